Source: an optimization exercise on an open RTL-to-GDS flow (aim: small area). Production flows keep margins and buffers that such runs may drop.
Where RTL was checked, it was by simulation tests only, not by an equivalence proof against the original.
The runs stand in the order in which they began. Some may have run side by side, so a run need not build on the results above it, and the first need not be the original design.
Not every run is shown, and edits may drop behaviour that the tests do not exercise.
Function not checked in run 1: the RTL went through the layout flow alone.
Power figures rest on the tool's default switching activity, not on a simulated workload.

$ cat flow/run.sh
#!/bin/bash
# synth_recipe.tcl (not shown) runs the flow's synth.tcl, then flattens the netlist and writes it again
# the make line also repeats each setting of config.mk as NAME=value (left out here)
make -C /OpenROAD-flow-scripts/flow DESIGN_CONFIG=/design/flow/config.mk WORK_HOME=/design/flow/orfs CLKGATE_MAP_FILE= SYNTH_SCRIPT=/design/flow/synth_recipe.tcl finish
$ cat flow/config.mk
export PLATFORM = sky130hd
export DESIGN_NAME = q100_core
export DESIGN_NICKNAME = q100_core
export VERILOG_FILES = /design/flow/design.v
export SDC_FILE = /design/flow/constraint.sdc
export NUM_CORES = 4
export LEC_CHECK = 0
export CAP_MARGIN = 20
export CORE_MARGIN = 2
export CORE_UTILIZATION = 40
export SLEW_MARGIN = 20
export SYNTH_HIERARCHICAL = 1
export SYNTH_MINIMUM_KEEP_SIZE = 0
$ cat flow/constraint.sdc
create_clock -name core_clock -period 10.0 [get_ports {clk}]
set_input_delay 2.0000 -clock core_clock [delete_from_list [all_inputs] [get_ports {clk}]]
set_output_delay 2.0000 -clock core_clock [all_outputs]
set_load 0.01 [all_outputs]
$ cat flow/design.v
module q100_multree(input [15:0] a, input [15:0] b, output [31:0] r0, output [31:0] r1);
wire m1;
assign m1 = ~(a[0] & b[0]);
wire m2;
assign m2 = ~(a[0] & b[1]);
wire m3;
assign m3 = ~(a[0] & b[2]);
wire m4;
assign m4 = ~(a[0] & b[3]);
wire m5;
assign m5 = ~(a[0] & b[4]);
wire m6;
assign m6 = ~(a[0] & b[5]);
wire m7;
assign m7 = ~(a[0] & b[6]);
wire m8;
assign m8 = ~(a[0] & b[7]);
wire m9;
assign m9 = ~(a[0] & b[8]);
wire m10;
assign m10 = ~(a[0] & b[9]);
wire m11;
assign m11 = ~(a[0] & b[10]);
wire m12;
assign m12 = ~(a[0] & b[11]);
wire m13;
assign m13 = ~(a[0] & b[12]);
wire m14;
assign m14 = ~(a[0] & b[13]);
wire m15;
assign m15 = ~(a[0] & b[14]);
wire m16;
assign m16 = ~(a[0] & b[15]);
wire m17;
assign m17 = ~(a[1] & b[0]);
wire m18;
assign m18 = ~(a[1] & b[1]);
wire m19;
assign m19 = ~(a[1] & b[2]);
wire m20;
assign m20 = ~(a[1] & b[3]);
wire m21;
assign m21 = ~(a[1] & b[4]);
wire m22;
assign m22 = ~(a[1] & b[5]);
wire m23;
assign m23 = ~(a[1] & b[6]);
wire m24;
assign m24 = ~(a[1] & b[7]);
wire m25;
assign m25 = ~(a[1] & b[8]);
wire m26;
assign m26 = ~(a[1] & b[9]);
wire m27;
assign m27 = ~(a[1] & b[10]);
wire m28;
assign m28 = ~(a[1] & b[11]);
wire m29;
assign m29 = ~(a[1] & b[12]);
wire m30;
assign m30 = ~(a[1] & b[13]);
wire m31;
assign m31 = ~(a[1] & b[14]);
wire m32;
assign m32 = ~(a[1] & b[15]);
wire m33;
assign m33 = ~(a[2] & b[0]);
wire m34;
assign m34 = ~(a[2] & b[1]);
wire m35;
assign m35 = ~(a[2] & b[2]);
wire m36;
assign m36 = ~(a[2] & b[3]);
wire m37;
assign m37 = ~(a[2] & b[4]);
wire m38;
assign m38 = ~(a[2] & b[5]);
wire m39;
assign m39 = ~(a[2] & b[6]);
wire m40;
assign m40 = ~(a[2] & b[7]);
wire m41;
assign m41 = ~(a[2] & b[8]);
wire m42;
assign m42 = ~(a[2] & b[9]);
wire m43;
assign m43 = ~(a[2] & b[10]);
wire m44;
assign m44 = ~(a[2] & b[11]);
wire m45;
assign m45 = ~(a[2] & b[12]);
wire m46;
assign m46 = ~(a[2] & b[13]);
wire m47;
assign m47 = ~(a[2] & b[14]);
wire m48;
assign m48 = ~(a[2] & b[15]);
wire m49;
assign m49 = ~(a[3] & b[0]);
wire m50;
assign m50 = ~(a[3] & b[1]);
wire m51;
assign m51 = ~(a[3] & b[2]);
wire m52;
assign m52 = ~(a[3] & b[3]);
wire m53;
assign m53 = ~(a[3] & b[4]);
wire m54;
assign m54 = ~(a[3] & b[5]);
wire m55;
assign m55 = ~(a[3] & b[6]);
wire m56;
assign m56 = ~(a[3] & b[7]);
wire m57;
assign m57 = ~(a[3] & b[8]);
wire m58;
assign m58 = ~(a[3] & b[9]);
wire m59;
assign m59 = ~(a[3] & b[10]);
wire m60;
assign m60 = ~(a[3] & b[11]);
wire m61;
assign m61 = ~(a[3] & b[12]);
wire m62;
assign m62 = ~(a[3] & b[13]);
wire m63;
assign m63 = ~(a[3] & b[14]);
wire m64;
assign m64 = ~(a[3] & b[15]);
wire m65;
assign m65 = ~(a[4] & b[0]);
wire m66;
assign m66 = ~(a[4] & b[1]);
wire m67;
assign m67 = ~(a[4] & b[2]);
wire m68;
assign m68 = ~(a[4] & b[3]);
wire m69;
assign m69 = ~(a[4] & b[4]);
wire m70;
assign m70 = ~(a[4] & b[5]);
wire m71;
assign m71 = ~(a[4] & b[6]);
wire m72;
assign m72 = ~(a[4] & b[7]);
wire m73;
assign m73 = ~(a[4] & b[8]);
wire m74;
assign m74 = ~(a[4] & b[9]);
wire m75;
assign m75 = ~(a[4] & b[10]);
wire m76;
assign m76 = ~(a[4] & b[11]);
wire m77;
assign m77 = ~(a[4] & b[12]);
wire m78;
assign m78 = ~(a[4] & b[13]);
wire m79;
assign m79 = ~(a[4] & b[14]);
wire m80;
assign m80 = ~(a[4] & b[15]);
wire m81;
assign m81 = ~(a[5] & b[0]);
wire m82;
assign m82 = ~(a[5] & b[1]);
wire m83;
assign m83 = ~(a[5] & b[2]);
wire m84;
assign m84 = ~(a[5] & b[3]);
wire m85;
assign m85 = ~(a[5] & b[4]);
wire m86;
assign m86 = ~(a[5] & b[5]);
wire m87;
assign m87 = ~(a[5] & b[6]);
wire m88;
assign m88 = ~(a[5] & b[7]);
wire m89;
assign m89 = ~(a[5] & b[8]);
wire m90;
assign m90 = ~(a[5] & b[9]);
wire m91;
assign m91 = ~(a[5] & b[10]);
wire m92;
assign m92 = ~(a[5] & b[11]);
wire m93;
assign m93 = ~(a[5] & b[12]);
wire m94;
assign m94 = ~(a[5] & b[13]);
wire m95;
assign m95 = ~(a[5] & b[14]);
wire m96;
assign m96 = ~(a[5] & b[15]);
wire m97;
assign m97 = ~(a[6] & b[0]);
wire m98;
assign m98 = ~(a[6] & b[1]);
wire m99;
assign m99 = ~(a[6] & b[2]);
wire m100;
assign m100 = ~(a[6] & b[3]);
wire m101;
assign m101 = ~(a[6] & b[4]);
wire m102;
assign m102 = ~(a[6] & b[5]);
wire m103;
assign m103 = ~(a[6] & b[6]);
wire m104;
assign m104 = ~(a[6] & b[7]);
wire m105;
assign m105 = ~(a[6] & b[8]);
wire m106;
assign m106 = ~(a[6] & b[9]);
wire m107;
assign m107 = ~(a[6] & b[10]);
wire m108;
assign m108 = ~(a[6] & b[11]);
wire m109;
assign m109 = ~(a[6] & b[12]);
wire m110;
assign m110 = ~(a[6] & b[13]);
wire m111;
assign m111 = ~(a[6] & b[14]);
wire m112;
assign m112 = ~(a[6] & b[15]);
wire m113;
assign m113 = ~(a[7] & b[0]);
wire m114;
assign m114 = ~(a[7] & b[1]);
wire m115;
assign m115 = ~(a[7] & b[2]);
wire m116;
assign m116 = ~(a[7] & b[3]);
wire m117;
assign m117 = ~(a[7] & b[4]);
wire m118;
assign m118 = ~(a[7] & b[5]);
wire m119;
assign m119 = ~(a[7] & b[6]);
wire m120;
assign m120 = ~(a[7] & b[7]);
wire m121;
assign m121 = ~(a[7] & b[8]);
wire m122;
assign m122 = ~(a[7] & b[9]);
wire m123;
assign m123 = ~(a[7] & b[10]);
wire m124;
assign m124 = ~(a[7] & b[11]);
wire m125;
assign m125 = ~(a[7] & b[12]);
wire m126;
assign m126 = ~(a[7] & b[13]);
wire m127;
assign m127 = ~(a[7] & b[14]);
wire m128;
assign m128 = ~(a[7] & b[15]);
wire m129;
assign m129 = ~(a[8] & b[0]);
wire m130;
assign m130 = ~(a[8] & b[1]);
wire m131;
assign m131 = ~(a[8] & b[2]);
wire m132;
assign m132 = ~(a[8] & b[3]);
wire m133;
assign m133 = ~(a[8] & b[4]);
wire m134;
assign m134 = ~(a[8] & b[5]);
wire m135;
assign m135 = ~(a[8] & b[6]);
wire m136;
assign m136 = ~(a[8] & b[7]);
wire m137;
assign m137 = ~(a[8] & b[8]);
wire m138;
assign m138 = ~(a[8] & b[9]);
wire m139;
assign m139 = ~(a[8] & b[10]);
wire m140;
assign m140 = ~(a[8] & b[11]);
wire m141;
assign m141 = ~(a[8] & b[12]);
wire m142;
assign m142 = ~(a[8] & b[13]);
wire m143;
assign m143 = ~(a[8] & b[14]);
wire m144;
assign m144 = ~(a[8] & b[15]);
wire m145;
assign m145 = ~(a[9] & b[0]);
wire m146;
assign m146 = ~(a[9] & b[1]);
wire m147;
assign m147 = ~(a[9] & b[2]);
wire m148;
assign m148 = ~(a[9] & b[3]);
wire m149;
assign m149 = ~(a[9] & b[4]);
wire m150;
assign m150 = ~(a[9] & b[5]);
wire m151;
assign m151 = ~(a[9] & b[6]);
wire m152;
assign m152 = ~(a[9] & b[7]);
wire m153;
assign m153 = ~(a[9] & b[8]);
wire m154;
assign m154 = ~(a[9] & b[9]);
wire m155;
assign m155 = ~(a[9] & b[10]);
wire m156;
assign m156 = ~(a[9] & b[11]);
wire m157;
assign m157 = ~(a[9] & b[12]);
wire m158;
assign m158 = ~(a[9] & b[13]);
wire m159;
assign m159 = ~(a[9] & b[14]);
wire m160;
assign m160 = ~(a[9] & b[15]);
wire m161;
assign m161 = ~(a[10] & b[0]);
wire m162;
assign m162 = ~(a[10] & b[1]);
wire m163;
assign m163 = ~(a[10] & b[2]);
wire m164;
assign m164 = ~(a[10] & b[3]);
wire m165;
assign m165 = ~(a[10] & b[4]);
wire m166;
assign m166 = ~(a[10] & b[5]);
wire m167;
assign m167 = ~(a[10] & b[6]);
wire m168;
assign m168 = ~(a[10] & b[7]);
wire m169;
assign m169 = ~(a[10] & b[8]);
wire m170;
assign m170 = ~(a[10] & b[9]);
wire m171;
assign m171 = ~(a[10] & b[10]);
wire m172;
assign m172 = ~(a[10] & b[11]);
wire m173;
assign m173 = ~(a[10] & b[12]);
wire m174;
assign m174 = ~(a[10] & b[13]);
wire m175;
assign m175 = ~(a[10] & b[14]);
wire m176;
assign m176 = ~(a[10] & b[15]);
wire m177;
assign m177 = ~(a[11] & b[0]);
wire m178;
assign m178 = ~(a[11] & b[1]);
wire m179;
assign m179 = ~(a[11] & b[2]);
wire m180;
assign m180 = ~(a[11] & b[3]);
wire m181;
assign m181 = ~(a[11] & b[4]);
wire m182;
assign m182 = ~(a[11] & b[5]);
wire m183;
assign m183 = ~(a[11] & b[6]);
wire m184;
assign m184 = ~(a[11] & b[7]);
wire m185;
assign m185 = ~(a[11] & b[8]);
wire m186;
assign m186 = ~(a[11] & b[9]);
wire m187;
assign m187 = ~(a[11] & b[10]);
wire m188;
assign m188 = ~(a[11] & b[11]);
wire m189;
assign m189 = ~(a[11] & b[12]);
wire m190;
assign m190 = ~(a[11] & b[13]);
wire m191;
assign m191 = ~(a[11] & b[14]);
wire m192;
assign m192 = ~(a[11] & b[15]);
wire m193;
assign m193 = ~(a[12] & b[0]);
wire m194;
assign m194 = ~(a[12] & b[1]);
wire m195;
assign m195 = ~(a[12] & b[2]);
wire m196;
assign m196 = ~(a[12] & b[3]);
wire m197;
assign m197 = ~(a[12] & b[4]);
wire m198;
assign m198 = ~(a[12] & b[5]);
wire m199;
assign m199 = ~(a[12] & b[6]);
wire m200;
assign m200 = ~(a[12] & b[7]);
wire m201;
assign m201 = ~(a[12] & b[8]);
wire m202;
assign m202 = ~(a[12] & b[9]);
wire m203;
assign m203 = ~(a[12] & b[10]);
wire m204;
assign m204 = ~(a[12] & b[11]);
wire m205;
assign m205 = ~(a[12] & b[12]);
wire m206;
assign m206 = ~(a[12] & b[13]);
wire m207;
assign m207 = ~(a[12] & b[14]);
wire m208;
assign m208 = ~(a[12] & b[15]);
wire m209;
assign m209 = ~(a[13] & b[0]);
wire m210;
assign m210 = ~(a[13] & b[1]);
wire m211;
assign m211 = ~(a[13] & b[2]);
wire m212;
assign m212 = ~(a[13] & b[3]);
wire m213;
assign m213 = ~(a[13] & b[4]);
wire m214;
assign m214 = ~(a[13] & b[5]);
wire m215;
assign m215 = ~(a[13] & b[6]);
wire m216;
assign m216 = ~(a[13] & b[7]);
wire m217;
assign m217 = ~(a[13] & b[8]);
wire m218;
assign m218 = ~(a[13] & b[9]);
wire m219;
assign m219 = ~(a[13] & b[10]);
wire m220;
assign m220 = ~(a[13] & b[11]);
wire m221;
assign m221 = ~(a[13] & b[12]);
wire m222;
assign m222 = ~(a[13] & b[13]);
wire m223;
assign m223 = ~(a[13] & b[14]);
wire m224;
assign m224 = ~(a[13] & b[15]);
wire m225;
assign m225 = ~(a[14] & b[0]);
wire m226;
assign m226 = ~(a[14] & b[1]);
wire m227;
assign m227 = ~(a[14] & b[2]);
wire m228;
assign m228 = ~(a[14] & b[3]);
wire m229;
assign m229 = ~(a[14] & b[4]);
wire m230;
assign m230 = ~(a[14] & b[5]);
wire m231;
assign m231 = ~(a[14] & b[6]);
wire m232;
assign m232 = ~(a[14] & b[7]);
wire m233;
assign m233 = ~(a[14] & b[8]);
wire m234;
assign m234 = ~(a[14] & b[9]);
wire m235;
assign m235 = ~(a[14] & b[10]);
wire m236;
assign m236 = ~(a[14] & b[11]);
wire m237;
assign m237 = ~(a[14] & b[12]);
wire m238;
assign m238 = ~(a[14] & b[13]);
wire m239;
assign m239 = ~(a[14] & b[14]);
wire m240;
assign m240 = ~(a[14] & b[15]);
wire m241;
assign m241 = ~(a[15] & b[0]);
wire m242;
assign m242 = ~(a[15] & b[1]);
wire m243;
assign m243 = ~(a[15] & b[2]);
wire m244;
assign m244 = ~(a[15] & b[3]);
wire m245;
assign m245 = ~(a[15] & b[4]);
wire m246;
assign m246 = ~(a[15] & b[5]);
wire m247;
assign m247 = ~(a[15] & b[6]);
wire m248;
assign m248 = ~(a[15] & b[7]);
wire m249;
assign m249 = ~(a[15] & b[8]);
wire m250;
assign m250 = ~(a[15] & b[9]);
wire m251;
assign m251 = ~(a[15] & b[10]);
wire m252;
assign m252 = ~(a[15] & b[11]);
wire m253;
assign m253 = ~(a[15] & b[12]);
wire m254;
assign m254 = ~(a[15] & b[13]);
wire m255;
assign m255 = ~(a[15] & b[14]);
wire m256;
assign m256 = ~(a[15] & b[15]);
wire m257;
wire m258;
assign m257 = m14 ^ m29;
assign m258 = ~(m14 | m29);
wire m259;
wire m260;
q100_fa u_m259(.a(m15), .b(m30), .c(m45), .s(m259), .co(m260));
wire m261;
wire m262;
assign m261 = m60 ^ m75;
assign m262 = ~(m60 | m75);
wire m263;
wire m264;
q100_fa u_m263(.a(m31), .b(m46), .c(m61), .s(m263), .co(m264));
wire m265;
wire m266;
q100_fa u_m265(.a(m76), .b(m91), .c(m106), .s(m265), .co(m266));
wire m267;
wire m268;
assign m267 = m121 ^ m136;
assign m268 = ~(m121 | m136);
wire m269;
wire m270;
q100_fa u_m269(.a(m47), .b(m62), .c(m77), .s(m269), .co(m270));
wire m271;
wire m272;
q100_fa u_m271(.a(m92), .b(m107), .c(m122), .s(m271), .co(m272));
wire m273;
wire m274;
q100_fa u_m273(.a(m137), .b(m152), .c(m167), .s(m273), .co(m274));
wire m275;
wire m276;
q100_fa u_m275(.a(m63), .b(m78), .c(m93), .s(m275), .co(m276));
wire m277;
wire m278;
q100_fa u_m277(.a(m108), .b(m123), .c(m138), .s(m277), .co(m278));
wire m279;
wire m280;
q100_fa u_m279(.a(m79), .b(m94), .c(m109), .s(m279), .co(m280));
wire m281;
wire m282;
assign m281 = m10 ^ m25;
assign m282 = ~(m10 | m25);
wire m283;
wire m284;
q100_fa u_m283(.a(m11), .b(m26), .c(m41), .s(m283), .co(m284));
wire m285;
wire m286;
assign m285 = m56 ^ m71;
assign m286 = ~(m56 | m71);
wire m287;
wire m288;
q100_fa u_m287(.a(m12), .b(m27), .c(m42), .s(m287), .co(m288));
wire m289;
wire m290;
q100_fa u_m289(.a(m57), .b(m72), .c(m87), .s(m289), .co(m290));
wire m291;
wire m292;
assign m291 = m102 ^ m117;
assign m292 = ~(m102 | m117);
wire m293;
wire m294;
q100_fa u_m293(.a(m13), .b(m28), .c(m43), .s(m293), .co(m294));
wire m295;
wire m296;
q100_fa u_m295(.a(m58), .b(m73), .c(m88), .s(m295), .co(m296));
wire m297;
wire m298;
q100_fa u_m297(.a(m103), .b(m118), .c(m133), .s(m297), .co(m298));
wire m299;
wire m300;
assign m299 = m148 ^ m163;
assign m300 = ~(m148 | m163);
wire m301;
wire m302;
q100_fa u_m301(.a(m44), .b(m59), .c(m74), .s(m301), .co(m302));
wire m303;
wire m304;
q100_fa u_m303(.a(m89), .b(m104), .c(m119), .s(m303), .co(m304));
wire m305;
wire m306;
q100_fa u_m305(.a(m134), .b(m149), .c(m164), .s(m305), .co(m306));
wire m307;
wire m308;
q100_fa u_m307(.a(m179), .b(m194), .c(m209), .s(m307), .co(m308));
wire m309;
wire m310;
q100_fa u_m309(.a(m90), .b(m105), .c(m120), .s(m309), .co(m310));
wire m311;
wire m312;
q100_fa u_m311(.a(m135), .b(m150), .c(m165), .s(m311), .co(m312));
wire m313;
wire m314;
q100_fa u_m313(.a(m180), .b(m195), .c(m210), .s(m313), .co(m314));
wire m315;
wire m316;
q100_fa u_m315(.a(m225), .b(~m258), .c(m259), .s(m315), .co(m316));
wire m317;
wire m318;
q100_fa u_m317(.a(m151), .b(m166), .c(m181), .s(m317), .co(m318));
wire m319;
wire m320;
q100_fa u_m319(.a(m196), .b(m211), .c(m226), .s(m319), .co(m320));
wire m321;
wire m322;
q100_fa u_m321(.a(m260), .b(m263), .c(m265), .s(m321), .co(m322));
wire m323;
wire m324;
q100_fa u_m323(.a(m16), .b(m241), .c(m262), .s(m323), .co(m324));
wire m325;
wire m326;
q100_fa u_m325(.a(m182), .b(m197), .c(m212), .s(m325), .co(m326));
wire m327;
wire m328;
q100_fa u_m327(.a(m227), .b(m264), .c(m266), .s(m327), .co(m328));
wire m329;
wire m330;
q100_fa u_m329(.a(m269), .b(m271), .c(m273), .s(m329), .co(m330));
wire m331;
wire m332;
q100_fa u_m331(.a(m32), .b(m242), .c(1'b1), .s(m331), .co(m332));
wire m333;
wire m334;
q100_fa u_m333(.a(m153), .b(m168), .c(m183), .s(m333), .co(m334));
wire m335;
wire m336;
q100_fa u_m335(.a(m198), .b(m213), .c(m228), .s(m335), .co(m336));
wire m337;
wire m338;
q100_fa u_m337(.a(m270), .b(m272), .c(m274), .s(m337), .co(m338));
wire m339;
wire m340;
q100_fa u_m339(.a(m48), .b(m243), .c(~m275), .s(m339), .co(m340));
wire m341;
wire m342;
q100_fa u_m341(.a(m124), .b(m139), .c(m154), .s(m341), .co(m342));
wire m343;
wire m344;
q100_fa u_m343(.a(m169), .b(m184), .c(m199), .s(m343), .co(m344));
wire m345;
wire m346;
q100_fa u_m345(.a(m214), .b(m229), .c(m276), .s(m345), .co(m346));
wire m347;
wire m348;
q100_fa u_m347(.a(m64), .b(m244), .c(~m278), .s(m347), .co(m348));
wire m349;
wire m350;
q100_fa u_m349(.a(m95), .b(m110), .c(m125), .s(m349), .co(m350));
wire m351;
wire m352;
q100_fa u_m351(.a(m140), .b(m155), .c(m170), .s(m351), .co(m352));
wire m353;
wire m354;
q100_fa u_m353(.a(m185), .b(m200), .c(m215), .s(m353), .co(m354));
wire m355;
wire m356;
q100_fa u_m355(.a(m80), .b(~m230), .c(m245), .s(m355), .co(m356));
wire m357;
wire m358;
q100_fa u_m357(.a(m111), .b(m126), .c(m141), .s(m357), .co(m358));
wire m359;
wire m360;
q100_fa u_m359(.a(m156), .b(m171), .c(m186), .s(m359), .co(m360));
wire m361;
wire m362;
q100_fa u_m361(.a(m201), .b(m216), .c(m231), .s(m361), .co(m362));
wire m363;
wire m364;
q100_fa u_m363(.a(m127), .b(m142), .c(m157), .s(m363), .co(m364));
wire m365;
wire m366;
q100_fa u_m365(.a(m172), .b(m187), .c(m202), .s(m365), .co(m366));
wire m367;
wire m368;
q100_fa u_m367(.a(m143), .b(m158), .c(m173), .s(m367), .co(m368));
wire m369;
wire m370;
assign m369 = m7 ^ m22;
assign m370 = ~(m7 | m22);
wire m371;
wire m372;
q100_fa u_m371(.a(m8), .b(m23), .c(m38), .s(m371), .co(m372));
wire m373;
wire m374;
assign m373 = m53 ^ m68;
assign m374 = ~(m53 | m68);
wire m375;
wire m376;
q100_fa u_m375(.a(m9), .b(m24), .c(m39), .s(m375), .co(m376));
wire m377;
wire m378;
q100_fa u_m377(.a(m54), .b(m69), .c(m84), .s(m377), .co(m378));
wire m379;
wire m380;
assign m379 = m99 ^ m114;
assign m380 = ~(m99 | m114);
wire m381;
wire m382;
q100_fa u_m381(.a(m40), .b(m55), .c(m70), .s(m381), .co(m382));
wire m383;
wire m384;
q100_fa u_m383(.a(m85), .b(m100), .c(m115), .s(m383), .co(m384));
wire m385;
wire m386;
q100_fa u_m385(.a(m130), .b(m145), .c(~m281), .s(m385), .co(m386));
wire m387;
wire m388;
q100_fa u_m387(.a(m86), .b(m101), .c(m116), .s(m387), .co(m388));
wire m389;
wire m390;
q100_fa u_m389(.a(m131), .b(m146), .c(m161), .s(m389), .co(m390));
wire m391;
wire m392;
q100_fa u_m391(.a(m282), .b(~m283), .c(m285), .s(m391), .co(m392));
wire m393;
wire m394;
q100_fa u_m393(.a(m132), .b(m147), .c(m162), .s(m393), .co(m394));
wire m395;
wire m396;
q100_fa u_m395(.a(m177), .b(m284), .c(m287), .s(m395), .co(m396));
wire m397;
wire m398;
q100_fa u_m397(.a(m286), .b(~m289), .c(m291), .s(m397), .co(m398));
wire m399;
wire m400;
q100_fa u_m399(.a(m178), .b(m193), .c(m288), .s(m399), .co(m400));
wire m401;
wire m402;
q100_fa u_m401(.a(m290), .b(m293), .c(m295), .s(m401), .co(m402));
wire m403;
wire m404;
q100_fa u_m403(.a(m292), .b(~m297), .c(m299), .s(m403), .co(m404));
wire m405;
wire m406;
q100_fa u_m405(.a(m294), .b(m296), .c(m298), .s(m405), .co(m406));
wire m407;
wire m408;
q100_fa u_m407(.a(m301), .b(m303), .c(m305), .s(m407), .co(m408));
wire m409;
wire m410;
q100_fa u_m409(.a(m257), .b(m300), .c(~m307), .s(m409), .co(m410));
wire m411;
wire m412;
q100_fa u_m411(.a(m302), .b(m304), .c(m306), .s(m411), .co(m412));
wire m413;
wire m414;
q100_fa u_m413(.a(m308), .b(m309), .c(m311), .s(m413), .co(m414));
wire m415;
wire m416;
q100_fa u_m415(.a(~m261), .b(m313), .c(m315), .s(m415), .co(m416));
wire m417;
wire m418;
q100_fa u_m417(.a(m310), .b(m312), .c(m314), .s(m417), .co(m418));
wire m419;
wire m420;
q100_fa u_m419(.a(m316), .b(m317), .c(m319), .s(m419), .co(m420));
wire m421;
wire m422;
q100_fa u_m421(.a(m267), .b(~m321), .c(m323), .s(m421), .co(m422));
wire m423;
wire m424;
q100_fa u_m423(.a(m318), .b(m320), .c(m322), .s(m423), .co(m424));
wire m425;
wire m426;
q100_fa u_m425(.a(m325), .b(m327), .c(m329), .s(m425), .co(m426));
wire m427;
wire m428;
q100_fa u_m427(.a(m268), .b(m324), .c(m331), .s(m427), .co(m428));
wire m429;
wire m430;
q100_fa u_m429(.a(m277), .b(m326), .c(m328), .s(m429), .co(m430));
wire m431;
wire m432;
q100_fa u_m431(.a(m330), .b(m333), .c(m335), .s(m431), .co(m432));
wire m433;
wire m434;
q100_fa u_m433(.a(m332), .b(~m337), .c(m339), .s(m433), .co(m434));
wire m435;
wire m436;
q100_fa u_m435(.a(m279), .b(m334), .c(m336), .s(m435), .co(m436));
wire m437;
wire m438;
q100_fa u_m437(.a(m338), .b(m341), .c(m343), .s(m437), .co(m438));
wire m439;
wire m440;
q100_fa u_m439(.a(m340), .b(~m345), .c(m347), .s(m439), .co(m440));
wire m441;
wire m442;
q100_fa u_m441(.a(m280), .b(m342), .c(m344), .s(m441), .co(m442));
wire m443;
wire m444;
q100_fa u_m443(.a(m346), .b(m349), .c(m351), .s(m443), .co(m444));
wire m445;
wire m446;
q100_fa u_m445(.a(m348), .b(~m353), .c(m355), .s(m445), .co(m446));
wire m447;
wire m448;
q100_fa u_m447(.a(m350), .b(m352), .c(m354), .s(m447), .co(m448));
wire m449;
wire m450;
q100_fa u_m449(.a(m357), .b(m359), .c(m361), .s(m449), .co(m450));
wire m451;
wire m452;
q100_fa u_m451(.a(m96), .b(m246), .c(m356), .s(m451), .co(m452));
wire m453;
wire m454;
q100_fa u_m453(.a(m217), .b(m232), .c(m358), .s(m453), .co(m454));
wire m455;
wire m456;
q100_fa u_m455(.a(m360), .b(m362), .c(m363), .s(m455), .co(m456));
wire m457;
wire m458;
q100_fa u_m457(.a(m112), .b(m247), .c(~m365), .s(m457), .co(m458));
wire m459;
wire m460;
q100_fa u_m459(.a(m188), .b(m203), .c(m218), .s(m459), .co(m460));
wire m461;
wire m462;
q100_fa u_m461(.a(m233), .b(m364), .c(m366), .s(m461), .co(m462));
wire m463;
wire m464;
q100_fa u_m463(.a(m128), .b(m248), .c(~m367), .s(m463), .co(m464));
wire m465;
wire m466;
q100_fa u_m465(.a(m159), .b(m174), .c(m189), .s(m465), .co(m466));
wire m467;
wire m468;
q100_fa u_m467(.a(m204), .b(m219), .c(m234), .s(m467), .co(m468));
wire m469;
wire m470;
q100_fa u_m469(.a(m144), .b(m249), .c(~m368), .s(m469), .co(m470));
wire m471;
wire m472;
q100_fa u_m471(.a(m175), .b(m190), .c(m205), .s(m471), .co(m472));
wire m473;
wire m474;
q100_fa u_m473(.a(~m160), .b(m220), .c(m235), .s(m473), .co(m474));
wire m475;
wire m476;
q100_fa u_m475(.a(m191), .b(m206), .c(m221), .s(m475), .co(m476));
wire m477;
wire m478;
assign m477 = m5 ^ m20;
assign m478 = ~(m5 | m20);
wire m479;
wire m480;
q100_fa u_m479(.a(m6), .b(m21), .c(m36), .s(m479), .co(m480));
wire m481;
wire m482;
assign m481 = m51 ^ m66;
assign m482 = ~(m51 | m66);
wire m483;
wire m484;
q100_fa u_m483(.a(m37), .b(m52), .c(m67), .s(m483), .co(m484));
wire m485;
wire m486;
q100_fa u_m485(.a(m82), .b(m97), .c(~m369), .s(m485), .co(m486));
wire m487;
wire m488;
q100_fa u_m487(.a(m83), .b(m98), .c(m113), .s(m487), .co(m488));
wire m489;
wire m490;
q100_fa u_m489(.a(m370), .b(~m371), .c(m373), .s(m489), .co(m490));
wire m491;
wire m492;
q100_fa u_m491(.a(m129), .b(m372), .c(m375), .s(m491), .co(m492));
wire m493;
wire m494;
q100_fa u_m493(.a(m374), .b(~m377), .c(m379), .s(m493), .co(m494));
wire m495;
wire m496;
q100_fa u_m495(.a(m376), .b(m378), .c(m381), .s(m495), .co(m496));
wire m497;
wire m498;
q100_fa u_m497(.a(~m380), .b(m383), .c(m385), .s(m497), .co(m498));
wire m499;
wire m500;
q100_fa u_m499(.a(m382), .b(m384), .c(m386), .s(m499), .co(m500));
wire m501;
wire m502;
q100_fa u_m501(.a(m387), .b(m389), .c(~m391), .s(m501), .co(m502));
wire m503;
wire m504;
q100_fa u_m503(.a(m388), .b(m390), .c(m393), .s(m503), .co(m504));
wire m505;
wire m506;
q100_fa u_m505(.a(m392), .b(~m395), .c(m397), .s(m505), .co(m506));
wire m507;
wire m508;
q100_fa u_m507(.a(m394), .b(m396), .c(m399), .s(m507), .co(m508));
wire m509;
wire m510;
q100_fa u_m509(.a(m398), .b(~m401), .c(m403), .s(m509), .co(m510));
wire m511;
wire m512;
q100_fa u_m511(.a(m400), .b(m402), .c(m405), .s(m511), .co(m512));
wire m513;
wire m514;
q100_fa u_m513(.a(m404), .b(~m407), .c(m409), .s(m513), .co(m514));
wire m515;
wire m516;
q100_fa u_m515(.a(m406), .b(m408), .c(m411), .s(m515), .co(m516));
wire m517;
wire m518;
q100_fa u_m517(.a(~m410), .b(m413), .c(m415), .s(m517), .co(m518));
wire m519;
wire m520;
q100_fa u_m519(.a(m412), .b(m414), .c(m416), .s(m519), .co(m520));
wire m521;
wire m522;
q100_fa u_m521(.a(m417), .b(m419), .c(~m421), .s(m521), .co(m522));
wire m523;
wire m524;
q100_fa u_m523(.a(m418), .b(m420), .c(m423), .s(m523), .co(m524));
wire m525;
wire m526;
q100_fa u_m525(.a(m422), .b(~m425), .c(m427), .s(m525), .co(m526));
wire m527;
wire m528;
q100_fa u_m527(.a(m424), .b(m426), .c(m429), .s(m527), .co(m528));
wire m529;
wire m530;
q100_fa u_m529(.a(m428), .b(~m431), .c(m433), .s(m529), .co(m530));
wire m531;
wire m532;
q100_fa u_m531(.a(m430), .b(m432), .c(m435), .s(m531), .co(m532));
wire m533;
wire m534;
q100_fa u_m533(.a(m434), .b(~m437), .c(m439), .s(m533), .co(m534));
wire m535;
wire m536;
q100_fa u_m535(.a(m436), .b(m438), .c(m441), .s(m535), .co(m536));
wire m537;
wire m538;
q100_fa u_m537(.a(m440), .b(~m443), .c(m445), .s(m537), .co(m538));
wire m539;
wire m540;
q100_fa u_m539(.a(m442), .b(m444), .c(m447), .s(m539), .co(m540));
wire m541;
wire m542;
q100_fa u_m541(.a(m446), .b(~m449), .c(m451), .s(m541), .co(m542));
wire m543;
wire m544;
q100_fa u_m543(.a(m448), .b(m450), .c(m453), .s(m543), .co(m544));
wire m545;
wire m546;
q100_fa u_m545(.a(m452), .b(~m455), .c(m457), .s(m545), .co(m546));
wire m547;
wire m548;
q100_fa u_m547(.a(m454), .b(m456), .c(m459), .s(m547), .co(m548));
wire m549;
wire m550;
q100_fa u_m549(.a(m458), .b(~m461), .c(m463), .s(m549), .co(m550));
wire m551;
wire m552;
q100_fa u_m551(.a(m460), .b(m462), .c(m465), .s(m551), .co(m552));
wire m553;
wire m554;
q100_fa u_m553(.a(m464), .b(~m467), .c(m469), .s(m553), .co(m554));
wire m555;
wire m556;
q100_fa u_m555(.a(m466), .b(m468), .c(m471), .s(m555), .co(m556));
wire m557;
wire m558;
q100_fa u_m557(.a(m250), .b(m470), .c(~m473), .s(m557), .co(m558));
wire m559;
wire m560;
q100_fa u_m559(.a(m236), .b(m472), .c(m474), .s(m559), .co(m560));
wire m561;
wire m562;
q100_fa u_m561(.a(m176), .b(m251), .c(~m475), .s(m561), .co(m562));
wire m563;
wire m564;
q100_fa u_m563(.a(m207), .b(m222), .c(m237), .s(m563), .co(m564));
wire m565;
wire m566;
q100_fa u_m565(.a(m192), .b(m252), .c(~m476), .s(m565), .co(m566));
wire m567;
wire m568;
q100_fa u_m567(.a(~m208), .b(m223), .c(m238), .s(m567), .co(m568));
wire m569;
wire m570;
assign m569 = m4 ^ m19;
assign m570 = ~(m4 | m19);
wire m571;
wire m572;
q100_fa u_m571(.a(m35), .b(m50), .c(m65), .s(m571), .co(m572));
wire m573;
wire m574;
q100_fa u_m573(.a(m81), .b(~m478), .c(m479), .s(m573), .co(m574));
wire m575;
wire m576;
q100_fa u_m575(.a(m480), .b(m483), .c(m485), .s(m575), .co(m576));
wire m577;
wire m578;
q100_fa u_m577(.a(m484), .b(m486), .c(m487), .s(m577), .co(m578));
wire m579;
wire m580;
q100_fa u_m579(.a(m488), .b(~m490), .c(m491), .s(m579), .co(m580));
wire m581;
wire m582;
q100_fa u_m581(.a(m492), .b(m495), .c(m497), .s(m581), .co(m582));
wire m583;
wire m584;
q100_fa u_m583(.a(m496), .b(m498), .c(m499), .s(m583), .co(m584));
wire m585;
wire m586;
q100_fa u_m585(.a(m500), .b(m502), .c(m503), .s(m585), .co(m586));
wire m587;
wire m588;
q100_fa u_m587(.a(m504), .b(~m506), .c(m507), .s(m587), .co(m588));
wire m589;
wire m590;
q100_fa u_m589(.a(m508), .b(~m510), .c(m511), .s(m589), .co(m590));
wire m591;
wire m592;
q100_fa u_m591(.a(m512), .b(m515), .c(m517), .s(m591), .co(m592));
wire m593;
wire m594;
q100_fa u_m593(.a(m516), .b(m518), .c(m519), .s(m593), .co(m594));
wire m595;
wire m596;
q100_fa u_m595(.a(m520), .b(m522), .c(m523), .s(m595), .co(m596));
wire m597;
wire m598;
q100_fa u_m597(.a(m524), .b(~m526), .c(m527), .s(m597), .co(m598));
wire m599;
wire m600;
q100_fa u_m599(.a(m528), .b(~m530), .c(m531), .s(m599), .co(m600));
wire m601;
wire m602;
q100_fa u_m601(.a(m532), .b(~m534), .c(m535), .s(m601), .co(m602));
wire m603;
wire m604;
q100_fa u_m603(.a(m536), .b(~m538), .c(m539), .s(m603), .co(m604));
wire m605;
wire m606;
q100_fa u_m605(.a(m540), .b(~m542), .c(m543), .s(m605), .co(m606));
wire m607;
wire m608;
q100_fa u_m607(.a(m544), .b(~m546), .c(m547), .s(m607), .co(m608));
wire m609;
wire m610;
q100_fa u_m609(.a(m548), .b(~m550), .c(m551), .s(m609), .co(m610));
wire m611;
wire m612;
q100_fa u_m611(.a(m552), .b(~m554), .c(m555), .s(m611), .co(m612));
wire m613;
wire m614;
q100_fa u_m613(.a(m556), .b(~m558), .c(m559), .s(m613), .co(m614));
wire m615;
wire m616;
q100_fa u_m615(.a(m560), .b(~m562), .c(m563), .s(m615), .co(m616));
wire m617;
wire m618;
q100_fa u_m617(.a(m253), .b(~m564), .c(m566), .s(m617), .co(m618));
wire m619;
wire m620;
q100_fa u_m619(.a(m224), .b(~m239), .c(m254), .s(m619), .co(m620));
wire m621;
wire m622;
assign m621 = m3 ^ m18;
assign m622 = ~(m3 | m18);
wire m623;
wire m624;
q100_fa u_m623(.a(m34), .b(m49), .c(~m569), .s(m623), .co(m624));
wire m625;
wire m626;
q100_fa u_m625(.a(m477), .b(m570), .c(~m571), .s(m625), .co(m626));
wire m627;
wire m628;
q100_fa u_m627(.a(~m481), .b(m572), .c(m573), .s(m627), .co(m628));
wire m629;
wire m630;
q100_fa u_m629(.a(~m482), .b(m574), .c(m575), .s(m629), .co(m630));
wire m631;
wire m632;
q100_fa u_m631(.a(~m489), .b(m576), .c(m577), .s(m631), .co(m632));
wire m633;
wire m634;
q100_fa u_m633(.a(~m493), .b(m578), .c(m579), .s(m633), .co(m634));
wire m635;
wire m636;
q100_fa u_m635(.a(~m494), .b(m580), .c(m581), .s(m635), .co(m636));
wire m637;
wire m638;
q100_fa u_m637(.a(m501), .b(m582), .c(m583), .s(m637), .co(m638));
wire m639;
wire m640;
q100_fa u_m639(.a(~m505), .b(m584), .c(m585), .s(m639), .co(m640));
wire m641;
wire m642;
q100_fa u_m641(.a(~m509), .b(m586), .c(m587), .s(m641), .co(m642));
wire m643;
wire m644;
q100_fa u_m643(.a(~m513), .b(m588), .c(m589), .s(m643), .co(m644));
wire m645;
wire m646;
q100_fa u_m645(.a(~m514), .b(m590), .c(m591), .s(m645), .co(m646));
wire m647;
wire m648;
q100_fa u_m647(.a(m521), .b(m592), .c(m593), .s(m647), .co(m648));
wire m649;
wire m650;
q100_fa u_m649(.a(~m525), .b(m594), .c(m595), .s(m649), .co(m650));
wire m651;
wire m652;
q100_fa u_m651(.a(~m529), .b(m596), .c(m597), .s(m651), .co(m652));
wire m653;
wire m654;
q100_fa u_m653(.a(~m533), .b(m598), .c(m599), .s(m653), .co(m654));
wire m655;
wire m656;
q100_fa u_m655(.a(~m537), .b(m600), .c(m601), .s(m655), .co(m656));
wire m657;
wire m658;
q100_fa u_m657(.a(~m541), .b(m602), .c(m603), .s(m657), .co(m658));
wire m659;
wire m660;
q100_fa u_m659(.a(~m545), .b(m604), .c(m605), .s(m659), .co(m660));
wire m661;
wire m662;
q100_fa u_m661(.a(~m549), .b(m606), .c(m607), .s(m661), .co(m662));
wire m663;
wire m664;
q100_fa u_m663(.a(~m553), .b(m608), .c(m609), .s(m663), .co(m664));
wire m665;
wire m666;
q100_fa u_m665(.a(~m557), .b(m610), .c(m611), .s(m665), .co(m666));
wire m667;
wire m668;
q100_fa u_m667(.a(~m561), .b(m612), .c(m613), .s(m667), .co(m668));
wire m669;
wire m670;
q100_fa u_m669(.a(~m565), .b(m614), .c(m615), .s(m669), .co(m670));
wire m671;
wire m672;
q100_fa u_m671(.a(m567), .b(m616), .c(~m617), .s(m671), .co(m672));
wire m673;
wire m674;
q100_fa u_m673(.a(~m568), .b(m618), .c(m619), .s(m673), .co(m674));
wire m675;
wire m676;
q100_fa u_m675(.a(m240), .b(m255), .c(m620), .s(m675), .co(m676));
assign r0 = {1'b1, ~m256, m674, ~m672, ~m670, ~m668, ~m666, ~m664, ~m662, ~m660, ~m658, ~m656, ~m654, ~m652, ~m650, ~m648, ~m646, ~m644, ~m642, ~m640, ~m638, ~m636, ~m634, ~m632, ~m630, ~m628, m626, ~m624, m622, ~m33, ~m2, ~m1};
assign r1 = {1'b0, m676, m675, m673, ~m671, ~m669, ~m667, ~m665, ~m663, ~m661, ~m659, ~m657, ~m655, ~m653, ~m651, ~m649, ~m647, ~m645, ~m643, ~m641, ~m639, ~m637, ~m635, ~m633, ~m631, ~m629, ~m627, m625, ~m623, m621, ~m17, 1'b0};
endmodule
module q100_fa(input a, input b, input c, output s, output co);
assign s = a ^ b ^ c;
assign co = (a & b) | (a & c) | (b & c);
endmodule
module q100_rdport(
    input  [32:0]      sel,     
    input  [33*32-1:0] d,       
    output [31:0]      y
);
genvar b, k;
generate
    for (b = 0; b < 32; b++) begin : g_bit
        wire [10:0] t;
        for (k = 0; k < 11; k++) begin : g_grp
            q100_aoi222 u_aoi(
                .a1(sel[3*k]),   .b1(d[32*(3*k)   + b]),
                .a2(sel[3*k+1]), .b2(d[32*(3*k+1) + b]),
                .a3(sel[3*k+2]), .b3(d[32*(3*k+2) + b]),
                .y(t[k]));
        end
        q100_nand11 u_or(.a(t), .y(y[b]));
    end
endgenerate
endmodule
module q100_aoi222(input a1, input b1, input a2, input b2, input a3, input b3, output y);
assign y = ~((a1 & b1) | (a2 & b2) | (a3 & b3));
endmodule
module q100_nand11(input [10:0] a, output y);
assign y = ~&a;
endmodule
module q100_core
(
    input clk,
    input rst,
    output [12-1:0] itcm_addr_o,
    input  [32-1:0] itcm_din_i,
    output [17-1:0] dtcm_addr_o,
    output [4-1:0]       dtcm_we_o,
    output [32-1:0] dtcm_dout_o,
    input  [32-1:0] dtcm_din_i,
    output                        done_intr_o
);
localparam [6:0] OP_LUI   = 7'b0110111;
localparam [6:0] OP_AUIPC = 7'b0010111;
localparam [6:0] OP_JAL   = 7'b1101111;
localparam [6:0] OP_JALR  = 7'b1100111;
localparam [6:0] OP_BR    = 7'b1100011;
localparam [6:0] OP_LD    = 7'b0000011;
localparam [6:0] OP_ST    = 7'b0100011;
localparam [6:0] OP_IMM   = 7'b0010011;
localparam [6:0] OP_OP    = 7'b0110011;
localparam [6:0] OP_SYS   = 7'b1110011;
logic [31:0] pc, pc_d, instr_d;           
logic [31:0] d_ins, d_pc;                 
logic [31:0] e_ins, e_pc;                 
logic [31:0] e_xa, e_xb;                  
logic        e_bub;                       
logic        x_vld;                       
logic [31:0] x_tgt;
logic [2:0]  x_bd;
logic [31:0] x_res, x_rs2v;
logic        x_wb, x_ld, x_we0, x_we1, x_we23, x_csrw, x_csrv;
logic        f_ax, f_aw, f_bx, f_bw;     
logic [4:0]  x_rd;
logic        m_wb, m_ld, m_csrw, m_csrv;  
logic [31:0] m_res;
logic [4:0]  m_rd;
logic [31:0] rf [1:31];
logic        done;
logic keep;
wire [31:0] fa = x_vld ? x_tgt : pc;
assign itcm_addr_o = fa[12-1:0];
always_ff @(posedge clk) begin
    if (rst) pc <= 0;
    else if (!(keep | done)) pc <= fa + 32'd4;
    pc_d <= fa;
    if (rst || pc_d != pc) instr_d <= itcm_din_i;
end
wire [31:0] instr = (pc_d == pc) ? instr_d : itcm_din_i;
always_ff @(posedge clk) begin
    if (rst) begin
        d_ins <= 0;
        d_pc  <= 0;
    end else if (!keep) begin
        d_ins <= instr;
        d_pc  <= pc_d;
    end
end
function automatic logic rs1_none(input logic [6:0] op);
    rs1_none = (op == OP_LUI) | (op == OP_AUIPC) | (op == OP_JAL);
endfunction
function automatic logic rs2_none(input logic [6:0] op);
    rs2_none = (op == OP_LUI) | (op == OP_AUIPC) | (op == OP_JAL) | (op == OP_JALR) |
               (op == OP_LD) | (op == OP_IMM) | (op == OP_SYS);
endfunction
wire [4:0] d_rs1 = rs1_none(d_ins[6:0]) ? 5'd0 : d_ins[19:15];
wire [4:0] d_rs2 = rs2_none(d_ins[6:0]) ? 5'd0 : d_ins[24:20];
wire [6:0] e_opr = e_ins[6:0];
assign keep = !e_bub & (e_opr == OP_LD) & ((e_ins[11:7] == d_rs1) | (e_ins[11:7] == d_rs2));
wire [31:0] w_res = m_ld ? dtcm_din_i : m_res;
wire d_auipc = (d_ins[6:0] == OP_AUIPC);
wire fd_a = m_wb & (d_rs1 == m_rd);
wire fd_b = m_wb & (d_rs2 == m_rd);
logic [32:0] sel_a, sel_b;
logic [33*32-1:0] rd_in;
always_comb begin
    sel_a[0]  = d_auipc;
    sel_a[32] = fd_a & !d_auipc;
    sel_b[0]  = 1'b0;
    sel_b[32] = fd_b;
    rd_in[31:0] = d_pc;
    rd_in[32*32 +: 32] = w_res;
    for (int i = 1; i < 32; i++) begin
        sel_a[i] = (d_rs1 == i) & !fd_a & !d_auipc;
        sel_b[i] = (d_rs2 == i) & !fd_b;
        rd_in[32*i +: 32] = rf[i];
    end
end
wire [31:0] rd_a, rd_b;
q100_rdport u_rda(.sel(sel_a), .d(rd_in), .y(rd_a));
q100_rdport u_rdb(.sel(sel_b), .d(rd_in), .y(rd_b));
always_ff @(posedge clk) begin
    e_ins <= d_ins;
    e_pc  <= d_pc;
    e_bub <= keep;
    e_xa  <= rd_a;
    e_xb  <= rd_b;
end
wire v = !e_bub;
wire is_lui   = v & (e_opr == OP_LUI);
wire is_auipc = v & (e_opr == OP_AUIPC);
wire is_jal   = v & (e_opr == OP_JAL);
wire is_jalr  = v & (e_opr == OP_JALR);
wire is_br    = v & (e_opr == OP_BR);
wire is_ld    = v & (e_opr == OP_LD);
wire is_st    = v & (e_opr == OP_ST);
wire is_imm   = v & (e_opr == OP_IMM);
wire is_op    = v & (e_opr == OP_OP);
wire is_sys   = v & (e_opr == OP_SYS);
wire [2:0] f3  = e_ins[14:12];
wire       f70 = e_ins[25];
wire       f75 = e_ins[30];
wire [4:0] e_rs1  = (v & !rs1_none(e_opr)) ? e_ins[19:15] : 5'd0;
wire [4:0] e_rs2  = (v & !rs2_none(e_opr)) ? e_ins[24:20] : 5'd0;
wire [4:0] e_rd   = v ? e_ins[11:7] : 5'd0;
wire [31:0] imm_i = {{20{e_ins[31]}}, e_ins[31:20]};
wire [31:0] imm_s = {{20{e_ins[31]}}, e_ins[31:25], e_ins[11:7]};
wire [31:0] imm_b = {{20{e_ins[31]}}, e_ins[7], e_ins[30:25], e_ins[11:8], 1'b0};
wire [31:0] imm_u = {e_ins[31:12], 12'h0};
wire [31:0] imm_j = {{12{e_ins[31]}}, e_ins[19:12], e_ins[20], e_ins[30:21], 1'b0};
wire e_regwr = is_ld | is_imm | is_op | is_auipc | is_lui;
always_ff @(posedge clk) begin
    f_ax <= !keep & e_regwr & (e_rd != 0) & (e_rd == d_rs1);
    f_aw <= !keep & x_wb & (x_rd != 0) & (e_rd != d_rs1) & (x_rd == d_rs1);
    f_bx <= !keep & e_regwr & (e_rd != 0) & (e_rd == d_rs2);
    f_bw <= !keep & x_wb & (x_rd != 0) & (e_rd != d_rs2) & (x_rd == d_rs2);
end
wire [31:0] porta = f_ax ? x_res : f_aw ? w_res : e_xa;
wire [31:0] rs2v  = f_bx ? x_res : f_bw ? w_res : e_xb;
wire b_imm = is_imm | is_lui | is_auipc | is_ld | is_st;
wire [31:0] portb = !b_imm ? rs2v :
                    (is_lui | is_auipc) ? imm_u :
                    is_st ? imm_s : imm_i;
wire arith = is_imm | is_op;
wire op_mul = is_op & (f3 == 3'b000) & f70;
wire op_sub = is_op & (f3 == 3'b000) & !f70 & f75;
wire op_lt  = arith & (f3 == 3'b010);
wire op_ltu = arith & (f3 == 3'b011);
wire op_xor = arith & (f3 == 3'b100);
wire op_or  = arith & (f3 == 3'b110);
wire op_and = arith & (f3 == 3'b111);
wire op_sll = arith & (f3 == 3'b001);
wire op_sr  = arith & (f3 == 3'b101);
wire op_add = !(op_mul | op_sub | op_lt | op_ltu | op_xor | op_or | op_and | op_sll | op_sr | is_lui);
wire [31:0] mr0, mr1;
q100_multree u_mul(.a(porta[15:0]), .b(portb[15:0]), .r0(mr0), .r1(mr1));
wire [31:0] add_a = op_mul ? mr0 : porta;
wire [31:0] add_b = op_mul ? mr1 : op_sub ? ~portb : portb;
wire [31:0] sum = add_a + add_b + {31'd0, op_sub};
wire [32:0] diff = {1'b0, porta} + {1'b0, ~portb} + 33'd1;
wire ltu = !diff[32];
wire lts = (porta[31] ^ portb[31]) ? porta[31] : ltu;
wire eq  = (porta == portb);
wire        sh_left = (f3 == 3'b001);
wire        sh_fill = f75 & porta[31];
logic [31:0] sh_st [0:5];
assign sh_st[0] = porta;
generate
    for (genvar k = 0; k < 5; k++) begin : g_sh
        localparam int K = 1 << k;
        localparam bit P = k % 2;           
        wire s_n = !portb[k];
        wire s_r = portb[k] & !sh_left;
        wire s_l = portb[k] & sh_left;
        for (genvar i = 0; i < 32; i++) begin : g_b
            wire xr = (i + K <= 31) ? sh_st[k][(i + K) % 32] : (sh_fill ^ P);
            wire xl = (i - K >= 0)  ? sh_st[k][(i - K + 32) % 32] : P;
            q100_aoi222 u_m(.a1(s_n), .b1(sh_st[k][i]), .a2(s_r), .b2(xr), .a3(s_l), .b3(xl),
                            .y(sh_st[k + 1][i]));
        end
    end
endgenerate
wire [31:0] sh_out = ~sh_st[5];
wire [31:0] alu_res = ({32{op_add | op_sub | op_mul}} & sum) |
                      ({32{op_lt}}  & {31'd0, lts}) |
                      ({32{op_ltu}} & {31'd0, ltu}) |
                      ({32{op_xor}} & (porta ^ portb)) |
                      ({32{op_or}}  & (porta | portb)) |
                      ({32{op_and}} & (porta & portb)) |
                      ({32{op_sll | op_sr}} & sh_out) |
                      ({32{is_lui}} & portb);
logic br_take;
always_comb begin
    case (f3)
        3'b000: br_take = eq;
        3'b001: br_take = !eq;
        3'b100: br_take = lts;
        3'b101: br_take = !lts;
        3'b110: br_take = ltu;
        3'b111: br_take = !ltu;
        default: br_take = 1'b0;
    endcase
end
wire branch_en = is_jal | is_jalr | (is_br & br_take);
wire cancel = |x_bd;
wire [31:0] tgt_imm = (e_opr == OP_JAL) ? imm_j : (e_opr == OP_BR) ? imm_b : imm_i;
wire [31:0] tgt = ((e_opr == OP_JALR) ? porta : e_pc) + tgt_imm;
always_ff @(posedge clk) begin
    x_vld   <= branch_en;
    x_tgt   <= tgt;
    x_bd    <= {x_bd[1:0], branch_en};
    x_res   <= alu_res;
    x_rs2v  <= rs2v;
    x_rd    <= e_rd;
    x_wb    <= (is_lui | is_auipc | is_jal | is_jalr | is_ld | is_imm | is_op) & !cancel;
    x_ld    <= is_ld;
    x_we0   <= is_st & !cancel;
    x_we1   <= is_st & !cancel & (f3 != 3'b000);
    x_we23  <= is_st & !cancel & (f3 == 3'b010);
    x_csrw  <= is_sys & !cancel & (e_ins[31:20] == 12'd0);
    x_csrv  <= ((f3 == 3'b001) | (f3 == 3'b010) | (f3 == 3'b011)) ? e_xa[0] : e_ins[15];
end
assign dtcm_addr_o = x_res[17-1:0];
assign dtcm_dout_o = x_rs2v;
assign dtcm_we_o   = {x_we23, x_we23, x_we1, x_we0};
always_ff @(posedge clk) begin
    m_wb   <= x_wb;
    m_res  <= x_res;
    m_ld   <= x_ld;
    m_rd   <= x_rd;
    m_csrw <= x_csrw;
    m_csrv <= x_csrv;
end
wire [31:0] rf_wdata = rst ? 32'd0 : w_res;
generate
    for (genvar i = 1; i < 32; i++) begin : g_rf
        always_ff @(posedge clk)
            if (rst | (m_wb & (m_rd == i))) rf[i] <= rf_wdata;
    end
endgenerate
always_ff @(posedge clk)
    if (rst) done <= 1'b0;
    else if (m_csrw) done <= m_csrv;
assign done_intr_o = done;
endmodule
==> run_results.csv, run 1 <==
group,metric,value,unit
floorplan,die_x,423,um
logic_synthesis,ys_ff_latch,1438,
detailed_routing,drc,0,
floorplan,rows,153,
logic_synthesis,synth_compound_area_share,18.7,%
cells_and_area,synthToLayoutAreaGrowth,15.9,%
timing,final-hold-violation-count,0,
logic_synthesis,muxShareOfSynthArea,2.55,%
detailed_routing,ant_nets,0,
setup_path,crit_path_max_incr_delay,830,ps
timing,tightest_slew,1360,ps
pwr,peakVddDrop,0.000186,V
logic_synthesis,synth_top_family_by_area,"compound AO/OA/AOI/OAI gates",
clock_tree,clock-sinks,1438,
clock_tree,h-tree-depth,4,
place,io_buffers,131,
timing,grt_setup_unrepaired,"false",
setup_path,crit_path_max_fanout,11,
detailed_routing,routed_wl,294000,um
pwr,p_leak,0.0294,uW
logic_synthesis,ys.warnings.count,11,
logic_synthesis,synthArstFlopShare,0,%
logic_synthesis,synthSimpleGateAreaFrac,9.75,%
cells_and_area,mostFrequentLayoutCells,"1,024 x edfxtp_1, 868 x a222oi_1, 414 x nand2_1",
setup_path,cp.buffers_inverters,7,
setup_path,r2r_slack,1460,ps
cells_and_area,layout_commonest_cell,"edfxtp_1",
logic_synthesis,synthAdderAreaFrac,8.36,%
place,gp_congestion,1.01,
setup_path,cp_slowest_cell,"o21ai_0",
setup_path,critical_path_class,"primary input to register",
setup_path,worstSetupStartpointType,"primary input",
timing,setup_viol,0,
timing,drv_slew,0,
detailed_routing,via_per_inst,6.80,
setup_path,crit_top_cell,"fa_1",
logic_synthesis,yosysSeqAreaShare,55.7,%
cells_and_area,drive_gt1_share,12.2,%
global_route,overflow,0,
floorplan,coreArea,174000,sq um
global_route,antenna_found_initial,27,
timing,fin_crit_sh,91.2,%
global_route,grt_first_pass_wirelength,407000,um
status,outcome,"no timing/DRC/antenna violations",
detailed_routing,dr.pass1.iters,14,
setup_path,cp.arrival,9780,ps
timing,layout_min_cycle_time,9120,ps
floorplan,die_h,423,um
detailed_routing,vias,57600,
clock_tree,cts_hold_buf,0,
global_route,grt_pass1_vias,54600,
cells_and_area,nFillCells,15700,
hold_path,hp-class,"register to register",
clock_tree,cts_max_path_buffers,3,
logic_synthesis,ys.flop_type,"edfxtp_1",
pwr,pwr_density_cell,297,nW/um^2
cells_and_area,design_area,81300,sq um
clock_tree,post_cts_resize_count,0,
timing,finalClockSkew,43.4,ps
logic_synthesis,synth-xor-area-share,1.65,%
logic_synthesis,netlist_area,70100,sq um
place,dp_hpwl,195000,um
logic_synthesis,syn_avg_cell_area,12.5,sq um
detailed_routing,initialDrtViolationCount,12700,
timing,fmax,110,MHz
clock_tree,cts_made_buffers,153,
clock_tree,post-cts-setup-buffers,0,
clock_tree,cts_tree,"done",
cells_and_area,nets,6417,
floorplan,initial_utilization,40.3,%
logic_synthesis,ys_types,103,
logic_synthesis,synth-edff-count,1024,
clock_tree,clock_latency,810,ps
detailed_routing,wire_per_inst,34.8,um
timing,slew-limit-headroom,8.28,%
place,placed_area,76200,sq um
setup_path,end_kind,"register",
floorplan,dieArea,179000,sq um
setup_path,path_delay_family,"compound AO/OA/AOI/OAI gates",
logic_synthesis,syn-instance-count,5595,
cells_and_area,top_register,"rf",
global_route,grt_use_total,31.7,%
run,max_cap_viol_count,0,
timing,tns,0,ps
global_route,grt_max_degree,86,
clock_tree,cts-root-buf,"clkbuf_16",
clock_tree,clk_pin_slew_worst_paths,70,ps
floorplan,ioPinCount,132,
cells_and_area,largest_reg_flops,992,
setup_path,critPathRequiredTime,10670,ps
## report_power, final
group          total (uW)  internal (uW)  switching [uW]
registers            8670           7890             782
clock network        5670           3250            2420
logic                9810           3320            6500
total               24200          14500            9700
## routing by layer
metal | vias up | GRT usage [%] | wire length [um]
li1 | 23700 | - | -
met1 | 28500 | 39.9 | 106000
met2 | 4495 | 47.8 | 128000
met3 | 821 | 9.14 | 38200
met4 | 14 | 19.9 | 21800
met5 | - | 0.565 | 220
## area by class of cell
cell class                 instances  area, sq um  share of cell area, %
clock buffer                     212         4250                   5.24
tap                             2325         2910                   3.58
timing repair buffer             428         3560                   4.38
antenna                           12         30.0                 0.0370
clock inverter                    66          726                  0.893
multi-input combinational       3718        29700                   36.6
inverter                         263          988                   1.22
sequential                      1438        39000                   48.1
## modules after synthesis, one instance, submodules excluded, excerpt
| module | cells | flip-flops and latches | cell area [sq um] |
|---|---|---|---|
| q100_core | 3837 | 1438 | 53900 |
| q100_multree | 442 | 0 | 2110 |
| q100_nand11 | 4 | 0 | 23.8 |
| q100_fa | 1 | 0 | 20.0 |
| q100_aoi222 | 1 | 0 | 10.0 |
## synth_stat cells, types with 71 or more instances
cell,number,area [sq um]
nand3_1,106,531
o21ai_0,117,586
dfxtp_1,414,8290
nor2_1,486,1820
mux2i_1,138,1380
clkbuf_1,117,439
ha_1,150,1880
nand2_1,416,1560
edfxtp_1,1024,30700
or3_1,71,444
xnor2_1,82,718
nand4_1,147,920
fa_1,199,3980
inv_1,261,980
a222oi_1,868,8690
a21oi_1,217,1090
## path summary, 6_finish.rpt
path                 startpoint   endpoint  cells past startpoint
setup / recovery  dtcm_din_i[1]  x_res[31]                     29
hold / removal           x_csrv     m_csrv                      0
setup reg to reg           m_ld  x_res[31]                     28
hold reg to reg          x_csrv     m_csrv                      0
## metrics by stage
stage	setup slack (ps)	utilization [%]	total power, uW	std cells	hold WS, ps
after floorplan	623	-	14100	5658	310
after global placement	265	43.8	18200	8171	314
after detailed placement	225	43.8	18300	8172	314
after CTS	1010	46.7	23900	8450	313
after global routing	610	46.7	25100	8453	319
final	883	46.7	24200	8462	331
## kinds of logic (layout without fill, tap and decap cells)
family | after synthesis | in the layout
buffers and inverters | 502 | 969
XOR/XNOR | 132 | 132
flip-flops | 1438 | 1438
other | 4 | 79
AO/OA/AOI/OAI | 1533 | 1533
AND/OR/NAND/NOR | 1464 | 1464
adder cells (fa/ha/maj) | 349 | 349
multiplexers | 173 | 173
==> run 2, diff against run 1 <==
==> flow/design.v (replaced) <==
module q100_multree(input [15:0] a, input [15:0] b, output [31:0] r0, output [31:0] r1);
wire [15:0] a_n = ~a;
wire one_n1;
wire two_n2;
wire neg3;
assign one_n1 = ~(b[0] ^ 1'b0);
assign two_n2 = ~((b[1] & ~b[0] & ~1'b0) | (~b[1] & b[0] & 1'b0));
assign neg3 = b[1];
wire m4;
q100_bsel u_m4(.one_n(one_n1), .aj_n(a_n[0]), .two_n(two_n2), .aj1_n(1'b1), .neg(neg3), .y(m4));
wire m5;
q100_bsel u_m5(.one_n(one_n1), .aj_n(a_n[1]), .two_n(two_n2), .aj1_n(a_n[0]), .neg(neg3), .y(m5));
wire m6;
q100_bsel u_m6(.one_n(one_n1), .aj_n(a_n[2]), .two_n(two_n2), .aj1_n(a_n[1]), .neg(neg3), .y(m6));
wire m7;
q100_bsel u_m7(.one_n(one_n1), .aj_n(a_n[3]), .two_n(two_n2), .aj1_n(a_n[2]), .neg(neg3), .y(m7));
wire m8;
q100_bsel u_m8(.one_n(one_n1), .aj_n(a_n[4]), .two_n(two_n2), .aj1_n(a_n[3]), .neg(neg3), .y(m8));
wire m9;
q100_bsel u_m9(.one_n(one_n1), .aj_n(a_n[5]), .two_n(two_n2), .aj1_n(a_n[4]), .neg(neg3), .y(m9));
wire m10;
q100_bsel u_m10(.one_n(one_n1), .aj_n(a_n[6]), .two_n(two_n2), .aj1_n(a_n[5]), .neg(neg3), .y(m10));
wire m11;
q100_bsel u_m11(.one_n(one_n1), .aj_n(a_n[7]), .two_n(two_n2), .aj1_n(a_n[6]), .neg(neg3), .y(m11));
wire m12;
q100_bsel u_m12(.one_n(one_n1), .aj_n(a_n[8]), .two_n(two_n2), .aj1_n(a_n[7]), .neg(neg3), .y(m12));
wire m13;
q100_bsel u_m13(.one_n(one_n1), .aj_n(a_n[9]), .two_n(two_n2), .aj1_n(a_n[8]), .neg(neg3), .y(m13));
wire m14;
q100_bsel u_m14(.one_n(one_n1), .aj_n(a_n[10]), .two_n(two_n2), .aj1_n(a_n[9]), .neg(neg3), .y(m14));
wire m15;
q100_bsel u_m15(.one_n(one_n1), .aj_n(a_n[11]), .two_n(two_n2), .aj1_n(a_n[10]), .neg(neg3), .y(m15));
wire m16;
q100_bsel u_m16(.one_n(one_n1), .aj_n(a_n[12]), .two_n(two_n2), .aj1_n(a_n[11]), .neg(neg3), .y(m16));
wire m17;
q100_bsel u_m17(.one_n(one_n1), .aj_n(a_n[13]), .two_n(two_n2), .aj1_n(a_n[12]), .neg(neg3), .y(m17));
wire m18;
q100_bsel u_m18(.one_n(one_n1), .aj_n(a_n[14]), .two_n(two_n2), .aj1_n(a_n[13]), .neg(neg3), .y(m18));
wire m19;
q100_bsel u_m19(.one_n(one_n1), .aj_n(a_n[15]), .two_n(two_n2), .aj1_n(a_n[14]), .neg(neg3), .y(m19));
wire m20;
q100_bsel u_m20(.one_n(one_n1), .aj_n(a_n[15]), .two_n(two_n2), .aj1_n(a_n[15]), .neg(neg3), .y(m20));
wire one_n21;
wire two_n22;
wire neg23;
assign one_n21 = ~(b[2] ^ b[1]);
assign two_n22 = ~((b[3] & ~b[2] & ~b[1]) | (~b[3] & b[2] & b[1]));
assign neg23 = b[3];
wire m24;
q100_bsel u_m24(.one_n(one_n21), .aj_n(a_n[0]), .two_n(two_n22), .aj1_n(1'b1), .neg(neg23), .y(m24));
wire m25;
q100_bsel u_m25(.one_n(one_n21), .aj_n(a_n[1]), .two_n(two_n22), .aj1_n(a_n[0]), .neg(neg23), .y(m25));
wire m26;
q100_bsel u_m26(.one_n(one_n21), .aj_n(a_n[2]), .two_n(two_n22), .aj1_n(a_n[1]), .neg(neg23), .y(m26));
wire m27;
q100_bsel u_m27(.one_n(one_n21), .aj_n(a_n[3]), .two_n(two_n22), .aj1_n(a_n[2]), .neg(neg23), .y(m27));
wire m28;
q100_bsel u_m28(.one_n(one_n21), .aj_n(a_n[4]), .two_n(two_n22), .aj1_n(a_n[3]), .neg(neg23), .y(m28));
wire m29;
q100_bsel u_m29(.one_n(one_n21), .aj_n(a_n[5]), .two_n(two_n22), .aj1_n(a_n[4]), .neg(neg23), .y(m29));
wire m30;
q100_bsel u_m30(.one_n(one_n21), .aj_n(a_n[6]), .two_n(two_n22), .aj1_n(a_n[5]), .neg(neg23), .y(m30));
wire m31;
q100_bsel u_m31(.one_n(one_n21), .aj_n(a_n[7]), .two_n(two_n22), .aj1_n(a_n[6]), .neg(neg23), .y(m31));
wire m32;
q100_bsel u_m32(.one_n(one_n21), .aj_n(a_n[8]), .two_n(two_n22), .aj1_n(a_n[7]), .neg(neg23), .y(m32));
wire m33;
q100_bsel u_m33(.one_n(one_n21), .aj_n(a_n[9]), .two_n(two_n22), .aj1_n(a_n[8]), .neg(neg23), .y(m33));
wire m34;
q100_bsel u_m34(.one_n(one_n21), .aj_n(a_n[10]), .two_n(two_n22), .aj1_n(a_n[9]), .neg(neg23), .y(m34));
wire m35;
q100_bsel u_m35(.one_n(one_n21), .aj_n(a_n[11]), .two_n(two_n22), .aj1_n(a_n[10]), .neg(neg23), .y(m35));
wire m36;
q100_bsel u_m36(.one_n(one_n21), .aj_n(a_n[12]), .two_n(two_n22), .aj1_n(a_n[11]), .neg(neg23), .y(m36));
wire m37;
q100_bsel u_m37(.one_n(one_n21), .aj_n(a_n[13]), .two_n(two_n22), .aj1_n(a_n[12]), .neg(neg23), .y(m37));
wire m38;
q100_bsel u_m38(.one_n(one_n21), .aj_n(a_n[14]), .two_n(two_n22), .aj1_n(a_n[13]), .neg(neg23), .y(m38));
wire m39;
q100_bsel u_m39(.one_n(one_n21), .aj_n(a_n[15]), .two_n(two_n22), .aj1_n(a_n[14]), .neg(neg23), .y(m39));
wire m40;
q100_bsel u_m40(.one_n(one_n21), .aj_n(a_n[15]), .two_n(two_n22), .aj1_n(a_n[15]), .neg(neg23), .y(m40));
wire one_n41;
wire two_n42;
wire neg43;
assign one_n41 = ~(b[4] ^ b[3]);
assign two_n42 = ~((b[5] & ~b[4] & ~b[3]) | (~b[5] & b[4] & b[3]));
assign neg43 = b[5];
wire m44;
q100_bsel u_m44(.one_n(one_n41), .aj_n(a_n[0]), .two_n(two_n42), .aj1_n(1'b1), .neg(neg43), .y(m44));
wire m45;
q100_bsel u_m45(.one_n(one_n41), .aj_n(a_n[1]), .two_n(two_n42), .aj1_n(a_n[0]), .neg(neg43), .y(m45));
wire m46;
q100_bsel u_m46(.one_n(one_n41), .aj_n(a_n[2]), .two_n(two_n42), .aj1_n(a_n[1]), .neg(neg43), .y(m46));
wire m47;
q100_bsel u_m47(.one_n(one_n41), .aj_n(a_n[3]), .two_n(two_n42), .aj1_n(a_n[2]), .neg(neg43), .y(m47));
wire m48;
q100_bsel u_m48(.one_n(one_n41), .aj_n(a_n[4]), .two_n(two_n42), .aj1_n(a_n[3]), .neg(neg43), .y(m48));
wire m49;
q100_bsel u_m49(.one_n(one_n41), .aj_n(a_n[5]), .two_n(two_n42), .aj1_n(a_n[4]), .neg(neg43), .y(m49));
wire m50;
q100_bsel u_m50(.one_n(one_n41), .aj_n(a_n[6]), .two_n(two_n42), .aj1_n(a_n[5]), .neg(neg43), .y(m50));
wire m51;
q100_bsel u_m51(.one_n(one_n41), .aj_n(a_n[7]), .two_n(two_n42), .aj1_n(a_n[6]), .neg(neg43), .y(m51));
wire m52;
q100_bsel u_m52(.one_n(one_n41), .aj_n(a_n[8]), .two_n(two_n42), .aj1_n(a_n[7]), .neg(neg43), .y(m52));
wire m53;
q100_bsel u_m53(.one_n(one_n41), .aj_n(a_n[9]), .two_n(two_n42), .aj1_n(a_n[8]), .neg(neg43), .y(m53));
wire m54;
q100_bsel u_m54(.one_n(one_n41), .aj_n(a_n[10]), .two_n(two_n42), .aj1_n(a_n[9]), .neg(neg43), .y(m54));
wire m55;
q100_bsel u_m55(.one_n(one_n41), .aj_n(a_n[11]), .two_n(two_n42), .aj1_n(a_n[10]), .neg(neg43), .y(m55));
wire m56;
q100_bsel u_m56(.one_n(one_n41), .aj_n(a_n[12]), .two_n(two_n42), .aj1_n(a_n[11]), .neg(neg43), .y(m56));
wire m57;
q100_bsel u_m57(.one_n(one_n41), .aj_n(a_n[13]), .two_n(two_n42), .aj1_n(a_n[12]), .neg(neg43), .y(m57));
wire m58;
q100_bsel u_m58(.one_n(one_n41), .aj_n(a_n[14]), .two_n(two_n42), .aj1_n(a_n[13]), .neg(neg43), .y(m58));
wire m59;
q100_bsel u_m59(.one_n(one_n41), .aj_n(a_n[15]), .two_n(two_n42), .aj1_n(a_n[14]), .neg(neg43), .y(m59));
wire m60;
q100_bsel u_m60(.one_n(one_n41), .aj_n(a_n[15]), .two_n(two_n42), .aj1_n(a_n[15]), .neg(neg43), .y(m60));
wire one_n61;
wire two_n62;
wire neg63;
assign one_n61 = ~(b[6] ^ b[5]);
assign two_n62 = ~((b[7] & ~b[6] & ~b[5]) | (~b[7] & b[6] & b[5]));
assign neg63 = b[7];
wire m64;
q100_bsel u_m64(.one_n(one_n61), .aj_n(a_n[0]), .two_n(two_n62), .aj1_n(1'b1), .neg(neg63), .y(m64));
wire m65;
q100_bsel u_m65(.one_n(one_n61), .aj_n(a_n[1]), .two_n(two_n62), .aj1_n(a_n[0]), .neg(neg63), .y(m65));
wire m66;
q100_bsel u_m66(.one_n(one_n61), .aj_n(a_n[2]), .two_n(two_n62), .aj1_n(a_n[1]), .neg(neg63), .y(m66));
wire m67;
q100_bsel u_m67(.one_n(one_n61), .aj_n(a_n[3]), .two_n(two_n62), .aj1_n(a_n[2]), .neg(neg63), .y(m67));
wire m68;
q100_bsel u_m68(.one_n(one_n61), .aj_n(a_n[4]), .two_n(two_n62), .aj1_n(a_n[3]), .neg(neg63), .y(m68));
wire m69;
q100_bsel u_m69(.one_n(one_n61), .aj_n(a_n[5]), .two_n(two_n62), .aj1_n(a_n[4]), .neg(neg63), .y(m69));
wire m70;
q100_bsel u_m70(.one_n(one_n61), .aj_n(a_n[6]), .two_n(two_n62), .aj1_n(a_n[5]), .neg(neg63), .y(m70));
wire m71;
q100_bsel u_m71(.one_n(one_n61), .aj_n(a_n[7]), .two_n(two_n62), .aj1_n(a_n[6]), .neg(neg63), .y(m71));
wire m72;
q100_bsel u_m72(.one_n(one_n61), .aj_n(a_n[8]), .two_n(two_n62), .aj1_n(a_n[7]), .neg(neg63), .y(m72));
wire m73;
q100_bsel u_m73(.one_n(one_n61), .aj_n(a_n[9]), .two_n(two_n62), .aj1_n(a_n[8]), .neg(neg63), .y(m73));
wire m74;
q100_bsel u_m74(.one_n(one_n61), .aj_n(a_n[10]), .two_n(two_n62), .aj1_n(a_n[9]), .neg(neg63), .y(m74));
wire m75;
q100_bsel u_m75(.one_n(one_n61), .aj_n(a_n[11]), .two_n(two_n62), .aj1_n(a_n[10]), .neg(neg63), .y(m75));
wire m76;
q100_bsel u_m76(.one_n(one_n61), .aj_n(a_n[12]), .two_n(two_n62), .aj1_n(a_n[11]), .neg(neg63), .y(m76));
wire m77;
q100_bsel u_m77(.one_n(one_n61), .aj_n(a_n[13]), .two_n(two_n62), .aj1_n(a_n[12]), .neg(neg63), .y(m77));
wire m78;
q100_bsel u_m78(.one_n(one_n61), .aj_n(a_n[14]), .two_n(two_n62), .aj1_n(a_n[13]), .neg(neg63), .y(m78));
wire m79;
q100_bsel u_m79(.one_n(one_n61), .aj_n(a_n[15]), .two_n(two_n62), .aj1_n(a_n[14]), .neg(neg63), .y(m79));
wire m80;
q100_bsel u_m80(.one_n(one_n61), .aj_n(a_n[15]), .two_n(two_n62), .aj1_n(a_n[15]), .neg(neg63), .y(m80));
wire one_n81;
wire two_n82;
wire neg83;
assign one_n81 = ~(b[8] ^ b[7]);
assign two_n82 = ~((b[9] & ~b[8] & ~b[7]) | (~b[9] & b[8] & b[7]));
assign neg83 = b[9];
wire m84;
q100_bsel u_m84(.one_n(one_n81), .aj_n(a_n[0]), .two_n(two_n82), .aj1_n(1'b1), .neg(neg83), .y(m84));
wire m85;
q100_bsel u_m85(.one_n(one_n81), .aj_n(a_n[1]), .two_n(two_n82), .aj1_n(a_n[0]), .neg(neg83), .y(m85));
wire m86;
q100_bsel u_m86(.one_n(one_n81), .aj_n(a_n[2]), .two_n(two_n82), .aj1_n(a_n[1]), .neg(neg83), .y(m86));
wire m87;
q100_bsel u_m87(.one_n(one_n81), .aj_n(a_n[3]), .two_n(two_n82), .aj1_n(a_n[2]), .neg(neg83), .y(m87));
wire m88;
q100_bsel u_m88(.one_n(one_n81), .aj_n(a_n[4]), .two_n(two_n82), .aj1_n(a_n[3]), .neg(neg83), .y(m88));
wire m89;
q100_bsel u_m89(.one_n(one_n81), .aj_n(a_n[5]), .two_n(two_n82), .aj1_n(a_n[4]), .neg(neg83), .y(m89));
wire m90;
q100_bsel u_m90(.one_n(one_n81), .aj_n(a_n[6]), .two_n(two_n82), .aj1_n(a_n[5]), .neg(neg83), .y(m90));
wire m91;
q100_bsel u_m91(.one_n(one_n81), .aj_n(a_n[7]), .two_n(two_n82), .aj1_n(a_n[6]), .neg(neg83), .y(m91));
wire m92;
q100_bsel u_m92(.one_n(one_n81), .aj_n(a_n[8]), .two_n(two_n82), .aj1_n(a_n[7]), .neg(neg83), .y(m92));
wire m93;
q100_bsel u_m93(.one_n(one_n81), .aj_n(a_n[9]), .two_n(two_n82), .aj1_n(a_n[8]), .neg(neg83), .y(m93));
wire m94;
q100_bsel u_m94(.one_n(one_n81), .aj_n(a_n[10]), .two_n(two_n82), .aj1_n(a_n[9]), .neg(neg83), .y(m94));
wire m95;
q100_bsel u_m95(.one_n(one_n81), .aj_n(a_n[11]), .two_n(two_n82), .aj1_n(a_n[10]), .neg(neg83), .y(m95));
wire m96;
q100_bsel u_m96(.one_n(one_n81), .aj_n(a_n[12]), .two_n(two_n82), .aj1_n(a_n[11]), .neg(neg83), .y(m96));
wire m97;
q100_bsel u_m97(.one_n(one_n81), .aj_n(a_n[13]), .two_n(two_n82), .aj1_n(a_n[12]), .neg(neg83), .y(m97));
wire m98;
q100_bsel u_m98(.one_n(one_n81), .aj_n(a_n[14]), .two_n(two_n82), .aj1_n(a_n[13]), .neg(neg83), .y(m98));
wire m99;
q100_bsel u_m99(.one_n(one_n81), .aj_n(a_n[15]), .two_n(two_n82), .aj1_n(a_n[14]), .neg(neg83), .y(m99));
wire m100;
q100_bsel u_m100(.one_n(one_n81), .aj_n(a_n[15]), .two_n(two_n82), .aj1_n(a_n[15]), .neg(neg83), .y(m100));
wire one_n101;
wire two_n102;
wire neg103;
assign one_n101 = ~(b[10] ^ b[9]);
assign two_n102 = ~((b[11] & ~b[10] & ~b[9]) | (~b[11] & b[10] & b[9]));
assign neg103 = b[11];
wire m104;
q100_bsel u_m104(.one_n(one_n101), .aj_n(a_n[0]), .two_n(two_n102), .aj1_n(1'b1), .neg(neg103), .y(m104));
wire m105;
q100_bsel u_m105(.one_n(one_n101), .aj_n(a_n[1]), .two_n(two_n102), .aj1_n(a_n[0]), .neg(neg103), .y(m105));
wire m106;
q100_bsel u_m106(.one_n(one_n101), .aj_n(a_n[2]), .two_n(two_n102), .aj1_n(a_n[1]), .neg(neg103), .y(m106));
wire m107;
q100_bsel u_m107(.one_n(one_n101), .aj_n(a_n[3]), .two_n(two_n102), .aj1_n(a_n[2]), .neg(neg103), .y(m107));
wire m108;
q100_bsel u_m108(.one_n(one_n101), .aj_n(a_n[4]), .two_n(two_n102), .aj1_n(a_n[3]), .neg(neg103), .y(m108));
wire m109;
q100_bsel u_m109(.one_n(one_n101), .aj_n(a_n[5]), .two_n(two_n102), .aj1_n(a_n[4]), .neg(neg103), .y(m109));
wire m110;
q100_bsel u_m110(.one_n(one_n101), .aj_n(a_n[6]), .two_n(two_n102), .aj1_n(a_n[5]), .neg(neg103), .y(m110));
wire m111;
q100_bsel u_m111(.one_n(one_n101), .aj_n(a_n[7]), .two_n(two_n102), .aj1_n(a_n[6]), .neg(neg103), .y(m111));
wire m112;
q100_bsel u_m112(.one_n(one_n101), .aj_n(a_n[8]), .two_n(two_n102), .aj1_n(a_n[7]), .neg(neg103), .y(m112));
wire m113;
q100_bsel u_m113(.one_n(one_n101), .aj_n(a_n[9]), .two_n(two_n102), .aj1_n(a_n[8]), .neg(neg103), .y(m113));
wire m114;
q100_bsel u_m114(.one_n(one_n101), .aj_n(a_n[10]), .two_n(two_n102), .aj1_n(a_n[9]), .neg(neg103), .y(m114));
wire m115;
q100_bsel u_m115(.one_n(one_n101), .aj_n(a_n[11]), .two_n(two_n102), .aj1_n(a_n[10]), .neg(neg103), .y(m115));
wire m116;
q100_bsel u_m116(.one_n(one_n101), .aj_n(a_n[12]), .two_n(two_n102), .aj1_n(a_n[11]), .neg(neg103), .y(m116));
wire m117;
q100_bsel u_m117(.one_n(one_n101), .aj_n(a_n[13]), .two_n(two_n102), .aj1_n(a_n[12]), .neg(neg103), .y(m117));
wire m118;
q100_bsel u_m118(.one_n(one_n101), .aj_n(a_n[14]), .two_n(two_n102), .aj1_n(a_n[13]), .neg(neg103), .y(m118));
wire m119;
q100_bsel u_m119(.one_n(one_n101), .aj_n(a_n[15]), .two_n(two_n102), .aj1_n(a_n[14]), .neg(neg103), .y(m119));
wire m120;
q100_bsel u_m120(.one_n(one_n101), .aj_n(a_n[15]), .two_n(two_n102), .aj1_n(a_n[15]), .neg(neg103), .y(m120));
wire one_n121;
wire two_n122;
wire neg123;
assign one_n121 = ~(b[12] ^ b[11]);
assign two_n122 = ~((b[13] & ~b[12] & ~b[11]) | (~b[13] & b[12] & b[11]));
assign neg123 = b[13];
wire m124;
q100_bsel u_m124(.one_n(one_n121), .aj_n(a_n[0]), .two_n(two_n122), .aj1_n(1'b1), .neg(neg123), .y(m124));
wire m125;
q100_bsel u_m125(.one_n(one_n121), .aj_n(a_n[1]), .two_n(two_n122), .aj1_n(a_n[0]), .neg(neg123), .y(m125));
wire m126;
q100_bsel u_m126(.one_n(one_n121), .aj_n(a_n[2]), .two_n(two_n122), .aj1_n(a_n[1]), .neg(neg123), .y(m126));
wire m127;
q100_bsel u_m127(.one_n(one_n121), .aj_n(a_n[3]), .two_n(two_n122), .aj1_n(a_n[2]), .neg(neg123), .y(m127));
wire m128;
q100_bsel u_m128(.one_n(one_n121), .aj_n(a_n[4]), .two_n(two_n122), .aj1_n(a_n[3]), .neg(neg123), .y(m128));
wire m129;
q100_bsel u_m129(.one_n(one_n121), .aj_n(a_n[5]), .two_n(two_n122), .aj1_n(a_n[4]), .neg(neg123), .y(m129));
wire m130;
q100_bsel u_m130(.one_n(one_n121), .aj_n(a_n[6]), .two_n(two_n122), .aj1_n(a_n[5]), .neg(neg123), .y(m130));
wire m131;
q100_bsel u_m131(.one_n(one_n121), .aj_n(a_n[7]), .two_n(two_n122), .aj1_n(a_n[6]), .neg(neg123), .y(m131));
wire m132;
q100_bsel u_m132(.one_n(one_n121), .aj_n(a_n[8]), .two_n(two_n122), .aj1_n(a_n[7]), .neg(neg123), .y(m132));
wire m133;
q100_bsel u_m133(.one_n(one_n121), .aj_n(a_n[9]), .two_n(two_n122), .aj1_n(a_n[8]), .neg(neg123), .y(m133));
wire m134;
q100_bsel u_m134(.one_n(one_n121), .aj_n(a_n[10]), .two_n(two_n122), .aj1_n(a_n[9]), .neg(neg123), .y(m134));
wire m135;
q100_bsel u_m135(.one_n(one_n121), .aj_n(a_n[11]), .two_n(two_n122), .aj1_n(a_n[10]), .neg(neg123), .y(m135));
wire m136;
q100_bsel u_m136(.one_n(one_n121), .aj_n(a_n[12]), .two_n(two_n122), .aj1_n(a_n[11]), .neg(neg123), .y(m136));
wire m137;
q100_bsel u_m137(.one_n(one_n121), .aj_n(a_n[13]), .two_n(two_n122), .aj1_n(a_n[12]), .neg(neg123), .y(m137));
wire m138;
q100_bsel u_m138(.one_n(one_n121), .aj_n(a_n[14]), .two_n(two_n122), .aj1_n(a_n[13]), .neg(neg123), .y(m138));
wire m139;
q100_bsel u_m139(.one_n(one_n121), .aj_n(a_n[15]), .two_n(two_n122), .aj1_n(a_n[14]), .neg(neg123), .y(m139));
wire m140;
q100_bsel u_m140(.one_n(one_n121), .aj_n(a_n[15]), .two_n(two_n122), .aj1_n(a_n[15]), .neg(neg123), .y(m140));
wire one_n141;
wire two_n142;
wire neg143;
assign one_n141 = ~(b[14] ^ b[13]);
assign two_n142 = ~((b[15] & ~b[14] & ~b[13]) | (~b[15] & b[14] & b[13]));
assign neg143 = b[15];
wire m144;
q100_bsel u_m144(.one_n(one_n141), .aj_n(a_n[0]), .two_n(two_n142), .aj1_n(1'b1), .neg(neg143), .y(m144));
wire m145;
q100_bsel u_m145(.one_n(one_n141), .aj_n(a_n[1]), .two_n(two_n142), .aj1_n(a_n[0]), .neg(neg143), .y(m145));
wire m146;
q100_bsel u_m146(.one_n(one_n141), .aj_n(a_n[2]), .two_n(two_n142), .aj1_n(a_n[1]), .neg(neg143), .y(m146));
wire m147;
q100_bsel u_m147(.one_n(one_n141), .aj_n(a_n[3]), .two_n(two_n142), .aj1_n(a_n[2]), .neg(neg143), .y(m147));
wire m148;
q100_bsel u_m148(.one_n(one_n141), .aj_n(a_n[4]), .two_n(two_n142), .aj1_n(a_n[3]), .neg(neg143), .y(m148));
wire m149;
q100_bsel u_m149(.one_n(one_n141), .aj_n(a_n[5]), .two_n(two_n142), .aj1_n(a_n[4]), .neg(neg143), .y(m149));
wire m150;
q100_bsel u_m150(.one_n(one_n141), .aj_n(a_n[6]), .two_n(two_n142), .aj1_n(a_n[5]), .neg(neg143), .y(m150));
wire m151;
q100_bsel u_m151(.one_n(one_n141), .aj_n(a_n[7]), .two_n(two_n142), .aj1_n(a_n[6]), .neg(neg143), .y(m151));
wire m152;
q100_bsel u_m152(.one_n(one_n141), .aj_n(a_n[8]), .two_n(two_n142), .aj1_n(a_n[7]), .neg(neg143), .y(m152));
wire m153;
q100_bsel u_m153(.one_n(one_n141), .aj_n(a_n[9]), .two_n(two_n142), .aj1_n(a_n[8]), .neg(neg143), .y(m153));
wire m154;
q100_bsel u_m154(.one_n(one_n141), .aj_n(a_n[10]), .two_n(two_n142), .aj1_n(a_n[9]), .neg(neg143), .y(m154));
wire m155;
q100_bsel u_m155(.one_n(one_n141), .aj_n(a_n[11]), .two_n(two_n142), .aj1_n(a_n[10]), .neg(neg143), .y(m155));
wire m156;
q100_bsel u_m156(.one_n(one_n141), .aj_n(a_n[12]), .two_n(two_n142), .aj1_n(a_n[11]), .neg(neg143), .y(m156));
wire m157;
q100_bsel u_m157(.one_n(one_n141), .aj_n(a_n[13]), .two_n(two_n142), .aj1_n(a_n[12]), .neg(neg143), .y(m157));
wire m158;
q100_bsel u_m158(.one_n(one_n141), .aj_n(a_n[14]), .two_n(two_n142), .aj1_n(a_n[13]), .neg(neg143), .y(m158));
wire m159;
q100_bsel u_m159(.one_n(one_n141), .aj_n(a_n[15]), .two_n(two_n142), .aj1_n(a_n[14]), .neg(neg143), .y(m159));
wire m160;
q100_bsel u_m160(.one_n(one_n141), .aj_n(a_n[15]), .two_n(two_n142), .aj1_n(a_n[15]), .neg(neg143), .y(m160));
wire m161;
wire m162;
assign m161 = m14 ^ m32;
assign m162 = m14 & m32;
wire m163;
wire m164;
assign m163 = m15 ^ m33;
assign m164 = m15 & m33;
wire m165;
wire m166;
q100_fa u_m165(.a(m16), .b(m34), .c(m52), .s(m165), .co(m166));
wire m167;
wire m168;
assign m167 = m70 ^ m88;
assign m168 = m70 & m88;
wire m169;
wire m170;
q100_fa u_m169(.a(m17), .b(m35), .c(m53), .s(m169), .co(m170));
wire m171;
wire m172;
assign m171 = m71 ^ m89;
assign m172 = m71 & m89;
wire m173;
wire m174;
q100_fa u_m173(.a(m18), .b(m36), .c(m54), .s(m173), .co(m174));
wire m175;
wire m176;
q100_fa u_m175(.a(m72), .b(m90), .c(m108), .s(m175), .co(m176));
wire m177;
wire m178;
assign m177 = m126 ^ m144;
assign m178 = m126 & m144;
wire m179;
wire m180;
q100_fa u_m179(.a(m19), .b(m37), .c(m55), .s(m179), .co(m180));
wire m181;
wire m182;
q100_fa u_m181(.a(m73), .b(m91), .c(m109), .s(m181), .co(m182));
wire m183;
wire m184;
assign m183 = m127 ^ m145;
assign m184 = m127 & m145;
wire m185;
wire m186;
assign m185 = m38 ^ m56;
assign m186 = m38 | m56;
wire m187;
wire m188;
q100_fa u_m187(.a(m74), .b(m92), .c(m110), .s(m187), .co(m188));
wire m189;
wire m190;
q100_fa u_m189(.a(~m20), .b(m128), .c(m146), .s(m189), .co(m190));
wire m191;
wire m192;
assign m191 = m39 ^ m57;
assign m192 = m39 | m57;
wire m193;
wire m194;
q100_fa u_m193(.a(m75), .b(m93), .c(m111), .s(m193), .co(m194));
wire m195;
wire m196;
assign m195 = m129 ^ m147;
assign m196 = m129 & m147;
wire m197;
wire m198;
q100_fa u_m197(.a(m58), .b(m76), .c(m94), .s(m197), .co(m198));
wire m199;
wire m200;
q100_fa u_m199(.a(m112), .b(m130), .c(m148), .s(m199), .co(m200));
wire m201;
wire m202;
assign m201 = m59 ^ m77;
assign m202 = m59 | m77;
wire m203;
wire m204;
assign m203 = m95 ^ m113;
assign m204 = m95 & m113;
wire m205;
wire m206;
q100_fa u_m205(.a(m78), .b(m96), .c(m114), .s(m205), .co(m206));
wire m207;
wire m208;
assign m207 = m79 ^ m97;
assign m208 = m79 & m97;
wire m209;
wire m210;
assign m209 = m10 ^ m28;
assign m210 = m10 & m28;
wire m211;
wire m212;
assign m211 = m11 ^ m29;
assign m212 = m11 & m29;
wire m213;
wire m214;
q100_fa u_m213(.a(m12), .b(m30), .c(m48), .s(m213), .co(m214));
wire m215;
wire m216;
assign m215 = m66 ^ m84;
assign m216 = m66 & m84;
wire m217;
wire m218;
q100_fa u_m217(.a(m13), .b(m31), .c(m49), .s(m217), .co(m218));
wire m219;
wire m220;
assign m219 = m67 ^ m85;
assign m220 = m67 & m85;
wire m221;
wire m222;
q100_fa u_m221(.a(m50), .b(m68), .c(m86), .s(m221), .co(m222));
wire m223;
wire m224;
q100_fa u_m223(.a(m104), .b(neg103), .c(m161), .s(m223), .co(m224));
wire m225;
wire m226;
q100_fa u_m225(.a(m51), .b(m69), .c(m87), .s(m225), .co(m226));
wire m227;
wire m228;
q100_fa u_m227(.a(m105), .b(m162), .c(m163), .s(m227), .co(m228));
wire m229;
wire m230;
q100_fa u_m229(.a(m106), .b(m124), .c(neg123), .s(m229), .co(m230));
wire m231;
wire m232;
q100_fa u_m231(.a(m164), .b(m165), .c(m167), .s(m231), .co(m232));
wire m233;
wire m234;
q100_fa u_m233(.a(m107), .b(m125), .c(m166), .s(m233), .co(m234));
wire m235;
wire m236;
q100_fa u_m235(.a(m168), .b(m169), .c(m171), .s(m235), .co(m236));
wire m237;
wire m238;
q100_fa u_m237(.a(neg143), .b(m170), .c(m172), .s(m237), .co(m238));
wire m239;
wire m240;
q100_fa u_m239(.a(m173), .b(m175), .c(m177), .s(m239), .co(m240));
wire m241;
wire m242;
q100_fa u_m241(.a(m174), .b(m176), .c(m178), .s(m241), .co(m242));
wire m243;
wire m244;
q100_fa u_m243(.a(m179), .b(m181), .c(m183), .s(m243), .co(m244));
wire m245;
wire m246;
q100_fa u_m245(.a(m180), .b(m182), .c(m184), .s(m245), .co(m246));
wire m247;
wire m248;
q100_fa u_m247(.a(~m185), .b(m187), .c(m189), .s(m247), .co(m248));
wire m249;
wire m250;
q100_fa u_m249(.a(m186), .b(m188), .c(m190), .s(m249), .co(m250));
wire m251;
wire m252;
q100_fa u_m251(.a(~m191), .b(m193), .c(m195), .s(m251), .co(m252));
wire m253;
wire m254;
q100_fa u_m253(.a(m192), .b(m194), .c(m196), .s(m253), .co(m254));
wire m255;
wire m256;
q100_fa u_m255(.a(~m40), .b(m197), .c(m199), .s(m255), .co(m256));
wire m257;
wire m258;
q100_fa u_m257(.a(m131), .b(m149), .c(m198), .s(m257), .co(m258));
wire m259;
wire m260;
q100_fa u_m259(.a(m200), .b(~m201), .c(m203), .s(m259), .co(m260));
wire m261;
wire m262;
q100_fa u_m261(.a(m132), .b(m150), .c(m202), .s(m261), .co(m262));
wire m263;
wire m264;
q100_fa u_m263(.a(~m60), .b(m204), .c(m205), .s(m263), .co(m264));
wire m265;
wire m266;
assign m265 = m115 ^ m133;
assign m266 = m115 | m133;
wire m267;
wire m268;
q100_fa u_m267(.a(m151), .b(m206), .c(m207), .s(m267), .co(m268));
wire m269;
wire m270;
q100_fa u_m269(.a(m98), .b(m116), .c(m134), .s(m269), .co(m270));
wire m271;
wire m272;
q100_fa u_m271(.a(~m80), .b(m152), .c(m208), .s(m271), .co(m272));
wire m273;
wire m274;
assign m273 = m99 ^ m117;
assign m274 = m99 | m117;
wire m275;
wire m276;
assign m275 = m135 ^ m153;
assign m276 = m135 & m153;
wire m277;
wire m278;
q100_fa u_m277(.a(m118), .b(m136), .c(m154), .s(m277), .co(m278));
wire m279;
wire m280;
assign m279 = m119 ^ m137;
assign m280 = m119 & m137;
wire m281;
wire m282;
assign m281 = m8 ^ m26;
assign m282 = m8 & m26;
wire m283;
wire m284;
assign m283 = m9 ^ m27;
assign m284 = m9 & m27;
wire m285;
wire m286;
q100_fa u_m285(.a(m46), .b(m64), .c(neg63), .s(m285), .co(m286));
wire m287;
wire m288;
q100_fa u_m287(.a(m47), .b(m65), .c(m210), .s(m287), .co(m288));
wire m289;
wire m290;
q100_fa u_m289(.a(neg83), .b(m212), .c(m213), .s(m289), .co(m290));
wire m291;
wire m292;
q100_fa u_m291(.a(m214), .b(m216), .c(m217), .s(m291), .co(m292));
wire m293;
wire m294;
q100_fa u_m293(.a(m218), .b(m220), .c(m221), .s(m293), .co(m294));
wire m295;
wire m296;
q100_fa u_m295(.a(m222), .b(m224), .c(m225), .s(m295), .co(m296));
wire m297;
wire m298;
q100_fa u_m297(.a(m226), .b(m228), .c(m229), .s(m297), .co(m298));
wire m299;
wire m300;
q100_fa u_m299(.a(m230), .b(m232), .c(m233), .s(m299), .co(m300));
wire m301;
wire m302;
q100_fa u_m301(.a(m234), .b(m236), .c(m237), .s(m301), .co(m302));
wire m303;
wire m304;
q100_fa u_m303(.a(m238), .b(m240), .c(m241), .s(m303), .co(m304));
wire m305;
wire m306;
q100_fa u_m305(.a(m242), .b(m244), .c(m245), .s(m305), .co(m306));
wire m307;
wire m308;
q100_fa u_m307(.a(m246), .b(m248), .c(m249), .s(m307), .co(m308));
wire m309;
wire m310;
q100_fa u_m309(.a(m250), .b(m252), .c(m253), .s(m309), .co(m310));
wire m311;
wire m312;
q100_fa u_m311(.a(m254), .b(m256), .c(m257), .s(m311), .co(m312));
wire m313;
wire m314;
q100_fa u_m313(.a(m258), .b(m260), .c(m261), .s(m313), .co(m314));
wire m315;
wire m316;
q100_fa u_m315(.a(m262), .b(m264), .c(m267), .s(m315), .co(m316));
wire m317;
wire m318;
q100_fa u_m317(.a(m266), .b(m268), .c(m269), .s(m317), .co(m318));
wire m319;
wire m320;
q100_fa u_m319(.a(m270), .b(m272), .c(m275), .s(m319), .co(m320));
wire m321;
wire m322;
q100_fa u_m321(.a(m274), .b(m276), .c(m277), .s(m321), .co(m322));
wire m323;
wire m324;
assign m323 = m155 ^ m278;
assign m324 = m155 | m278;
wire m325;
wire m326;
q100_fa u_m325(.a(m138), .b(m156), .c(m280), .s(m325), .co(m326));
wire m327;
wire m328;
assign m327 = m139 ^ m157;
assign m328 = m139 & m157;
wire m329;
wire m330;
assign m329 = m6 ^ m24;
assign m330 = m6 & m24;
wire m331;
wire m332;
assign m331 = m7 ^ m25;
assign m332 = m7 & m25;
wire m333;
wire m334;
q100_fa u_m333(.a(m44), .b(neg43), .c(m281), .s(m333), .co(m334));
wire m335;
wire m336;
q100_fa u_m335(.a(m45), .b(m282), .c(m283), .s(m335), .co(m336));
wire m337;
wire m338;
q100_fa u_m337(.a(m209), .b(m284), .c(m285), .s(m337), .co(m338));
wire m339;
wire m340;
q100_fa u_m339(.a(m211), .b(m286), .c(m287), .s(m339), .co(m340));
wire m341;
wire m342;
q100_fa u_m341(.a(m215), .b(m288), .c(m289), .s(m341), .co(m342));
wire m343;
wire m344;
q100_fa u_m343(.a(m219), .b(m290), .c(m291), .s(m343), .co(m344));
wire m345;
wire m346;
q100_fa u_m345(.a(m223), .b(m292), .c(m293), .s(m345), .co(m346));
wire m347;
wire m348;
q100_fa u_m347(.a(m227), .b(m294), .c(m295), .s(m347), .co(m348));
wire m349;
wire m350;
q100_fa u_m349(.a(m231), .b(m296), .c(m297), .s(m349), .co(m350));
wire m351;
wire m352;
q100_fa u_m351(.a(m235), .b(m298), .c(m299), .s(m351), .co(m352));
wire m353;
wire m354;
q100_fa u_m353(.a(m239), .b(m300), .c(m301), .s(m353), .co(m354));
wire m355;
wire m356;
q100_fa u_m355(.a(m243), .b(m302), .c(m303), .s(m355), .co(m356));
wire m357;
wire m358;
q100_fa u_m357(.a(m247), .b(m304), .c(m305), .s(m357), .co(m358));
wire m359;
wire m360;
q100_fa u_m359(.a(m251), .b(m306), .c(m307), .s(m359), .co(m360));
wire m361;
wire m362;
q100_fa u_m361(.a(m255), .b(m308), .c(m309), .s(m361), .co(m362));
wire m363;
wire m364;
q100_fa u_m363(.a(m259), .b(m310), .c(m311), .s(m363), .co(m364));
wire m365;
wire m366;
q100_fa u_m365(.a(m263), .b(m312), .c(m313), .s(m365), .co(m366));
wire m367;
wire m368;
q100_fa u_m367(.a(~m265), .b(m314), .c(m315), .s(m367), .co(m368));
wire m369;
wire m370;
q100_fa u_m369(.a(m271), .b(m316), .c(m317), .s(m369), .co(m370));
wire m371;
wire m372;
q100_fa u_m371(.a(~m273), .b(m318), .c(m319), .s(m371), .co(m372));
wire m373;
wire m374;
q100_fa u_m373(.a(~m100), .b(m320), .c(m321), .s(m373), .co(m374));
wire m375;
wire m376;
q100_fa u_m375(.a(m279), .b(m322), .c(~m323), .s(m375), .co(m376));
wire m377;
wire m378;
q100_fa u_m377(.a(~m120), .b(m324), .c(m325), .s(m377), .co(m378));
wire m379;
wire m380;
assign m379 = m326 ^ m327;
assign m380 = m326 | m327;
wire m381;
wire m382;
q100_fa u_m381(.a(~m140), .b(m158), .c(m328), .s(m381), .co(m382));
assign r0 = {1'b1, ~m160, m382, m380, m378, m376, m374, m372, m370, m368, m366, m364, m362, m360, m358, m356, m354, m352, m350, m348, m346, m344, m342, m340, m338, m336, m334, m332, m330, neg23, m5, m4};
assign r1 = {1'b0, m159, ~m159, m381, ~m379, m377, m375, m373, m371, m369, m367, m365, m363, m361, m359, m357, m355, m353, m351, m349, m347, m345, m343, m341, m339, m337, m335, m333, m331, m329, 1'b0, neg3};
endmodule
module q100_bsel(input one_n, input aj_n, input two_n, input aj1_n, input neg, output y);
wire m;
q100_oai22 u_sel(.a1(one_n), .b1(aj_n), .a2(two_n), .b2(aj1_n), .y(m));
q100_xor2 u_neg(.a(m), .b(neg), .y(y));
endmodule
module q100_oai22(input a1, input b1, input a2, input b2, output y);
assign y = ~((a1 | b1) & (a2 | b2));
endmodule
module q100_xor2(input a, input b, output y);
assign y = a ^ b;
endmodule
module q100_fa(input a, input b, input c, output s, output co);
assign s = a ^ b ^ c;
assign co = (a & b) | (a & c) | (b & c);
endmodule
module q100_rdport(
    input  [32:0]      sel,     
    input  [33*32-1:0] d,       
    output [31:0]      y
);
genvar b, k;
generate
    for (b = 0; b < 32; b++) begin : g_bit
        wire [10:0] t;
        for (k = 0; k < 11; k++) begin : g_grp
            q100_aoi222 u_aoi(
                .a1(sel[3*k]),   .b1(d[32*(3*k)   + b]),
                .a2(sel[3*k+1]), .b2(d[32*(3*k+1) + b]),
                .a3(sel[3*k+2]), .b3(d[32*(3*k+2) + b]),
                .y(t[k]));
        end
        q100_nand11 u_or(.a(t), .y(y[b]));
    end
endgenerate
endmodule
module q100_aoi222(input a1, input b1, input a2, input b2, input a3, input b3, output y);
assign y = ~((a1 & b1) | (a2 & b2) | (a3 & b3));
endmodule
module q100_nand11(input [10:0] a, output y);
assign y = ~&a;
endmodule
module q100_core
(
    input clk,
    input rst,
    output [12-1:0] itcm_addr_o,
    input  [32-1:0] itcm_din_i,
    output [17-1:0] dtcm_addr_o,
    output [4-1:0]       dtcm_we_o,
    output [32-1:0] dtcm_dout_o,
    input  [32-1:0] dtcm_din_i,
    output                        done_intr_o
);
localparam [6:0] OP_LUI   = 7'b0110111;
localparam [6:0] OP_AUIPC = 7'b0010111;
localparam [6:0] OP_JAL   = 7'b1101111;
localparam [6:0] OP_JALR  = 7'b1100111;
localparam [6:0] OP_BR    = 7'b1100011;
localparam [6:0] OP_LD    = 7'b0000011;
localparam [6:0] OP_ST    = 7'b0100011;
localparam [6:0] OP_IMM   = 7'b0010011;
localparam [6:0] OP_OP    = 7'b0110011;
localparam [6:0] OP_SYS   = 7'b1110011;
logic [31:0] pc, pc_d, instr_d;           
logic [31:0] d_ins, d_pc;                 
logic [31:0] e_ins, e_pc;                 
logic [31:0] e_xa, e_xb;                  
logic        e_bub;                       
logic        x_vld;                       
logic [31:0] x_tgt;
logic [2:0]  x_bd;
logic [31:0] x_res, x_rs2v;
logic        x_wb, x_ld, x_we0, x_we1, x_we23, x_csrw, x_csrv;
logic        f_ax, f_aw, f_bx, f_bw;     
logic [4:0]  x_rd;
logic        m_wb, m_ld, m_csrw, m_csrv;  
logic [31:0] m_res;
logic [4:0]  m_rd;
logic [31:0] rf [1:31];
logic        done;
logic keep;
wire [31:0] fa = x_vld ? x_tgt : pc;
assign itcm_addr_o = fa[12-1:0];
wire [31:0] fa4;
wire [32:2] inc_c;
assign fa4[1:0] = fa[1:0];
assign inc_c[2] = 1'b1;
generate
    for (genvar i = 2; i < 32; i++) begin : g_inc
        q100_ha u_ha(.a(fa[i]), .b(inc_c[i]), .s(fa4[i]), .co(inc_c[i + 1]));
    end
endgenerate
always_ff @(posedge clk) begin
    if (rst) pc <= 0;
    else if (!(keep | done)) pc <= fa4;
    pc_d <= fa;
    if (rst || pc_d != pc) instr_d <= itcm_din_i;
end
wire [31:0] instr = (pc_d == pc) ? instr_d : itcm_din_i;
always_ff @(posedge clk) begin
    if (rst) d_ins <= 0;
    else if (!keep) d_ins <= instr;
    if (!keep) d_pc <= pc_d;
end
function automatic logic rs1_none(input logic [6:0] op);
    rs1_none = (op == OP_LUI) | (op == OP_AUIPC) | (op == OP_JAL);
endfunction
function automatic logic rs2_none(input logic [6:0] op);
    rs2_none = (op == OP_LUI) | (op == OP_AUIPC) | (op == OP_JAL) | (op == OP_JALR) |
               (op == OP_LD) | (op == OP_IMM) | (op == OP_SYS);
endfunction
wire [4:0] d_rs1 = rs1_none(d_ins[6:0]) ? 5'd0 : d_ins[19:15];
wire [4:0] d_rs2 = rs2_none(d_ins[6:0]) ? 5'd0 : d_ins[24:20];
wire [6:0] e_opr = e_ins[6:0];
assign keep = !e_bub & (e_opr == OP_LD) & ((e_ins[11:7] == d_rs1) | (e_ins[11:7] == d_rs2));
wire [31:0] w_res = m_ld ? dtcm_din_i : m_res;
wire d_auipc = (d_ins[6:0] == OP_AUIPC);
wire fd_a = m_wb & (d_rs1 == m_rd);
wire fd_b = m_wb & (d_rs2 == m_rd);
logic [32:0] sel_a, sel_b;
logic [33*32-1:0] rd_in;
always_comb begin
    sel_a[0]  = d_auipc;
    sel_a[32] = fd_a & !d_auipc;
    sel_b[0]  = 1'b0;
    sel_b[32] = fd_b;
    rd_in[31:0] = d_pc;
    rd_in[32*32 +: 32] = w_res;
    for (int i = 1; i < 32; i++) begin
        sel_a[i] = (d_rs1 == i) & !fd_a & !d_auipc;
        sel_b[i] = (d_rs2 == i) & !fd_b;
        rd_in[32*i +: 32] = rf[i];
    end
end
wire [31:0] rd_a, rd_b;
q100_rdport u_rda(.sel(sel_a), .d(rd_in), .y(rd_a));
q100_rdport u_rdb(.sel(sel_b), .d(rd_in), .y(rd_b));
always_ff @(posedge clk) begin
    e_ins <= d_ins;
    e_pc  <= d_pc;
    e_bub <= keep;
    e_xa  <= rd_a;
    e_xb  <= rd_b;
end
wire v = !e_bub;
wire is_lui   = v & (e_opr == OP_LUI);
wire is_auipc = v & (e_opr == OP_AUIPC);
wire is_jal   = v & (e_opr == OP_JAL);
wire is_jalr  = v & (e_opr == OP_JALR);
wire is_br    = v & (e_opr == OP_BR);
wire is_ld    = v & (e_opr == OP_LD);
wire is_st    = v & (e_opr == OP_ST);
wire is_imm   = v & (e_opr == OP_IMM);
wire is_op    = v & (e_opr == OP_OP);
wire is_sys   = v & (e_opr == OP_SYS);
wire [2:0] f3  = e_ins[14:12];
wire       f70 = e_ins[25];
wire       f75 = e_ins[30];
wire [4:0] e_rs1  = (v & !rs1_none(e_opr)) ? e_ins[19:15] : 5'd0;
wire [4:0] e_rs2  = (v & !rs2_none(e_opr)) ? e_ins[24:20] : 5'd0;
wire [4:0] e_rd   = v ? e_ins[11:7] : 5'd0;
wire [31:0] imm_i = {{20{e_ins[31]}}, e_ins[31:20]};
wire [31:0] imm_s = {{20{e_ins[31]}}, e_ins[31:25], e_ins[11:7]};
wire [31:0] imm_b = {{20{e_ins[31]}}, e_ins[7], e_ins[30:25], e_ins[11:8], 1'b0};
wire [31:0] imm_u = {e_ins[31:12], 12'h0};
wire [31:0] imm_j = {{12{e_ins[31]}}, e_ins[19:12], e_ins[20], e_ins[30:21], 1'b0};
wire e_regwr = is_ld | is_imm | is_op | is_auipc | is_lui;
always_ff @(posedge clk) begin
    f_ax <= !keep & e_regwr & (e_rd != 0) & (e_rd == d_rs1);
    f_aw <= !keep & x_wb & (x_rd != 0) & (e_rd != d_rs1) & (x_rd == d_rs1);
    f_bx <= !keep & e_regwr & (e_rd != 0) & (e_rd == d_rs2);
    f_bw <= !keep & x_wb & (x_rd != 0) & (e_rd != d_rs2) & (x_rd == d_rs2);
end
wire [31:0] porta = f_ax ? x_res : f_aw ? w_res : e_xa;
wire [31:0] rs2v  = f_bx ? x_res : f_bw ? w_res : e_xb;
wire b_imm = is_imm | is_lui | is_auipc | is_ld | is_st;
wire [31:0] portb = !b_imm ? rs2v :
                    (is_lui | is_auipc) ? imm_u :
                    is_st ? imm_s : imm_i;
wire arith = is_imm | is_op;
wire op_mul = is_op & (f3 == 3'b000) & f70;
wire op_sub = is_op & (f3 == 3'b000) & !f70 & f75;
wire op_lt  = arith & (f3 == 3'b010);
wire op_ltu = arith & (f3 == 3'b011);
wire op_xor = arith & (f3 == 3'b100);
wire op_or  = arith & (f3 == 3'b110);
wire op_and = arith & (f3 == 3'b111);
wire op_sll = arith & (f3 == 3'b001);
wire op_sr  = arith & (f3 == 3'b101);
wire op_add = !(op_mul | op_sub | op_lt | op_ltu | op_xor | op_or | op_and | op_sll | op_sr | is_lui);
wire [31:0] mr0, mr1;
q100_multree u_mul(.a(porta[15:0]), .b(portb[15:0]), .r0(mr0), .r1(mr1));
wire [31:0] add_a = op_mul ? mr0 : porta;
wire [31:0] add_b = op_mul ? mr1 : op_sub ? ~portb : portb;
wire [31:0] sum = add_a + add_b + {31'd0, op_sub};
wire [32:0] diff = {1'b0, porta} + {1'b0, ~portb} + 33'd1;
wire ltu = !diff[32];
wire lts = (porta[31] ^ portb[31]) ? porta[31] : ltu;
wire eq  = (porta == portb);
wire        sh_left = (f3 == 3'b001);
wire        sh_fill = f75 & porta[31];
logic [31:0] sh_st [0:5];
assign sh_st[0] = porta;
generate
    for (genvar k = 0; k < 5; k++) begin : g_sh
        localparam int K = 1 << k;
        localparam bit P = k % 2;           
        wire s_n = !portb[k];
        wire s_r = portb[k] & !sh_left;
        wire s_l = portb[k] & sh_left;
        for (genvar i = 0; i < 32; i++) begin : g_b
            wire xr = (i + K <= 31) ? sh_st[k][(i + K) % 32] : (sh_fill ^ P);
            wire xl = (i - K >= 0)  ? sh_st[k][(i - K + 32) % 32] : P;
            q100_aoi222 u_m(.a1(s_n), .b1(sh_st[k][i]), .a2(s_r), .b2(xr), .a3(s_l), .b3(xl),
                            .y(sh_st[k + 1][i]));
        end
    end
endgenerate
wire [31:0] sh_out = ~sh_st[5];
wire lu11 = op_and | op_or | is_lui;
wire lu10 = op_or | op_xor;
wire lu01 = op_or | op_xor | is_lui;
logic [31:0] logic_res;
always_comb
    for (int i = 0; i < 32; i++)
        logic_res[i] = porta[i] ? (portb[i] ? lu11 : lu10) : (portb[i] ? lu01 : 1'b0);
wire [31:0] alu_res = ({32{op_add | op_sub | op_mul}} & sum) |
                      ({32{op_lt}}  & {31'd0, lts}) |
                      ({32{op_ltu}} & {31'd0, ltu}) |
                      logic_res |
                      ({32{op_sll | op_sr}} & sh_out);
logic br_take;
always_comb begin
    case (f3)
        3'b000: br_take = eq;
        3'b001: br_take = !eq;
        3'b100: br_take = lts;
        3'b101: br_take = !lts;
        3'b110: br_take = ltu;
        3'b111: br_take = !ltu;
        default: br_take = 1'b0;
    endcase
end
wire branch_en = is_jal | is_jalr | (is_br & br_take);
wire cancel = |x_bd;
wire [31:0] tgt_imm = (e_opr == OP_JAL) ? imm_j : (e_opr == OP_BR) ? imm_b : imm_i;
wire [31:0] tgt = ((e_opr == OP_JALR) ? porta : e_pc) + tgt_imm;
always_ff @(posedge clk) begin
    x_vld   <= branch_en;
    x_tgt   <= tgt;
    x_bd    <= {x_bd[1:0], branch_en};
    x_res   <= alu_res;
    x_rs2v  <= rs2v;
    x_rd    <= e_rd;
    x_wb    <= (is_lui | is_auipc | is_jal | is_jalr | is_ld | is_imm | is_op) & !cancel;
    x_ld    <= is_ld;
    x_we0   <= is_st & !cancel;
    x_we1   <= is_st & !cancel & (f3 != 3'b000);
    x_we23  <= is_st & !cancel & (f3 == 3'b010);
    x_csrw  <= is_sys & !cancel & (e_ins[31:20] == 12'd0);
    x_csrv  <= ((f3 == 3'b001) | (f3 == 3'b010) | (f3 == 3'b011)) ? e_xa[0] : e_ins[15];
end
assign dtcm_addr_o = x_res[17-1:0];
assign dtcm_dout_o = x_rs2v;
assign dtcm_we_o   = {x_we23, x_we23, x_we1, x_we0};
always_ff @(posedge clk) begin
    m_wb   <= x_wb;
    m_res  <= x_res;
    m_ld   <= x_ld;
    m_rd   <= x_rd;
    m_csrw <= x_csrw;
    m_csrv <= x_csrv;
end
wire [31:0] rf_wdata = rst ? 32'd0 : w_res;
generate
    for (genvar i = 1; i < 32; i++) begin : g_rf
        always_ff @(posedge clk)
            if (rst | (m_wb & (m_rd == i))) rf[i] <= rf_wdata;
    end
endgenerate
always_ff @(posedge clk)
    if (rst) done <= 1'b0;
    else if (m_csrw) done <= m_csrv;
assign done_intr_o = done;
endmodule
module q100_ha(input a, input b, output s, output co);
assign s = a ^ b;
assign co = a & b;
endmodule
==> run 2 against run 1 <==
Still clean; via count is 3.3% lower; hold slack better by 4.3 ps; core utilization is 0.21 points lower; clock-buffer cell count is 12 lower; area after synthesis is 3.0% lower; clock power is 1% lower; global-route usage is 0.39 points lower; register-to-register slack worse by 90 ps; sequential cell count stayed put; critical path depth is 3 lower; critical path type unchanged.
==> run_results.csv, run 2 <==
group,metric,value,unit
status,outcome,"no timing/DRC/antenna violations",
global_route,grt_max_degree,92,
detailed_routing,vias,55600,
logic_synthesis,ys_types,89,
pwr,switching_power,10400,uW
detailed_routing,wire_per_inst,35.4,um
pwr,p_comb_share,44.6,%
clock_tree,clock_latency,820,ps
detailed_routing,via_per_inst,7.00,
pwr,pwr_density_cell,328,nW/um^2
setup_path,end_kind,"register",
detailed_routing,ant_nets,0,
pwr,sw_frac_of_total,40.2,%
cells_and_area,mostFrequentLayoutCells,"1,056 x edfxtp_1, 864 x a222oi_1, 377 x dfxtp_1",
setup_path,critical_path_class,"primary input to register",
logic_synthesis,synthArstFlopShare,0,%
pwr,peakVddDrop,0.000281,V
global_route,overflow,0,
detailed_routing,routed_wl,281000,um
setup_path,critPathRequiredTime,10670,ps
clock_tree,cts_hold_buf,0,
floorplan,dieArea,173000,sq um
logic_synthesis,ys.warnings.count,11,
cells_and_area,nets,5910,
floorplan,die_h,416,um
logic_synthesis,synth_top_area_share,46.6,%
pwr,p_leak,0.0296,uW
timing,layout_min_cycle_time,9190,ps
floorplan,die_x,416,um
cells_and_area,top_register,"rf",
pwr,clkPwrFrac,21.7,%
logic_synthesis,synth_commonest_cells,"1,056 x edfxtp_1, 864 x a222oi_1, 386 x nor2_1",
floorplan,ioPinCount,132,
logic_synthesis,ys.flop_type,"edfxtp_1",
clock_tree,cts_tree,"done",
clock_tree,post_cts_resize_count,0,
cells_and_area,largest_reg_flops,992,
clock_tree,h-tree-depth,4,
place,gp_congestion,1.00,
logic_synthesis,yosysSeqAreaShare,57.9,%
clock_tree,clk_pin_slew_worst_paths,60,ps
floorplan,initial_utilization,40.2,%
clock_tree,post-cts-setup-buffers,0,
pwr,p_int,15400,uW
clock_tree,cts_made_buffers,150,
clock_tree,clock-sinks,1438,
cells_and_area,layout_commonest_cell,"edfxtp_1",
global_route,grt_first_pass_wirelength,391000,um
clock_tree,cts_max_path_buffers,3,
cells_and_area,drive_gt1_share,12.1,%
cells_and_area,synthToLayoutAreaGrowth,15.6,%
timing,grt_setup_unrepaired,"false",
timing,finalClockSkew,41.3,ps
pwr,power.total,25800,uW
logic_synthesis,synth_most_common_cell,"edfxtp_1",
hold_path,hp-class,"register to register",
global_route,grt_pass1_vias,53000,
pwr,pwr-share-seq,33.7,%
timing,setup_viol,0,
logic_synthesis,post-synth-top-area-cell,"edfxtp_1",
timing,tns,0,ps
timing,fmax,109,MHz
detailed_routing,drc,0,
timing,slew-limit-headroom,17.7,%
global_route,antenna_found_initial,16,
setup_path,cp.arrival,9850,ps
logic_synthesis,synth.area.top_cells,"edfxtp_1 47%, a222oi_1 13%, dfxtp_1 11%, ha_1 2.7%, fa_1 2.6%",
timing,final-hold-violation-count,0,
timing,fin_crit_sh,91.9,%
cells_and_area,fin_util,46.5,%
logic_synthesis,synth-edff-count,1056,
floorplan,coreArea,169000,sq um
logic_synthesis,syn-instance-count,5251,
setup_path,crit_path_max_fanout,17,
timing,drv_slew,0,
logic_synthesis,netlist_area,68000,sq um
logic_synthesis,ys_ff_latch,1438,
setup_path,worstSetupStartpointType,"primary input",
detailed_routing,initialDrtViolationCount,12300,
place,dp_hpwl,181000,um
logic_synthesis,syn_avg_cell_area,12.9,sq um
detailed_routing,dr.pass1.iters,15,
run,max_cap_viol_count,0,
timing,tightest_slew,1200,ps
place,io_buffers,131,
floorplan,rows,151,
clock_tree,cts-root-buf,"clkbuf_16",
global_route,grt_use_total,31.3,%
==> run 2: cell count changes after synthesis, sizes merged, moves of 32 or more <==
cell | before | now
edfxtp | 1024 | 1056
nor2 | 487 | 387
xor2 | 50 | 193
a211oi | 41 | 106
nand2 | 417 | 135
dfxtp | 414 | 382
o22ai | 20 | 161
and2 | 63 | 14
inv | 262 | 186
fa | 199 | 87
==> run 2: cells by family (layout without fill, tap and decap cells) <==
logic type	Yosys count	after routing	share of synthesized area [%]
buffers and inverters	445	853	3.06
and+or+nand+nor	1003	1003	7.26
muxes	181	181	2.76
DFF	1438	1438	57.9
adders and majority gates	235	235	5.28
other	4	77	0.0221
AOI/OAI and AO/OA	1690	1690	20.4
xor gates and xnor gates	255	255	3.28
==> run 2: final cells by class <==
type / count / area, sq um
Antenna cell: 2 / 5.00
Timing Repair Buffer: 393 / 3300
Tap cell: 2218 / 2780
Clock inverter: 73 / 687
Fill cell: 15000 / 90500
Multi-Input combinational cell: 3439 / 27600
Sequential cell: 1438 / 39400
Clock buffer: 200 / 4150
Inverter: 187 / 702
==> run 2: final timing paths <==
path / startpoint / endpoint / slack (ps) / cells after the start
max: dtcm_din_i[3] / x_res[28] / 810 / 26
min: x_csrw / m_csrw / 340 / 0
max reg2reg: m_ld / x_res[28] / 1370 / 25
min reg2reg: x_csrw / m_csrw / 340 / 0
==> run 2: power by group through the flow <==
stage	sequential, uW	combinational [uW]	clock [uW]
3_3_place_gp	8710	11100	0
2_1_floorplan	8440	9120	0
4_1_cts	8640	11200	5600
6_report	8680	11500	5590
5_1_grt	8760	12400	5840
3_5_place_dp	8760	11100	0
==> run 2: per-layer routing <==
| metal | up-vias | part of all wire (%) | GRT usage (%) | wire [um] |
|---|---|---|---|---|
| met5 | - | 0.0085 | 0 | 24 |
| met4 | 4 | 6.8 | 18.9 | 19100 |
| met3 | 930 | 13 | 8.29 | 35600 |
| met2 | 4302 | 45 | 48.4 | 125000 |
| met1 | 27400 | 36 | 39.2 | 101000 |
| li1 | 23000 | - | - | - |
==> run 2: Yosys stat by module (local to each module, per instance), excerpt <==
module	flops+latches	area, sq um	cells	copies in the design
q100_oai22	0	6.26	1	136
q100_fa	0	20.0	1	84
q100_aoi222	0	10.0	1	864
q100_xor2	0	8.76	1	136
q100_ha	0	12.5	1	30
q100_multree	0	1190	173	1
q100_core	1438	52500	3572	1
q100_nand11	0	23.8	4	64
==> run 2: worst max-delay path, cell delays in order <==
cell	delay (ps)
clkdlybuf4s50_1	400
mux2i_1	920
a211oi_1	220
a21oi_1	500
o22ai_2	280
and3b_1	290
a21oi_1	40
buf_4	230
o22ai_1	170
xor2_1	220
fa_1	480
fa_1	460
fa_1	550
fa_1	420
o22ai_1	190
a21oi_1	80
ha_1	400
and4_1	220
and2_1	190
o31ai_1	300
nor2_1	100
a221oi_2	440
o21ai_1	250
a21oi_1	220
mux2i_1	200
o21ai_1	70
==> run 2: through the flow <==
stage,hold slack [ps],instances,cell area (sq um),worst slack (ps)
floorplan,310,5322,68300,46.0
global placement,313,7674,73600,262
detailed placement,315,7674,73600,290
CTS,328,7947,78500,1100
global route,341,7948,78600,554
finish,335,7950,78600,812
==> run 3, diff against run 2 <==
--- a/flow/config.mk
+++ b/flow/config.mk
@@ -8,6 +8,8 @@
 export CAP_MARGIN = 20
 export CORE_MARGIN = 2
 export CORE_UTILIZATION = 40
+export CTS_CLUSTER_DIAMETER = 80
+export CTS_CLUSTER_SIZE = 20
 export SLEW_MARGIN = 20
 export SYNTH_HIERARCHICAL = 1
 export SYNTH_MINIMUM_KEEP_SIZE = 0
==> run 3 against run 2 <==
Total power decreased by 7.2%; worst setup slack improved by 38 ps; still clean; synthesized cell count unchanged.
==> run_results.csv, run 3 <==
group,metric,value,unit
status,outcome,"no timing/DRC/antenna violations",
detailed_routing,ant_nets,0,
logic_synthesis,ys_types,89,
logic_synthesis,synth_commonest_cells,"1,056 x edfxtp_1, 864 x a222oi_1, 386 x nor2_1",
setup_path,cp.arrival,9740,ps
cells_and_area,multi_input_area,27600,sq um
clock_tree,post-cts-setup-buffers,0,
cells_and_area,mostFrequentLayoutCells,"1,056 x edfxtp_1, 864 x a222oi_1, 377 x dfxtp_1",
clock_tree,cts_tree,"done",
hold_path,hp-class,"register to register",
pwr,pwr_density_cell,313,nW/um^2
clock_tree,cts_made_buffers,86,
detailed_routing,via_per_inst,7.01,
global_route,grt_pass1_vias,52200,
logic_synthesis,syn_avg_cell_area,12.9,sq um
clock_tree,clk_pin_slew_worst_paths,80,ps
cells_and_area,drive_gt1_share,10.4,%
place,dp_hpwl,181000,um
logic_synthesis,ys_ff_latch,1438,
floorplan,die_x,416,um
place,gp_congestion,1.00,
logic_synthesis,synth.area.top_cells,"edfxtp_1 47%, a222oi_1 13%, dfxtp_1 11%, ha_1 2.7%, fa_1 2.6%",
run,max_cap_viol_count,0,
setup_path,critPathRequiredTime,10590,ps
setup_path,r2r_slack,1480,ps
detailed_routing,initialDrtViolationCount,12700,
cells_and_area,synthToLayoutAreaGrowth,12.2,%
timing,final-hold-violation-count,0,
clock_tree,cts-root-buf,"clkbuf_16",
logic_synthesis,ys.flop_type,"edfxtp_1",
setup_path,end_kind,"register",
timing,fmax,109,MHz
logic_synthesis,syn-instance-count,5251,
timing,layout_min_cycle_time,9150,ps
floorplan,coreArea,169000,sq um
cells_and_area,nets,5845,
cells_and_area,design_area,76300,sq um
detailed_routing,dr.pass1.iters,14,
cells_and_area,nFillCells,15200,
timing,grt_setup_unrepaired,"false",
place,placed_area,73600,sq um
logic_synthesis,netlist_area,68000,sq um
logic_synthesis,post-synth-top-area-cell,"edfxtp_1",
timing,tns,0,ps
setup_path,worstSetupStartpointType,"primary input",
clock_tree,post_cts_resize_count,0,
place,io_buffers,131,
floorplan,die_h,416,um
hold_path,hold-path-endpoint,"m_csrw",
detailed_routing,wire_per_inst,35.6,um
global_route,grt_busiest_layer,"met2",
clock_tree,cts_hold_buf,0,
floorplan,dieArea,173000,sq um
global_route,grt.met3_usage,7.80,%
logic_synthesis,ys.warnings.count,11,
hold_path,holdPathStages,0,
logic_synthesis,synth_most_common_cell,"edfxtp_1",
cells_and_area,seq_area,39400,sq um
setup_path,rr_startpoint,"m_ld",
clock_tree,cts_max_path_buffers,3,
cells_and_area,top_register,"rf",
logic_synthesis,yosysSeqAreaShare,57.9,%
pwr,peakVddDrop,0.000292,V
timing,setup_viol,0,
logic_synthesis,synthArstFlopShare,0,%
timing,drv_slew,0,
logic_synthesis,synth-edff-count,1056,
cells_and_area,largest_reg_flops,992,
setup_path,reg2reg_depth,25,
detailed_routing,vias,54900,
global_route,grt_max_degree,92,
global_route,antenna_found_initial,19,
floorplan,initial_utilization,40.2,%
global_route,grtUsageMet2,48.9,%
detailed_routing,drc,0,
floorplan,ioPinCount,132,
floorplan,rows,151,
cells_and_area,layout_commonest_cell,"edfxtp_1",
setup_path,crit_path_max_fanout,17,
hold_path,worstHoldStart,"x_csrw",
timing,finalClockSkew,24.6,ps
timing,tightest_slew,1260,ps
timing,slew-limit-headroom,15.2,%
setup_path,r2r_end,"x_res[28]",
logic_synthesis,synth_top_area_share,46.6,%
clock_tree,clock_latency,730,ps
clock_tree,h-tree-depth,3,
detailed_routing,routed_wl,279000,um
global_route,grt_first_pass_wirelength,389000,um
global_route,grt_use_total,31.1,%
global_route,overflow,0,
global_route,grt_use_met1,39.2,%
setup_path,critical_path_class,"primary input to register",
clock_tree,clock-sinks,1438,
timing,fin_crit_sh,91.5,%
pwr,p_leak,0.0285,uW
[run 3: cell count changes in the layout (fill, tap and decap cells not counted), moves of 3 or more]
cell	delta
clkinv_8	-4
clkbuf_16	-69
clkinv_2	-24
bufinv_16	-10
clkinvlp_4	-3
diode_2	+4
clkbuf_1	+15
clkbuf_8	-6
clkinv_1	-21
[run 3: per-stage QoR]
step,hold WS (ps),worst slack [ps],utilization (%),instances,total power [uW]
floorplan,310,46.0,-,5322,17600
global placement,313,262,43.5,7674,19800
detailed placement,315,290,43.6,7674,19800
CTS,332,1010,45.1,7829,23600
global route,344,462,45.1,7829,25200
finish,336,850,45.1,7835,23900
[run 3: cell type report]
cell class              count  area share (%)
diodes                      6          0.0197
clock inverters            14           0.184
flip-flops and latches   1438            51.6
repair buffers            392            4.31
clock buffers             141            3.15
inverters                 187           0.920
multi-input cells        3439            36.2
well taps                2218            3.64
[run 3: worst max path at each step]
stage                              from        end  slack [ps]  depth (start not counted)
final                     dtcm_din_i[3]  x_res[28]         850                         26
after detailed placement  dtcm_din_i[6]  x_res[28]         290                         27
after global placement    dtcm_din_i[6]  x_res[28]         260                         27
after floorplan           dtcm_din_i[4]  x_res[28]          50                         27
after global routing      dtcm_din_i[6]  x_res[28]         460                         27
after CTS                 dtcm_din_i[6]  x_res[28]        1010                         27
[run 3: logic make-up after synthesis]
group           Yosys count  synth area share [%]
compound gates         1690                  20.4
xor+xnor                255                  3.28
fa+ha+maj               235                  5.28
buf+inv                 445                  3.06
flops                  1438                  57.9
mux                     181                  2.76
other cells               4                0.0221
simple gates           1003                  7.26
[run 3: power breakdown]
group | leakage, uW | switching (uW) | internal, uW | total (uW)
Clock | 0.00123 | 2040 | 1690 | 3730
Sequential | 0.0140 | 766 | 7900 | 8660
Combinational | 0.0132 | 7210 | 4310 | 11500
[run 3: per-module statistics from Yosys, one instance, submodules excluded, a selection]
module / flip-flops and latches / cell area (sq um) / cells inside / copies in the design
q100_xor2: 0 / 8.76 / 1 / 136
q100_ha: 0 / 12.5 / 1 / 30
q100_aoi222: 0 / 10.0 / 1 / 864
q100_nand11: 0 / 23.8 / 4 / 64
q100_multree: 0 / 1190 / 173 / 1
q100_oai22: 0 / 6.26 / 1 / 136
q100_fa: 0 / 20.0 / 1 / 84
q100_core: 1438 / 52500 / 3572 / 1
[run 3: critical path: stages]
cell             delay, ps
clkdlybuf4s50_1        400
mux2i_1                860
a211oi_1               210
a21oi_1                470
o22ai_2                280
and3b_1                260
a21oi_1                110
buf_4                  270
o22ai_1                120
xor2_1                 190
fa_1                   490
fa_1                   460
fa_1                   550
fa_1                   420
o22ai_1                190
a21oi_1                 90
ha_1                   400
and4_1                 220
and2_1                 190
o31ai_1                300
nor2_1                 100
a221oi_2               430
o21ai_1                240
a21oi_1                220
mux2i_1                200
o21ai_1                 70
[run 3: routing by layer]
layer | vias to the layer above | share of wire [%] | wire [um]
met2 | 4137 | 45 | 126000
met3 | 788 | 13 | 35000
met5 | - | 0.014 | 39
li1 | 22800 | - | -
met4 | 6 | 5.9 | 16400
met1 | 27200 | 36 | 101000
==> run 4, diff against run 3 <==
--- a/flow/config.mk
+++ b/flow/config.mk
@@ -7,7 +7,7 @@
 export LEC_CHECK = 0
 export CAP_MARGIN = 20
 export CORE_MARGIN = 2
-export CORE_UTILIZATION = 40
+export CORE_UTILIZATION = 50
 export CTS_CLUSTER_DIAMETER = 80
 export CTS_CLUSTER_SIZE = 20
 export SLEW_MARGIN = 20
==> run 4 against run 3 <==
Still clean on timing, DRC and antenna; clock skew grew 55 ps; combinational power is essentially flat; first-iteration DRC count shrank 1.0%.
==> run_results.csv, run 4 <==
group,metric,value,unit
logic_synthesis,synth_most_common_cell,"edfxtp_1",
cells_and_area,top_register,"rf",
floorplan,rows,135,
status,outcome,"no timing/DRC/antenna violations",
place,io_buffers,131,
floorplan,coreArea,135000,sq um
floorplan,die_h,373,um
floorplan,initial_utilization,50.3,%
logic_synthesis,synth_top_family_by_area,"compound AO/OA/AOI/OAI gates",
clock_tree,cts-root-buf,"clkbuf_16",
timing,slew-limit-headroom,19.1,%
place,gp_congestion,1.02,
logic_synthesis,synth_commonest_cells,"1,056 x edfxtp_1, 864 x a222oi_1, 386 x nor2_1",
logic_synthesis,yosysSeqAreaShare,57.9,%
clock_tree,clock_latency,760,ps
hold_path,worstHoldStart,"x_csrv",
place,placed_area,73100,sq um
cells_and_area,layout_commonest_cell,"edfxtp_1",
global_route,grt_pass1_vias,50800,
setup_path,worstSetupStartpointType,"primary input",
logic_synthesis,synthArstFlopShare,0,%
detailed_routing,routed_wl,271000,um
setup_path,crit_path_max_fanout,17,
clock_tree,post-cts-setup-buffers,0,
logic_synthesis,synth_compound_area_share,20.4,%
logic_synthesis,muxShareOfSynthArea,2.76,%
timing,finalClockSkew,79.7,ps
pwr,peakVddDrop,0.000378,V
clock_tree,cts_max_path_buffers,3,
setup_path,critPathRequiredTime,10600,ps
setup_path,reg2reg_depth,28,
cells_and_area,synthToLayoutAreaGrowth,11.6,%
cells_and_area,drive_gt1_share,10.6,%
pwr,p_leak,0.0285,uW
floorplan,die_x,373,um
cells_and_area,nets,5851,
global_route,grt_max_degree,92,
setup_path,rr_startpoint,"m_ld",
setup_path,cp.arrival,10060,ps
setup_path,r2r_end,"x_res[28]",
timing,fin_ws,546,ps
global_route,grt_first_pass_wirelength,377000,um
timing,layout_min_cycle_time,9450,ps
detailed_routing,vias,54400,
cells_and_area,design_area,75900,sq um
detailed_routing,wire_per_inst,36.6,um
logic_synthesis,post-synth-top-area-cell,"edfxtp_1",
timing,grt_setup_unrepaired,"false",
run,max_cap_viol_count,0,
logic_synthesis,ys.flop_type,"edfxtp_1",
cells_and_area,largest_reg_flops,992,
setup_path,critical_path_class,"primary input to register",
hold_path,hp-class,"register to register",
timing,final-hold-violation-count,0,
timing,drv_slew,0,
cells_and_area,mostFrequentLayoutCells,"1,056 x edfxtp_1, 864 x a222oi_1, 377 x dfxtp_1",
floorplan,ioPinCount,132,
logic_synthesis,synth-xor-area-share,3.28,%
detailed_routing,drc,0,
logic_synthesis,synthAdderAreaFrac,5.28,%
logic_synthesis,netlist_area,68000,sq um
logic_synthesis,syn_avg_cell_area,12.9,sq um
clock_tree,clock-sinks,1438,
clock_tree,cts_made_buffers,88,
global_route,grt_use_total,37.6,%
logic_synthesis,synth_top_area_share,46.6,%
pwr,power.total,24100,uW
hold_path,holdPathStages,0,
clock_tree,post_cts_resize_count,0,
timing,fin_crit_sh,94.5,%
global_route,antenna_found_initial,26,
logic_synthesis,synth-edff-count,1056,
setup_path,r2r_slack,1160,ps
floorplan,dieArea,139000,sq um
hold_path,hold-path-endpoint,"m_csrv",
logic_synthesis,synth.area.top_cells,"edfxtp_1 47%, a222oi_1 13%, dfxtp_1 11%, ha_1 2.7%, fa_1 2.6%",
clock_tree,cts_hold_buf,0,
cells_and_area,nFillCells,11300,
place,dp_hpwl,175000,um
timing,fmax,106,MHz
timing,tightest_slew,1210,ps
clock_tree,h-tree-depth,3,
global_route,overflow,0,
logic_synthesis,synthSimpleGateAreaFrac,7.26,%
logic_synthesis,ys_ff_latch,1438,
detailed_routing,ant_nets,0,
detailed_routing,dr.pass1.iters,16,
logic_synthesis,ys_types,89,
cells_and_area,multi_input_area,27500,sq um
setup_path,end_kind,"register",
cells_and_area,seq_area,39400,sq um
clock_tree,cts_tree,"done",
logic_synthesis,syn-instance-count,5251,
clock_tree,clk_pin_slew_worst_paths,80,ps
place,place_ws,-30.3,ps
detailed_routing,initialDrtViolationCount,12600,
pwr,pwr_density_cell,318,nW/um^2
detailed_routing,via_per_inst,7.35,
timing,setup_viol,0,
logic_synthesis,ys.warnings.count,11,
[run 4: cell counts after synthesis]
Identical to the previous run, type by type.
[run 4: report_power, final]
| part | total [uW] | internal [uW] | switching, uW |
|---|---|---|---|
| Sequential | 8600 | 7900 | 708 |
| Clock | 3850 | 1760 | 2090 |
| Combinational | 11700 | 4310 | 7370 |
| Total | 24100 | 14000 | 10200 |
[run 4: stage by stage]
step	setup TNS (ps)	hold WS [ps]	std cells	utilization, %
3_3_place_gp	0	313	7240	54.0
4_1_cts	0	334	7384	56.0
2_1_floorplan	0	310	5322	-
6_report	0	334	7402	56.1
5_1_grt	0	350	7392	56.1
3_5_place_dp	-30.3	313	7240	54.0
[run 4: worst max path at each step]
stage               depth (start not counted)  slack, ps   endpoint          start
floorplan                                  27         50  x_res[28]  dtcm_din_i[4]
detailed placement                         28        -30  x_res[28]  dtcm_din_i[5]
global route                               28        380  x_res[28]  dtcm_din_i[5]
global placement                           28         50  x_res[28]  dtcm_din_i[5]
finish                                     28        550  x_res[28]  dtcm_din_i[5]
CTS                                        28        710  x_res[28]  dtcm_din_i[5]
[run 4: cells by family (layout without fill, tap and decap cells)]
kind of cell | count (synthesis) | count (layout)
AOI/OAI and AO/OA | 1690 | 1690
buffers and inverters | 445 | 727
adders and majority gates | 235 | 235
and+or+nand+nor | 1003 | 1003
xor gates and xnor gates | 255 | 255
other | 4 | 92
muxes | 181 | 181
DFF | 1438 | 1438
[run 4: final cells by class]
cell class	count	area share, %
flip-flops and latches	1438	51.9
clock buffers	124	3.19
diodes	17	0.0561
clock inverters	20	0.396
inverters	187	0.925
well taps	1781	2.94
repair buffers	396	4.36
multi-input cells	3439	36.2
[run 4: metal layers]
metal / up-vias / track usage [%] / routed length, um
li1: 22800 / - / -
met1: 26900 / 49.3 / 100000
met2: 4065 / 56.0 / 117000
met3: 688 / 8.55 / 32300
met4: 16 / 25.1 / 21000
met5: - / 0 / 102
[run 4: per-module statistics from Yosys (local to each module, per instance), excerpt]
module        cells  area, sq um  times used
q100_aoi222       1         10.0         864
q100_core      3572        52500           1
q100_fa           1         20.0          84
q100_ha           1         12.5          30
q100_multree    173         1190           1
q100_nand11       4         23.8          64
q100_oai22        1         6.26         136
q100_xor2         1         8.76         136
[run 4: critical path, cell delays in order]
cell and delay, ps:
clkdlybuf4s50_1 460, mux2i_1 210, nand2_1 120, o21ai_0 90, o21ai_0 820, nand2_1 340
o21ai_2 440, and3b_1 260, a21oi_1 110, buf_4 280, o22ai_1 130, xor2_1 190
fa_1 490, fa_1 430, fa_1 490, fa_1 500, o22ai_1 80, a21oi_1 260
ha_1 330, and4_1 240, and2_1 200, o31ai_1 360, nor2_1 110, a221oi_2 390
o21ai_1 210, a21oi_1 220, mux2i_1 210, o21ai_1 80
==> run 5, diff against run 4 <==
--- a/flow/config.mk
+++ b/flow/config.mk
@@ -7,9 +7,9 @@
 export LEC_CHECK = 0
 export CAP_MARGIN = 20
 export CORE_MARGIN = 2
-export CORE_UTILIZATION = 50
-export CTS_CLUSTER_DIAMETER = 80
-export CTS_CLUSTER_SIZE = 20
+export CORE_UTILIZATION = 40
+export CTS_CLUSTER_DIAMETER = 90
+export CTS_CLUSTER_SIZE = 24
 export SLEW_MARGIN = 20
 export SYNTH_HIERARCHICAL = 1
 export SYNTH_MINIMUM_KEEP_SIZE = 0
==> run 5 against run 4 <==
Still clean; largest cell class unchanged; core utilization is 11 points lower; clock power is 9.9% lower; critical endpoint unchanged; die area is 25% higher; design area is 0.21% higher; global-route usage is 6.7 points lower; cell count is 5.6% higher; non-clock buffer count is 3 lower.
==> run_results.csv, run 5 <==
group,metric,value,unit
timing,grt_setup_unrepaired,"false",
cells_and_area,nFillCells,15300,
timing,drv_slew,0,
clock_tree,post_cts_resize_count,0,
run,max_cap_viol_count,0,
setup_path,critPathRequiredTime,10580,ps
logic_synthesis,synth_commonest_cells,"1,056 x edfxtp_1, 864 x a222oi_1, 386 x nor2_1",
pwr,peakVddDrop,0.000281,V
hold_path,holdPathStages,0,
global_route,grt_pass1_vias,52000,
detailed_routing,routed_wl,278000,um
global_route,overflow,0,
cells_and_area,drive_gt1_share,10.1,%
clock_tree,clk_pin_slew_worst_paths,100,ps
logic_synthesis,synth_top_area_share,46.6,%
logic_synthesis,synthArstFlopShare,0,%
cells_and_area,mostFrequentLayoutCells,"1,056 x edfxtp_1, 864 x a222oi_1, 377 x dfxtp_1",
detailed_routing,dr.pass1.iters,17,
clock_tree,clock_latency,740,ps
floorplan,coreArea,169000,sq um
timing,hold_slack,339,ps
logic_synthesis,yosysSeqAreaShare,57.9,%
logic_synthesis,syn-instance-count,5251,
hold_path,worstHoldStart,"x_csrw",
clock_tree,h-tree-depth,3,
timing,tns,0,ps
timing,layout_min_cycle_time,9220,ps
logic_synthesis,ys_ff_latch,1438,
detailed_routing,wire_per_inst,35.6,um
detailed_routing,initialDrtViolationCount,12700,
cells_and_area,synthToLayoutAreaGrowth,11.8,%
detailed_routing,ant_nets,0,
timing,setup_viol,0,
clock_tree,cts-root-buf,"clkbuf_16",
floorplan,initial_utilization,40.2,%
place,gp_congestion,1.00,
setup_path,worstSetupStartpointType,"primary input",
logic_synthesis,netlist_area,68000,sq um
hold_path,hp-class,"register to register",
clock_tree,post-cts-setup-buffers,0,
setup_path,crit_path_max_fanout,17,
timing,slew-limit-headroom,17.7,%
setup_path,critical_path_class,"primary input to register",
timing,fmax,108,MHz
floorplan,ioPinCount,132,
logic_synthesis,ys.warnings.count,11,
detailed_routing,via_per_inst,7.03,
global_route,antenna_found_initial,22,
place,place_ws,290,ps
clock_tree,cts_tree,"done",
cells_and_area,top_register,"rf",
global_route,grt_busiest_layer,"met2",
timing,fin_crit_sh,92.2,%
logic_synthesis,ys.flop_type,"edfxtp_1",
logic_synthesis,syn_avg_cell_area,12.9,sq um
timing,final-hold-violation-count,0,
cells_and_area,fin_util,45.0,%
logic_synthesis,ys_types,89,
logic_synthesis,synth-edff-count,1056,
logic_synthesis,synth.area.top_cells,"edfxtp_1 47%, a222oi_1 13%, dfxtp_1 11%, ha_1 2.7%, fa_1 2.6%",
timing,finalClockSkew,41.8,ps
detailed_routing,vias,54900,
setup_path,end_kind,"register",
place,placed_area,73600,sq um
setup_path,r2r_end,"x_res[28]",
cells_and_area,nets,5833,
timing,fin_ws,780,ps
clock_tree,cts_hold_buf,0,
pwr,pwr_density_cell,311,nW/um^2
cells_and_area,design_area,76000,sq um
floorplan,rows,151,
status,outcome,"no timing/DRC/antenna violations",
floorplan,die_x,416,um
floorplan,die_h,416,um
logic_synthesis,synth_most_common_cell,"edfxtp_1",
global_route,grt_max_degree,92,
setup_path,reg2reg_depth,25,
timing,tightest_slew,1230,ps
global_route,grtUsageMet2,48.3,%
place,io_buffers,131,
detailed_routing,drc,0,
global_route,grt_use_met1,38.9,%
cells_and_area,layout_commonest_cell,"edfxtp_1",
setup_path,r2r_slack,1370,ps
clock_tree,cts_made_buffers,73,
global_route,grt.met3_usage,8.00,%
hold_path,hold-path-endpoint,"m_csrw",
pwr,p_leak,0.0283,uW
floorplan,dieArea,173000,sq um
global_route,grt_first_pass_wirelength,388000,um
cells_and_area,largest_reg_flops,992,
clock_tree,cts_max_path_buffers,3,
logic_synthesis,post-synth-top-area-cell,"edfxtp_1",
clock_tree,clock-sinks,1438,
global_route,grt_use_total,30.9,%
place,dp_hpwl,181000,um
setup_path,rr_startpoint,"m_ld",
setup_path,cp.arrival,9800,ps
[run 5: cell counts after synthesis]
No cell type changed its count.
[run 5: worst max path at each step]
stage | startpoint | endpoint | slack (ps) | depth (start not counted)
floorplan | dtcm_din_i[4] | x_res[28] | 50 | 27
global placement | dtcm_din_i[6] | x_res[28] | 260 | 27
detailed placement | dtcm_din_i[6] | x_res[28] | 290 | 27
CTS | dtcm_din_i[6] | x_res[28] | 990 | 27
global route | dtcm_din_i[6] | x_res[28] | 460 | 27
finish | dtcm_din_i[3] | x_res[28] | 780 | 26
[run 5: critical path, stage by stage]
cell and delay [ps]:
clkdlybuf4s50_1 410, mux2i_1 870, a211oi_1 210, a21oi_1 480
o22ai_2 280, and3b_1 260, a21oi_1 110, buf_4 270
o22ai_1 120, xor2_1 190, fa_1 490, fa_1 460
fa_1 550, fa_1 410, o22ai_1 190, a21oi_1 80
ha_1 400, and4_1 220, and2_1 190, o31ai_1 310
nor2_1 100, a221oi_2 440, o21ai_1 240, a21oi_1 220
mux2i_1 200, o21ai_1 70
[run 5: metal layers]
layer / wire [um] / up-vias
li1: - / 22800
met1: 99900 / 27100
met2: 125000 / 4201
met3: 35800 / 817
met4: 17800 / 14
met5: 95 / -
[run 5: per-stage QoR]
stage	std cells	power [uW]
2_1_floorplan	5322	17600
3_3_place_gp	7674	19800
3_5_place_dp	7674	19800
4_1_cts	7808	23300
5_1_grt	7810	24900
6_report	7814	23600
[run 5: cell families (layout without fill, tap and decap cells)]
group,after synthesis,after routing,share of synthesized area [%]
adder cells (fa/ha/maj),235,235,5.28
XOR/XNOR,255,255,3.28
buffers and inverters,445,714,3.06
AO/OA/AOI/OAI,1690,1690,20.4
multiplexers,181,181,2.76
AND/OR/NAND/NOR,1003,1003,7.26
other,4,80,0.0221
flip-flops,1438,1438,57.9
[run 5: area by class of cell]
cell class              instances  area [sq um]  share of cell area (%)
flip-flops and latches       1438         39400                    51.8
clock inverters                14           191                   0.252
diodes                          5          12.5                  0.0165
multi-input cells            3439         27600                    36.3
repair buffers                393          3300                    4.35
well taps                    2218          2780                    3.65
inverters                     187           702                   0.923
clock buffers                 120          2060                    2.70
[run 5: power by group]
group	switching (uW)	leakage, uW	total (uW)	internal [uW]
Clock	2010	0.00107	3470	1460
Combinational	7190	0.0132	11500	4300
Sequential	765	0.0140	8660	7900
[run 5: per-module statistics from Yosys, one instance, submodules excluded, a selection]
module | flops+latches | times used | cells inside | cell area, sq um
q100_multree | 0 | 1 | 173 | 1190
q100_oai22 | 0 | 136 | 1 | 6.26
q100_aoi222 | 0 | 864 | 1 | 10.0
q100_fa | 0 | 84 | 1 | 20.0
q100_xor2 | 0 | 136 | 1 | 8.76
q100_ha | 0 | 30 | 1 | 12.5
q100_core | 1438 | 1 | 3572 | 52500
q100_nand11 | 0 | 64 | 4 | 23.8
==> run 6, diff against run 5 <==
--- a/flow/config.mk
+++ b/flow/config.mk
@@ -8,8 +8,8 @@
 export CAP_MARGIN = 20
 export CORE_MARGIN = 2
 export CORE_UTILIZATION = 40
-export CTS_CLUSTER_DIAMETER = 90
-export CTS_CLUSTER_SIZE = 24
+export CTS_CLUSTER_DIAMETER = 100
+export CTS_CLUSTER_SIZE = 28
 export SLEW_MARGIN = 20
 export SYNTH_HIERARCHICAL = 1
 export SYNTH_MINIMUM_KEEP_SIZE = 0
==> run 6 against run 5 <==
Still clean; fmax up 0.59%; via count down 0.23%; largest power group unchanged; area after synthesis unchanged; critical path type unchanged.
==> run_results.csv, run 6 <==
group,metric,value,unit
status,outcome,"no timing/DRC/antenna violations",
timing,final-hold-violation-count,0,
place,io_buffers,131,
setup_path,critical_path_class,"primary input to register",
setup_path,crit_top_cell,"fa_1",
cells_and_area,layout_commonest_cell,"edfxtp_1",
global_route,grt_pass1_vias,51900,
floorplan,dieArea,173000,sq um
setup_path,critPathRequiredTime,10620,ps
logic_synthesis,synth.area.top_cells,"edfxtp_1 47%, a222oi_1 13%, dfxtp_1 11%, ha_1 2.7%, fa_1 2.6%",
place,gp_congestion,1.00,
detailed_routing,drc,0,
pwr,pwr_density_cell,308,nW/um^2
timing,slew-limit-headroom,18.0,%
cells_and_area,design_area,75700,sq um
timing,fin_crit_sh,91.7,%
logic_synthesis,synthArstFlopShare,0,%
clock_tree,clk_pin_slew_worst_paths,120,ps
logic_synthesis,ys.flop_type,"edfxtp_1",
timing,setup_viol,0,
clock_tree,clock-sinks,1438,
timing,layout_min_cycle_time,9170,ps
logic_synthesis,synth_commonest_cells,"1,056 x edfxtp_1, 864 x a222oi_1, 386 x nor2_1",
place,dp_hpwl,181000,um
clock_tree,cts_tree,"done",
clock_tree,cts_made_buffers,61,
timing,grt_setup_unrepaired,"false",
setup_path,worstSetupStartpointType,"primary input",
detailed_routing,wire_per_inst,35.8,um
run,max_cap_viol_count,0,
detailed_routing,routed_wl,279000,um
detailed_routing,vias,54800,
place,place_ws,290,ps
cells_and_area,synthToLayoutAreaGrowth,11.3,%
logic_synthesis,synth_top_area_share,46.6,%
detailed_routing,dr.pass1.iters,15,
global_route,overflow,0,
timing,tightest_slew,1220,ps
cells_and_area,mostFrequentLayoutCells,"1,056 x edfxtp_1, 864 x a222oi_1, 377 x dfxtp_1",
clock_tree,clock_latency,780,ps
timing,fin_ws,834,ps
timing,fmax,109,MHz
logic_synthesis,syn_avg_cell_area,12.9,sq um
logic_synthesis,yosysSeqAreaShare,57.9,%
hold_path,hp-class,"register to register",
cells_and_area,nets,5821,
timing,finalClockSkew,54.1,ps
logic_synthesis,synth_most_common_cell,"edfxtp_1",
cells_and_area,fin_util,44.8,%
clock_tree,post-cts-setup-buffers,0,
logic_synthesis,ys_types,89,
setup_path,cp.buffers_inverters,3,
clock_tree,h-tree-depth,2,
logic_synthesis,ys.warnings.count,11,
floorplan,ioPinCount,132,
global_route,grt_max_degree,92,
pwr,peakVddDrop,0.000282,V
detailed_routing,via_per_inst,7.03,
floorplan,coreArea,169000,sq um
logic_synthesis,netlist_area,68000,sq um
timing,tns,0,ps
logic_synthesis,syn-instance-count,5251,
global_route,grt_first_pass_wirelength,387000,um
floorplan,die_h,416,um
global_route,grt_use_total,30.8,%
cells_and_area,drive_gt1_share,9.91,%
cells_and_area,diodes,0,
floorplan,die_x,416,um
floorplan,rows,151,
logic_synthesis,ys_ff_latch,1438,
clock_tree,cts_hold_buf,0,
setup_path,path_delay_family,"compound AO/OA/AOI/OAI gates",
setup_path,crit_path_max_fanout,10,
floorplan,initial_utilization,40.2,%
setup_path,end_kind,"register",
cells_and_area,top_register,"rf",
clock_tree,post_cts_resize_count,0,
clock_tree,cts-root-buf,"clkbuf_16",
logic_synthesis,post-synth-top-area-cell,"edfxtp_1",
global_route,antenna_found_initial,17,
timing,hold_slack,342,ps
detailed_routing,initialDrtViolationCount,12700,
setup_path,cp_slowest_cell,"xnor2_1",
setup_path,crit_path_max_incr_delay,910,ps
clock_tree,cts_max_path_buffers,3,
pwr,p_leak,0.0282,uW
setup_path,cp.arrival,9790,ps
detailed_routing,ant_nets,0,
place,placed_area,73600,sq um
logic_synthesis,synth-edff-count,1056,
timing,drv_slew,0,
cells_and_area,largest_reg_flops,992,
[run 6: cell counts after synthesis]
Identical to the previous run, type by type.
[run 6: stage by stage]
step | total power, uW | std cells
after floorplan | 17600 | 5322
after global placement | 19800 | 7674
after detailed placement | 19800 | 7674
after CTS | 23100 | 7789
after global routing | 24600 | 7790
final | 23300 | 7790
[run 6: kinds of logic after synthesis]
group | synth area share, %
compound gates | 20.4
xor+xnor | 3.28
fa+ha+maj | 5.28
buf+inv | 3.06
flops | 57.9
mux | 2.76
other cells | 0.0221
simple gates | 7.26
[run 6: path summary, 6_finish.rpt]
| path | start | endpoint | slack [ps] | depth (start not counted) |
|---|---|---|---|---|
| worst max-delay path | dtcm_din_i[6] | x_res[28] | 830 | 27 |
| worst min-delay path | x_ld | m_ld | 340 | 0 |
| worst max register to register | e_bub | x_res[28] | 1410 | 25 |
| worst min register to register | x_ld | m_ld | 340 | 0 |
[run 6: routing by layer]
layer  global-route usage, %  vias up  wire length [um]
met2                    48.4     4142            125000
met1                    39.1    27100            100000
met3                    7.74      808             35600
li1                        -    22700                 -
met4                    16.8        8             17900
met5                       0        -                57
[run 6: layout make-up]
class | instances | area (sq um)
fill | 15300 | 93400
sequential | 1438 | 39400
multi-input combinational | 3439 | 27600
timing repair buffer | 393 | 3300
tap | 2218 | 2780
clock buffer | 102 | 1690
inverter | 187 | 702
clock inverter | 13 | 248
[run 6: per-module statistics from Yosys (local to each module, per instance), excerpt]
| module | flip-flops and latches | cells inside | copies in the design | cell area, sq um |
|---|---|---|---|---|
| q100_xor2 | 0 | 1 | 136 | 8.76 |
| q100_fa | 0 | 1 | 84 | 20.0 |
| q100_nand11 | 0 | 4 | 64 | 23.8 |
| q100_core | 1438 | 3572 | 1 | 52500 |
| q100_multree | 0 | 173 | 1 | 1190 |
| q100_ha | 0 | 1 | 30 | 12.5 |
| q100_oai22 | 0 | 1 | 136 | 6.26 |
| q100_aoi222 | 0 | 1 | 864 | 10.0 |
[run 6: power by group]
group | internal [uW] | switching [uW] | total, uW
logic | 4300 | 7180 | 11500
clock network | 1240 | 1960 | 3190
registers | 7900 | 766 | 8660
total | 13400 | 9910 | 23300
==> run 7, diff against run 6 <==
--- a/flow/config.mk
+++ b/flow/config.mk
@@ -8,8 +8,8 @@
 export CAP_MARGIN = 20
 export CORE_MARGIN = 2
 export CORE_UTILIZATION = 40
-export CTS_CLUSTER_DIAMETER = 100
-export CTS_CLUSTER_SIZE = 28
+export CTS_CLUSTER_DIAMETER = 90
+export CTS_CLUSTER_SIZE = 26
 export SLEW_MARGIN = 20
 export SYNTH_HIERARCHICAL = 1
 export SYNTH_MINIMUM_KEEP_SIZE = 0
==> run 7 against run 6 <==
Sequential cell count is the same; still clean; first-iteration DRC count is 1.1% higher; non-clock buffer count did not move; register-to-register slack got worse by 30 ps.
==> run_results.csv, run 7 <==
group,metric,value,unit
clock_tree,h-tree-depth,3,
pwr,p_leak,0.0283,uW
clock_tree,clk_pin_slew_worst_paths,90,ps
detailed_routing,ant_nets,0,
logic_synthesis,syn-instance-count,5251,
setup_path,rr_startpoint,"m_ld",
pwr,pwr_density_cell,311,nW/um^2
setup_path,end_kind,"register",
logic_synthesis,synth_commonest_cells,"1,056 x edfxtp_1, 864 x a222oi_1, 386 x nor2_1",
global_route,grt_max_degree,92,
logic_synthesis,ys_types,89,
timing,slew-limit-headroom,15.8,%
place,gp_congestion,1.00,
floorplan,die_x,416,um
logic_synthesis,synth_most_common_cell,"edfxtp_1",
logic_synthesis,synth.area.top_cells,"edfxtp_1 47%, a222oi_1 13%, dfxtp_1 11%, ha_1 2.7%, fa_1 2.6%",
detailed_routing,dr.pass1.iters,14,
setup_path,crit_top_cell,"fa_1",
logic_synthesis,post-synth-top-area-cell,"edfxtp_1",
cells_and_area,largest_reg_flops,992,
cells_and_area,layout.cells.non_filler,7813,
hold_path,worstHoldStart,"x_csrw",
floorplan,coreArea,169000,sq um
cells_and_area,layout_commonest_cell,"edfxtp_1",
detailed_routing,vias,55000,
global_route,grt_pass1_vias,51800,
setup_path,crit_path_start,"dtcm_din_i[6]",
clock_tree,cts_max_path_buffers,3,
global_route,grt_use_total,31.0,%
cells_and_area,drive_gt1_share,10.2,%
detailed_routing,initialDrtViolationCount,12900,
floorplan,die_h,416,um
logic_synthesis,netlist_area,68000,sq um
clock_tree,clock_latency,750,ps
setup_path,critical_path_class,"primary input to register",
floorplan,ioPinCount,132,
detailed_routing,routed_wl,279000,um
clock_tree,cts_tree,"done",
timing,layout_min_cycle_time,9200,ps
cells_and_area,mostFrequentLayoutCells,"1,056 x edfxtp_1, 864 x a222oi_1, 377 x dfxtp_1",
status,outcome,"no timing/DRC/antenna violations",
logic_synthesis,yosysSeqAreaShare,57.9,%
place,dp_hpwl,181000,um
setup_path,cp_slowest_cell,"xnor2_1",
setup_path,cp.arrival,9800,ps
cells_and_area,nFillCells,15300,
logic_synthesis,ys.warnings.count,11,
clock_tree,cts_made_buffers,70,
detailed_routing,via_per_inst,7.03,
setup_path,crit_path_max_fanout,10,
clock_tree,cts-root-buf,"clkbuf_16",
hold_path,hp-class,"register to register",
cells_and_area,fin_util,45.0,%
global_route,overflow,0,
global_route,antenna_found_initial,26,
timing,finalClockSkew,60.1,ps
floorplan,rows,151,
timing,fmax,109,MHz
timing,fin_crit_sh,92.0,%
place,dp_cells,7674,
logic_synthesis,synth-edff-count,1056,
place,io_buffers,131,
clock_tree,post-cts-setup-buffers,0,
clock_tree,cts_hold_buf,0,
timing,grt_setup_unrepaired,"false",
run,max_cap_viol_count,0,
global_route,grt_first_pass_wirelength,389000,um
cells_and_area,nets,5830,
timing,tightest_slew,1260,ps
clock_tree,post_cts_resize_count,0,
logic_synthesis,synth_top_area_share,46.6,%
timing,final-hold-violation-count,0,
pwr,peakVddDrop,0.000284,V
logic_synthesis,synthArstFlopShare,0,%
timing,tns,0,ps
floorplan,initial_utilization,40.2,%
floorplan,dieArea,173000,sq um
logic_synthesis,ys_ff_latch,1438,
timing,setup_viol,0,
cells_and_area,synthToLayoutAreaGrowth,11.8,%
logic_synthesis,syn_avg_cell_area,12.9,sq um
logic_synthesis,ys.flop_type,"edfxtp_1",
clock_tree,clock-sinks,1438,
setup_path,worstSetupStartpointType,"primary input",
setup_path,crit_path_max_incr_delay,900,ps
timing,drv_slew,0,
setup_path,critPathRequiredTime,10600,ps
detailed_routing,wire_per_inst,35.7,um
detailed_routing,drc,0,
cells_and_area,top_register,"rf",
==> run 7: cell count changes in the layout (fill, tap and decap cells not counted), moves of 2 or more <==
cell       delta
inv_6         +2
inv_12        +2
clkinv_8      +4
inv_8         -2
clkbuf_16    +11
diode_2       +9
==> run 7: path summary, 6_finish.rpt <==
path | slack (ps) | to | cells after the start
max reg2reg | 1380 | x_res[28] | 26
min reg2reg | 340 | m_csrw | 0
max | 800 | x_res[28] | 27
min | 340 | m_csrw | 0
==> run 7: worst max-delay path: cells and delay by family <==
| kind | cells | cell delay (ps) |
|---|---|---|
| adder cells (fa/ha/maj) | 5 | 2310 |
| buffers and inverters | 3 | 920 |
| XOR/XNOR | 2 | 1110 |
| multiplexers | 2 | 380 |
| AND/OR/NAND/NOR | 4 | 600 |
| AO/OA/AOI/OAI | 11 | 2460 |
==> run 7: cell type report <==
| type | instances | area (sq um) | area share (%) |
|---|---|---|---|
| flip-flops and latches | 1438 | 39400 | 51.8 |
| multi-input cells | 3439 | 27600 | 36.3 |
| repair buffers | 393 | 3300 | 4.35 |
| well taps | 2218 | 2780 | 3.65 |
| clock buffers | 111 | 1950 | 2.56 |
| inverters | 187 | 702 | 0.923 |
| clock inverters | 18 | 297 | 0.390 |
| diodes | 9 | 22.5 | 0.0296 |
==> run 7: kinds of logic (layout without fill, tap and decap cells) <==
| group | Yosys count | after routing | share of synthesized area [%] |
|---|---|---|---|
| buf+inv | 445 | 709 | 3.06 |
| xor+xnor | 255 | 255 | 3.28 |
| mux | 181 | 181 | 2.76 |
| other cells | 4 | 84 | 0.0221 |
| compound gates | 1690 | 1690 | 20.4 |
| simple gates | 1003 | 1003 | 7.26 |
| flops | 1438 | 1438 | 57.9 |
| fa+ha+maj | 235 | 235 | 5.28 |
==> run 7: power by group <==
part / leakage (uW) / switching, uW / internal (uW) / total [uW]
combinational: 0.0132 / 7180 / 4300 / 11500
clock: 0.00106 / 2030 / 1440 / 3470
sequential: 0.0140 / 766 / 7900 / 8660
==> run 7: per-stage QoR <==
| step | setup slack (ps) | instance area [sq um] | power (uW) | hold WS (ps) |
|---|---|---|---|---|
| 6_report | 801 | 76000 | 23600 | 342 |
| 5_1_grt | 471 | 76000 | 24900 | 351 |
| 4_1_cts | 1020 | 75900 | 23300 | 338 |
| 3_5_place_dp | 290 | 73600 | 19800 | 315 |
| 3_3_place_gp | 262 | 73600 | 19800 | 313 |
| 2_1_floorplan | 46.0 | 68300 | 17600 | 310 |
==> run 7: metal layers <==
layer | GRT usage [%] | routed length (um) | share of wire, % | vias up
li1 | - | - | - | 22700
met1 | 39.4 | 101000 | 36 | 27200
met2 | 49.0 | 126000 | 45 | 4239
met3 | 7.81 | 35500 | 13 | 776
met4 | 16.0 | 16500 | 5.9 | 20
met5 | 0 | 146 | 0.052 | -
==> run 7: modules after synthesis (local to each module, per instance), excerpt <==
| module | copies in the design | cells | flops+latches | area, sq um |
|---|---|---|---|---|
| q100_xor2 | 136 | 1 | 0 | 8.76 |
| q100_oai22 | 136 | 1 | 0 | 6.26 |
| q100_nand11 | 64 | 4 | 0 | 23.8 |
| q100_ha | 30 | 1 | 0 | 12.5 |
| q100_aoi222 | 864 | 1 | 0 | 10.0 |
| q100_fa | 84 | 1 | 0 | 20.0 |
| q100_multree | 1 | 173 | 0 | 1190 |
| q100_core | 1 | 3572 | 1438 | 52500 |

## afterwards: timing with drivers on the ports
The results above use ideal ports. As a check the final layouts listed here were re-extracted and re-timed, cells and wires unchanged.
Step 1 sets driving cells, clkbuf_16 on the clock port and buf_2 on the other inputs (assumed; they add their load-dependent delay and slew).
Step 2, shift: input delay + t, output delay - t, t = (earliest + latest rising clock arrival at the registers) / 2. This alone moves slack from input paths to output paths.
Three values: ideal ports, drivers, drivers and shift; two values: the first two.
run	t (ns)	setup WS [ns]	clock arrival spread, ns	worst slew at a driven data input, ns
run 1	0.866	0.883 / 0.910 / 0.044	0.043 / 0.044	0.05
run 2	0.881	0.812 / 0.861 / -0.020	0.042 / 0.043	0.06
run 3	0.788	0.850 / 0.891 / 0.103	0.030 / 0.030	0.07
run 4	0.791	0.546 / 0.586 / -0.205	0.088 / 0.088	0.05
run 5	0.798	0.780 / 0.829 / 0.031	0.048 / 0.048	0.07
run 6	0.839	0.834 / 0.899 / 0.061	0.055 / 0.055	0.07
run 7	0.805	0.801 / 0.864 / 0.059	0.062 / 0.062	0.06
Met with ideal ports but missed after step 2: setup timing in run 2 and run 4. The setup slack of run 1, which loses most, moves by +0.027 ns with the drivers and by -0.839 ns with both steps.
